Context: an optimization exercise on an open-source flow, tuned for small area, a short achievable clock period and few clock cycles. The choices shown serve that exercise and are no tape-out recipe.
Where RTL was checked, it was by simulation tests only, not by an equivalence proof against the original.
Order is by start time. A run may have started before the one above it ended, and the first run may already hold edits.
Not every run is shown, and edits may drop behaviour that the tests do not exercise.
Function not checked in runs 2 to 5 and 9 to 13: the RTL went through the layout flow alone.

## flow/config.mk

```make
export PLATFORM = sky130hd
export DESIGN_NAME = CONV
export DESIGN_NICKNAME = CONV
export VERILOG_FILES = /design/flow/design.v
export SDC_FILE = /design/flow/constraint.sdc
export NUM_CORES = 4
export LEC_CHECK = 0
export CAP_MARGIN = 20
export CORE_MARGIN = 2
export CORE_UTILIZATION = 40
export SLEW_MARGIN = 20
```

## flow/constraint.sdc

```tcl
create_clock -name core_clock -period 10.0 [get_ports {clk}]
set_input_delay 2.0000 -clock core_clock [delete_from_list [all_inputs] [get_ports {clk}]]
set_output_delay 2.0000 -clock core_clock [all_outputs]
set_load 0.01 [all_outputs]
```

## flow/design.v

```verilog
module  CONV(
	input		clk,
	input		reset,
	output	reg	busy,	
	input		ready,	
	output	reg [11:0]	iaddr,
	input	signed [19:0] idata,	
	output	 reg cwr,
	output	 reg [11:0]	caddr_wr,
	output	 reg [19:0]	cdata_wr,
	output	 reg	crd,
	output	 reg [11:0]	caddr_rd,
	input	 [19:0]	cdata_rd,
	output reg 	[2:0] 	csel
	);
	reg [11:0] image_addr;
	reg [11:0] L1_image_addr;
	reg [9:0] L1_write_addr;
	wire [11:0] L1_image_addr1;
	wire [11:0] L1_image_addr2;
	wire [11:0] L1_image_addr3;
	wire [11:0] image_addr1;
	wire [11:0] image_addr2;
	wire [11:0] image_addr3;
	wire [11:0] image_addr4;
	wire [11:0] image_addr5;
	wire [11:0] image_addr6;
	wire [11:0] image_addr7;
	wire [11:0] image_addr8;
	reg [2:0] state , next_state;
	reg [3:0] kernel_count;
	reg signed	[19:0] ker;
	reg signed [19:0] cdata_max;
	reg signed [39:0] gray_data;
	reg signed [39:0] L0_conv_data;
	wire signed [39:0] L0_round_data;
	wire signed [19:0] L0_relu_data;
	wire zero_padding;
	parameter  INIT = 3'b000 ;
	parameter  L0_READ = 3'b001 ;
	parameter  RELU = 3'b010 ;
	parameter  L0_WRITE = 3'b011 ;
	parameter  L1_INIT = 3'b100 ;
	parameter  L1_READ = 3'b101 ;
	parameter  L1_WRITE = 3'b110 ;
	parameter  FINISH = 3'b111 ;
always @(posedge clk or posedge reset) begin
	if (reset) begin
		state <= INIT;
	end
	else begin
		state <= next_state;
	end
end
always@(*)begin
    case (state)
        INIT:begin
			if(ready) next_state =  L0_READ;
            else next_state = INIT;
		end 
        L0_READ :begin
			if(kernel_count == 4'd10) next_state = RELU;
			else next_state = L0_READ;
		end 
		RELU :begin
			next_state = L0_WRITE;
		end 
		L0_WRITE: begin
			if(image_addr == 12'd4095) next_state = L1_INIT;
			else next_state = L0_READ;
		end
		L1_INIT: begin
			 next_state = L1_READ;
		end
		L1_READ: begin
			 if(kernel_count ==  4'd6) next_state = L1_WRITE;
			 else next_state = L1_READ;
		end
		L1_WRITE: begin
			 if(L1_write_addr == 10'd1023) next_state = FINISH;
			 else next_state = L1_READ;
		end
		FINISH: begin
			 next_state = FINISH;
		end
        default: begin
			next_state = FINISH;
		end
    endcase
end
always @(*) begin
    case (state)
        INIT: begin
                busy = 0;
				cwr =  0;
				csel = 3'b000;
				crd = 0;
        end 
        L0_READ: begin
                busy = 1;
				cwr =  0;
				csel = 3'b000;
				crd = 0; 
        end
		RELU: begin
				busy = 1;
				cwr =  0;
				csel = 3'b000;
				crd = 0;
		end
		L0_WRITE: begin
				busy = 1;
				cwr =  1;
				csel = 3'b001;
				crd = 0;
		end
		L1_INIT:begin
				busy = 1;
				cwr =  0;
				csel = 3'b000;
				crd = 0;
		end
		L1_READ:begin
				busy = 1;
				cwr =  0;
				csel = 3'b001;
				crd =  1;
		end
		L1_WRITE:begin
				busy = 1;
				cwr =  1;
				csel = 3'b011;
				crd =  0;
		end
        FINISH: begin
                busy = 0;
				cwr =  0;
				csel = 3'b000;
				crd = 0;
        end
        default: begin
                busy = 0;
				cwr =  0;
				csel = 3'b000;
				crd = 0;
		end
    endcase
end
always @(posedge clk) begin
	if(state == INIT) begin
		image_addr <= 12'b0;
	end
	else if(state == L0_WRITE ) begin
		image_addr <= image_addr + 1;
	end
end
assign image_addr1 = image_addr-12'b000001000001;
assign image_addr2 = image_addr1+12'b000000000001;
assign image_addr3 = image_addr2+12'b000000000001;
assign image_addr4 = image_addr-12'b000000000001;
assign image_addr5 = image_addr+12'b000000000001;
assign image_addr6 = image_addr+12'b000000111111;
assign image_addr7 = image_addr6+12'b000000000001;
assign image_addr8 = image_addr7+12'b000000000001;
always @(posedge clk ) begin
	case (kernel_count)
		4'd0: 	iaddr <= image_addr;
		4'd1: 	iaddr <= image_addr1;
		4'd2: 	iaddr <= image_addr2;
		4'd3:	iaddr <= image_addr3;
		4'd4:	iaddr <= image_addr4;
		4'd5:	iaddr <= image_addr5;
		4'd6:	iaddr <= image_addr6;
		4'd7:	iaddr <= image_addr7;
		4'd8:	iaddr <= image_addr8;
		default: begin
		end
	endcase
end
assign zero_padding = 	 ((image_addr[11:6] == 6'b000000) && (kernel_count==4'd2||kernel_count==4'd3||kernel_count==4'd4))
						||((image_addr[11:6] == 6'b111111) && (kernel_count==4'd7||kernel_count==4'd8||kernel_count==4'd9))
						||((image_addr[5:0] == 6'b000000) && (kernel_count==4'd2||kernel_count==4'd5||kernel_count==4'd7))
						||((image_addr[5:0]	== 6'b111111) && (kernel_count==4'd4||kernel_count==4'd6||kernel_count==4'd9));
always@(*) begin
	if(reset) begin
		ker = 20'HF8F71;
	end
	else begin
		case (kernel_count)
			4'd1:	ker = 20'HF8F71;
			4'd2:	ker = 20'H0A89E;
			4'd3:	ker = 20'H092D5;
			4'd4:	ker = 20'H06D43;
			4'd5:	ker = 20'H01004;
			4'd6:	ker = 20'HF6E54;
			4'd7:	ker = 20'HFA6D7;
			4'd8:	ker = 20'HFC834;
			4'd9:	ker = 20'HFAC19;
			default:ker = 20'H00000;
		endcase
	end
end
always @(posedge clk) begin
	if(state == INIT) begin
		gray_data <= 20'sb0;
	end
	else if(state == L0_READ ) begin
		case (kernel_count)
			4'd1: 	gray_data  <= (zero_padding)?20'sb0:idata*ker;
			4'd2: 	gray_data  <= (zero_padding)?20'sb0:idata*ker;
			4'd3:	gray_data  <= (zero_padding)?20'sb0:idata*ker;
			4'd4:	gray_data  <= (zero_padding)?20'sb0:idata*ker;
			4'd5:	gray_data  <= (zero_padding)?20'sb0:idata*ker;
			4'd6:	gray_data  <= (zero_padding)?20'sb0:idata*ker;
			4'd7:	gray_data  <= (zero_padding)?20'sb0:idata*ker;
			4'd8:	gray_data  <= (zero_padding)?20'sb0:idata*ker; 
			4'd9: 	gray_data  <= (zero_padding)?20'sb0:idata*ker;
			default: begin
				gray_data  <= 20'sb0;
			end
		endcase
	end
end
always @(posedge clk) begin
	if(state == INIT || state == RELU || state == L1_WRITE) begin
		kernel_count <= 4'b0;
	end
	else if(state == L0_READ ) begin
		kernel_count <= kernel_count + 1;
	end
	else if (state == L1_READ)begin
		kernel_count <= kernel_count + 1;
	end
end
always@(posedge clk or posedge reset) 
begin
	if(reset) begin
		L0_conv_data <= 0;
    end else if (state == L0_WRITE) begin 
        L0_conv_data <= 0;       
    end else begin 
        L0_conv_data <= L0_conv_data + gray_data;
    end
end
assign L0_round_data = (state == RELU && L0_conv_data[15] ) ? 
						(L0_conv_data+40'h0013110000):(L0_conv_data+40'h0013100000);
assign L0_relu_data =  (L0_round_data>0) ? L0_round_data[35:16] :20'b0; 
always @(posedge clk or posedge reset) begin
	if(reset)begin
		cdata_wr <= 0;
	end
	else begin
		case (state)
			INIT:		cdata_wr <= 0;
			L0_READ:	cdata_wr <= 0;
			RELU:		cdata_wr <= L0_relu_data;
			L0_WRITE:	cdata_wr <= cdata_wr;
			L1_INIT:	cdata_wr <= 0;
			L1_READ:	cdata_wr <= (kernel_count == 4'd6)?cdata_max:0;
			L1_WRITE:	cdata_wr <= 0;
			FINISH: 	cdata_wr <= 0;
			default: 	cdata_wr <= 0;
		endcase
	end
end
always @(posedge clk or posedge reset) begin
	if(reset)begin
		caddr_wr <= 0;
	end
	else begin
		case (state)
			INIT:		caddr_wr <= image_addr;
			L0_READ:	caddr_wr <= image_addr;
			RELU:		caddr_wr <= image_addr;
			L0_WRITE:	caddr_wr <= image_addr;
			L1_INIT:	caddr_wr <= L1_write_addr;
			L1_READ:	caddr_wr <= L1_write_addr;
			L1_WRITE:	caddr_wr <= L1_write_addr;
			FINISH: 	caddr_wr <= 0;
			default: 	begin
			end
		endcase
	end
end
always @(posedge clk or posedge reset) begin
	if (reset) begin
		L1_image_addr <=12'b0; 
	end
	else if(state == L1_WRITE) begin
		if(L1_image_addr[5:0] == 6'b111110)
			L1_image_addr <= L1_image_addr +12'b000001000010;
		else 
			L1_image_addr <= L1_image_addr +12'b000000000010;	
	end
end
assign L1_image_addr1 = L1_image_addr + 12'd1;
assign L1_image_addr2 = L1_image_addr + 12'd64;
assign L1_image_addr3 = L1_image_addr + 12'd65;
always @(posedge clk or posedge reset) begin
	if (reset) begin
		L1_write_addr <= 10'b0;
	end
	else if (state == L1_WRITE)begin
		L1_write_addr <= L1_write_addr +1;
	end
end
always@(posedge clk or posedge reset) begin
	if(reset) begin
		caddr_rd <= 12'b0;
	end
	else if (state == L1_READ)begin
		case (kernel_count)
			4'd1:	caddr_rd  <= L1_image_addr;
			4'd2:	caddr_rd  <= L1_image_addr1;
			4'd3:	caddr_rd  <= L1_image_addr2;
			4'd4:	caddr_rd  <= L1_image_addr3;
			default: caddr_rd <=  12'b0;
		endcase
	end
end
always@(posedge clk or posedge reset)begin
	if(reset) begin
		cdata_max <= 20'b0;
	end
	else if(state == L1_READ)begin
		case (kernel_count)
			4'd0:  	cdata_max  <= 20'b0;
			4'd1:  	cdata_max  <= 20'b0;
			4'd2:	cdata_max  <= (cdata_max >= cdata_rd)?cdata_max:cdata_rd;
			4'd3:	cdata_max  <= (cdata_max >= cdata_rd)?cdata_max:cdata_rd;
			4'd4:	cdata_max  <= (cdata_max >= cdata_rd)?cdata_max:cdata_rd;
			4'd5:	cdata_max  <= (cdata_max >= cdata_rd)?cdata_max:cdata_rd;
			default: begin
			end
		endcase
	end
end
endmodule
```

## flow/run.sh

```bash
#!/bin/bash
# synth_recipe.tcl (not shown) runs the flow's synth.tcl, then flattens the netlist and writes it again
# the make line also repeats each setting of config.mk as NAME=value (left out here)
make -C /OpenROAD-flow-scripts/flow DESIGN_CONFIG=/design/flow/config.mk WORK_HOME=/design/flow/orfs CLKGATE_MAP_FILE= SYNTH_SCRIPT=/design/flow/synth_recipe.tcl finish
```

==> results of run 1 <==
==> metal layers <==
metal,vias to the layer above,GRT usage [%],routed length (um)
li1,10340,-,-
met1,10860,30.09,35650
met2,544,34.79,35090
met3,104,2.485,3672
met4,0,4.532,1606
met5,-,0,0
==> worst register-to-register path: stages (launching register included) <==
cell and delay, ns:
dfxtp_1 0.36, nor2b_1 0.15, buf_4 0.28, nand2_1 0.18
fa_1 0.70, inv_1 0.13, fa_1 0.53, fa_1 0.44
fa_1 0.50, fa_1 0.51, fa_1 0.49, inv_1 0.05
fa_1 0.52, inv_1 0.04, ha_1 0.32, a21oi_1 0.14
o21ai_0 0.14, or3b_2 0.46, a21oi_1 0.29, o31ai_2 0.14
a2111oi_2 0.44, o31ai_1 0.15, xnor2_1 0.14, a22o_1 0.18
==> kinds of logic after synthesis <==
kind of cell / after synthesis / synth area share [%]
compound gates: 534 / 12.60
mux: 33 / 1.179
xor+xnor: 161 / 4.995
simple gates: 930 / 15.88
flops: 213 / 17.80
buf+inv: 709 / 9.547
fa+ha+maj: 610 / 37.99
other cells: 1 / 0.01328
==> layout by cell type (no fill, tap or decap), types with 103 or more instances in the layout <==
cell type        Yosys  layout
o21ai_0            128     128
nor2_1             233     233
a21oi_1            124     124
fa_1               413     413
nand2_1            313     313
inv_1              560     559
dfrtp_1            128     128
ha_1               193     193
clkdlybuf4s50_1      0     103
==> state kept, by name (all words and copies together), names as in the netlist, named ones only <==
register / count
caddr_wr: 12
image_addr: 12
state: 3
L1_image_addr: 11
L0_conv_data: 40
iaddr: 12
cdata_wr: 20
gray_data: 40
kernel_count: 4
caddr_rd: 12
cdata_max: 20
L1_write_addr: 10
==> through the flow <==
stage                     util [%]  hold WS, ns  area (um2)  setup WS (ns)
final                        45.11       0.4651       31530         0.8264
after global routing         45.10       0.4900       31530         0.4351
after global placement       43.82       0.4547       30640         0.3276
after detailed placement     43.84       0.4638       30650         0.3122
after CTS                    45.08       0.4699       31520         0.8571
after floorplan                  -       0.4323       28230         0.8113
==> worst max path at each step <==
stage	startpoint	endpoint	slack [ns]
final	reset	gray_data[38]$_SDFFE_PP0P_	0.83
after global routing	reset	gray_data[38]$_SDFFE_PP0P_	0.44
after CTS	reset	gray_data[39]$_SDFFE_PP0P_	0.86
after detailed placement	reset	gray_data[39]$_SDFFE_PP0P_	0.31
after global placement	reset	gray_data[39]$_SDFFE_PP0P_	0.33
after floorplan	reset	gray_data[39]$_SDFFE_PP0P_	0.81
==> layout make-up <==
class	instances	area [um2]	area share, %
antenna	1	2.502	0.007936
clock buffer	37	763.2	2.420
clock inverter	11	106.4	0.3373
inverter	565	2126	6.742
multi-input combinational	2269	20560	65.19
sequential	213	5025	15.94
tap	940	1176	3.730
timing repair buffer	189	1777	5.634
==> impl_metrics.env, run 1 <==
export IMPL_status="timing/DRC/antenna clean"
export IMPL_cts_resized=0
export IMPL_htree_levels=1
export IMPL_required_ns=10.43
export IMPL_overflow=0
export IMPL_reg2reg_setup_slack_ns=2.60
export IMPL_drive_gt1_share_pct=5.390
export IMPL_viasPerCell=5.171
export IMPL_drtPass1Iterations=7
export IMPL_insertion_delay_ns=0.57
export IMPL_crit_cells=28
export IMPL_fin_cells=4225
export IMPL_start_util_pct=40.38
export IMPL_slowest_delay_ns=0.54
export IMPL_ioPinCount=105
export IMPL_setup_viol=0
export IMPL_place_inst=4176
export IMPL_synth_common_cells="inv_1 (560), fa_1 (413), nand2_1 (313)"
export IMPL_fp_dieH_um=269.7
export IMPL_async_reset_ff_share_pct=60.09
export IMPL_wirelength_um=76020
export IMPL_slew_viol_final=0
export IMPL_drc=0
export IMPL_rr_worst_depth=23
export IMPL_crit_top_cell="fa_1"
export IMPL_regToRegEndpoint="gray_data[39]$_SDFFE_PP0P_"
export IMPL_ys_warn_count=1
export IMPL_yosys_area_top_type="fa_1"
export IMPL_portBuffers=103
export IMPL_gp_congestion=0.9475
export IMPL_worst_setup_path_end_kind="flop"
export IMPL_drv_cap=0
export IMPL_fillers=6939
export IMPL_hold_depth=2
export IMPL_cp_start_kind="input pin"
export IMPL_hold_violations=0
export IMPL_ys_seq_elements=213
export IMPL_cts_setup_buffers=0
export IMPL_clockBufferDepth=3
export IMPL_clkSlewWorstSetupHoldPaths_ns=0.06
export IMPL_min_period_ns=9.174
export IMPL_yosys_top_cells_area="fa_1 (29%), dfrtp_1 (11%), ha_1 (8.6%), inv_1 (7.4%), dfxtp_1 (5.2%)"
export IMPL_wl_per_cell_um=17.99
export IMPL_hold_end="gray_data[0]$_SDFFE_PP0P_"
export IMPL_max_freq_mhz=109.0
export IMPL_synth_ff_type="dfrtp_1"
export IMPL_antenna_found_initial=0
export IMPL_critPathBufInv=9
export IMPL_cts_made_buffers=26
export IMPL_synth_top_cell_area_share_pct=29.29
export IMPL_grt_setup_unrepaired="no"
export IMPL_grt_pass1_wl_um=124400
export IMPL_drtIter0Drc=1299
export IMPL_synth_cells=3191
export IMPL_fin_worst_skew_ns=0.04008
export IMPL_vias=21850
export IMPL_post_route_period_util_pct=91.74
export IMPL_dp_hpwl_um=61260
export IMPL_grt_pass1_vias=22540
export IMPL_nets=3913
export IMPL_die_w_um=269.7
export IMPL_area_growth_syn_to_layout_pct=11.71
export IMPL_cts_sinks=213
export IMPL_core_um2=69910
export IMPL_synth_avg_cell_area_um2=8.846
export IMPL_critPathTopFamily="adder cells"
export IMPL_relSlewSlack_pct=28.35
export IMPL_cp_max_fo=30
export IMPL_setup_tns_ns=0
export IMPL_cts_tree="yes"
export IMPL_critPathSlowestCell="fa_1"
export IMPL_hp_class="flop to flop"
export IMPL_holdBufCountCts=0
export IMPL_netlist_area_um2=28230
export IMPL_ctsRootBufferMaster="clkbuf_16"
export IMPL_grt_total_usage_pct=21.19
export IMPL_rows=97
export IMPL_syn_nets=3840
export IMPL_ys_types=94
export IMPL_synth_seq_area_share_pct=17.80
export IMPL_worst_pin_slew_ns=1.073
export IMPL_antenna_left=0
export IMPL_worstSetupPathType="input pin to flop"
export IMPL_synth_most_common_cell="inv_1"
export IMPL_hp_start="gray_data[0]$_SDFFE_PP0P_"
export IMPL_synth_edf_count=12
export IMPL_worstPathArrival_ns=9.60
export IMPL_die_area_um2=72710
export IMPL_grt_max_degree=76
Testbench counts, summed over its fixed seeds: cycles 983,072.
Power of run 1 is left out: the tool's default activity adds up to more than one toggle a clock period on the data nets, which glitch-free logic cannot reach.
--- run 2: outline of the changes from run 1 ---
flow/design.v: 338 -> 4398 lines; modules unchanged: 0
  CONV: edited, 338 -> 4390 lines, shown in part
  FA3: new, 4 lines
  HA2: new, 4 lines
==> module CONV, changes in run 2, first 68 of 4698 lines <==
@@ -1,10 +1,10 @@
-module  CONV(
+module CONV(
 	input		clk,
 	input		reset,
-	output	reg	busy,	
-	input		ready,	
+	output	reg	busy,
+	input		ready,
 	output	reg [11:0]	iaddr,
-	input	signed [19:0] idata,	
+	input	signed [19:0] idata,
 	output	 reg cwr,
 	output	 reg [11:0]	caddr_wr,
 	output	 reg [19:0]	cdata_wr,
@@ -13,326 +13,4378 @@
 	input	 [19:0]	cdata_rd,
 	output reg 	[2:0] 	csel
 	);
-	reg [11:0] image_addr;
-	reg [11:0] L1_image_addr;
-	reg [9:0] L1_write_addr;
-	wire [11:0] L1_image_addr1;
-	wire [11:0] L1_image_addr2;
-	wire [11:0] L1_image_addr3;
-	wire [11:0] image_addr1;
-	wire [11:0] image_addr2;
-	wire [11:0] image_addr3;
-	wire [11:0] image_addr4;
-	wire [11:0] image_addr5;
-	wire [11:0] image_addr6;
-	wire [11:0] image_addr7;
-	wire [11:0] image_addr8;
-	reg [2:0] state , next_state;
-	reg [3:0] kernel_count;
-	reg signed	[19:0] ker;
-	reg signed [19:0] cdata_max;
-	reg signed [39:0] gray_data;
-	reg signed [39:0] L0_conv_data;
-	wire signed [39:0] L0_round_data;
-	wire signed [19:0] L0_relu_data;
-	wire zero_padding;
-	parameter  INIT = 3'b000 ;
-	parameter  L0_READ = 3'b001 ;
-	parameter  RELU = 3'b010 ;
-	parameter  L0_WRITE = 3'b011 ;
-	parameter  L1_INIT = 3'b100 ;
-	parameter  L1_READ = 3'b101 ;
-	parameter  L1_WRITE = 3'b110 ;
-	parameter  FINISH = 3'b111 ;
+reg        run, fin;
+reg  [3:0] k;        
+reg  [6:0] x;        
+reg  [3:0] S;        
+wire       last = S[3] & (k == 4'd9);
 always @(posedge clk or posedge reset) begin
 	if (reset) begin
-		state <= INIT;
+		run <= 1'b0; fin <= 1'b0;
+		k <= 4'd0; x <= 7'd0; S <= 4'd0;
+	end else if (!run) begin
+		if (ready && !fin) run <= 1'b1;
+	end else if (!fin) begin
+		if (last) fin <= 1'b1;
+		if (k == 4'd9) begin
+			k <= 4'd0;
+			if (x == 7'd64) begin
+				x <= 7'd0; S <= S + 4'd1;
==> module FA3 as of run 2 <==
module FA3(input a, input b, input c, output s, output co);
	assign s = a ^ b ^ c;
	assign co = (a & b) | (a & c) | (b & c);
endmodule
==> module HA2 as of run 2 <==
module HA2(input a, input b, output s, output co);
	assign s = a ^ b;
	assign co = a & b;
endmodule
removed: flow/run.sh
==> flow/flow/run.sh (new file) <==
#!/bin/bash
# Standard layout, with timing repair asked for extra setup slack so that the
# resizer also works on paths that already meet the 10 ns clock.
set -euo pipefail
bash standard.sh SETUP_SLACK_MARGIN=7.0 finish > flow_standard.log 2>&1
==> flow/standard.sh (new file) <==
#!/bin/bash
# synth_recipe.tcl (not shown) runs the flow's synth.tcl, then flattens the netlist and writes it again
# the make line also repeats each setting of config.mk as NAME=value (left out here)
make -C /OpenROAD-flow-scripts/flow DESIGN_CONFIG=/design/flow/config.mk WORK_HOME=/design/flow/orfs CLKGATE_MAP_FILE= SYNTH_SCRIPT=/design/flow/synth_recipe.tcl "${@:-finish}"
==> flow/config.mk (replaced) <==
export PLATFORM = sky130hd
export DESIGN_NAME = CONV
export DESIGN_NICKNAME = CONV
export VERILOG_FILES = /design/flow/design.v
export SDC_FILE = /design/flow/constraint.sdc
export NUM_CORES = 4
export LEC_CHECK = 0
export CAP_MARGIN = 50
export CORE_MARGIN = 2
export CORE_UTILIZATION = 65
export CTS_CLUSTER_DIAMETER = 100
export CTS_CLUSTER_SIZE = 25
export SLEW_MARGIN = 75
export SYNTH_HIERARCHICAL = 1
==> run 2 against run 1 <==
  * Sequential share of layout area up 24 points
  * Die area rose by 0.91%
  * Critical path depth shrank 21
  * Hold slack worse by 0.14 ns
  * Clock skew decreased by 0.020 ns
  * Non-clock buffer count grew 159
  * Critical path type is now flop to flop
  * Largest cell class unchanged
  * Highest routed layer is now met5
==> impl_metrics.env, run 2 <==
export IMPL_synth_cells=2952
export IMPL_cts_tree="yes"
export IMPL_fillers=4065
export IMPL_hold_violations=0
export IMPL_die_w_um=270.9
export IMPL_fp_dieH_um=270.9
export IMPL_area_growth_syn_to_layout_pct=14.76
export IMPL_nets=4457
export IMPL_rows=97
export IMPL_fin_cells=4312
export IMPL_fin_ws_ns=6.794
export IMPL_fin_worst_skew_ns=0.01997
export IMPL_ctsRootBufferMaster="clkbuf_16"
export IMPL_min_period_ns=3.206
export IMPL_max_freq_mhz=311.9
export IMPL_cts_made_buffers=49
export IMPL_synth_top_cell_area_share_pct=41.73
export IMPL_antenna_found_initial=6
export IMPL_synth_seq_area_share_pct=44.82
export IMPL_post_route_period_util_pct=32.06
export IMPL_grt_pass1_vias=28380
export IMPL_htree_levels=2
export IMPL_yosys_top_cells_area="fa_1 (42%), dfxtp_1 (39%), dfrtp_1 (3.6%), ha_1 (3.3%), inv_1 (2.8%)"
export IMPL_dp_hpwl_um=104400
export IMPL_wl_per_cell_um=33.34
export IMPL_synth_ff_type="dfxtp_1"
export IMPL_antenna_left=0
export IMPL_cp_max_fo=3
export IMPL_slew_viol_final=0
export IMPL_ys_types=70
export IMPL_async_reset_ff_share_pct=6.600
export IMPL_core_um2=70270
export IMPL_synth_edf_count=40
export IMPL_grt_total_usage_pct=40.41
export IMPL_overflow=0
export IMPL_insertion_delay_ns=0.66
export IMPL_vias=25490
export IMPL_drc=0
export IMPL_start_util_pct=65.88
export IMPL_syn_nets=4082
export IMPL_drtPass1Iterations=8
export IMPL_grt_pass1_wl_um=202500
export IMPL_cts_sinks=1000
export IMPL_synth_common_cells="fa_1 (965), dfxtp_1 (894), inv_1 (348)"
export IMPL_critPathSlowestCell="fa_1"
export IMPL_netlist_area_um2=46300
export IMPL_drive_gt1_share_pct=22.34
export IMPL_setup_viol=0
export IMPL_viasPerCell=5.912
export IMPL_worst_setup_path_end_kind="flop"
export IMPL_status="timing/DRC/antenna clean"
export IMPL_setup_tns_ns=0
export IMPL_pre_cts_slack_ns=6.662
export IMPL_final_common_cell="fa_1"
export IMPL_place_inst=3984
export IMPL_drtIter0Drc=2635
export IMPL_synth_most_common_cell="fa_1"
export IMPL_required_ns=10.60
export IMPL_hp_class="flop to flop"
export IMPL_synth_avg_cell_area_um2=15.68
export IMPL_cp_start_kind="flop"
export IMPL_grt_setup_unrepaired="yes"
export IMPL_ys_seq_elements=1000
export IMPL_clockBufferDepth=3
export IMPL_worstSetupPathType="flop to flop"
export IMPL_grt_max_degree=48
export IMPL_multi_input_area_um2=24570
export IMPL_worstPathArrival_ns=3.80
export IMPL_slowest_delay_ns=0.57
export IMPL_wirelength_um=143800
export IMPL_whs_ns=0.3232
export IMPL_seq_area_um2=21390
export IMPL_gp_congestion=1.022
export IMPL_ys_warn_count=7
export IMPL_yosys_area_top_type="fa_1"
export IMPL_ioPinCount=105
export IMPL_crit_top_cell="fa_2"
export IMPL_clkSlewWorstSetupHoldPaths_ns=0.11
export IMPL_final_cell_mix="fa_1 (888), dfxtp_1 (689), inv_1 (333), buf_4 (207), dfxtp_4 (151)"
export IMPL_portBuffers=102
export IMPL_worstPathCellList="buf_12 > fa_1 > fa_1 > inv_2 > fa_2 > fa_2 > fa_2"
export IMPL_die_area_um2=73380
export IMPL_drv_cap=0
run 2: cells by family (layout without fill, tap and decap cells):
group | count (synthesis) | after routing | synth area share (%)
multiplexers | 44 | 44 | 1.035
AND/OR/NAND/NOR | 208 | 208 | 2.286
buffers and inverters | 372 | 786 | 3.121
XOR/XNOR | 64 | 64 | 1.211
AO/OA/AOI/OAI | 175 | 175 | 2.486
adder cells (fa/ha/maj) | 1087 | 1087 | 45.02
flip-flops | 1000 | 1000 | 44.82
other | 2 | 8 | 0.01622
run 2: metrics by stage:
step	instance area [um2]	util (%)
CTS	52530	74.76
finish	53130	75.60
global route	53120	75.59
detailed placement	49070	69.83
floorplan	46540	-
global placement	48660	69.24
run 2: final timing paths:
path	start	endpoint	slack, ns	cells after the start
max	sr2[17]$_DFF_P_	r5_19_3$_DFF_P_	6.79	7
min	sr7[11]$_DFF_P_	sr8[11]$_DFF_P_	0.32	0
max reg2reg	sr2[17]$_DFF_P_	r5_19_3$_DFF_P_	6.79	7
min reg2reg	sr7[11]$_DFF_P_	sr8[11]$_DFF_P_	0.32	0
max in group asynchronous	reset	rv$_DFF_PP0_	7.98	4
min in group asynchronous	reset	cwr$_DFF_PP0_	1.66	3
run 2: repair_timing:
action,in CTS,in global routing
resized for setup,432,70
endpoints found under the setup margin,106,120
pin swaps,98,69
gates cloned,0,0
hold buffers,0,0
buffers inserted,198,32
run 2: routing by layer:
metal  share of wire, %  track usage, %  wire length, um
met2                 45           60.74            65020
met3                 11           13.23            16320
met1                 36           51.46            51310
met5              0.016               0               23
met4                7.7           24.93            11100
run 2: Yosys stat by module (local to each module, per instance):
module	copies in the design	cells inside	cell area, um2	flops+latches
CONV	1	1966	26720	1000
FA3	964	1	20.02	0
HA2	22	1	12.51	0
run 2: cell type report:
class | instances | area share (%)
tap | 940 | 2.214
sequential | 1000 | 40.26
antenna | 6 | 0.02826
clock inverter | 11 | 0.3580
clock buffer | 79 | 2.560
timing repair buffer | 348 | 5.873
multi-input combinational | 1580 | 46.24
inverter | 348 | 2.466
run 2: critical path, delay by kind of cell (launching register included):
family | cells | cell delay [ns]
fa+ha+maj | 5 | 2.55
buf+inv | 2 | 0.19
flops | 1 | 0.40
Power of run 2 is left out for the same reason.
==> run 3: changes to the inputs <==
==> flow/flow/run.sh (replaced) <==
#!/bin/bash
# Standard layout, with timing repair asked for extra setup slack so that the
# resizer also works on paths that already meet the 10 ns clock.
set -euo pipefail
bash standard.sh SETUP_SLACK_MARGIN=6.8 finish > flow_standard.log 2>&1
==> run 3 against run 2 <==
  * Die area stayed put
  * Count of clock-buffer cells in the layout shrank 3
  * First-iteration DRC count is 3.0% lower
  * Utilization decreased by 1.4 points
  * Clock skew is 0.017 ns higher
  * Global-route usage decreased by 2.0 points
  * Hold slack better by 0.0038 ns
  * Critical path depth down 1
  * Via count is 2.0% lower
  * Wire length fell by 5.0%
  * Largest cell class unchanged
  * Fmax decreased by 0.44%
  * Sequential share of layout area grew 0.69 points
==> impl_metrics.env, run 3 <==
export IMPL_status="timing/DRC/antenna clean"
export IMPL_synth_cells=2952
export IMPL_gp_congestion=1.044
export IMPL_antenna_left=0
export IMPL_synth_top_cell_area_share_pct=41.73
export IMPL_wl_per_cell_um=32.04
export IMPL_die_w_um=270.9
export IMPL_required_ns=10.54
export IMPL_ctsRootBufferMaster="clkbuf_16"
export IMPL_start_util_pct=65.88
export IMPL_final_cell_mix="fa_1 (941), dfxtp_1 (704), inv_1 (344), buf_4 (178), dfxtp_4 (140)"
export IMPL_hold_depth=0
export IMPL_htree_levels=2
export IMPL_cts_tree="yes"
export IMPL_synth_simple_area_share_pct=2.286
export IMPL_rows=97
export IMPL_clkSlewWorstSetupHoldPaths_ns=0.11
export IMPL_min_period_ns=3.220
export IMPL_ys_types=70
export IMPL_dp_hpwl_um=105700
export IMPL_wirelength_um=136600
export IMPL_synth_avg_cell_area_um2=15.68
export IMPL_clockBufferDepth=3
export IMPL_cp_start_kind="flop"
export IMPL_setup_tns_ns=0
export IMPL_synth_seq_area_share_pct=44.82
export IMPL_hp_class="flop to flop"
export IMPL_overflow=0
export IMPL_fin_area_um2=52120
export IMPL_nets=4415
export IMPL_synth_common_cells="fa_1 (965), dfxtp_1 (894), inv_1 (348)"
export IMPL_drc=0
export IMPL_setup_viol=0
export IMPL_ys_warn_count=7
export IMPL_cts_sinks=1000
export IMPL_grt_total_usage_pct=38.40
export IMPL_worstSetupPathType="flop to flop"
export IMPL_synth_top_family_by_area="adder cells"
export IMPL_cp_max_fo=5
export IMPL_fp_dieH_um=270.9
export IMPL_synthMuxAreaShare_pct=1.035
export IMPL_synth_fa_ha_area_share_pct=45.02
export IMPL_drtIter0Drc=2557
export IMPL_synth_ff_type="dfxtp_1"
export IMPL_slew_viol_final=0
export IMPL_grt_pass1_vias=27550
export IMPL_holdBufCountCts=0
export IMPL_viasPerCell=5.860
export IMPL_portBuffers=102
export IMPL_synth_compound_area_share_pct=2.486
export IMPL_placedInstanceArea_um2=49090
export IMPL_ioPinCount=105
export IMPL_area_growth_syn_to_layout_pct=12.58
export IMPL_synth_edf_count=40
export IMPL_max_freq_mhz=310.6
export IMPL_netlist_area_um2=46300
export IMPL_drive_gt1_share_pct=18.40
export IMPL_whs_ns=0.3269
export IMPL_yosys_area_top_type="fa_1"
export IMPL_syn_nets=4082
export IMPL_synth_most_common_cell="fa_1"
export IMPL_rr_worst_depth=6
export IMPL_yosys_top_cells_area="fa_1 (42%), dfxtp_1 (39%), dfrtp_1 (3.6%), ha_1 (3.3%), inv_1 (2.8%)"
export IMPL_drtPass1Iterations=7
export IMPL_final_common_cell="fa_1"
export IMPL_async_reset_ff_share_pct=6.600
export IMPL_grt_max_degree=48
export IMPL_insertion_delay_ns=0.66
export IMPL_post_route_period_util_pct=32.20
export IMPL_cts_made_buffers=48
export IMPL_core_um2=70270
export IMPL_die_area_um2=73380
export IMPL_drv_cap=0
export IMPL_worst_setup_path_end_kind="flop"
export IMPL_vias=24990
export IMPL_grt_setup_unrepaired="yes"
export IMPL_grt_pass1_wl_um=193300
export IMPL_fin_worst_skew_ns=0.03737
export IMPL_worstPathArrival_ns=3.76
export IMPL_ys_seq_elements=1000
export IMPL_antenna_found_initial=3
export IMPL_synth_xor_area_share_pct=1.211
export IMPL_hold_violations=0
==> run 3: cell types whose count changed in the layout (fill, tap and decap cells not counted), moves of 5 or more <==
cell / change
buf_12: -7
inv_1: +11
buf_4: -29
buf_6: -40
inv_2: -11
fa_1: +53
buf_2: +33
dfxtp_1: +15
ha_4: -5
ha_1: +8
dfxtp_4: -11
fa_2: -53
==> run 3: worst paths after layout <==
path	from	to	slack, ns
worst max-delay path	sr11[19]$_DFF_P_	r5_20_3$_DFF_P_	6.78
min in group asynchronous	reset	rc[11]$_DFFE_PP0P_	1.71
worst min register to register	sr7[14]$_DFF_P_	sr8[14]$_DFF_P_	0.33
worst max register to register	sr11[19]$_DFF_P_	r5_20_3$_DFF_P_	6.78
max in group asynchronous	reset	k[2]$_DFFE_PP0P_	7.70
worst min-delay path	sr7[14]$_DFF_P_	sr8[14]$_DFF_P_	0.33
==> run 3: stage by stage <==
stage / std cells / utilization (%) / setup WS (ns)
after CTS: 4171 / 72.98 / 6.752
after detailed placement: 3993 / 69.86 / 6.562
after global placement: 3986 / 69.00 / 6.085
after floorplan: 2952 / - / 6.805
after global routing: 4261 / 74.16 / 6.745
final: 4264 / 74.17 / 6.780
==> run 3: worst max-delay path, stage by stage, from the launching register on <==
cell and delay, ns:
dfxtp_2 0.50, fa_1 0.47, fa_1 0.49, fa_1 0.51, fa_1 0.59, inv_1 0.08, fa_1 0.47
==> run 3: logic make-up after synthesis <==
kind of cell	after synthesis
AO/OA/AOI/OAI	175
XOR/XNOR	64
adder cells (fa/ha/maj)	1087
buffers and inverters	372
flip-flops	1000
multiplexers	44
other	2
AND/OR/NAND/NOR	208
==> run 3: per-module statistics from Yosys, one instance, submodules excluded <==
module | times used | flops+latches | cells | cell area [um2]
HA2 | 22 | 0 | 1 | 12.51
CONV | 1 | 1000 | 1966 | 26720
FA3 | 964 | 0 | 1 | 20.02
==> run 3: per-layer routing <==
layer / global-route usage (%) / vias up / part of all wire, %
li1: - / 9804 / -
met1: 50.04 / 13290 / 37
met2: 59.01 / 1467 / 46
met3: 11.47 / 423 / 10
met4: 20.11 / 2 / 6.7
met5: 0 / - / 0.0095
==> run 3: layout make-up <==
class | instances | area [um2]
multi-input cells | 1580 | 24310
flip-flops and latches | 1000 | 21340
fillers | 4263 | 18150
repair buffers | 307 | 2505
inverters | 348 | 1310
clock buffers | 76 | 1306
well taps | 940 | 1176
clock inverters | 10 | 165.2
diodes | 3 | 7.507
==> run 3: repair_timing <==
item / CTS / global route
gates resized for setup: 328 / 50
setup buffers: 92 / 90
pin swaps: 12 / 40
setup endpoints to repair: 86 / 31
Power of run 3 is left out for the same reason.
## Run 4: large edit since run 3, in outline
flow/design.v: 4398 -> 3928 lines; modules unchanged: 2
  CONV: edited, 4390 -> 3920 lines, shown in part
==> module CONV, changes in run 4, first 137 of 3769 lines <==
@@ -1716,149 +1716,226 @@
 wire t1635;
 wire t1636;
 wire t1637;
+wire t1638;
+wire t1639;
+wire t1640;
+wire t1641;
+wire t1642;
+wire t1643;
+wire t1644;
+wire t1645;
+wire t1646;
+wire t1647;
+wire t1648;
+wire t1649;
+wire t1650;
+wire t1651;
+wire t1652;
+wire t1653;
+wire t1654;
+wire t1655;
+wire t1656;
+wire t1657;
+wire t1658;
+wire t1659;
+wire t1660;
+wire t1661;
+wire t1662;
+wire t1663;
+wire t1664;
+wire t1665;
+wire t1666;
+wire t1667;
+wire t1668;
+wire t1669;
+wire t1670;
+wire t1671;
+wire t1672;
+wire t1673;
+wire t1674;
+wire t1675;
+wire t1676;
+wire t1677;
+wire t1678;
+wire t1679;
+wire t1680;
+wire t1681;
+wire t1682;
+wire t1683;
+wire t1684;
+wire t1685;
+wire t1686;
+wire t1687;
+wire t1688;
+wire t1689;
+wire t1690;
+wire t1691;
+wire t1692;
+wire t1693;
+wire t1694;
+wire t1695;
+wire t1696;
+wire t1697;
+wire t1698;
+wire t1699;
+wire t1700;
+wire t1701;
+wire t1702;
+wire t1703;
+wire t1704;
+wire t1705;
+wire t1706;
+wire t1707;
+wire t1708;
+wire t1709;
+wire t1710;
+wire t1711;
+wire t1712;
+wire t1713;
+wire t1714;
+wire t1715;
+wire t1716;
+wire t1717;
+wire t1718;
+wire t1719;
+wire t1720;
+wire t1721;
+wire t1722;
+wire t1723;
+wire t1724;
+wire t1725;
+wire t1726;
+wire t1727;
+wire t1728;
+wire t1729;
+wire t1730;
+wire t1731;
+wire t1732;
+wire t1733;
+wire t1734;
+wire t1735;
+wire t1736;
+wire t1737;
+wire t1738;
+wire t1739;
+wire t1740;
+wire t1741;
+wire t1742;
+wire t1743;
+wire t1744;
+wire t1745;
+wire t1746;
+wire t1747;
+wire t1748;
+wire t1749;
+wire t1750;
+wire t1751;
+wire t1752;
+wire t1753;
+wire t1754;
+wire t1755;
+wire t1756;
+wire t1757;
+wire t1758;
+wire t1759;
+wire t1760;
+wire t1761;
+wire t1762;
+wire t1763;
+wire t1764;
+wire t1765;
+wire t1766;
+wire t1767;
+wire t1768;
+wire t1769;
+wire t1770;
==> run 4 against run 3 <==
  * Global-route usage fell by 1.6 points
  * Non-clock buffer count fell by 21
  * Die area fell by 6.2%
  * Critical path depth rose by 1
  * Setup slack got worse by 0.12 ns
  * Cell area fell by 5.1%
  * Synthesized area fell by 6.3%
  * Register-to-register slack got worse by 0.12 ns
==> impl_metrics.env, run 4 <==
export IMPL_synth_edf_count=40
export IMPL_drv_cap=0
export IMPL_pre_cts_slack_ns=6.514
export IMPL_fin_ws_ns=6.658
export IMPL_synth_seq_area_share_pct=42.49
export IMPL_overflow=0
export IMPL_wirelength_um=123600
export IMPL_max_freq_mhz=299.2
export IMPL_required_ns=10.57
export IMPL_worstPathArrival_ns=3.91
export IMPL_grt_max_degree=43
export IMPL_status="timing/DRC/antenna clean"
export IMPL_reg2reg_setup_slack_ns=6.66
export IMPL_slew_viol_final=0
export IMPL_hold_end="sr7[12]$_DFF_P_"
export IMPL_fp_dieH_um=262.3
export IMPL_seq_area_um2=19050
export IMPL_cts_made_buffers=44
export IMPL_drc=0
export IMPL_worst_setup_path_end_kind="flop"
export IMPL_whs_ns=0.3165
export IMPL_syn_nets=3814
export IMPL_worstSetupPathType="flop to flop"
export IMPL_ctsRootBufferMaster="clkbuf_16"
export IMPL_grt_total_usage_pct=36.80
export IMPL_crit_top_cell="fa_1"
export IMPL_wl_per_cell_um=31.62
export IMPL_setup_viol=0
export IMPL_synth_top_cell_area_share_pct=44.69
export IMPL_core_um2=65860
export IMPL_final_common_cell="fa_1"
export IMPL_portBuffers=102
export IMPL_antenna_left=0
export IMPL_final_cell_mix="fa_1 (882), dfxtp_1 (586), inv_1 (239), dfxtp_4 (151), buf_4 (132)"
export IMPL_cts_tree="yes"
export IMPL_synth_cells=2690
export IMPL_netlist_area_um2=43370
export IMPL_slowest_delay_ns=0.59
export IMPL_setup_tns_ns=0
export IMPL_clkSlewWorstSetupHoldPaths_ns=0.11
export IMPL_synth_ff_type="dfxtp_1"
export IMPL_gp_congestion=1.041
export IMPL_worstPathCellList="buf_4 > fa_1 > fa_1 > fa_1 > fa_1 > inv_2 > fa_2"
export IMPL_drtIter0Drc=2507
export IMPL_reg2reg_from="sr12[8]$_DFF_P_"
export IMPL_area_growth_syn_to_layout_pct=14.10
export IMPL_critPathSlowestCell="fa_1"
export IMPL_insertion_delay_ns=0.64
export IMPL_ys_types=63
export IMPL_ys_seq_elements=884
export IMPL_fillers=3905
export IMPL_synth_avg_cell_area_um2=16.12
export IMPL_grt_pass1_wl_um=177300
export IMPL_post_route_period_util_pct=33.42
export IMPL_drtPass1Iterations=7
export IMPL_min_period_ns=3.342
export IMPL_vias=23180
export IMPL_met2_usage_pct=55.75
export IMPL_viasPerCell=5.929
export IMPL_clockBufferDepth=3
export IMPL_ioPinCount=105
export IMPL_dp_hpwl_um=93370
export IMPL_critPathTopFamily="adder cells"
export IMPL_start_util_pct=65.84
export IMPL_hp_start="sr6[12]$_DFF_P_"
export IMPL_cp_max_fo=6
export IMPL_multi_input_area_um2=24330
export IMPL_async_reset_ff_share_pct=7.466
export IMPL_ys_warn_count=7
export IMPL_grt_pass1_vias=25870
export IMPL_synth_most_common_cell="fa_1"
export IMPL_die_w_um=262.3
export IMPL_cp_start_kind="flop"
export IMPL_rows=94
export IMPL_htree_levels=2
export IMPL_regToRegEndpoint="r5_10_2$_DFF_P_"
export IMPL_fin_worst_skew_ns=0.04411
export IMPL_rr_worst_depth=7
export IMPL_hold_violations=0
export IMPL_die_area_um2=68800
export IMPL_antenna_found_initial=6
export IMPL_grt_use_met1_pct=50.28
export IMPL_gr_usage_met3_pct=11.83
export IMPL_cts_sinks=884
export IMPL_critPathBufInv=2
export IMPL_hold_depth=0
export IMPL_hp_class="flop to flop"
export IMPL_yosys_top_cells_area="fa_1 (45%), dfxtp_1 (36%), dfrtp_1 (3.8%), ha_1 (3.3%), edfxtp_1 (2.8%)"
export IMPL_busiest_layer="met2"
export IMPL_yosys_area_top_type="fa_1"
export IMPL_nets=4130
export IMPL_synth_common_cells="fa_1 (968), dfxtp_1 (778), inv_1 (245)"
export IMPL_holdBufCountCts=0
export IMPL_grt_setup_unrepaired="yes"
export IMPL_drive_gt1_share_pct=21.05
## run 4: modules after synthesis, one instance, submodules excluded
| module | area [um2] | flip-flops and latches | cells |
|---|---|---|---|
| CONV | 23790 | 884 | 1706 |
| FA3 | 20.02 | 0 | 1 |
| HA2 | 12.51 | 0 | 1 |
## run 4: cells by family (layout without fill, tap and decap cells)
group | after synthesis | after routing | synth area share, %
multiplexers | 46 | 46 | 1.143
AO/OA/AOI/OAI | 156 | 156 | 2.447
AND/OR/NAND/NOR | 194 | 194 | 2.331
XOR/XNOR | 65 | 65 | 1.313
flip-flops | 884 | 884 | 42.49
adder cells (fa/ha/maj) | 1081 | 1081 | 47.95
buffers and inverters | 262 | 613 | 2.308
other | 2 | 6 | 0.01732
## run 4: how the worst max path moves through the flow
stage	endpoint	from	cells after the start	slack, ns
global route	r5_15_5$_DFF_P_	sr2[4]$_DFF_P_	7	6.64
global placement	r5_15_5$_DFF_P_	sr2[4]$_DFF_P_	6	6.07
detailed placement	r5_25_4$_DFF_P_	sr12[19]$_DFF_P_	6	6.51
finish	r5_10_2$_DFF_P_	sr12[8]$_DFF_P_	7	6.66
CTS	cdata_wr[9]	cdata_wr[9]$_DFF_P_	1	6.71
floorplan	r5_10_2$_DFF_P_	sr12[5]$_DFF_P_	6	6.81
## run 4: metal layers
metal / up-vias / wire [um]
li1: 9062 / -
met1: 12310 / 46940
met2: 1484 / 55410
met3: 318 / 14770
met4: 2 / 6480
met5: - / 13
## run 4: final cells by class
| cell class | count | share of cell area (%) |
|---|---|---|
| antenna | 4 | 0.02023 |
| timing repair buffer | 286 | 5.505 |
| sequential | 884 | 38.50 |
| tap | 864 | 2.185 |
| clock buffer | 71 | 2.430 |
| clock inverter | 10 | 0.3161 |
| multi-input combinational | 1544 | 49.16 |
| inverter | 246 | 1.879 |
## run 4: repair_timing
action,CTS,global route
pin swaps,25,64
setup endpoints to repair,106,113
gates cloned,0,0
gates resized for setup,227,118
buffers inserted,80,93
## run 4: through the flow
stage | util, % | std cells | cell area [um2]
2_1_floorplan | - | 2690 | 43370
3_3_place_gp | 68.99 | 3645 | 45440
5_1_grt | 75.11 | 3905 | 49470
3_5_place_dp | 70.09 | 3651 | 46170
6_report | 75.13 | 3909 | 49480
4_1_cts | 73.56 | 3812 | 48450
Power of run 4 is left out for the same reason.
==> run 5: changes to the inputs <==
==> flow/flow/run.sh (replaced) <==
#!/bin/bash
# Standard layout, with timing repair asked for extra setup slack so that the
# resizer also works on paths that already meet the 10 ns clock.
set -euo pipefail
bash standard.sh SETUP_SLACK_MARGIN=6.5 finish > flow_standard.log 2>&1
==> run 5 against run 4 <==
  * Via count down 3.4%
  * Synthesized area unchanged
  * Global-route usage down 0.92 points
  * Fmax down 3.4%
  * Count of clock-buffer cells in the layout down 1
  * Wire length down 3.5%
  * Setup slack worse by 0.12 ns
  * Cell area down 3.6%
  * Sequential cell count unchanged
  * Non-clock buffer count down 165
  * Die area unchanged
  * Largest cell class unchanged
==> impl_metrics.env, run 5 <==
export IMPL_ioPinCount=105
export IMPL_viasPerCell=5.983
export IMPL_required_ns=8.00
export IMPL_wl_per_cell_um=31.89
export IMPL_drtPass1Iterations=7
export IMPL_antenna_left=0
export IMPL_htree_levels=2
export IMPL_grt_setup_unrepaired="no"
export IMPL_gp_congestion=1.050
export IMPL_clkSlewWorstSetupHoldPaths_ns=0.10
export IMPL_critPathTopFamily="buffers and inverters"
export IMPL_hp_start="sr19[15]$_DFF_P_"
export IMPL_setup_viol=0
export IMPL_final_cell_mix="fa_1 (968), dfxtp_1 (614), inv_1 (244), dfxtp_4 (127), ha_1 (113)"
export IMPL_overflow=0
export IMPL_synth_ff_type="dfxtp_1"
export IMPL_die_area_um2=68800
export IMPL_setup_tns_ns=0
export IMPL_antenna_found_initial=6
export IMPL_reg2reg_from="sr0[0]$_SDFF_PP0_"
export IMPL_fin_worst_skew_ns=0.03515
export IMPL_synth_cells=2690
export IMPL_async_reset_ff_share_pct=7.466
export IMPL_area_growth_syn_to_layout_pct=9.940
export IMPL_hold_violations=0
export IMPL_grt_total_usage_pct=35.88
export IMPL_core_um2=65860
export IMPL_hold_depth=0
export IMPL_netlist_area_um2=43370
export IMPL_drive_gt1_share_pct=10.40
export IMPL_regToRegEndpoint="r5_10_2$_DFF_P_"
export IMPL_synth_edf_count=40
export IMPL_synth_avg_cell_area_um2=16.12
export IMPL_drc=0
export IMPL_hold_end="sr20[15]$_DFF_P_"
export IMPL_cts_tree="yes"
export IMPL_post_route_period_util_pct=34.59
export IMPL_max_freq_mhz=289.1
export IMPL_syn_nets=3814
export IMPL_grt_pass1_wl_um=172800
export IMPL_drtIter0Drc=2262
export IMPL_whs_ns=0.3114
export IMPL_cp_max_fo=1
export IMPL_rows=94
export IMPL_ys_seq_elements=884
export IMPL_start_util_pct=65.84
export IMPL_reg2reg_setup_slack_ns=6.54
export IMPL_cts_sinks=884
export IMPL_worstSetupPathType="flop to primary output"
export IMPL_ys_types=63
export IMPL_slew_viol_final=0
export IMPL_status="timing/DRC/antenna clean"
export IMPL_nets=3965
export IMPL_grt_pass1_vias=25070
export IMPL_grt_max_degree=43
export IMPL_critPathBufInv=1
export IMPL_min_period_ns=3.459
export IMPL_ys_warn_count=7
export IMPL_synth_top_cell_area_share_pct=44.69
export IMPL_crit_cells=1
export IMPL_wirelength_um=119300
export IMPL_insertion_delay_ns=0.64
export IMPL_fp_dieH_um=262.3
export IMPL_hp_class="flop to flop"
export IMPL_worstPathCellList="clkdlybuf4s50_1"
export IMPL_rr_worst_depth=7
export IMPL_vias=22390
export IMPL_critPathSlowestCell="clkdlybuf4s50_1"
export IMPL_dp_hpwl_um=93210
export IMPL_worstPathArrival_ns=1.46
export IMPL_synth_common_cells="fa_1 (968), dfxtp_1 (778), inv_1 (245)"
export IMPL_holdBufCountCts=0
export IMPL_slowest_delay_ns=0.52
export IMPL_synth_seq_area_share_pct=42.49
export IMPL_portBuffers=102
export IMPL_ctsRootBufferMaster="clkbuf_16"
export IMPL_die_w_um=262.3
export IMPL_yosys_area_top_type="fa_1"
export IMPL_clockBufferDepth=3
export IMPL_cts_made_buffers=44
export IMPL_yosys_top_cells_area="fa_1 (45%), dfxtp_1 (36%), dfrtp_1 (3.8%), ha_1 (3.3%), edfxtp_1 (2.8%)"
export IMPL_synth_most_common_cell="fa_1"
export IMPL_final_common_cell="fa_1"
export IMPL_cts_setup_buffers=0
export IMPL_drv_cap=0
export IMPL_worst_setup_path_end_kind="primary output"
export IMPL_cp_start_kind="flop"
-- run 5: Yosys stat by module, one instance, submodules excluded --
module  area, um2  cells inside  flip-flops and latches  times used
HA2         12.51             1                       0          17
FA3         20.02             1                       0         967
CONV        23790          1706                     884           1
-- run 5: layout make-up --
class / count / area, um2
fill: 4134 / 18190
timing repair buffer: 121 / 1239
multi-input combinational: 1544 / 24110
inverter: 246 / 929.6
clock buffer: 70 / 1209
sequential: 884 / 18960
tap: 864 / 1081
antenna: 2 / 5.005
clock inverter: 11 / 151.4
-- run 5: stage by stage --
stage | cell area (um2) | util [%] | setup slack, ns | cells
finish | 47680 | 72.39 | 6.541 | 3742
global route | 47670 | 72.38 | 6.489 | 3740
CTS | 47480 | 72.09 | 6.455 | 3735
detailed placement | 46170 | 70.09 | 6.616 | 3654
global placement | 45440 | 69.00 | 6.022 | 3646
floorplan | 43370 | - | 6.792 | 2690
-- run 5: what timing repair did --
action                     4_1_cts  5_1_grt
resized for setup               37       24
pin swaps                        0        1
cloned                           0        0
setup endpoints to repair       37       25
-- run 5: how the worst max path moves through the flow --
stage                             start              end  slack (ns)
global placement       sr12[10]$_DFF_P_  r5_10_2$_DFF_P_        6.02
detailed placement       sr1[1]$_DFF_P_  r5_10_2$_DFF_P_        6.62
finish              caddr_rd[5]$_DFF_P_      caddr_rd[5]        6.54
CTS                 cdata_wr[6]$_DFF_P_      cdata_wr[6]        6.45
floorplan              sr12[10]$_DFF_P_  r5_10_2$_DFF_P_        6.79
global route        caddr_rd[5]$_DFF_P_      caddr_rd[5]        6.49
-- run 5: logic make-up (layout without fill, tap and decap cells) --
group,after synthesis,in the layout,share of synthesized area (%)
buffers and inverters,262,448,2.308
DFF,884,884,42.49
and+or+nand+nor,194,194,2.331
xor gates and xnor gates,65,65,1.313
muxes,46,46,1.143
AOI/OAI and AO/OA,156,156,2.447
other,2,4,0.01732
adders and majority gates,1081,1081,47.95
-- run 5: layer usage --
metal | track usage, % | vias up | share of wire, %
li1 | - | 8745 | -
met1 | 48.72 | 11950 | 38
met2 | 54.42 | 1411 | 45
met3 | 13.90 | 280 | 13
met4 | 10.98 | 8 | 3.9
met5 | 0 | - | 0.047
Power of run 5 is left out for the same reason.
==> run 6: changes to the inputs <==
--- a/flow/design.v
+++ b/flow/design.v
@@ -3875,6 +3875,7 @@
 reg  [19:0] hold;        
 reg         hold_v;
 reg  [9:0]  wc;          
+reg         endw;        
 wire [19:0] mx    = (rf || rq > acc) ? rq : acc;
 wire        res_v = rv & rl;
 wire        wr1   = ~l0go & (hold_v | res_v);
@@ -3888,7 +3889,7 @@
 	if (reset) begin
 		oc <= 12'd0; l0done <= 1'b0; rc <= 12'd0; rdone <= 1'b0;
 		rv1 <= 1'b0; rl1 <= 1'b0; rf1 <= 1'b0; rv <= 1'b0; rl <= 1'b0; rf <= 1'b0;
-		hold_v <= 1'b0; wc <= 10'd0;
+		hold_v <= 1'b0; wc <= 10'd0; endw <= 1'b0;
 		cwr <= 1'b0; crd <= 1'b0; busy <= 1'b0;
 	end else begin
 		if (l0go) oc <= oc + 12'd1;
@@ -3903,7 +3904,8 @@
 		cwr <= l0go | wr1;
 		crd <= rd1;
 		if (!run && ready && !fin) busy <= 1'b1;
-		if (cwr && csel[1] && wc == 10'd0 && rdone) busy <= 1'b0;
+		endw <= wr1 && wc == 10'h3ff;
+		if (endw) busy <= 1'b0;
 	end
 end
 always @(posedge clk) begin
==> flow/flow/run.sh (replaced) <==
#!/bin/bash
# The standard layout (standard.sh, unchanged synthesis and steps),
# with the timing repair asked for extra setup slack (SETUP_SLACK_MARGIN) so
# that the resizer also speeds up paths that already meet the 10 ns clock.
# The clock period and constraints are the design's. make's output goes to
# flow_standard.log; each ORFS step also logs under orfs/logs/.
set -euo pipefail
bash standard.sh SETUP_SLACK_MARGIN=6.8 finish > flow_standard.log 2>&1
==> run 6 against run 5 <==
  * Via count grew 5.3%
  * Sequential cell count grew 1
  * Wire length rose by 6.9%
  * Sequential share of layout area decreased by 1.4 points
  * Critical path type is now flop to flop
==> impl_metrics.env, run 6 <==
export IMPL_status="timing/DRC/antenna clean"
export IMPL_gp_congestion=1.047
export IMPL_worstPathArrival_ns=3.89
export IMPL_hold_depth=0
export IMPL_die_w_um=262.8
export IMPL_drtIter0Drc=2548
export IMPL_seq_area_um2=19070
export IMPL_fp_dieH_um=262.8
export IMPL_dp_hpwl_um=95830
export IMPL_setup_tns_ns=0
export IMPL_drv_cap=0
export IMPL_synth_top_cell_area_share_pct=44.51
export IMPL_cts_made_buffers=46
export IMPL_setup_viol=0
export IMPL_cts_tree="yes"
export IMPL_rows=94
export IMPL_multi_input_area_um2=24420
export IMPL_htree_levels=2
export IMPL_vias=23580
export IMPL_antenna_found_initial=5
export IMPL_drtPass1Iterations=7
export IMPL_die_area_um2=69070
export IMPL_ioPinCount=105
export IMPL_fin_worst_skew_ns=0.05067
export IMPL_synth_cells=2715
export IMPL_cp_start_kind="flop"
export IMPL_drc=0
export IMPL_grt_max_degree=43
export IMPL_grt_pass1_vias=26240
export IMPL_rr_worst_depth=6
export IMPL_synth_common_cells="fa_1 (968), dfxtp_1 (778), inv_1 (244)"
export IMPL_clkSlewWorstSetupHoldPaths_ns=0.11
export IMPL_wirelength_um=127500
export IMPL_ctsRootBufferMaster="clkbuf_16"
export IMPL_pre_cts_slack_ns=6.558
export IMPL_synth_seq_area_share_pct=42.38
export IMPL_cp_max_fo=9
export IMPL_synth_most_common_cell="fa_1"
export IMPL_wl_per_cell_um=32.45
export IMPL_required_ns=10.52
export IMPL_core_um2=65980
export IMPL_viasPerCell=5.999
export IMPL_hp_class="flop to flop"
export IMPL_fillers=3839
export IMPL_worstSetupPathType="flop to flop"
export IMPL_hold_violations=0
export IMPL_grt_setup_unrepaired="yes"
export IMPL_overflow=0
export IMPL_worst_setup_path_end_kind="flop"
export IMPL_clockBufferDepth=3
export IMPL_synth_avg_cell_area_um2=16.04
export IMPL_final_cell_mix="fa_1 (891), dfxtp_1 (593), inv_1 (238), dfxtp_4 (154), buf_4 (134)"
export IMPL_ys_warn_count=7
export IMPL_start_util_pct=65.99
export IMPL_synth_ff_type="dfxtp_1"
export IMPL_insertion_delay_ns=0.67
export IMPL_max_freq_mhz=296.8
export IMPL_netlist_area_um2=43540
export IMPL_cts_sinks=885
export IMPL_min_period_ns=3.370
export IMPL_holdBufCountCts=0
export IMPL_slowest_delay_ns=0.61
export IMPL_drive_gt1_share_pct=20.80
export IMPL_nets=4148
export IMPL_critPathSlowestCell="fa_1"
export IMPL_ys_types=66
export IMPL_worstPathCellList="fa_1 > fa_1 > fa_1 > fa_1 > inv_1 > fa_1"
export IMPL_crit_top_cell="fa_1"
export IMPL_ys_seq_elements=885
export IMPL_post_route_period_util_pct=33.70
export IMPL_grt_total_usage_pct=37.66
export IMPL_syn_nets=3838
export IMPL_antenna_left=0
export IMPL_slew_viol_final=0
export IMPL_area_growth_syn_to_layout_pct=14.10
export IMPL_portBuffers=102
export IMPL_fin_ws_ns=6.630
export IMPL_async_reset_ff_share_pct=7.571
export IMPL_synth_edf_count=40
export IMPL_grt_pass1_wl_um=181100
export IMPL_yosys_area_top_type="fa_1"
export IMPL_final_common_cell="fa_1"
export IMPL_yosys_top_cells_area="fa_1 (45%), dfxtp_1 (36%), dfrtp_1 (3.9%), ha_1 (3.2%), edfxtp_1 (2.8%)"
## run 6: cell types whose count changed after synthesis, sizes merged, moves of 4 or more
cell / change
buf: +5
clkbuf: +5
mux2: +4
nor2: +15
nor2b: -4
nor3: +4
o22ai: +15
o2bb2ai: -19
## run 6: routing by layer
layer | part of all wire [%] | vias to the layer above | track usage [%]
met2 | 46 | 1511 | 57.45
met1 | 37 | 12520 | 51.14
met4 | 5.6 | 4 | 16.94
met3 | 11 | 396 | 10.89
met5 | 0.051 | - | 0
li1 | - | 9141 | -
## run 6: logic make-up (layout without fill, tap and decap cells)
| kind of cell | count (synthesis) | after routing | synth area share (%) |
|---|---|---|---|
| AO/OA/AOI/OAI | 158 | 158 | 2.486 |
| XOR/XNOR | 62 | 62 | 1.247 |
| adder cells (fa/ha/maj) | 1080 | 1080 | 47.73 |
| buffers and inverters | 270 | 618 | 2.405 |
| flip-flops | 885 | 885 | 42.38 |
| multiplexers | 53 | 53 | 1.310 |
| other | 2 | 5 | 0.01725 |
| AND/OR/NAND/NOR | 205 | 205 | 2.425 |
## run 6: layout make-up
cell class | instances | share of cell area, %
multi-input combinational | 1560 | 49.16
sequential | 885 | 38.40
timing repair buffer | 288 | 5.382
clock buffer | 74 | 2.529
tap | 864 | 2.176
inverter | 244 | 1.851
clock inverter | 12 | 0.4937
antenna | 3 | 0.01511
## run 6: per-module statistics from Yosys, one instance, submodules excluded
| module | flops+latches | cells | copies in the design | cell area (um2) |
|---|---|---|---|---|
| HA2 | 0 | 1 | 17 | 12.51 |
| FA3 | 0 | 1 | 967 | 20.02 |
| CONV | 885 | 1731 | 1 | 23970 |
## run 6: worst paths after layout
check                              endpoint  slack (ns)        startpoint
setup / recovery            r5_33_1$_DFF_P_        6.63  sr12[17]$_DFF_P_
setup reg to reg            r5_33_1$_DFF_P_        6.63  sr12[17]$_DFF_P_
max in group asynchronous      rv$_DFF_PP0_        7.67             reset
hold reg to reg            sr19[11]$_DFF_P_        0.32  sr18[11]$_DFF_P_
min in group asynchronous  k[1]$_DFFE_PP0P_        1.72             reset
hold / removal             sr19[11]$_DFF_P_        0.32  sr18[11]$_DFF_P_
## run 6: repair_timing
item	in CTS	in global routing
setup endpoints to repair	106	75
pin swaps	17	63
endpoints found under the hold margin	0	0
buffers inserted	101	69
resized for setup	303	74
gates cloned	0	0
## run 6: per-stage QoR
stage               area [um2]  hold slack (ns)  cells  utilization, %
finish                   49680           0.3161   3930           75.29
global route             49670           0.3257   3928           75.28
CTS                      48870           0.3212   3858           74.07
detailed placement       46340           0.3118   3671           70.24
global placement         45580           0.3095   3663           69.08
floorplan                43540           0.3096   2715               -
## run 6: critical path, delay by kind of cell (launching register included)
family     cells  cell delay [ns]
buf+inv        1             0.08
flops          1             0.47
fa+ha+maj      5             2.69
Testbench counts for the RTL of run 6, summed over its fixed seeds: cycles 83,824.
Power of run 6 is left out for the same reason.
==> run 7: changes to the inputs <==
--- a/flow/config.mk
+++ b/flow/config.mk
@@ -5,6 +5,7 @@
 export SDC_FILE = /design/flow/constraint.sdc
 export NUM_CORES = 4
 export LEC_CHECK = 0
+export ABC_AREA = 1
 export CAP_MARGIN = 50
 export CORE_MARGIN = 2
 export CORE_UTILIZATION = 65
==> run 7 against run 6 <==
  * Cell area increased by 2.4%
  * Critical path type unchanged
  * Still clean
  * Utilization decreased by 0.86 points
  * Die area increased by 2.8%
  * Largest cell class unchanged
  * Synthesized area increased by 2.9%
  * Global-route usage increased by 1.5 points
==> impl_metrics.env, run 7 <==
export IMPL_drtIter0Drc=2857
export IMPL_yosys_area_top_type="fa_1"
export IMPL_cp_start_kind="flop"
export IMPL_clkSlewWorstSetupHoldPaths_ns=0.10
export IMPL_drtPass1Iterations=6
export IMPL_critPathSlowestCell="fa_1"
export IMPL_dp_hpwl_um=101200
export IMPL_grt_pass1_vias=28590
export IMPL_synth_top_cell_area_share_pct=43.27
export IMPL_synth_edf_count=40
export IMPL_worstPathArrival_ns=3.82
export IMPL_insertion_delay_ns=0.65
export IMPL_worstSetupPathType="flop to flop"
export IMPL_synth_most_common_cell="fa_1"
export IMPL_fin_ws_ns=6.673
export IMPL_die_area_um2=71010
export IMPL_vias=26090
export IMPL_yosys_top_cells_area="fa_1 (43%), dfxtp_1 (35%), dfrtp_1 (3.7%), inv_1 (3.4%), nand2_1 (3.2%)"
export IMPL_synth_common_cells="fa_1 (968), dfxtp_1 (778), inv_1 (400)"
export IMPL_reg2reg_from="sr11[1]$_DFF_P_"
export IMPL_portBuffers=102
export IMPL_grt_total_usage_pct=39.19
export IMPL_antenna_left=0
export IMPL_cts_tree="yes"
export IMPL_core_um2=68350
export IMPL_wl_per_cell_um=30.36
export IMPL_worstPathCellList="fa_1 > fa_1 > inv_1 > fa_1 > fa_1 > fa_1"
export IMPL_regToRegEndpoint="r5_16_4$_DFF_P_"
export IMPL_max_freq_mhz=300.6
export IMPL_rows=96
export IMPL_setup_tns_ns=0
export IMPL_setup_viol=0
export IMPL_drive_gt1_share_pct=16.40
export IMPL_hp_start="sr19[16]$_DFF_P_"
export IMPL_wirelength_um=135500
export IMPL_ioPinCount=105
export IMPL_synth_cells=3248
export IMPL_hold_end="sr20[16]$_DFF_P_"
export IMPL_cts_sinks=885
export IMPL_overflow=0
export IMPL_multi_input_area_um2=24950
export IMPL_die_w_um=266.5
export IMPL_worst_setup_path_end_kind="flop"
export IMPL_slowest_delay_ns=0.54
export IMPL_slew_viol_final=0
export IMPL_grt_max_degree=55
export IMPL_htree_levels=2
export IMPL_nets=4668
export IMPL_netlist_area_um2=44780
export IMPL_final_common_cell="fa_1"
export IMPL_final_cell_mix="fa_1 (896), dfxtp_1 (600), inv_1 (392), nand2_1 (380), nor2_1 (167)"
export IMPL_rr_worst_depth=6
export IMPL_hold_depth=0
export IMPL_viasPerCell=5.844
export IMPL_grt_pass1_wl_um=192100
export IMPL_async_reset_ff_share_pct=7.571
export IMPL_start_util_pct=65.53
export IMPL_min_period_ns=3.327
export IMPL_ys_types=42
export IMPL_antenna_found_initial=9
export IMPL_hold_violations=0
export IMPL_ctsRootBufferMaster="clkbuf_16"
export IMPL_fillers=4091
export IMPL_gp_congestion=1.023
export IMPL_synth_avg_cell_area_um2=13.79
export IMPL_required_ns=10.49
export IMPL_ys_warn_count=7
export IMPL_status="timing/DRC/antenna clean"
export IMPL_post_route_period_util_pct=33.27
export IMPL_seq_area_um2=19050
export IMPL_grt_setup_unrepaired="yes"
export IMPL_syn_nets=4371
export IMPL_fin_worst_skew_ns=0.04724
export IMPL_synth_ff_type="dfxtp_1"
export IMPL_crit_top_cell="fa_1"
export IMPL_drc=0
export IMPL_reg2reg_setup_slack_ns=6.67
export IMPL_hp_class="flop to flop"
export IMPL_clockBufferDepth=3
export IMPL_pre_cts_slack_ns=6.626
export IMPL_fp_dieH_um=266.5
export IMPL_cp_max_fo=6
export IMPL_area_growth_syn_to_layout_pct=13.59
export IMPL_drv_cap=0
export IMPL_ys_seq_elements=885
export IMPL_synth_seq_area_share_pct=41.20
export IMPL_cts_made_buffers=44
run 7: modules after synthesis (local to each module, per instance):
module	copies in the design	cells inside	cell area, um2
CONV	1	2264	25210
FA3	967	1	20.02
HA2	17	1	12.51
run 7: timing repair:
item / in CTS / in global routing
pin swaps: 19 / 57
setup buffers: 68 / 96
hold buffers: 0 / 0
endpoints found under the setup margin: 98 / 88
gates resized for setup: 201 / 113
run 7: area by class of cell:
cell class,count,share of cell area (%)
clock inverters,11,0.3493
multi-input cells,1935,49.05
repair buffers,275,5.595
diodes,3,0.01476
well taps,882,2.169
clock buffers,69,2.369
inverters,404,3.006
flip-flops and latches,885,37.44
run 7: logic make-up after synthesis:
family | after synthesis | synth area share, %
XOR/XNOR | 43 | 0.8409
AO/OA/AOI/OAI | 101 | 1.254
adder cells (fa/ha/maj) | 1080 | 46.40
other | 2 | 0.01677
buffers and inverters | 428 | 3.671
flip-flops | 885 | 41.20
AND/OR/NAND/NOR | 709 | 6.613
run 7: metal layers:
layer	track usage [%]	routed length [um]	up-vias
met5	0	83	-
met4	18.36	8194	12
met3	13.20	16050	444
met2	61.67	63070	1752
met1	49.56	48140	13450
li1	-	-	10430
run 7: worst max-delay path: cells and delay by family, from the launching register on:
kind	cells	cell delay, ns
fa+ha+maj	5	2.45
flops	1	0.52
buf+inv	1	0.21
run 7: per-stage QoR:
stage,std cells,cell area [um2],util (%),hold WS (ns)
floorplan,3248,44790,-,0.3096
global placement,4214,46830,68.52,0.3096
detailed placement,4216,47480,69.46,0.3118
CTS,4364,49730,72.76,0.3180
global route,4461,50860,74.42,0.3280
finish,4464,50870,74.43,0.3204
run 7: worst max-delay path by stage:
stage / start / to / slack (ns)
floorplan: sr12[5]$_DFF_P_ / r5_10_2$_DFF_P_ / 6.81
global placement: sr2[4]$_DFF_P_ / r5_15_5$_DFF_P_ / 6.10
detailed placement: sr20[0]$_DFF_P_ / r5_16_5$_DFF_P_ / 6.63
CTS: sr12[8]$_DFF_P_ / r5_15_5$_DFF_P_ / 6.72
global route: sr11[1]$_DFF_P_ / r5_16_4$_DFF_P_ / 6.68
finish: sr11[1]$_DFF_P_ / r5_16_4$_DFF_P_ / 6.67
Power of run 7 is not shown: the default activity estimate is doubtful for this run.
==> run 8: changes to the inputs <==
--- a/flow/flow/run.sh
+++ b/flow/flow/run.sh
@@ -5,4 +5,4 @@
 # The clock period and constraints are the design's. make's output goes to
 # flow_standard.log; each ORFS step also logs under orfs/logs/.
 set -euo pipefail
-bash standard.sh SETUP_SLACK_MARGIN=6.8 finish > flow_standard.log 2>&1
+bash standard.sh SETUP_SLACK_MARGIN=6.7 finish > flow_standard.log 2>&1
==> flow/config.mk (replaced) <==
export PLATFORM = sky130hd
export DESIGN_NAME = CONV
export DESIGN_NICKNAME = CONV
export VERILOG_FILES = /design/flow/design.v
export SDC_FILE = /design/flow/constraint.sdc
export NUM_CORES = 4
export LEC_CHECK = 0
export CAP_MARGIN = 20
export CORE_MARGIN = 2
export CORE_UTILIZATION = 65
export CTS_CLUSTER_DIAMETER = 100
export CTS_CLUSTER_SIZE = 25
export SLEW_MARGIN = 40
export SYNTH_HIERARCHICAL = 1
==> run 8 against run 7 <==
  * Cell area shrank 4.8%
  * Critical path depth is the same
  * Synthesized area is 2.8% lower
  * Clock skew fell by 0.010 ns
  * Count of clock-buffer cells in the layout shrank 15
  * Sequential share of layout area rose by 1.7 points
  * Highest routed layer unchanged
  * Synthesized cell count down 16%
  * Setup slack got worse by 0.011 ns
  * Still clean
  * First-iteration DRC count down 13%
  * Hold slack worse by 0.0043 ns
==> impl_metrics.env, run 8 <==
export IMPL_worst_setup_path_end_kind="flop"
export IMPL_drive_gt1_share_pct=12.89
export IMPL_min_period_ns=3.338
export IMPL_antenna_found_initial=5
export IMPL_yosys_top_cells_area="fa_1 (45%), dfxtp_1 (36%), dfrtp_1 (3.9%), ha_1 (3.2%), edfxtp_1 (2.8%)"
export IMPL_cts_sinks=885
export IMPL_nets=4058
export IMPL_worstSetupPathType="flop to flop"
export IMPL_grt_total_usage_pct=37.51
export IMPL_slew_viol_final=0
export IMPL_clkSlewWorstSetupHoldPaths_ns=0.11
export IMPL_cp_max_fo=7
export IMPL_synth_common_cells="fa_1 (968), dfxtp_1 (778), inv_1 (244)"
export IMPL_relSlewSlack_pct=38.42
export IMPL_cp_start_kind="flop"
export IMPL_post_route_period_util_pct=33.38
export IMPL_whs_ns=0.3161
export IMPL_synth_most_common_cell="fa_1"
export IMPL_grt_pass1_vias=25870
export IMPL_htree_levels=2
export IMPL_hp_class="flop to flop"
export IMPL_final_common_cell="fa_1"
export IMPL_rows=94
export IMPL_hold_violations=0
export IMPL_ioPinCount=105
export IMPL_start_util_pct=65.99
export IMPL_viasPerCell=6.053
export IMPL_overflow=0
export IMPL_area_growth_syn_to_layout_pct=11.22
export IMPL_synth_top_cell_area_share_pct=44.51
export IMPL_die_w_um=262.8
export IMPL_synth_ff_type="dfxtp_1"
export IMPL_worstPathArrival_ns=3.83
export IMPL_worst_pin_slew_ns=0.9141
export IMPL_synth_avg_cell_area_um2=16.04
export IMPL_vias=23130
export IMPL_max_freq_mhz=299.6
export IMPL_gp_congestion=1.069
export IMPL_grt_pass1_wl_um=180100
export IMPL_fin_worst_skew_ns=0.03680
export IMPL_synth_seq_area_share_pct=42.38
export IMPL_fin_cells=3821
export IMPL_ctsRootBufferMaster="clkbuf_16"
export IMPL_place_inst=3660
export IMPL_drtIter0Drc=2486
export IMPL_synth_cells=2715
export IMPL_async_reset_ff_share_pct=7.571
export IMPL_required_ns=10.49
export IMPL_cts_made_buffers=44
export IMPL_setup_tns_ns=0
export IMPL_core_um2=65980
export IMPL_grt_max_degree=68
export IMPL_dp_hpwl_um=96260
export IMPL_setup_viol=0
export IMPL_wirelength_um=126200
export IMPL_insertion_delay_ns=0.65
export IMPL_syn_nets=3838
export IMPL_antenna_left=0
export IMPL_final_cell_mix="fa_1 (958), dfxtp_1 (615), inv_1 (241), dfxtp_4 (120), ha_1 (112)"
export IMPL_drtPass1Iterations=5
export IMPL_die_area_um2=69070
export IMPL_clockBufferDepth=3
export IMPL_drc=0
export IMPL_drv_cap=0
export IMPL_ys_seq_elements=885
export IMPL_wl_per_cell_um=33.02
export IMPL_status="timing/DRC/antenna clean"
export IMPL_cts_tree="yes"
export IMPL_portBuffers=102
export IMPL_grt_setup_unrepaired="yes"
export IMPL_yosys_area_top_type="fa_1"
export IMPL_ys_types=66
export IMPL_netlist_area_um2=43540
export IMPL_synth_edf_count=40
export IMPL_fp_dieH_um=262.8
export IMPL_ys_warn_count=7
[run 8: cell types whose count changed in the layout (fill, tap and decap cells not counted), moves of 23 or more]
cell / previous run / this run
nand3_1: 96 / 14
nor2_1: 167 / 43
buf_12: 47 / 24
dfxtp_4: 147 / 120
mux2_2: 0 / 27
dlygate4sd2_1: 0 / 57
buf_4: 116 / 73
nand2_1: 380 / 53
xnor2_1: 7 / 41
fa_2: 72 / 10
fa_1: 896 / 958
inv_1: 392 / 241
[run 8: cell type report]
class	instances	area, um2
Inverter	244	919.6
Clock inverter	12	211.5
Clock buffer	54	1160
Timing Repair Buffer	200	1984
Tap cell	864	1081
Fill cell	4024	17560
Multi-Input combinational cell	1560	24100
Antenna cell	2	5.005
Sequential cell	885	18960
[run 8: final timing paths]
check	from	end	slack [ns]	cells past startpoint
max	sr0[12]$_SDFF_PP0_	r5_22_5$_DFF_P_	6.66	6
max in group asynchronous	reset	rv$_DFF_PP0_	7.65	3
min reg2reg	sr9[17]$_DFF_P_	sr10[17]$_DFF_P_	0.32	0
min	sr9[17]$_DFF_P_	sr10[17]$_DFF_P_	0.32	0
min in group asynchronous	reset	endw$_DFF_PP0_	1.89	3
max reg2reg	sr0[12]$_SDFF_PP0_	r5_22_5$_DFF_P_	6.66	6
[run 8: metrics by stage]
stage | instance area (um2) | util [%] | setup WS, ns
4_1_cts | 47540 | 72.05 | 6.661
6_report | 48420 | 73.39 | 6.662
5_1_grt | 48420 | 73.39 | 6.696
3_3_place_gp | 45560 | 69.04 | 6.155
2_1_floorplan | 43540 | - | 6.792
3_5_place_dp | 45600 | 69.11 | 6.240
[run 8: timing repair]
item	4_1_cts	5_1_grt
setup endpoints to repair	195	43
buffers inserted	20	73
pin swaps	2	8
hold buffers	0	0
resized for setup	273	57
[run 8: cell families (layout without fill, tap and decap cells)]
| logic type | after synthesis | in the layout | share of synthesized area [%] |
|---|---|---|---|
| flip-flops | 885 | 885 | 42.38 |
| buffers and inverters | 270 | 510 | 2.405 |
| adder cells (fa/ha/maj) | 1080 | 1080 | 47.73 |
| AND/OR/NAND/NOR | 205 | 205 | 2.425 |
| AO/OA/AOI/OAI | 158 | 158 | 2.486 |
| other | 2 | 4 | 0.01725 |
| multiplexers | 53 | 53 | 1.310 |
| XOR/XNOR | 62 | 62 | 1.247 |
[run 8: modules after synthesis, one instance, submodules excluded]
module | area, um2 | flops+latches
HA2 | 12.51 | 0
CONV | 23970 | 885
FA3 | 20.02 | 0
[run 8: routing by layer]
layer	routed length, um	vias up	GRT usage [%]	share of wire (%)
li1	-	8937	-	-
met1	47960	12390	51.21	38
met2	58380	1449	57.21	46
met3	13590	349	11.61	11
met4	6218	4	15.00	4.9
met5	20	-	0	0.016
[run 8: critical path, cell delays in order (launching register included)]
cell	delay (ns)
dfxtp_4	0.54
fa_1	0.46
fa_1	0.48
fa_1	0.60
inv_1	0.12
fa_1	0.54
fa_1	0.44
Power of run 8 is left out: the tool's default activity adds up to more than one toggle a clock period on the data nets, which glitch-free logic cannot reach.
==> run 9: changes to the inputs <==
--- a/flow/design.v
+++ b/flow/design.v
@@ -2388,35 +2388,8 @@
 wire t2138;
 wire t2139;
 wire t2140;
-reg r9_0_0;
-reg r9_1_0;
-reg r9_1_1;
-reg r9_2_0;
-reg r9_3_0;
-reg r9_3_1;
-reg r9_4_0;
-reg r9_5_0;
-reg r9_5_1;
-reg r9_6_0;
-reg r9_6_1;
-reg r9_7_0;
-reg r9_7_1;
-reg r9_8_0;
-reg r9_8_1;
-reg r9_9_0;
-reg r9_9_1;
-reg r9_10_0;
-reg r9_10_1;
-reg r9_11_0;
-reg r9_11_1;
-reg r9_12_0;
-reg r9_12_1;
-reg r9_13_0;
-reg r9_13_1;
-reg r9_14_0;
-reg r9_14_1;
-reg r9_15_0;
-reg r9_15_1;
+wire [16:0] lows;
+reg lowc;
 reg r9_16_0;
 reg r9_16_1;
 reg r9_17_0;
@@ -3786,35 +3759,8 @@
 assign t2138 = ~t2049;
 assign t2139 = t2050 ^ t2138;
 assign t2140 = t2050 | t2138;
-always @(posedge clk) r9_0_0 <= r5_0_0;
-always @(posedge clk) r9_1_0 <= r5_1_0;
-always @(posedge clk) r9_1_1 <= r5_1_1;
-always @(posedge clk) r9_2_0 <= t2053;
-always @(posedge clk) r9_3_0 <= r5_3_0;
-always @(posedge clk) r9_3_1 <= t2054;
-always @(posedge clk) r9_4_0 <= t2056;
-always @(posedge clk) r9_5_0 <= t2058;
-always @(posedge clk) r9_5_1 <= t2057;
-always @(posedge clk) r9_6_0 <= t2061;
-always @(posedge clk) r9_6_1 <= t2059;
-always @(posedge clk) r9_7_0 <= t2064;
-always @(posedge clk) r9_7_1 <= t2062;
-always @(posedge clk) r9_8_0 <= t2066;
-always @(posedge clk) r9_8_1 <= t2065;
-always @(posedge clk) r9_9_0 <= t2069;
-always @(posedge clk) r9_9_1 <= t2067;
-always @(posedge clk) r9_10_0 <= t2072;
-always @(posedge clk) r9_10_1 <= t2070;
-always @(posedge clk) r9_11_0 <= t2075;
-always @(posedge clk) r9_11_1 <= t2073;
-always @(posedge clk) r9_12_0 <= t2078;
-always @(posedge clk) r9_12_1 <= t2076;
-always @(posedge clk) r9_13_0 <= t2080;
-always @(posedge clk) r9_13_1 <= t2079;
-always @(posedge clk) r9_14_0 <= t2083;
-always @(posedge clk) r9_14_1 <= t2081;
-always @(posedge clk) r9_15_0 <= t2086;
-always @(posedge clk) r9_15_1 <= t2084;
+assign lows = {1'b0, t2086, ~t2083, ~t2080, ~t2078, t2075, t2072, t2069, ~t2066, t2064, t2061, t2058, ~t2056, r5_3_0, ~t2053, r5_1_0, ~r5_0_0} + {1'b0, ~t2084, ~t2081, t2079, t2076, t2073, t2070, t2067, t2065, t2062, t2059, ~t2057, 1'b0, t2054, 1'b0, ~r5_1_1, 1'b0};
+always @(posedge clk) lowc <= lows[16];
 always @(posedge clk) r9_16_0 <= t2089;
 always @(posedge clk) r9_16_1 <= t2087;
 always @(posedge clk) r9_17_0 <= t2091;
@@ -3859,10 +3805,10 @@
 always @(posedge clk) r9_36_1 <= t2137;
 always @(posedge clk) r9_37_0 <= t2051;
 always @(posedge clk) r9_37_1 <= t2140;
-wire [37:0] fa = {r9_37_0, r9_36_0, r9_35_0, r9_34_0, ~r9_33_0, ~r9_32_0, r9_31_0, r9_30_0, ~r9_29_0, ~r9_28_0, ~r9_27_0, r9_26_0, r9_25_0, r9_24_0, r9_23_0, r9_22_0, ~r9_21_0, r9_20_0, r9_19_0, r9_18_0, ~r9_17_0, r9_16_0, r9_15_0, ~r9_14_0, ~r9_13_0, ~r9_12_0, r9_11_0, r9_10_0, r9_9_0, ~r9_8_0, r9_7_0, r9_6_0, r9_5_0, ~r9_4_0, r9_3_0, ~r9_2_0, r9_1_0, ~r9_0_0};
-wire [37:0] fb = {~r9_37_1, ~r9_36_1, ~r9_35_1, ~r9_34_1, ~r9_33_1, r9_32_1, r9_31_1, r9_30_1, r9_29_1, ~r9_28_1, r9_27_1, r9_26_1, r9_25_1, r9_24_1, r9_23_1, ~r9_22_1, r9_21_1, r9_20_1, r9_19_1, r9_18_1, r9_17_1, r9_16_1, ~r9_15_1, ~r9_14_1, r9_13_1, r9_12_1, r9_11_1, r9_10_1, r9_9_1, r9_8_1, r9_7_1, r9_6_1, ~r9_5_1, 1'b0, r9_3_1, 1'b0, ~r9_1_1, 1'b0};
-wire [37:0] tsum = fa + fb;
-wire [19:0] l0v = tsum[37] ? 20'd0 : tsum[35:16];
+wire [37:0] fa = {r9_37_0, r9_36_0, r9_35_0, r9_34_0, ~r9_33_0, ~r9_32_0, r9_31_0, r9_30_0, ~r9_29_0, ~r9_28_0, ~r9_27_0, r9_26_0, r9_25_0, r9_24_0, r9_23_0, r9_22_0, ~r9_21_0, r9_20_0, r9_19_0, r9_18_0, ~r9_17_0, r9_16_0, 1'b0, 1'b0, 1'b0, 1'b0, 1'b0, 1'b0, 1'b0, 1'b0, 1'b0, 1'b0, 1'b0, 1'b0, 1'b0, 1'b0, 1'b0, 1'b0};
+wire [37:0] fb = {~r9_37_1, ~r9_36_1, ~r9_35_1, ~r9_34_1, ~r9_33_1, r9_32_1, r9_31_1, r9_30_1, r9_29_1, ~r9_28_1, r9_27_1, r9_26_1, r9_25_1, r9_24_1, r9_23_1, ~r9_22_1, r9_21_1, r9_20_1, r9_19_1, r9_18_1, r9_17_1, r9_16_1, 1'b0, 1'b0, 1'b0, 1'b0, 1'b0, 1'b0, 1'b0, 1'b0, 1'b0, 1'b0, 1'b0, 1'b0, 1'b0, 1'b0, 1'b0, 1'b0};
+wire [21:0] tsum = fa[37:16] + fb[37:16] + {21'd0, lowc};
+wire [19:0] l0v = tsum[21] ? 20'd0 : tsum[19:0];
 wire        l0go = vp[2];
 reg  [11:0] oc;          
 reg         l0done;      
==> run 9 against run 8 <==
  * Still clean on timing, DRC and antenna
  * First-iteration DRC count is 11% lower
  * Sequential share of layout area rose by 0.22 points
  * Utilization is 2.0 points lower
  * Critical path type unchanged
==> impl_metrics.env, run 9 <==
export IMPL_status="timing/DRC/antenna clean"
export IMPL_synth_seq_area_share_pct=41.85
export IMPL_wl_per_cell_um=31.80
export IMPL_synth_edf_count=40
export IMPL_synth_ff_type="dfxtp_1"
export IMPL_whs_ns=0.3054
export IMPL_drc=0
export IMPL_cts_tree="yes"
export IMPL_fin_ws_ns=6.651
export IMPL_setup_tns_ns=0
export IMPL_setup_viol=0
export IMPL_die_area_um2=67920
export IMPL_area_growth_syn_to_layout_pct=9.288
export IMPL_min_period_ns=3.349
export IMPL_pre_cts_slack_ns=6.227
export IMPL_critPathSlowestCell="fa_1"
export IMPL_yosys_top_cells_area="fa_1 (45%), dfxtp_1 (35%), dfrtp_1 (3.9%), ha_1 (3.2%), edfxtp_1 (2.8%)"
export IMPL_ctsRootBufferMaster="clkbuf_16"
export IMPL_synth_most_common_cell="fa_1"
export IMPL_synth_avg_cell_area_um2=16.30
export IMPL_slew_viol_final=0
export IMPL_syn_nets=3749
export IMPL_antenna_found_initial=4
export IMPL_ys_seq_elements=858
export IMPL_max_freq_mhz=298.6
export IMPL_rows=94
export IMPL_vias=21600
export IMPL_worstSetupPathType="flop to flop"
export IMPL_relSlewSlack_pct=44.62
export IMPL_cp_start_kind="flop"
export IMPL_drive_gt1_share_pct=10.92
export IMPL_dp_hpwl_um=91740
export IMPL_drtPass1Iterations=7
export IMPL_grt_setup_unrepaired="yes"
export IMPL_fin_cells=3667
export IMPL_worst_setup_path_end_kind="flop"
export IMPL_drtIter0Drc=2202
export IMPL_worst_pin_slew_ns=0.8296
export IMPL_grt_max_degree=68
export IMPL_hp_class="flop to flop"
export IMPL_synth_common_cells="fa_1 (970), dfxtp_1 (751), inv_1 (239)"
export IMPL_async_reset_ff_share_pct=7.809
export IMPL_antenna_left=0
export IMPL_yosys_area_top_type="fa_1"
export IMPL_grt_pass1_vias=24260
export IMPL_startpoint="sr2[14]$_DFF_P_"
export IMPL_fp_dieH_um=260.6
export IMPL_core_um2=65510
export IMPL_synth_cells=2626
export IMPL_grt_total_usage_pct=36.09
export IMPL_insertion_delay_ns=0.64
export IMPL_die_w_um=260.6
export IMPL_final_cell_mix="fa_1 (966), dfxtp_1 (592), inv_1 (238), dfxtp_4 (121), ha_1 (110)"
export IMPL_gp_congestion=1.039
export IMPL_viasPerCell=5.891
export IMPL_wirelength_um=116600
export IMPL_clockBufferDepth=3
export IMPL_final_common_cell="fa_1"
export IMPL_crit_top_cell="fa_1"
export IMPL_cts_sinks=858
export IMPL_nets=3907
export IMPL_grt_pass1_wl_um=167500
export IMPL_start_util_pct=65.33
export IMPL_netlist_area_um2=42800
export IMPL_place_inst=3571
export IMPL_htree_levels=2
export IMPL_diodes=0
export IMPL_synth_top_cell_area_share_pct=45.37
export IMPL_ys_warn_count=7
export IMPL_post_route_period_util_pct=33.49
export IMPL_overflow=0
export IMPL_fin_worst_skew_ns=0.04202
export IMPL_drv_cap=0
export IMPL_hp_start="sr9[12]$_DFF_P_"
export IMPL_required_ns=10.50
export IMPL_reg2reg_from="sr2[14]$_DFF_P_"
export IMPL_cts_made_buffers=43
export IMPL_portBuffers=102
export IMPL_clkSlewWorstSetupHoldPaths_ns=0.11
export IMPL_hold_violations=0
export IMPL_ys_types=66
export IMPL_slowest_delay_ns=0.70
export IMPL_cp_max_fo=8
export IMPL_ioPinCount=105
export IMPL_worstPathArrival_ns=3.85
export IMPL_worstPathCellList="fa_1 > fa_1 > fa_1 > inv_1 > fa_1 > fa_1"
[run 9: cell types whose count changed after synthesis, sizes merged, moves of 6 or more]
| cell | delta |
|---|---|
| dfxtp | -27 |
| o2bb2ai | +20 |
| a21o | -17 |
| o22ai | -17 |
| nor2 | -11 |
| nand2 | -6 |
| o21ai | -6 |
[run 9: timing repair]
item	in CTS	in global routing
setup buffers	1	31
pin swaps	0	1
resized for setup	239	74
setup endpoints to repair	191	46
hold buffers	0	0
[run 9: path summary, 6_finish.rpt]
kind | endpoint | slack [ns] | cells after the start
hold reg to reg | sr10[12]$_DFF_P_ | 0.31 | 0
hold / removal | sr10[12]$_DFF_P_ | 0.31 | 0
setup / recovery | r5_15_5$_DFF_P_ | 6.65 | 6
min in group asynchronous | x[3]$_DFFE_PP0P_ | 1.89 | 3
setup reg to reg | r5_15_5$_DFF_P_ | 6.65 | 6
max in group asynchronous | rv$_DFF_PP0_ | 7.65 | 3
[run 9: per-layer routing]
layer  track usage (%)  share of wire [%]
met5                 0                  0
met3             13.94                 13
met1             49.46                 39
met2             53.61                 45
met4             12.56                3.8
[run 9: final cells by class]
| type | count | area (um2) |
|---|---|---|
| fill | 4115 | 18740 |
| clock inverter | 10 | 156.4 |
| timing repair buffer | 138 | 1257 |
| sequential | 858 | 18420 |
| inverter | 239 | 900.9 |
| clock buffer | 54 | 1127 |
| tap | 864 | 1081 |
| multi-input combinational | 1504 | 23840 |
[run 9: cells by family after synthesis]
family                   count (synthesis)  synth area share (%)
buffers and inverters                  264                 2.517
adder cells (fa/ha/maj)               1080                 48.59
AO/OA/AOI/OAI                          124                 1.970
AND/OR/NAND/NOR                        180                 2.222
flip-flops                             858                 41.85
other                                    2               0.01755
XOR/XNOR                                66                 1.351
multiplexers                            52                 1.485
[run 9: metrics by stage]
step / utilization (%) / cell area, um2
after global placement: 68.33 / 44760
after global routing: 71.40 / 46770
after CTS: 70.70 / 46320
after detailed placement: 68.40 / 44810
final: 71.40 / 46770
after floorplan: - / 42800
[run 9: modules after synthesis, one instance, submodules excluded]
module  area (um2)  cells  times used  flops+latches
HA2          12.51      1          17              0
FA3          20.02      1         967              0
CONV         23230   1642           1            858
[run 9: critical path, delay by kind of cell (launching register included)]
| kind | cells | cell delay, ns |
|---|---|---|
| DFF | 1 | 0.54 |
| adders and majority gates | 5 | 2.58 |
| buffers and inverters | 1 | 0.11 |
Power of run 9 is left out for the same reason.
==> run 10: changes to the inputs <==
==> flow/flow/run.sh (replaced) <==
#!/bin/bash
set -euo pipefail
export BUFFER_PORTS_ARGS="-buffer_cell sky130_fd_sc_hd__buf_1"
bash standard.sh SETUP_SLACK_MARGIN=6.7 finish > flow_standard.log 2>&1
==> run 10 against run 9 <==
  * Critical path depth is 1 higher
  * Clock skew fell by 0.0031 ns
  * Cell count rose by 1.6%
  * Sequential cell count is the same
  * Utilization up 0.10 points
  * Setup slack improved by 0.040 ns
  * Global-route usage increased by 0.21 points
  * Cell area grew 0.14%
  * Die area unchanged
  * Largest cell class unchanged
==> impl_metrics.env, run 10 <==
export IMPL_final_common_cell="fa_1"
export IMPL_setup_viol=0
export IMPL_drtPass1Iterations=5
export IMPL_drv_cap=0
export IMPL_place_inst=3571
export IMPL_cts_sinks=858
export IMPL_worstPathArrival_ns=3.79
export IMPL_required_ns=10.48
export IMPL_slew_viol_final=0
export IMPL_htree_levels=2
export IMPL_synth_most_common_cell="fa_1"
export IMPL_hp_class="flop to flop"
export IMPL_min_period_ns=3.309
export IMPL_synth_common_cells="fa_1 (970), dfxtp_1 (751), inv_1 (239)"
export IMPL_vias=21950
export IMPL_regToRegEndpoint="r5_22_5$_DFF_P_"
export IMPL_antenna_found_initial=7
export IMPL_seq_area_um2=18450
export IMPL_area_growth_syn_to_layout_pct=9.445
export IMPL_post_route_period_util_pct=33.09
export IMPL_cts_tree="yes"
export IMPL_hold_violations=0
export IMPL_reg2reg_setup_slack_ns=6.69
export IMPL_drc=0
export IMPL_worst_pin_slew_ns=0.7015
export IMPL_ioPinCount=105
export IMPL_setup_tns_ns=0
export IMPL_fillers=4184
export IMPL_yosys_area_top_type="fa_1"
export IMPL_multi_input_area_um2=23840
export IMPL_ys_warn_count=7
export IMPL_grt_setup_unrepaired="yes"
export IMPL_cp_start_kind="flop"
export IMPL_grt_max_degree=68
export IMPL_portBuffers=102
export IMPL_worstSetupPathType="flop to flop"
export IMPL_synth_edf_count=40
export IMPL_hold_depth=0
export IMPL_overflow=0
export IMPL_worst_setup_path_end_kind="flop"
export IMPL_synth_avg_cell_area_um2=16.30
export IMPL_die_w_um=260.6
export IMPL_fp_dieH_um=260.6
export IMPL_drtIter0Drc=2170
export IMPL_cp_max_fo=8
export IMPL_clockBufferDepth=3
export IMPL_final_cell_mix="fa_1 (961), dfxtp_1 (588), inv_1 (236), dfxtp_4 (132), ha_1 (110)"
export IMPL_startpoint="sr2[10]$_DFF_P_"
export IMPL_grt_pass1_vias=24250
export IMPL_cp_endpoint="r5_22_5$_DFF_P_"
export IMPL_ctsRootBufferMaster="clkbuf_16"
export IMPL_die_area_um2=67920
export IMPL_wirelength_um=118000
export IMPL_antenna_left=0
export IMPL_drive_gt1_share_pct=12.97
export IMPL_fin_cells=3724
export IMPL_gp_congestion=1.021
export IMPL_wl_per_cell_um=31.67
export IMPL_async_reset_ff_share_pct=7.809
export IMPL_synth_cells=2626
export IMPL_grt_pass1_wl_um=168100
export IMPL_insertion_delay_ns=0.63
export IMPL_reg2reg_from="sr2[10]$_DFF_P_"
export IMPL_core_um2=65510
export IMPL_netlist_area_um2=42800
export IMPL_nets=3963
export IMPL_rows=94
export IMPL_max_freq_mhz=302.2
export IMPL_ys_types=66
export IMPL_fin_worst_skew_ns=0.03887
export IMPL_synth_top_cell_area_share_pct=45.37
export IMPL_dp_hpwl_um=91410
export IMPL_status="timing/DRC/antenna clean"
export IMPL_syn_nets=3749
export IMPL_viasPerCell=5.894
export IMPL_diodes=0
export IMPL_relSlewSlack_pct=53.23
export IMPL_start_util_pct=65.33
export IMPL_synth_seq_area_share_pct=41.85
export IMPL_cts_made_buffers=44
export IMPL_ys_seq_elements=858
export IMPL_rr_worst_depth=7
export IMPL_clkSlewWorstSetupHoldPaths_ns=0.11
export IMPL_synth_ff_type="dfxtp_1"
export IMPL_grt_total_usage_pct=36.30
export IMPL_yosys_top_cells_area="fa_1 (45%), dfxtp_1 (35%), dfrtp_1 (3.9%), ha_1 (3.2%), edfxtp_1 (2.8%)"
-- run 10: changes by cell type in the layout (fill, tap and decap cells not counted), moves of 5 or more --
cell / before / now
buf_1: 0 / 102
dlygate4sd2_1: 56 / 0
buf_4: 32 / 75
clkdlybuf4s50_1: 42 / 0
buf_12: 3 / 15
dfxtp_4: 121 / 132
dfxtp_2: 38 / 31
fa_1: 966 / 961
fa_2: 4 / 9
-- run 10: final cells by class --
cell class | count | share of cell area (%)
Clock buffer | 56 | 2.492
Clock inverter | 10 | 0.3125
Inverter | 239 | 1.923
Multi-Input combinational cell | 1504 | 50.90
Sequential cell | 858 | 39.38
Tap cell | 864 | 2.308
Timing Repair Buffer | 193 | 2.684
-- run 10: critical path, stage by stage (launching register included) --
cell and delay (ns):
dfxtp_4 0.47, buf_4 0.15, fa_1 0.44, fa_1 0.54, fa_1 0.41, inv_1 0.24, fa_1 0.48, fa_1 0.44
-- run 10: worst min path at each step --
stage                     from  slack [ns]          endpoint
2_1_floorplan   sr9[0]$_DFF_P_        0.31   sr10[0]$_DFF_P_
3_3_place_gp   sr8[18]$_DFF_P_        0.31   sr9[18]$_DFF_P_
5_1_grt        sr9[11]$_DFF_P_        0.32  sr10[11]$_DFF_P_
4_1_cts        sr9[11]$_DFF_P_        0.31  sr10[11]$_DFF_P_
3_5_place_dp   sr9[11]$_DFF_P_        0.31  sr10[11]$_DFF_P_
6_report       sr9[11]$_DFF_P_        0.31  sr10[11]$_DFF_P_
-- run 10: what timing repair did --
action	4_1_cts	5_1_grt
resized for setup	190	78
pin swaps	0	7
buffers inserted	13	74
endpoints found under the setup margin	131	52
hold buffers	0	0
-- run 10: logic make-up after synthesis --
| group | count (synthesis) | share of synthesized area [%] |
|---|---|---|
| multiplexers | 52 | 1.485 |
| other | 2 | 0.01755 |
| buffers and inverters | 264 | 2.517 |
| AO/OA/AOI/OAI | 124 | 1.970 |
| AND/OR/NAND/NOR | 180 | 2.222 |
| flip-flops | 858 | 41.85 |
| XOR/XNOR | 66 | 1.351 |
| adder cells (fa/ha/maj) | 1080 | 48.59 |
-- run 10: through the flow --
step	util [%]	instance area [um2]	hold slack [ns]	setup WS [ns]
finish	71.50	46840	0.3073	6.691
global placement	67.35	44120	0.3098	6.079
global route	71.50	46840	0.3152	6.695
detailed placement	67.43	44170	0.3121	6.293
floorplan	-	42800	0.3096	6.792
CTS	70.15	45960	0.3128	6.682
-- run 10: routing by layer --
layer	share of wire (%)	track usage [%]	wire [um]
met1	40	50.94	46710
met2	45	54.37	52700
met3	11	11.64	13450
met4	4.3	12.71	5083
met5	0.011	0	13
-- run 10: per-module statistics from Yosys (local to each module, per instance) --
module,cells,cell area (um2)
FA3,1,20.02
HA2,1,12.51
CONV,1642,23230
Power of run 10 is left out for the same reason.
==> run 11: changes to the inputs <==
==> flow/flow/run.sh (replaced) <==
#!/bin/bash
# The standard layout (standard.sh, unchanged synthesis and steps),
# with the timing repair asked for extra setup slack (SETUP_SLACK_MARGIN) so
# that the resizer also speeds up paths that already meet the 10 ns clock.
# The clock period and constraints are the design's. make's output goes to
# flow_standard.log; each ORFS step also logs under orfs/logs/.
set -euo pipefail
bash standard.sh SETUP_SLACK_MARGIN=6.7 finish > flow_standard.log 2>&1
--- a/flow/config.mk
+++ b/flow/config.mk
@@ -10,5 +10,5 @@
 export CORE_UTILIZATION = 65
 export CTS_CLUSTER_DIAMETER = 100
 export CTS_CLUSTER_SIZE = 25
-export SLEW_MARGIN = 40
+export SLEW_MARGIN = 20
 export SYNTH_HIERARCHICAL = 1
==> run 11 against run 10 <==
  * Synthesized cell count stayed put
  * Die area stayed put
  * Critical path type unchanged
  * Fmax is 0.35% higher
  * Cell area is 0.46% higher
  * Utilization is 0.33 points higher
  * Count of clock-buffer cells in the layout is 4 lower
  * Sequential cell count stayed put
  * Hold slack better by 0.0031 ns
  * Via count is 1.2% lower
  * Largest cell class unchanged
  * Cell count is 0.91% lower
  * Setup slack better by 0.011 ns
==> impl_metrics.env, run 11 <==
export IMPL_cts_tree="yes"
export IMPL_cp_start_kind="flop"
export IMPL_hp_start="sr9[12]$_DFF_P_"
export IMPL_htree_levels=2
export IMPL_worst_pin_slew_ns=0.8963
export IMPL_ctsRootBufferMaster="clkbuf_16"
export IMPL_wl_per_cell_um=31.75
export IMPL_required_ns=10.50
export IMPL_netlist_area_um2=42800
export IMPL_synth_top_cell_area_share_pct=45.37
export IMPL_slowest_delay_ns=0.61
export IMPL_multi_input_area_um2=23840
export IMPL_synth_ff_type="dfxtp_1"
export IMPL_diodes=0
export IMPL_portBuffers=102
export IMPL_grt_pass1_vias=24300
export IMPL_overflow=0
export IMPL_grt_total_usage_pct=36.34
export IMPL_synth_avg_cell_area_um2=16.30
export IMPL_seq_area_um2=18440
export IMPL_clkSlewWorstSetupHoldPaths_ns=0.11
export IMPL_setup_viol=0
export IMPL_grt_pass1_wl_um=168900
export IMPL_startpoint="sr11[15]$_DFF_P_"
export IMPL_ys_warn_count=7
export IMPL_ioPinCount=105
export IMPL_wirelength_um=117200
export IMPL_area_growth_syn_to_layout_pct=9.948
export IMPL_start_util_pct=65.33
export IMPL_drc=0
export IMPL_holdBufCountCts=0
export IMPL_yosys_area_top_type="fa_1"
export IMPL_antenna_found_initial=8
export IMPL_die_w_um=260.6
export IMPL_post_route_period_util_pct=32.97
export IMPL_dp_hpwl_um=91760
export IMPL_clockBufferDepth=3
export IMPL_reg2reg_from="sr11[15]$_DFF_P_"
export IMPL_grt_max_degree=68
export IMPL_cts_made_buffers=43
export IMPL_synth_seq_area_share_pct=41.85
export IMPL_fillers=4125
export IMPL_insertion_delay_ns=0.64
export IMPL_critPathSlowestCell="fa_1"
export IMPL_slew_viol_final=0
export IMPL_fin_cells=3690
export IMPL_nets=3929
export IMPL_cts_sinks=858
export IMPL_gp_congestion=1.039
export IMPL_drtIter0Drc=2237
export IMPL_ys_types=66
export IMPL_synth_cells=2626
export IMPL_setup_tns_ns=0
export IMPL_synth_most_common_cell="fa_1"
export IMPL_syn_nets=3749
export IMPL_hold_violations=0
export IMPL_min_period_ns=3.297
export IMPL_fp_dieH_um=260.6
export IMPL_crit_top_cell="fa_1"
export IMPL_drtPass1Iterations=8
export IMPL_rows=94
export IMPL_ys_seq_elements=858
export IMPL_drv_cap=0
export IMPL_core_um2=65510
export IMPL_yosys_top_cells_area="fa_1 (45%), dfxtp_1 (35%), dfrtp_1 (3.9%), ha_1 (3.2%), edfxtp_1 (2.8%)"
export IMPL_worst_setup_path_end_kind="flop"
export IMPL_worstPathCellList="fa_1 > fa_1 > fa_1 > inv_1 > fa_1 > fa_1"
export IMPL_antenna_left=0
export IMPL_max_freq_mhz=303.3
export IMPL_placedInstanceArea_um2=44760
export IMPL_hp_class="flop to flop"
export IMPL_vias=21690
export IMPL_worstSetupPathType="flop to flop"
export IMPL_relSlewSlack_pct=40.25
export IMPL_viasPerCell=5.878
export IMPL_die_area_um2=67920
export IMPL_cp_max_fo=6
export IMPL_grt_setup_unrepaired="no"
export IMPL_drive_gt1_share_pct=11.71
export IMPL_synth_common_cells="fa_1 (970), dfxtp_1 (751), inv_1 (239)"
export IMPL_final_cell_mix="fa_1 (964), dfxtp_1 (591), inv_1 (238), dfxtp_4 (132), ha_1 (110)"
export IMPL_fin_worst_skew_ns=0.04529
export IMPL_fin_util_pct=71.83
export IMPL_final_common_cell="fa_1"
export IMPL_place_inst=3571
export IMPL_status="timing/DRC/antenna clean"
export IMPL_fin_area_um2=47060
export IMPL_async_reset_ff_share_pct=7.809
export IMPL_worstPathArrival_ns=3.80
export IMPL_synth_edf_count=40
## run 11: cell counts after synthesis
No cell type changed its count.
## run 11: kinds of logic after synthesis
kind of cell,Yosys count,share of synthesized area [%]
AOI/OAI and AO/OA,124,1.970
xor gates and xnor gates,66,1.351
adders and majority gates,1080,48.59
buffers and inverters,264,2.517
DFF,858,41.85
muxes,52,1.485
other,2,0.01755
and+or+nand+nor,180,2.222
## run 11: metal layers
metal  GRT usage (%)  vias up  share of wire (%)
met4           11.90        2                3.7
met1           50.21    11610                 39
met3           13.07      251                 12
li1                -     8530                  -
met5               0        -              0.010
met2           54.60     1296                 45
## run 11: area by class of cell
type | instances | area share [%]
tap | 864 | 2.297
clock inverter | 13 | 0.4041
timing repair buffer | 160 | 3.175
clock buffer | 52 | 2.358
inverter | 239 | 1.914
multi-input combinational | 1504 | 50.66
sequential | 858 | 39.19
## run 11: through the flow
step,worst slack (ns),hold WS (ns)
finish,6.703,0.3103
global route,6.695,0.3149
CTS,6.676,0.3150
detailed placement,6.111,0.3121
global placement,6.148,0.3096
floorplan,6.792,0.3096
## run 11: Yosys stat by module, one instance, submodules excluded
| module | copies in the design | cells |
|---|---|---|
| CONV | 1 | 1642 |
| FA3 | 967 | 1 |
| HA2 | 17 | 1 |
## run 11: path summary, 6_finish.rpt
check | endpoint | slack (ns) | depth (start not counted)
max | r5_22_5$_DFF_P_ | 6.70 | 6
min | sr10[12]$_DFF_P_ | 0.31 | 0
max reg2reg | r5_22_5$_DFF_P_ | 6.70 | 6
min reg2reg | sr10[12]$_DFF_P_ | 0.31 | 0
max in group asynchronous | rv$_DFF_PP0_ | 7.47 | 3
min in group asynchronous | rc[7]$_DFFE_PP0P_ | 2.00 | 3
## run 11: timing repair
item,4_1_cts,5_1_grt
resized for setup,296,69
endpoints found under the setup margin,198,47
endpoints found under the hold margin,0,0
pin swaps,0,2
setup buffers,8,46
## run 11: worst max-delay path: cells and delay by family (launching register included)
| family | cells | cell delay, ns |
|---|---|---|
| adders and majority gates | 5 | 2.50 |
| buffers and inverters | 1 | 0.11 |
| DFF | 1 | 0.58 |
Power of run 11 is left out for the same reason.
==> run 12: changes to the inputs <==
--- a/flow/design.v
+++ b/flow/design.v
@@ -1875,26 +1875,16 @@
 wire t1794;
 wire t1795;
 wire t1796;
-reg r5_0_0;
-reg r5_1_0;
-reg r5_1_1;
-reg r5_2_0;
-reg r5_2_1;
-reg r5_3_0;
-reg r5_4_0;
-reg r5_4_1;
-reg r5_5_0;
-reg r5_5_1;
-reg r5_6_0;
-reg r5_6_1;
-reg r5_6_2;
+wire [8:0] lowe;
 reg r5_7_0;
 reg r5_7_1;
 reg r5_7_2;
 reg r5_7_3;
+reg r5_7_4;
 reg r5_8_0;
 reg r5_8_1;
 reg r5_8_2;
+reg r5_8_3;
 reg r5_9_0;
 reg r5_9_1;
 reg r5_9_2;
@@ -2382,12 +2372,6 @@
 wire t2132;
 wire t2133;
 wire t2134;
-wire t2135;
-wire t2136;
-wire t2137;
-wire t2138;
-wire t2139;
-wire t2140;
 wire [16:0] lows;
 reg lowc;
 reg r9_16_0;
@@ -3359,26 +3343,16 @@
 assign t1792 = ~t1438;
 FA3 ut1793(.a(t1649), .b(t1651), .c(t1792), .s(t1793), .co(t1794));
 FA3 ut1795(.a(t1441), .b(t1443), .c(t1652), .s(t1795), .co(t1796));
-always @(posedge clk) r5_0_0 <= t678;
-always @(posedge clk) r5_1_0 <= t681;
-always @(posedge clk) r5_1_1 <= t679;
-always @(posedge clk) r5_2_0 <= t1132;
-always @(posedge clk) r5_2_1 <= t11;
-always @(posedge clk) r5_3_0 <= t1445;
-always @(posedge clk) r5_4_0 <= t1141;
-always @(posedge clk) r5_4_1 <= t1653;
-always @(posedge clk) r5_5_0 <= t1654;
-always @(posedge clk) r5_5_1 <= t1656;
-always @(posedge clk) r5_6_0 <= t1657;
-always @(posedge clk) r5_6_1 <= t1456;
-always @(posedge clk) r5_6_2 <= t1659;
+assign lowe = {2'b00, t1657, t1654, ~t1141, t1445, t1132, t681, ~t678} + {2'b00, ~t1456, t1656, t1653, 1'b0, ~t11, ~t679, 1'b0} + {2'b00, t1659, 1'b0, 1'b1, 1'b0, 1'b1, 1'b0, 1'b0};
 always @(posedge clk) r5_7_0 <= t1660;
 always @(posedge clk) r5_7_1 <= t1158;
 always @(posedge clk) r5_7_2 <= t1457;
 always @(posedge clk) r5_7_3 <= t1661;
+always @(posedge clk) r5_7_4 <= lowe[7];
 always @(posedge clk) r5_8_0 <= t1662;
 always @(posedge clk) r5_8_1 <= t1663;
 always @(posedge clk) r5_8_2 <= t1666;
+always @(posedge clk) r5_8_3 <= lowe[8];
 always @(posedge clk) r5_9_0 <= t1664;
 always @(posedge clk) r5_9_1 <= t1667;
 always @(posedge clk) r5_9_2 <= t1466;
@@ -3562,249 +3536,244 @@
 HA2 ut1848(.a(r5_26_1), .b(r5_26_2), .s(t1848), .co(t1849));
 assign t1850 = ~r5_27_1;
 HA2 ut1851(.a(r5_27_0), .b(t1850), .s(t1851), .co(t1852));
-HA2 ut1853(.a(r5_9_0), .b(r5_9_1), .s(t1853), .co(t1854));
-assign t1855 = r5_10_0 ^ r5_10_1;
-assign t1856 = r5_10_0 | r5_10_1;
-FA3 ut1857(.a(r5_11_0), .b(r5_11_2), .c(r5_11_3), .s(t1857), .co(t1858));
-HA2 ut1859(.a(r5_11_1), .b(r5_11_4), .s(t1859), .co(t1860));
-FA3 ut1861(.a(r5_12_0), .b(r5_12_2), .c(r5_12_3), .s(t1861), .co(t1862));
-assign t1863 = ~t1861;
-FA3 ut1864(.a(r5_12_1), .b(r5_12_4), .c(t1863), .s(t1864), .co(t1865));
-FA3 ut1866(.a(r5_13_0), .b(r5_13_2), .c(r5_13_4), .s(t1866), .co(t1867));
+assign t1853 = ~r5_7_1;
+HA2 ut1854(.a(r5_7_0), .b(t1853), .s(t1854), .co(t1855));
+FA3 ut1856(.a(r5_8_0), .b(r5_8_1), .c(r5_8_2), .s(t1856), .co(t1857));
+FA3 ut1858(.a(r5_9_0), .b(r5_9_1), .c(r5_9_4), .s(t1858), .co(t1859));
+assign t1860 = r5_10_0 ^ r5_10_1;
+assign t1861 = r5_10_0 | r5_10_1;
+FA3 ut1862(.a(r5_11_0), .b(r5_11_2), .c(r5_11_3), .s(t1862), .co(t1863));
+HA2 ut1864(.a(r5_11_1), .b(r5_11_4), .s(t1864), .co(t1865));
+FA3 ut1866(.a(r5_12_0), .b(r5_12_2), .c(r5_12_3), .s(t1866), .co(t1867));
 assign t1868 = ~t1866;
-FA3 ut1869(.a(r5_13_1), .b(r5_13_3), .c(t1868), .s(t1869), .co(t1870));
-FA3 ut1871(.a(r5_14_0), .b(r5_14_2), .c(r5_14_3), .s(t1871), .co(t1872));
-assign t1873 = ~r5_14_4;
-FA3 ut1874(.a(r5_14_1), .b(t1873), .c(r5_14_5), .s(t1874), .co(t1875));
-assign t1876 = ~r5_15_3;
-FA3 ut1877(.a(r5_15_2), .b(t1876), .c(r5_15_4), .s(t1877), .co(t1878));
-assign t1879 = ~t1797;
-HA2 ut1880(.a(r5_15_5), .b(t1879), .s(t1880), .co(t1881));
-FA3 ut1882(.a(r5_16_2), .b(r5_16_3), .c(r5_16_4), .s(t1882), .co(t1883));
-assign t1884 = ~r5_16_5;
-FA3 ut1885(.a(t1884), .b(t1800), .c(t1798), .s(t1885), .co(t1886));
-FA3 ut1887(.a(r5_17_5), .b(r5_17_6), .c(t1802), .s(t1887), .co(t1888));
-assign t1889 = ~t1804;
-FA3 ut1890(.a(t1889), .b(t1801), .c(t1887), .s(t1890), .co(t1891));
-FA3 ut1892(.a(r5_18_5), .b(r5_18_6), .c(t1806), .s(t1892), .co(t1893));
-assign t1894 = ~t1803;
-FA3 ut1895(.a(t1808), .b(t1894), .c(t1805), .s(t1895), .co(t1896));
-FA3 ut1897(.a(t1812), .b(t1814), .c(t1809), .s(t1897), .co(t1898));
-HA2 ut1899(.a(t1810), .b(t1807), .s(t1899), .co(t1900));
-assign t1901 = ~t1811;
-FA3 ut1902(.a(t1818), .b(t1901), .c(t1813), .s(t1902), .co(t1903));
-assign t1904 = ~t1820;
-HA2 ut1905(.a(t1815), .b(t1904), .s(t1905), .co(t1906));
-assign t1907 = ~t1817;
-FA3 ut1908(.a(t1824), .b(t1907), .c(t1819), .s(t1908), .co(t1909));
-assign t1910 = ~t1908;
-FA3 ut1911(.a(t1827), .b(t1821), .c(t1910), .s(t1911), .co(t1912));
-assign t1913 = ~t1831;
-FA3 ut1914(.a(r5_22_5), .b(t1829), .c(t1913), .s(t1914), .co(t1915));
-assign t1916 = ~t1825;
-FA3 ut1917(.a(t1823), .b(t1916), .c(t1828), .s(t1917), .co(t1918));
-FA3 ut1919(.a(t1835), .b(t1837), .c(t1832), .s(t1919), .co(t1920));
-HA2 ut1921(.a(t1833), .b(t1830), .s(t1921), .co(t1922));
-assign t1923 = ~t1841;
-FA3 ut1924(.a(r5_24_5), .b(t1839), .c(t1923), .s(t1924), .co(t1925));
-assign t1926 = ~t1836;
-FA3 ut1927(.a(t1834), .b(t1926), .c(t1838), .s(t1927), .co(t1928));
-assign t1929 = ~r5_25_2;
-FA3 ut1930(.a(t1929), .b(r5_25_3), .c(r5_25_4), .s(t1930), .co(t1931));
-assign t1932 = ~t1842;
-FA3 ut1933(.a(t1844), .b(t1840), .c(t1932), .s(t1933), .co(t1934));
-assign t1935 = ~t1846;
-FA3 ut1936(.a(r5_26_4), .b(r5_26_6), .c(t1935), .s(t1936), .co(t1937));
-assign t1938 = ~t1845;
-assign t1939 = t1848 ^ t1938;
-assign t1940 = t1848 | t1938;
-assign t1941 = ~r5_27_4;
-FA3 ut1942(.a(r5_27_2), .b(r5_27_3), .c(t1941), .s(t1942), .co(t1943));
-FA3 ut1944(.a(t1851), .b(t1847), .c(t1942), .s(t1944), .co(t1945));
-assign t1946 = ~r5_28_1;
-FA3 ut1947(.a(r5_28_0), .b(t1946), .c(r5_28_2), .s(t1947), .co(t1948));
-assign t1949 = ~r5_28_3;
-FA3 ut1950(.a(t1949), .b(t1852), .c(t1947), .s(t1950), .co(t1951));
-FA3 ut1952(.a(r5_29_0), .b(r5_29_2), .c(r5_29_3), .s(t1952), .co(t1953));
-assign t1954 = ~t1952;
-FA3 ut1955(.a(r5_29_1), .b(r5_29_4), .c(t1954), .s(t1955), .co(t1956));
-assign t1957 = ~r5_30_1;
-FA3 ut1958(.a(r5_30_0), .b(t1957), .c(r5_30_2), .s(t1958), .co(t1959));
-FA3 ut1960(.a(r5_31_1), .b(r5_31_2), .c(r5_31_3), .s(t1960), .co(t1961));
-assign t1962 = r5_31_0 ^ r5_31_4;
-assign t1963 = r5_31_0 | r5_31_4;
-assign t1964 = ~r5_32_0;
-FA3 ut1965(.a(t1964), .b(r5_32_1), .c(r5_32_2), .s(t1965), .co(t1966));
-assign t1967 = ~t1965;
-assign t1968 = r5_32_3 ^ t1967;
-assign t1969 = r5_32_3 | t1967;
-assign t1970 = ~r5_7_1;
-HA2 ut1971(.a(r5_7_0), .b(t1970), .s(t1971), .co(t1972));
-FA3 ut1973(.a(r5_8_0), .b(r5_8_1), .c(r5_8_2), .s(t1973), .co(t1974));
-assign t1975 = ~r5_9_4;
-FA3 ut1976(.a(r5_9_2), .b(r5_9_3), .c(t1975), .s(t1976), .co(t1977));
-assign t1978 = r5_10_2 ^ t1855;
-assign t1979 = r5_10_2 | t1855;
-assign t1980 = ~t1859;
-HA2 ut1981(.a(t1857), .b(t1980), .s(t1981), .co(t1982));
-assign t1983 = ~t1858;
-FA3 ut1984(.a(t1983), .b(t1860), .c(t1864), .s(t1984), .co(t1985));
-assign t1986 = ~t1862;
-FA3 ut1987(.a(t1986), .b(t1869), .c(t1865), .s(t1987), .co(t1988));
-assign t1989 = ~t1874;
-FA3 ut1990(.a(t1871), .b(t1989), .c(t1867), .s(t1990), .co(t1991));
-assign t1992 = ~t1872;
-FA3 ut1993(.a(t1877), .b(t1992), .c(t1875), .s(t1993), .co(t1994));
-assign t1995 = ~t1878;
-FA3 ut1996(.a(t1882), .b(t1995), .c(t1885), .s(t1996), .co(t1997));
-FA3 ut1998(.a(t1883), .b(t1886), .c(t1890), .s(t1998), .co(t1999));
-assign t2000 = ~t1895;
-FA3 ut2001(.a(t1892), .b(t2000), .c(t1888), .s(t2001), .co(t2002));
-assign t2003 = ~t1897;
-FA3 ut2004(.a(t2003), .b(t1899), .c(t1893), .s(t2004), .co(t2005));
-assign t2006 = ~t1900;
-FA3 ut2007(.a(t1902), .b(t1898), .c(t2006), .s(t2007), .co(t2008));
-assign t2009 = ~t1903;
-FA3 ut2010(.a(t2009), .b(t1911), .c(t1906), .s(t2010), .co(t2011));
-assign t2012 = ~t1909;
-FA3 ut2013(.a(t1914), .b(t2012), .c(t1917), .s(t2013), .co(t2014));
-assign t2015 = ~t1919;
-FA3 ut2016(.a(t2015), .b(t1921), .c(t1915), .s(t2016), .co(t2017));
-FA3 ut2018(.a(t1924), .b(t1927), .c(t1922), .s(t2018), .co(t2019));
-assign t2020 = ~t1930;
-FA3 ut2021(.a(t2020), .b(t1933), .c(t1925), .s(t2021), .co(t2022));
-assign t2023 = ~t1939;
-FA3 ut2024(.a(t1931), .b(t1936), .c(t2023), .s(t2024), .co(t2025));
-assign t2026 = ~t1944;
-FA3 ut2027(.a(t1849), .b(t2026), .c(t1937), .s(t2027), .co(t2028));
-FA3 ut2029(.a(t1943), .b(t1950), .c(t1945), .s(t2029), .co(t2030));
-assign t2031 = ~t1955;
-FA3 ut2032(.a(t1948), .b(t2031), .c(t1951), .s(t2032), .co(t2033));
-assign t2034 = ~r5_30_3;
-FA3 ut2035(.a(t2034), .b(t1958), .c(t1953), .s(t2035), .co(t2036));
-assign t2037 = t1960 ^ t1962;
-assign t2038 = t1960 | t1962;
-assign t2039 = ~t1963;
-assign t2040 = t1961 ^ t2039;
-assign t2041 = t1961 | t2039;
-assign t2042 = ~r5_33_0;
-FA3 ut2043(.a(t2042), .b(r5_33_1), .c(t1966), .s(t2043), .co(t2044));
-assign t2045 = ~r5_34_1;
-HA2 ut2046(.a(r5_34_0), .b(t2045), .s(t2046), .co(t2047));
-assign t2048 = r5_35_0 ^ r5_35_1;
-assign t2049 = r5_35_0 | r5_35_1;
-assign t2050 = r5_36_0 ^ r5_36_1;
-assign t2051 = r5_36_0 | r5_36_1;
-assign t2052 = ~r5_2_1;
-assign t2053 = r5_2_0 ^ t2052;
-assign t2054 = r5_2_0 | t2052;
-assign t2055 = ~r5_4_1;
-HA2 ut2056(.a(r5_4_0), .b(t2055), .s(t2056), .co(t2057));
-HA2 ut2058(.a(r5_5_0), .b(r5_5_1), .s(t2058), .co(t2059));
-assign t2060 = ~r5_6_1;
-FA3 ut2061(.a(r5_6_0), .b(t2060), .c(r5_6_2), .s(t2061), .co(t2062));
-assign t2063 = ~r5_7_2;
-FA3 ut2064(.a(t2063), .b(r5_7_3), .c(t1971), .s(t2064), .co(t2065));
-assign t2066 = t1973 ^ t1972;
-assign t2067 = t1973 | t1972;
-assign t2068 = ~t1976;
-FA3 ut2069(.a(t1853), .b(t2068), .c(t1974), .s(t2069), .co(t2070));
-assign t2071 = ~t1977;
-FA3 ut2072(.a(t1854), .b(t2071), .c(t1978), .s(t2072), .co(t2073));
-assign t2074 = ~t1979;
-FA3 ut2075(.a(t1856), .b(t1981), .c(t2074), .s(t2075), .co(t2076));
-assign t2077 = ~t1984;
-assign t2078 = t1982 ^ t2077;
-assign t2079 = t1982 | t2077;
-HA2 ut2080(.a(t1987), .b(t1985), .s(t2080), .co(t2081));
-assign t2082 = ~t1990;
-FA3 ut2083(.a(t1870), .b(t2082), .c(t1988), .s(t2083), .co(t2084));
-assign t2085 = ~t1993;
-FA3 ut2086(.a(t1880), .b(t2085), .c(t1991), .s(t2086), .co(t2087));
-assign t2088 = ~t1994;
-FA3 ut2089(.a(t1881), .b(t2088), .c(t1996), .s(t2089), .co(t2090));
-assign t2091 = t1997 ^ t1998;
-assign t2092 = t1997 | t1998;
-FA3 ut2093(.a(t1891), .b(t2001), .c(t1999), .s(t2093), .co(t2094));
-assign t2095 = ~t1896;
-FA3 ut2096(.a(t2095), .b(t2004), .c(t2002), .s(t2096), .co(t2097));
-assign t2098 = ~t2007;
-FA3 ut2099(.a(t1905), .b(t2098), .c(t2005), .s(t2099), .co(t2100));
-assign t2101 = ~t2010;
-HA2 ut2102(.a(t2008), .b(t2101), .s(t2102), .co(t2103));
-FA3 ut2104(.a(t1912), .b(t2013), .c(t2011), .s(t2104), .co(t2105));
-FA3 ut2106(.a(t1918), .b(t2016), .c(t2014), .s(t2106), .co(t2107));
-assign t2108 = ~t1920;
-FA3 ut2109(.a(t2108), .b(t2018), .c(t2017), .s(t2109), .co(t2110));
-FA3 ut2111(.a(t1928), .b(t2021), .c(t2019), .s(t2111), .co(t2112));
-assign t2113 = ~t2024;
-FA3 ut2114(.a(t1934), .b(t2113), .c(t2022), .s(t2114), .co(t2115));
-FA3 ut2116(.a(t1940), .b(t2027), .c(t2025), .s(t2116), .co(t2117));
-assign t2118 = ~t2028;
-assign t2119 = t2029 ^ t2118;
-assign t2120 = t2029 | t2118;
-assign t2121 = t2032 ^ t2030;
-assign t2122 = t2032 | t2030;
-assign t2123 = ~t1956;
-FA3 ut2124(.a(t2123), .b(t2035), .c(t2033), .s(t2124), .co(t2125));
-FA3 ut2126(.a(t1959), .b(t2037), .c(t2036), .s(t2126), .co(t2127));
-assign t2128 = ~t2040;
-FA3 ut2129(.a(t1968), .b(t2128), .c(t2038), .s(t2129), .co(t2130));
-assign t2131 = ~t1969;
-FA3 ut2132(.a(t2131), .b(t2043), .c(t2041), .s(t2132), .co(t2133));
-assign t2134 = t2046 ^ t2044;
-assign t2135 = t2046 | t2044;
-assign t2136 = t2048 ^ t2047;
-assign t2137 = t2048 | t2047;
-assign t2138 = ~t2049;
-assign t2139 = t2050 ^ t2138;
-assign t2140 = t2050 | t2138;
-assign lows = {1'b0, t2086, ~t2083, ~t2080, ~t2078, t2075, t2072, t2069, ~t2066, t2064, t2061, t2058, ~t2056, r5_3_0, ~t2053, r5_1_0, ~r5_0_0} + {1'b0, ~t2084, ~t2081, t2079, t2076, t2073, t2070, t2067, t2065, t2062, t2059, ~t2057, 1'b0, t2054, 1'b0, ~r5_1_1, 1'b0};
+FA3 ut1869(.a(r5_12_1), .b(r5_12_4), .c(t1868), .s(t1869), .co(t1870));
+FA3 ut1871(.a(r5_13_0), .b(r5_13_2), .c(r5_13_4), .s(t1871), .co(t1872));
+assign t1873 = ~t1871;
+FA3 ut1874(.a(r5_13_1), .b(r5_13_3), .c(t1873), .s(t1874), .co(t1875));
+FA3 ut1876(.a(r5_14_0), .b(r5_14_2), .c(r5_14_3), .s(t1876), .co(t1877));
+assign t1878 = ~r5_14_4;
+FA3 ut1879(.a(r5_14_1), .b(t1878), .c(r5_14_5), .s(t1879), .co(t1880));
+assign t1881 = ~r5_15_3;
+FA3 ut1882(.a(r5_15_2), .b(t1881), .c(r5_15_4), .s(t1882), .co(t1883));
+assign t1884 = ~t1797;
+HA2 ut1885(.a(r5_15_5), .b(t1884), .s(t1885), .co(t1886));
+FA3 ut1887(.a(r5_16_2), .b(r5_16_3), .c(r5_16_4), .s(t1887), .co(t1888));
+assign t1889 = ~r5_16_5;
+FA3 ut1890(.a(t1889), .b(t1800), .c(t1798), .s(t1890), .co(t1891));
+FA3 ut1892(.a(r5_17_5), .b(r5_17_6), .c(t1802), .s(t1892), .co(t1893));
+assign t1894 = ~t1804;
+FA3 ut1895(.a(t1894), .b(t1801), .c(t1892), .s(t1895), .co(t1896));
+FA3 ut1897(.a(r5_18_5), .b(r5_18_6), .c(t1806), .s(t1897), .co(t1898));
+assign t1899 = ~t1803;
+FA3 ut1900(.a(t1808), .b(t1899), .c(t1805), .s(t1900), .co(t1901));
+FA3 ut1902(.a(t1812), .b(t1814), .c(t1809), .s(t1902), .co(t1903));
+HA2 ut1904(.a(t1810), .b(t1807), .s(t1904), .co(t1905));
+assign t1906 = ~t1811;
+FA3 ut1907(.a(t1818), .b(t1906), .c(t1813), .s(t1907), .co(t1908));
+assign t1909 = ~t1820;
+HA2 ut1910(.a(t1815), .b(t1909), .s(t1910), .co(t1911));
+assign t1912 = ~t1817;
+FA3 ut1913(.a(t1824), .b(t1912), .c(t1819), .s(t1913), .co(t1914));
+assign t1915 = ~t1913;
+FA3 ut1916(.a(t1827), .b(t1821), .c(t1915), .s(t1916), .co(t1917));
+assign t1918 = ~t1831;
+FA3 ut1919(.a(r5_22_5), .b(t1829), .c(t1918), .s(t1919), .co(t1920));
+assign t1921 = ~t1825;
+FA3 ut1922(.a(t1823), .b(t1921), .c(t1828), .s(t1922), .co(t1923));
+FA3 ut1924(.a(t1835), .b(t1837), .c(t1832), .s(t1924), .co(t1925));
+HA2 ut1926(.a(t1833), .b(t1830), .s(t1926), .co(t1927));
+assign t1928 = ~t1841;
+FA3 ut1929(.a(r5_24_5), .b(t1839), .c(t1928), .s(t1929), .co(t1930));
+assign t1931 = ~t1836;
+FA3 ut1932(.a(t1834), .b(t1931), .c(t1838), .s(t1932), .co(t1933));
+assign t1934 = ~r5_25_2;
+FA3 ut1935(.a(t1934), .b(r5_25_3), .c(r5_25_4), .s(t1935), .co(t1936));
+assign t1937 = ~t1842;
+FA3 ut1938(.a(t1844), .b(t1840), .c(t1937), .s(t1938), .co(t1939));
+assign t1940 = ~t1846;
+FA3 ut1941(.a(r5_26_4), .b(r5_26_6), .c(t1940), .s(t1941), .co(t1942));
+assign t1943 = ~t1845;
+assign t1944 = t1848 ^ t1943;
+assign t1945 = t1848 | t1943;
+assign t1946 = ~r5_27_4;
+FA3 ut1947(.a(r5_27_2), .b(r5_27_3), .c(t1946), .s(t1947), .co(t1948));
+FA3 ut1949(.a(t1851), .b(t1847), .c(t1947), .s(t1949), .co(t1950));
+assign t1951 = ~r5_28_1;
+FA3 ut1952(.a(r5_28_0), .b(t1951), .c(r5_28_2), .s(t1952), .co(t1953));
+assign t1954 = ~r5_28_3;
+FA3 ut1955(.a(t1954), .b(t1852), .c(t1952), .s(t1955), .co(t1956));
+FA3 ut1957(.a(r5_29_0), .b(r5_29_2), .c(r5_29_3), .s(t1957), .co(t1958));
+assign t1959 = ~t1957;
+FA3 ut1960(.a(r5_29_1), .b(r5_29_4), .c(t1959), .s(t1960), .co(t1961));
+assign t1962 = ~r5_30_1;
+FA3 ut1963(.a(r5_30_0), .b(t1962), .c(r5_30_2), .s(t1963), .co(t1964));
+FA3 ut1965(.a(r5_31_1), .b(r5_31_2), .c(r5_31_3), .s(t1965), .co(t1966));
+assign t1967 = r5_31_0 ^ r5_31_4;
+assign t1968 = r5_31_0 | r5_31_4;
+assign t1969 = ~r5_32_0;
+FA3 ut1970(.a(t1969), .b(r5_32_1), .c(r5_32_2), .s(t1970), .co(t1971));
+assign t1972 = ~t1970;
+assign t1973 = r5_32_3 ^ t1972;
+assign t1974 = r5_32_3 | t1972;
+assign t1975 = ~r5_7_3;
+assign t1976 = r5_7_2 ^ t1975;
+assign t1977 = r5_7_2 | t1975;
+FA3 ut1978(.a(r5_8_3), .b(t1856), .c(t1855), .s(t1978), .co(t1979));
+assign t1980 = ~t1858;
+FA3 ut1981(.a(r5_9_2), .b(r5_9_3), .c(t1980), .s(t1981), .co(t1982));
+assign t1983 = r5_10_2 ^ t1860;
+assign t1984 = r5_10_2 | t1860;
+assign t1985 = ~t1864;
+HA2 ut1986(.a(t1862), .b(t1985), .s(t1986), .co(t1987));
+assign t1988 = ~t1863;
+FA3 ut1989(.a(t1988), .b(t1865), .c(t1869), .s(t1989), .co(t1990));
+assign t1991 = ~t1867;
+FA3 ut1992(.a(t1991), .b(t1874), .c(t1870), .s(t1992), .co(t1993));
+assign t1994 = ~t1879;
+FA3 ut1995(.a(t1876), .b(t1994), .c(t1872), .s(t1995), .co(t1996));
+assign t1997 = ~t1877;
+FA3 ut1998(.a(t1882), .b(t1997), .c(t1880), .s(t1998), .co(t1999));
+assign t2000 = ~t1883;
+FA3 ut2001(.a(t1887), .b(t2000), .c(t1890), .s(t2001), .co(t2002));
+FA3 ut2003(.a(t1888), .b(t1891), .c(t1895), .s(t2003), .co(t2004));
+assign t2005 = ~t1900;
+FA3 ut2006(.a(t1897), .b(t2005), .c(t1893), .s(t2006), .co(t2007));
+assign t2008 = ~t1902;
+FA3 ut2009(.a(t2008), .b(t1904), .c(t1898), .s(t2009), .co(t2010));
+assign t2011 = ~t1905;
+FA3 ut2012(.a(t1907), .b(t1903), .c(t2011), .s(t2012), .co(t2013));
+assign t2014 = ~t1908;
+FA3 ut2015(.a(t2014), .b(t1916), .c(t1911), .s(t2015), .co(t2016));
+assign t2017 = ~t1914;
+FA3 ut2018(.a(t1919), .b(t2017), .c(t1922), .s(t2018), .co(t2019));
+assign t2020 = ~t1924;
+FA3 ut2021(.a(t2020), .b(t1926), .c(t1920), .s(t2021), .co(t2022));
+FA3 ut2023(.a(t1929), .b(t1932), .c(t1927), .s(t2023), .co(t2024));
+assign t2025 = ~t1935;
+FA3 ut2026(.a(t2025), .b(t1938), .c(t1930), .s(t2026), .co(t2027));
+assign t2028 = ~t1944;
+FA3 ut2029(.a(t1936), .b(t1941), .c(t2028), .s(t2029), .co(t2030));
+assign t2031 = ~t1949;
+FA3 ut2032(.a(t1849), .b(t2031), .c(t1942), .s(t2032), .co(t2033));
+FA3 ut2034(.a(t1948), .b(t1955), .c(t1950), .s(t2034), .co(t2035));
+assign t2036 = ~t1960;
+FA3 ut2037(.a(t1953), .b(t2036), .c(t1956), .s(t2037), .co(t2038));
+assign t2039 = ~r5_30_3;
+FA3 ut2040(.a(t2039), .b(t1963), .c(t1958), .s(t2040), .co(t2041));
+assign t2042 = t1965 ^ t1967;
+assign t2043 = t1965 | t1967;
+assign t2044 = ~t1968;
+assign t2045 = t1966 ^ t2044;
+assign t2046 = t1966 | t2044;
+assign t2047 = ~r5_33_0;
+FA3 ut2048(.a(t2047), .b(r5_33_1), .c(t1971), .s(t2048), .co(t2049));
+assign t2050 = ~r5_34_1;
+HA2 ut2051(.a(r5_34_0), .b(t2050), .s(t2051), .co(t2052));
+assign t2053 = r5_35_0 ^ r5_35_1;
+assign t2054 = r5_35_0 | r5_35_1;
+assign t2055 = r5_36_0 ^ r5_36_1;
+assign t2056 = r5_36_0 | r5_36_1;
+HA2 ut2057(.a(r5_7_4), .b(t1854), .s(t2057), .co(t2058));
+assign t2059 = ~t1978;
+HA2 ut2060(.a(t1977), .b(t2059), .s(t2060), .co(t2061));
+assign t2062 = ~t1981;
+FA3 ut2063(.a(t1857), .b(t2062), .c(t1979), .s(t2063), .co(t2064));
+assign t2065 = ~t1982;
+FA3 ut2066(.a(t1859), .b(t1983), .c(t2065), .s(t2066), .co(t2067));
+assign t2068 = ~t1984;
+FA3 ut2069(.a(t1861), .b(t1986), .c(t2068), .s(t2069), .co(t2070));
+assign t2071 = ~t1989;
+assign t2072 = t1987 ^ t2071;
+assign t2073 = t1987 | t2071;
+HA2 ut2074(.a(t1992), .b(t1990), .s(t2074), .co(t2075));
+assign t2076 = ~t1995;
+FA3 ut2077(.a(t1875), .b(t2076), .c(t1993), .s(t2077), .co(t2078));
+assign t2079 = ~t1998;
+FA3 ut2080(.a(t1885), .b(t2079), .c(t1996), .s(t2080), .co(t2081));
+assign t2082 = ~t1999;
+FA3 ut2083(.a(t1886), .b(t2082), .c(t2001), .s(t2083), .co(t2084));
+assign t2085 = t2002 ^ t2003;
+assign t2086 = t2002 | t2003;
+FA3 ut2087(.a(t1896), .b(t2006), .c(t2004), .s(t2087), .co(t2088));
+assign t2089 = ~t1901;
+FA3 ut2090(.a(t2089), .b(t2009), .c(t2007), .s(t2090), .co(t2091));
+assign t2092 = ~t2012;
+FA3 ut2093(.a(t1910), .b(t2092), .c(t2010), .s(t2093), .co(t2094));
+assign t2095 = ~t2015;
+HA2 ut2096(.a(t2013), .b(t2095), .s(t2096), .co(t2097));
+FA3 ut2098(.a(t1917), .b(t2018), .c(t2016), .s(t2098), .co(t2099));
+FA3 ut2100(.a(t1923), .b(t2021), .c(t2019), .s(t2100), .co(t2101));
+assign t2102 = ~t1925;
+FA3 ut2103(.a(t2102), .b(t2023), .c(t2022), .s(t2103), .co(t2104));
+FA3 ut2105(.a(t1933), .b(t2026), .c(t2024), .s(t2105), .co(t2106));
+assign t2107 = ~t2029;
+FA3 ut2108(.a(t1939), .b(t2107), .c(t2027), .s(t2108), .co(t2109));
+FA3 ut2110(.a(t1945), .b(t2032), .c(t2030), .s(t2110), .co(t2111));
+assign t2112 = ~t2033;
+assign t2113 = t2034 ^ t2112;
+assign t2114 = t2034 | t2112;
+assign t2115 = t2037 ^ t2035;
+assign t2116 = t2037 | t2035;
+assign t2117 = ~t1961;
+FA3 ut2118(.a(t2117), .b(t2040), .c(t2038), .s(t2118), .co(t2119));
+FA3 ut2120(.a(t1964), .b(t2042), .c(t2041), .s(t2120), .co(t2121));
+assign t2122 = ~t2045;
+FA3 ut2123(.a(t1973), .b(t2122), .c(t2043), .s(t2123), .co(t2124));
+assign t2125 = ~t1974;
+FA3 ut2126(.a(t2125), .b(t2048), .c(t2046), .s(t2126), .co(t2127));
+assign t2128 = t2051 ^ t2049;
+assign t2129 = t2051 | t2049;
+assign t2130 = t2053 ^ t2052;
+assign t2131 = t2053 | t2052;
+assign t2132 = ~t2054;
+assign t2133 = t2055 ^ t2132;
+assign t2134 = t2055 | t2132;
+assign lows = {1'b0, t2080, ~t2077, ~t2074, ~t2072, t2069, t2066, t2063, ~t2060, t1976, 1'b0, 1'b0, 1'b0, 1'b0, 1'b0, 1'b0, 1'b0} + {1'b0, ~t2078, ~t2075, t2073, t2070, t2067, t2064, ~t2061, t2058, t2057, 1'b0, 1'b0, 1'b0, 1'b0, 1'b0, 1'b0, 1'b0};
 always @(posedge clk) lowc <= lows[16];
-always @(posedge clk) r9_16_0 <= t2089;
-always @(posedge clk) r9_16_1 <= t2087;
-always @(posedge clk) r9_17_0 <= t2091;
-always @(posedge clk) r9_17_1 <= t2090;
-always @(posedge clk) r9_18_0 <= t2093;
-always @(posedge clk) r9_18_1 <= t2092;
-always @(posedge clk) r9_19_0 <= t2096;
-always @(posedge clk) r9_19_1 <= t2094;
-always @(posedge clk) r9_20_0 <= t2099;
-always @(posedge clk) r9_20_1 <= t2097;
-always @(posedge clk) r9_21_0 <= t2102;
-always @(posedge clk) r9_21_1 <= t2100;
-always @(posedge clk) r9_22_0 <= t2104;
-always @(posedge clk) r9_22_1 <= t2103;
-always @(posedge clk) r9_23_0 <= t2106;
-always @(posedge clk) r9_23_1 <= t2105;
-always @(posedge clk) r9_24_0 <= t2109;
-always @(posedge clk) r9_24_1 <= t2107;
-always @(posedge clk) r9_25_0 <= t2111;
-always @(posedge clk) r9_25_1 <= t2110;
-always @(posedge clk) r9_26_0 <= t2114;
-always @(posedge clk) r9_26_1 <= t2112;
-always @(posedge clk) r9_27_0 <= t2116;
-always @(posedge clk) r9_27_1 <= t2115;
-always @(posedge clk) r9_28_0 <= t2119;
-always @(posedge clk) r9_28_1 <= t2117;
-always @(posedge clk) r9_29_0 <= t2121;
-always @(posedge clk) r9_29_1 <= t2120;
-always @(posedge clk) r9_30_0 <= t2124;
-always @(posedge clk) r9_30_1 <= t2122;
-always @(posedge clk) r9_31_0 <= t2126;
-always @(posedge clk) r9_31_1 <= t2125;
-always @(posedge clk) r9_32_0 <= t2129;
-always @(posedge clk) r9_32_1 <= t2127;
-always @(posedge clk) r9_33_0 <= t2132;
-always @(posedge clk) r9_33_1 <= t2130;
-always @(posedge clk) r9_34_0 <= t2134;
-always @(posedge clk) r9_34_1 <= t2133;
-always @(posedge clk) r9_35_0 <= t2136;
-always @(posedge clk) r9_35_1 <= t2135;
-always @(posedge clk) r9_36_0 <= t2139;
-always @(posedge clk) r9_36_1 <= t2137;
-always @(posedge clk) r9_37_0 <= t2051;
-always @(posedge clk) r9_37_1 <= t2140;
+always @(posedge clk) r9_16_0 <= t2083;
+always @(posedge clk) r9_16_1 <= t2081;
+always @(posedge clk) r9_17_0 <= t2085;
+always @(posedge clk) r9_17_1 <= t2084;
+always @(posedge clk) r9_18_0 <= t2087;
+always @(posedge clk) r9_18_1 <= t2086;
+always @(posedge clk) r9_19_0 <= t2090;
+always @(posedge clk) r9_19_1 <= t2088;
+always @(posedge clk) r9_20_0 <= t2093;
+always @(posedge clk) r9_20_1 <= t2091;
+always @(posedge clk) r9_21_0 <= t2096;
+always @(posedge clk) r9_21_1 <= t2094;
+always @(posedge clk) r9_22_0 <= t2098;
+always @(posedge clk) r9_22_1 <= t2097;
+always @(posedge clk) r9_23_0 <= t2100;
+always @(posedge clk) r9_23_1 <= t2099;
+always @(posedge clk) r9_24_0 <= t2103;
+always @(posedge clk) r9_24_1 <= t2101;
+always @(posedge clk) r9_25_0 <= t2105;
+always @(posedge clk) r9_25_1 <= t2104;
+always @(posedge clk) r9_26_0 <= t2108;
+always @(posedge clk) r9_26_1 <= t2106;
+always @(posedge clk) r9_27_0 <= t2110;
+always @(posedge clk) r9_27_1 <= t2109;
+always @(posedge clk) r9_28_0 <= t2113;
+always @(posedge clk) r9_28_1 <= t2111;
+always @(posedge clk) r9_29_0 <= t2115;
+always @(posedge clk) r9_29_1 <= t2114;
+always @(posedge clk) r9_30_0 <= t2118;
+always @(posedge clk) r9_30_1 <= t2116;
+always @(posedge clk) r9_31_0 <= t2120;
+always @(posedge clk) r9_31_1 <= t2119;
+always @(posedge clk) r9_32_0 <= t2123;
+always @(posedge clk) r9_32_1 <= t2121;
+always @(posedge clk) r9_33_0 <= t2126;
+always @(posedge clk) r9_33_1 <= t2124;
+always @(posedge clk) r9_34_0 <= t2128;
+always @(posedge clk) r9_34_1 <= t2127;
+always @(posedge clk) r9_35_0 <= t2130;
+always @(posedge clk) r9_35_1 <= t2129;
+always @(posedge clk) r9_36_0 <= t2133;
+always @(posedge clk) r9_36_1 <= t2131;
+always @(posedge clk) r9_37_0 <= t2056;
+always @(posedge clk) r9_37_1 <= t2134;
 wire [37:0] fa = {r9_37_0, r9_36_0, r9_35_0, r9_34_0, ~r9_33_0, ~r9_32_0, r9_31_0, r9_30_0, ~r9_29_0, ~r9_28_0, ~r9_27_0, r9_26_0, r9_25_0, r9_24_0, r9_23_0, r9_22_0, ~r9_21_0, r9_20_0, r9_19_0, r9_18_0, ~r9_17_0, r9_16_0, 1'b0, 1'b0, 1'b0, 1'b0, 1'b0, 1'b0, 1'b0, 1'b0, 1'b0, 1'b0, 1'b0, 1'b0, 1'b0, 1'b0, 1'b0, 1'b0};
 wire [37:0] fb = {~r9_37_1, ~r9_36_1, ~r9_35_1, ~r9_34_1, ~r9_33_1, r9_32_1, r9_31_1, r9_30_1, r9_29_1, ~r9_28_1, r9_27_1, r9_26_1, r9_25_1, r9_24_1, r9_23_1, ~r9_22_1, r9_21_1, r9_20_1, r9_19_1, r9_18_1, r9_17_1, r9_16_1, 1'b0, 1'b0, 1'b0, 1'b0, 1'b0, 1'b0, 1'b0, 1'b0, 1'b0, 1'b0, 1'b0, 1'b0, 1'b0, 1'b0, 1'b0, 1'b0};
 wire [21:0] tsum = fa[37:16] + fb[37:16] + {21'd0, lowc};
--- a/flow/flow/run.sh
+++ b/flow/flow/run.sh
@@ -5,4 +5,4 @@
 # The clock period and constraints are the design's. make's output goes to
 # flow_standard.log; each ORFS step also logs under orfs/logs/.
 set -euo pipefail
-bash standard.sh SETUP_SLACK_MARGIN=6.7 finish > flow_standard.log 2>&1
+bash standard.sh SETUP_SLACK_MARGIN=6.9 finish > flow_standard.log 2>&1
==> run 12 against run 11 <==
  * The run now fails in global routing
  * Synthesized area up 0.66%
  * Synthesized cell count grew 3.9%
==> impl_metrics.env, run 12 <==
export IMPL_dp_hpwl_um=107100
export IMPL_synth_seq_area_share_pct=41.11
export IMPL_pre_cts_slack_ns=5.653
export IMPL_rows=94
export IMPL_ys_seq_elements=848
export IMPL_clockBufferDepth=3
export IMPL_portBuffers=102
export IMPL_ys_types=60
export IMPL_stop_stage="global routing"
export IMPL_overflow=36
export IMPL_synth_cells=2729
export IMPL_ioPinCount=105
export IMPL_cts_made_buffers=44
export IMPL_grt_max_degree=68
export IMPL_synth_top_cell_area_share_pct=45.12
export IMPL_holdBufCountCts=0
export IMPL_place_inst=3672
export IMPL_cts_sinks=848
export IMPL_fp_dieH_um=261.4
export IMPL_synth_avg_cell_area_um2=15.79
export IMPL_async_reset_ff_share_pct=7.901
export IMPL_gp_congestion=1.037
export IMPL_synth_common_cells="fa_1 (971), dfxtp_1 (741), inv_1 (244)"
export IMPL_htree_levels=2
export IMPL_die_w_um=261.4
export IMPL_synth_edf_count=40
export IMPL_yosys_top_cells_area="fa_1 (45%), dfxtp_1 (34%), dfrtp_1 (3.9%), ha_1 (3.2%), edfxtp_1 (2.8%)"
export IMPL_start_util_pct=65.53
export IMPL_worst_path_end_type="sequential cell input"
export IMPL_ys_warn_count=7
export IMPL_synth_ff_type="dfxtp_1"
export IMPL_synth_most_common_cell="fa_1"
export IMPL_ctsRootBufferMaster="clkbuf_16"
export IMPL_syn_nets=3854
export IMPL_grt_total_usage_pct=64.15
export IMPL_grt_worst_endpoint="r5_7_4$_DFF_P_/D"
export IMPL_yosys_area_top_type="fa_1"
export IMPL_netlist_area_um2=43080
export IMPL_tool_error="[ERROR GRT-0232] Routing congestion too high. Check the congestion heatmap in the GUI."
export IMPL_status="did not finish"
run 12: per-stage QoR:
step	instance area (um2)	hold slack, ns
2_1_floorplan	43220	0.3089
3_3_place_gp	45280	0.3098
3_5_place_dp	45280	0.3120
4_1_cts	49600	0.3182
run 12: Yosys stat by module, one instance, submodules excluded:
| module | flip-flops and latches | copies in the design |
|---|---|---|
| CONV | 848 | 1 |
| FA3 | 0 | 967 |
| HA2 | 0 | 16 |
run 12: kinds of logic after synthesis:
family / Yosys count / synth area share (%)
adders and majority gates: 1082 / 48.34
DFF: 848 / 41.11
buffers and inverters: 279 / 2.489
and+or+nand+nor: 266 / 3.465
AOI/OAI and AO/OA: 176 / 2.957
xor gates and xnor gates: 64 / 1.301
muxes: 12 / 0.3137
other: 2 / 0.01743
run 12: worst max-delay path by stage:
| stage | slack (ns) | start | endpoint | cells past startpoint |
|---|---|---|---|---|
| detailed placement | 5.65 | sr11[2]$_DFF_P_ | r5_7_4$_DFF_P_ | 14 |
| global placement | 5.67 | sr12[2]$_DFF_P_ | r5_7_4$_DFF_P_ | 9 |
| CTS | 5.88 | sr11[1]$_DFF_P_ | r5_7_4$_DFF_P_ | 13 |
| floorplan | 6.12 | sr11[1]$_DFF_P_ | r5_7_4$_DFF_P_ | 13 |
run 12: routing by layer:
layer  track usage, %  overflow
met3            50.88        20
met1            65.80         1
met2            79.62         3
met4            55.54        12
met5            34.51         0
run 12: repair_timing:
item / 4_1_cts
setup endpoints to repair: 268
gates cloned: 2
pin swaps: 147
gates resized for setup: 787
setup buffers: 170
==> run 13: changes to the inputs <==
--- a/flow/design.v
+++ b/flow/design.v
@@ -3797,7 +3797,7 @@
 wire        rd1   = (l0go & (|oc[11:4])) | (l0done & ~rdone & ~wr1);
 always @(posedge clk) begin
 	rq <= cdata_rd;
-	if (rv) acc <= mx;
+	acc <= mx;
 	if (!hold_v || wr1) hold <= mx;
 end
 always @(posedge clk or posedge reset) begin
@@ -3809,7 +3809,7 @@
 	end else begin
 		if (l0go) oc <= oc + 12'd1;
 		if (l0go && oc == 12'hfff) l0done <= 1'b1;
-		rv1 <= rd1; rl1 <= rc[1:0] == 2'd3; rf1 <= rc[1:0] == 2'd0;
+		rv1 <= rd1; rl1 <= rd1 && rc[1:0] == 2'd3; rf1 <= rd1 && rc[1:0] == 2'd0;
 		rv <= rv1; rl <= rl1; rf <= rf1;
 		if (rd1) rc <= rc + 12'd1;
 		if (rd1 && rc == 12'hfff) rdone <= 1'b1;
--- a/flow/flow/run.sh
+++ b/flow/flow/run.sh
@@ -5,4 +5,4 @@
 # The clock period and constraints are the design's. make's output goes to
 # flow_standard.log; each ORFS step also logs under orfs/logs/.
 set -euo pipefail
-bash standard.sh SETUP_SLACK_MARGIN=6.9 finish > flow_standard.log 2>&1
+bash standard.sh SETUP_SLACK_MARGIN=6.7 finish > flow_standard.log 2>&1
--- a/flow/config.mk
+++ b/flow/config.mk
@@ -7,7 +7,7 @@
 export LEC_CHECK = 0
 export CAP_MARGIN = 20
 export CORE_MARGIN = 2
-export CORE_UTILIZATION = 65
+export CORE_UTILIZATION = 60
 export CTS_CLUSTER_DIAMETER = 100
 export CTS_CLUSTER_SIZE = 25
 export SLEW_MARGIN = 20
==> run 13 against run 12 <==
  * Now clean on timing, DRC and antenna
  * Synthesized area fell by 1.3%
  * Synthesized cell count is 1.2% lower
==> impl_metrics.env, run 13 <==
export IMPL_status="timing/DRC/antenna clean"
export IMPL_required_ns=10.54
export IMPL_start_util_pct=60.69
export IMPL_overflow=0
export IMPL_gp_congestion=1.004
export IMPL_grt_pass1_vias=26420
export IMPL_grt_pass1_wl_um=195900
export IMPL_worst_pin_slew_ns=1.150
export IMPL_synth_edf_count=20
export IMPL_htree_levels=2
export IMPL_clkSlewWorstSetupHoldPaths_ns=0.10
export IMPL_slew_viol_final=0
export IMPL_viasPerCell=6.101
export IMPL_hold_violations=0
export IMPL_cp_start_kind="flop"
export IMPL_drive_gt1_share_pct=15.63
export IMPL_synth_most_common_cell="fa_1"
export IMPL_netlist_area_um2=42500
export IMPL_post_route_period_util_pct=41.24
export IMPL_synth_ff_type="dfxtp_1"
export IMPL_routed_wl_met2_um=64080
export IMPL_synth_seq_area_share_pct=41.20
export IMPL_yosys_area_top_type="fa_1"
export IMPL_portBuffers=102
export IMPL_worstSetupPathType="flop to flop"
export IMPL_die_w_um=270.2
export IMPL_synth_cells=2696
export IMPL_min_period_ns=4.124
export IMPL_setup_tns_ns=0
export IMPL_rows=97
export IMPL_ys_warn_count=7
export IMPL_ys_types=57
export IMPL_top_layer_used="met5"
export IMPL_wl_met1_um=52580
export IMPL_async_reset_ff_share_pct=7.901
export IMPL_vias=24060
export IMPL_ys_seq_elements=848
export IMPL_cts_made_buffers=43
export IMPL_fin_worst_skew_ns=0.03349
export IMPL_hp_class="flop to flop"
export IMPL_cp_max_fo=5
export IMPL_drc=0
export IMPL_drtIter0Drc=3056
export IMPL_yosys_top_cells_area="fa_1 (46%), dfxtp_1 (36%), dfrtp_1 (3.9%), ha_1 (3.3%), inv_1 (2.1%)"
export IMPL_setup_viol=0
export IMPL_nets=4104
export IMPL_final_cell_mix="fa_1 (917), dfxtp_1 (602), inv_1 (235), dfxtp_4 (131), buf_4 (122)"
export IMPL_synth_avg_cell_area_um2=15.76
export IMPL_cts_tree="yes"
export IMPL_synth_common_cells="fa_1 (971), dfxtp_1 (761), inv_1 (239)"
export IMPL_wl_per_cell_um=36.54
export IMPL_fin_area_um2=48190
export IMPL_core_um2=70030
export IMPL_area_growth_syn_to_layout_pct=13.38
export IMPL_clockBufferDepth=3
export IMPL_ctsRootBufferMaster="clkbuf_16"
export IMPL_syn_nets=3821
export IMPL_insertion_delay_ns=0.63
export IMPL_drv_cap=0
export IMPL_fp_dieH_um=270.2
export IMPL_placedInstanceArea_um2=44800
export IMPL_grt_setup_unrepaired="yes"
export IMPL_ioPinCount=105
export IMPL_die_area_um2=72980
export IMPL_grt_total_usage_pct=39.53
export IMPL_grt_max_degree=68
export IMPL_worstPathArrival_ns=4.67
export IMPL_wl_met3_um=17230
export IMPL_synth_top_cell_area_share_pct=45.74
export IMPL_cts_sinks=848
export IMPL_wirelength_um=144100
export IMPL_antenna_found_initial=4
export IMPL_max_freq_mhz=242.5
export IMPL_drtPass1Iterations=6
export IMPL_antenna_left=0
export IMPL_final_common_cell="fa_1"
export IMPL_worst_setup_path_end_kind="flop"
export IMPL_dp_hpwl_um=104800
export IMPL_relSlewSlack_pct=21.38
run 13: changes by cell type after synthesis, sizes merged, moves of 19 or more:
| cell | previous run | this run |
|---|---|---|
| nor2 | 34 | 64 |
| o22ai | 39 | 1 |
| dfxtp | 741 | 761 |
| o21ai | 17 | 40 |
| or3 | 24 | 5 |
| a32o | 0 | 20 |
| edfxtp | 40 | 20 |
| o41ai | 22 | 1 |
run 13: layout make-up:
type                            instances  area [um2]
Timing Repair Buffer                  263        2554
Multi-Input combinational cell       1583       24180
Fill cell                            4403       21840
Tap cell                              940        1176
Antenna cell                            3       7.507
Clock buffer                           56        1125
Clock inverter                         11       198.9
Sequential cell                       848       18040
Inverter                              240       904.6
run 13: worst paths after layout:
kind / start / slack [ns] / endpoint / cells past startpoint
setup / recovery: sr0[2]$_SDFF_PP0_ / 5.88 / r5_7_4$_DFF_P_ / 13
hold / removal: sr9[16]$_DFF_P_ / 0.32 / sr10[16]$_DFF_P_ / 0
setup reg to reg: sr0[2]$_SDFF_PP0_ / 5.88 / r5_7_4$_DFF_P_ / 13
hold reg to reg: sr9[16]$_DFF_P_ / 0.32 / sr10[16]$_DFF_P_ / 0
max in group asynchronous: reset / 7.36 / hold_v$_DFFE_PP0P_ / 3
min in group asynchronous: reset / 2.00 / S[0]$_DFFE_PP0P_ / 3
run 13: per-module statistics from Yosys (local to each module, per instance):
module | copies in the design | cells inside | flip-flops and latches | cell area [um2]
CONV | 1 | 1713 | 848 | 22940
HA2 | 16 | 1 | 0 | 12.51
FA3 | 967 | 1 | 0 | 20.02
run 13: kinds of logic after synthesis:
group / synth area share, %
adder cells (fa/ha/maj): 49.00
other: 0.01767
multiplexers: 0.7683
AND/OR/NAND/NOR: 2.923
flip-flops: 41.20
XOR/XNOR: 1.339
buffers and inverters: 2.411
AO/OA/AOI/OAI: 2.335
run 13: per-stage QoR:
step | cells | hold WS [ns] | setup slack [ns] | utilization [%]
after global placement | 3727 | 0.3099 | 5.635 | 63.97
after global routing | 3942 | 0.3319 | 5.733 | 68.81
after floorplan | 2696 | 0.3089 | 6.117 | -
final | 3944 | 0.3195 | 5.876 | 68.81
after detailed placement | 3727 | 0.3121 | 5.624 | 63.98
after CTS | 3852 | 0.3282 | 5.832 | 67.39
run 13: worst max-delay path: stages (launching register included):
cell and delay [ns]:
dfxtp_4 0.38, fa_1 0.58, fa_1 0.46, fa_1 0.49, fa_1 0.49, inv_1 0.05, fa_1 0.44, ha_1 0.30
ha_1 0.30, nor2b_4 0.12, o21ai_1 0.06, nand2b_1 0.09, a21oi_2 0.16, xnor2_1 0.14
run 13: per-layer routing:
layer,vias to the layer above,track usage [%]
li1,8939,-
met1,12730,52.05
met2,1814,59.71
met3,578,12.86
met4,6,19.72
met5,-,0
run 13: timing repair:
action | in CTS | in global routing
hold endpoints to repair | 0 | 0
buffers inserted | 57 | 89
setup endpoints to repair | 218 | 57
gates cloned | 1 | 0
gates resized for setup | 329 | 64
hold buffers | 0 | 0
pin swaps | 7 | 31
Power of run 13 is left out for the same reason.
==> run 14: changes to the inputs <==
--- a/flow/design.v
+++ b/flow/design.v
@@ -1875,16 +1875,26 @@
 wire t1794;
 wire t1795;
 wire t1796;
-wire [8:0] lowe;
+reg r5_0_0;
+reg r5_1_0;
+reg r5_1_1;
+reg r5_2_0;
+reg r5_2_1;
+reg r5_3_0;
+reg r5_4_0;
+reg r5_4_1;
+reg r5_5_0;
+reg r5_5_1;
+reg r5_6_0;
+reg r5_6_1;
+reg r5_6_2;
 reg r5_7_0;
 reg r5_7_1;
 reg r5_7_2;
 reg r5_7_3;
-reg r5_7_4;
 reg r5_8_0;
 reg r5_8_1;
 reg r5_8_2;
-reg r5_8_3;
 reg r5_9_0;
 reg r5_9_1;
 reg r5_9_2;
@@ -2372,6 +2382,12 @@
 wire t2132;
 wire t2133;
 wire t2134;
+wire t2135;
+wire t2136;
+wire t2137;
+wire t2138;
+wire t2139;
+wire t2140;
 wire [16:0] lows;
 reg lowc;
 reg r9_16_0;
@@ -3343,16 +3359,26 @@
 assign t1792 = ~t1438;
 FA3 ut1793(.a(t1649), .b(t1651), .c(t1792), .s(t1793), .co(t1794));
 FA3 ut1795(.a(t1441), .b(t1443), .c(t1652), .s(t1795), .co(t1796));
-assign lowe = {2'b00, t1657, t1654, ~t1141, t1445, t1132, t681, ~t678} + {2'b00, ~t1456, t1656, t1653, 1'b0, ~t11, ~t679, 1'b0} + {2'b00, t1659, 1'b0, 1'b1, 1'b0, 1'b1, 1'b0, 1'b0};
+always @(posedge clk) r5_0_0 <= t678;
+always @(posedge clk) r5_1_0 <= t681;
+always @(posedge clk) r5_1_1 <= t679;
+always @(posedge clk) r5_2_0 <= t1132;
+always @(posedge clk) r5_2_1 <= t11;
+always @(posedge clk) r5_3_0 <= t1445;
+always @(posedge clk) r5_4_0 <= t1141;
+always @(posedge clk) r5_4_1 <= t1653;
+always @(posedge clk) r5_5_0 <= t1654;
+always @(posedge clk) r5_5_1 <= t1656;
+always @(posedge clk) r5_6_0 <= t1657;
+always @(posedge clk) r5_6_1 <= t1456;
+always @(posedge clk) r5_6_2 <= t1659;
 always @(posedge clk) r5_7_0 <= t1660;
 always @(posedge clk) r5_7_1 <= t1158;
 always @(posedge clk) r5_7_2 <= t1457;
 always @(posedge clk) r5_7_3 <= t1661;
-always @(posedge clk) r5_7_4 <= lowe[7];
 always @(posedge clk) r5_8_0 <= t1662;
 always @(posedge clk) r5_8_1 <= t1663;
 always @(posedge clk) r5_8_2 <= t1666;
-always @(posedge clk) r5_8_3 <= lowe[8];
 always @(posedge clk) r5_9_0 <= t1664;
 always @(posedge clk) r5_9_1 <= t1667;
 always @(posedge clk) r5_9_2 <= t1466;
@@ -3536,244 +3562,249 @@
 HA2 ut1848(.a(r5_26_1), .b(r5_26_2), .s(t1848), .co(t1849));
 assign t1850 = ~r5_27_1;
 HA2 ut1851(.a(r5_27_0), .b(t1850), .s(t1851), .co(t1852));
-assign t1853 = ~r5_7_1;
-HA2 ut1854(.a(r5_7_0), .b(t1853), .s(t1854), .co(t1855));
-FA3 ut1856(.a(r5_8_0), .b(r5_8_1), .c(r5_8_2), .s(t1856), .co(t1857));
-FA3 ut1858(.a(r5_9_0), .b(r5_9_1), .c(r5_9_4), .s(t1858), .co(t1859));
-assign t1860 = r5_10_0 ^ r5_10_1;
-assign t1861 = r5_10_0 | r5_10_1;
-FA3 ut1862(.a(r5_11_0), .b(r5_11_2), .c(r5_11_3), .s(t1862), .co(t1863));
-HA2 ut1864(.a(r5_11_1), .b(r5_11_4), .s(t1864), .co(t1865));
-FA3 ut1866(.a(r5_12_0), .b(r5_12_2), .c(r5_12_3), .s(t1866), .co(t1867));
+HA2 ut1853(.a(r5_9_0), .b(r5_9_1), .s(t1853), .co(t1854));
+assign t1855 = r5_10_0 ^ r5_10_1;
+assign t1856 = r5_10_0 | r5_10_1;
+FA3 ut1857(.a(r5_11_0), .b(r5_11_2), .c(r5_11_3), .s(t1857), .co(t1858));
+HA2 ut1859(.a(r5_11_1), .b(r5_11_4), .s(t1859), .co(t1860));
+FA3 ut1861(.a(r5_12_0), .b(r5_12_2), .c(r5_12_3), .s(t1861), .co(t1862));
+assign t1863 = ~t1861;
+FA3 ut1864(.a(r5_12_1), .b(r5_12_4), .c(t1863), .s(t1864), .co(t1865));
+FA3 ut1866(.a(r5_13_0), .b(r5_13_2), .c(r5_13_4), .s(t1866), .co(t1867));
 assign t1868 = ~t1866;
-FA3 ut1869(.a(r5_12_1), .b(r5_12_4), .c(t1868), .s(t1869), .co(t1870));
-FA3 ut1871(.a(r5_13_0), .b(r5_13_2), .c(r5_13_4), .s(t1871), .co(t1872));
-assign t1873 = ~t1871;
-FA3 ut1874(.a(r5_13_1), .b(r5_13_3), .c(t1873), .s(t1874), .co(t1875));
-FA3 ut1876(.a(r5_14_0), .b(r5_14_2), .c(r5_14_3), .s(t1876), .co(t1877));
-assign t1878 = ~r5_14_4;
-FA3 ut1879(.a(r5_14_1), .b(t1878), .c(r5_14_5), .s(t1879), .co(t1880));
-assign t1881 = ~r5_15_3;
-FA3 ut1882(.a(r5_15_2), .b(t1881), .c(r5_15_4), .s(t1882), .co(t1883));
-assign t1884 = ~t1797;
-HA2 ut1885(.a(r5_15_5), .b(t1884), .s(t1885), .co(t1886));
-FA3 ut1887(.a(r5_16_2), .b(r5_16_3), .c(r5_16_4), .s(t1887), .co(t1888));
-assign t1889 = ~r5_16_5;
-FA3 ut1890(.a(t1889), .b(t1800), .c(t1798), .s(t1890), .co(t1891));
-FA3 ut1892(.a(r5_17_5), .b(r5_17_6), .c(t1802), .s(t1892), .co(t1893));
-assign t1894 = ~t1804;
-FA3 ut1895(.a(t1894), .b(t1801), .c(t1892), .s(t1895), .co(t1896));
-FA3 ut1897(.a(r5_18_5), .b(r5_18_6), .c(t1806), .s(t1897), .co(t1898));
-assign t1899 = ~t1803;
-FA3 ut1900(.a(t1808), .b(t1899), .c(t1805), .s(t1900), .co(t1901));
-FA3 ut1902(.a(t1812), .b(t1814), .c(t1809), .s(t1902), .co(t1903));
-HA2 ut1904(.a(t1810), .b(t1807), .s(t1904), .co(t1905));
-assign t1906 = ~t1811;
-FA3 ut1907(.a(t1818), .b(t1906), .c(t1813), .s(t1907), .co(t1908));
-assign t1909 = ~t1820;
-HA2 ut1910(.a(t1815), .b(t1909), .s(t1910), .co(t1911));
-assign t1912 = ~t1817;
-FA3 ut1913(.a(t1824), .b(t1912), .c(t1819), .s(t1913), .co(t1914));
-assign t1915 = ~t1913;
-FA3 ut1916(.a(t1827), .b(t1821), .c(t1915), .s(t1916), .co(t1917));
-assign t1918 = ~t1831;
-FA3 ut1919(.a(r5_22_5), .b(t1829), .c(t1918), .s(t1919), .co(t1920));
-assign t1921 = ~t1825;
-FA3 ut1922(.a(t1823), .b(t1921), .c(t1828), .s(t1922), .co(t1923));
-FA3 ut1924(.a(t1835), .b(t1837), .c(t1832), .s(t1924), .co(t1925));
-HA2 ut1926(.a(t1833), .b(t1830), .s(t1926), .co(t1927));
-assign t1928 = ~t1841;
-FA3 ut1929(.a(r5_24_5), .b(t1839), .c(t1928), .s(t1929), .co(t1930));
-assign t1931 = ~t1836;
-FA3 ut1932(.a(t1834), .b(t1931), .c(t1838), .s(t1932), .co(t1933));
-assign t1934 = ~r5_25_2;
-FA3 ut1935(.a(t1934), .b(r5_25_3), .c(r5_25_4), .s(t1935), .co(t1936));
-assign t1937 = ~t1842;
-FA3 ut1938(.a(t1844), .b(t1840), .c(t1937), .s(t1938), .co(t1939));
-assign t1940 = ~t1846;
-FA3 ut1941(.a(r5_26_4), .b(r5_26_6), .c(t1940), .s(t1941), .co(t1942));
-assign t1943 = ~t1845;
-assign t1944 = t1848 ^ t1943;
-assign t1945 = t1848 | t1943;
-assign t1946 = ~r5_27_4;
-FA3 ut1947(.a(r5_27_2), .b(r5_27_3), .c(t1946), .s(t1947), .co(t1948));
-FA3 ut1949(.a(t1851), .b(t1847), .c(t1947), .s(t1949), .co(t1950));
-assign t1951 = ~r5_28_1;
-FA3 ut1952(.a(r5_28_0), .b(t1951), .c(r5_28_2), .s(t1952), .co(t1953));
-assign t1954 = ~r5_28_3;
-FA3 ut1955(.a(t1954), .b(t1852), .c(t1952), .s(t1955), .co(t1956));
-FA3 ut1957(.a(r5_29_0), .b(r5_29_2), .c(r5_29_3), .s(t1957), .co(t1958));
-assign t1959 = ~t1957;
-FA3 ut1960(.a(r5_29_1), .b(r5_29_4), .c(t1959), .s(t1960), .co(t1961));
-assign t1962 = ~r5_30_1;
-FA3 ut1963(.a(r5_30_0), .b(t1962), .c(r5_30_2), .s(t1963), .co(t1964));
-FA3 ut1965(.a(r5_31_1), .b(r5_31_2), .c(r5_31_3), .s(t1965), .co(t1966));
-assign t1967 = r5_31_0 ^ r5_31_4;
-assign t1968 = r5_31_0 | r5_31_4;
-assign t1969 = ~r5_32_0;
-FA3 ut1970(.a(t1969), .b(r5_32_1), .c(r5_32_2), .s(t1970), .co(t1971));
-assign t1972 = ~t1970;
-assign t1973 = r5_32_3 ^ t1972;
-assign t1974 = r5_32_3 | t1972;
-assign t1975 = ~r5_7_3;
-assign t1976 = r5_7_2 ^ t1975;
-assign t1977 = r5_7_2 | t1975;
-FA3 ut1978(.a(r5_8_3), .b(t1856), .c(t1855), .s(t1978), .co(t1979));
-assign t1980 = ~t1858;
-FA3 ut1981(.a(r5_9_2), .b(r5_9_3), .c(t1980), .s(t1981), .co(t1982));
-assign t1983 = r5_10_2 ^ t1860;
-assign t1984 = r5_10_2 | t1860;
-assign t1985 = ~t1864;
-HA2 ut1986(.a(t1862), .b(t1985), .s(t1986), .co(t1987));
-assign t1988 = ~t1863;
-FA3 ut1989(.a(t1988), .b(t1865), .c(t1869), .s(t1989), .co(t1990));
-assign t1991 = ~t1867;
-FA3 ut1992(.a(t1991), .b(t1874), .c(t1870), .s(t1992), .co(t1993));
-assign t1994 = ~t1879;
-FA3 ut1995(.a(t1876), .b(t1994), .c(t1872), .s(t1995), .co(t1996));
-assign t1997 = ~t1877;
-FA3 ut1998(.a(t1882), .b(t1997), .c(t1880), .s(t1998), .co(t1999));
-assign t2000 = ~t1883;
-FA3 ut2001(.a(t1887), .b(t2000), .c(t1890), .s(t2001), .co(t2002));
-FA3 ut2003(.a(t1888), .b(t1891), .c(t1895), .s(t2003), .co(t2004));
-assign t2005 = ~t1900;
-FA3 ut2006(.a(t1897), .b(t2005), .c(t1893), .s(t2006), .co(t2007));
-assign t2008 = ~t1902;
-FA3 ut2009(.a(t2008), .b(t1904), .c(t1898), .s(t2009), .co(t2010));
-assign t2011 = ~t1905;
-FA3 ut2012(.a(t1907), .b(t1903), .c(t2011), .s(t2012), .co(t2013));
-assign t2014 = ~t1908;
-FA3 ut2015(.a(t2014), .b(t1916), .c(t1911), .s(t2015), .co(t2016));
-assign t2017 = ~t1914;
-FA3 ut2018(.a(t1919), .b(t2017), .c(t1922), .s(t2018), .co(t2019));
-assign t2020 = ~t1924;
-FA3 ut2021(.a(t2020), .b(t1926), .c(t1920), .s(t2021), .co(t2022));
-FA3 ut2023(.a(t1929), .b(t1932), .c(t1927), .s(t2023), .co(t2024));
-assign t2025 = ~t1935;
-FA3 ut2026(.a(t2025), .b(t1938), .c(t1930), .s(t2026), .co(t2027));
-assign t2028 = ~t1944;
-FA3 ut2029(.a(t1936), .b(t1941), .c(t2028), .s(t2029), .co(t2030));
-assign t2031 = ~t1949;
-FA3 ut2032(.a(t1849), .b(t2031), .c(t1942), .s(t2032), .co(t2033));
-FA3 ut2034(.a(t1948), .b(t1955), .c(t1950), .s(t2034), .co(t2035));
-assign t2036 = ~t1960;
-FA3 ut2037(.a(t1953), .b(t2036), .c(t1956), .s(t2037), .co(t2038));
-assign t2039 = ~r5_30_3;
-FA3 ut2040(.a(t2039), .b(t1963), .c(t1958), .s(t2040), .co(t2041));
-assign t2042 = t1965 ^ t1967;
-assign t2043 = t1965 | t1967;
-assign t2044 = ~t1968;
-assign t2045 = t1966 ^ t2044;
-assign t2046 = t1966 | t2044;
-assign t2047 = ~r5_33_0;
-FA3 ut2048(.a(t2047), .b(r5_33_1), .c(t1971), .s(t2048), .co(t2049));
-assign t2050 = ~r5_34_1;
-HA2 ut2051(.a(r5_34_0), .b(t2050), .s(t2051), .co(t2052));
-assign t2053 = r5_35_0 ^ r5_35_1;
-assign t2054 = r5_35_0 | r5_35_1;
-assign t2055 = r5_36_0 ^ r5_36_1;
-assign t2056 = r5_36_0 | r5_36_1;
-HA2 ut2057(.a(r5_7_4), .b(t1854), .s(t2057), .co(t2058));
-assign t2059 = ~t1978;
-HA2 ut2060(.a(t1977), .b(t2059), .s(t2060), .co(t2061));
-assign t2062 = ~t1981;
-FA3 ut2063(.a(t1857), .b(t2062), .c(t1979), .s(t2063), .co(t2064));
-assign t2065 = ~t1982;
-FA3 ut2066(.a(t1859), .b(t1983), .c(t2065), .s(t2066), .co(t2067));
-assign t2068 = ~t1984;
-FA3 ut2069(.a(t1861), .b(t1986), .c(t2068), .s(t2069), .co(t2070));
-assign t2071 = ~t1989;
-assign t2072 = t1987 ^ t2071;
-assign t2073 = t1987 | t2071;
-HA2 ut2074(.a(t1992), .b(t1990), .s(t2074), .co(t2075));
-assign t2076 = ~t1995;
-FA3 ut2077(.a(t1875), .b(t2076), .c(t1993), .s(t2077), .co(t2078));
-assign t2079 = ~t1998;
-FA3 ut2080(.a(t1885), .b(t2079), .c(t1996), .s(t2080), .co(t2081));
-assign t2082 = ~t1999;
-FA3 ut2083(.a(t1886), .b(t2082), .c(t2001), .s(t2083), .co(t2084));
-assign t2085 = t2002 ^ t2003;
-assign t2086 = t2002 | t2003;
-FA3 ut2087(.a(t1896), .b(t2006), .c(t2004), .s(t2087), .co(t2088));
-assign t2089 = ~t1901;
-FA3 ut2090(.a(t2089), .b(t2009), .c(t2007), .s(t2090), .co(t2091));
-assign t2092 = ~t2012;
-FA3 ut2093(.a(t1910), .b(t2092), .c(t2010), .s(t2093), .co(t2094));
-assign t2095 = ~t2015;
-HA2 ut2096(.a(t2013), .b(t2095), .s(t2096), .co(t2097));
-FA3 ut2098(.a(t1917), .b(t2018), .c(t2016), .s(t2098), .co(t2099));
-FA3 ut2100(.a(t1923), .b(t2021), .c(t2019), .s(t2100), .co(t2101));
-assign t2102 = ~t1925;
-FA3 ut2103(.a(t2102), .b(t2023), .c(t2022), .s(t2103), .co(t2104));
-FA3 ut2105(.a(t1933), .b(t2026), .c(t2024), .s(t2105), .co(t2106));
-assign t2107 = ~t2029;
-FA3 ut2108(.a(t1939), .b(t2107), .c(t2027), .s(t2108), .co(t2109));
-FA3 ut2110(.a(t1945), .b(t2032), .c(t2030), .s(t2110), .co(t2111));
-assign t2112 = ~t2033;
-assign t2113 = t2034 ^ t2112;
-assign t2114 = t2034 | t2112;
-assign t2115 = t2037 ^ t2035;
-assign t2116 = t2037 | t2035;
-assign t2117 = ~t1961;
-FA3 ut2118(.a(t2117), .b(t2040), .c(t2038), .s(t2118), .co(t2119));
-FA3 ut2120(.a(t1964), .b(t2042), .c(t2041), .s(t2120), .co(t2121));
-assign t2122 = ~t2045;
-FA3 ut2123(.a(t1973), .b(t2122), .c(t2043), .s(t2123), .co(t2124));
-assign t2125 = ~t1974;
-FA3 ut2126(.a(t2125), .b(t2048), .c(t2046), .s(t2126), .co(t2127));
-assign t2128 = t2051 ^ t2049;
-assign t2129 = t2051 | t2049;
-assign t2130 = t2053 ^ t2052;
-assign t2131 = t2053 | t2052;
-assign t2132 = ~t2054;
-assign t2133 = t2055 ^ t2132;
-assign t2134 = t2055 | t2132;
-assign lows = {1'b0, t2080, ~t2077, ~t2074, ~t2072, t2069, t2066, t2063, ~t2060, t1976, 1'b0, 1'b0, 1'b0, 1'b0, 1'b0, 1'b0, 1'b0} + {1'b0, ~t2078, ~t2075, t2073, t2070, t2067, t2064, ~t2061, t2058, t2057, 1'b0, 1'b0, 1'b0, 1'b0, 1'b0, 1'b0, 1'b0};
+FA3 ut1869(.a(r5_13_1), .b(r5_13_3), .c(t1868), .s(t1869), .co(t1870));
+FA3 ut1871(.a(r5_14_0), .b(r5_14_2), .c(r5_14_3), .s(t1871), .co(t1872));
+assign t1873 = ~r5_14_4;
+FA3 ut1874(.a(r5_14_1), .b(t1873), .c(r5_14_5), .s(t1874), .co(t1875));
+assign t1876 = ~r5_15_3;
+FA3 ut1877(.a(r5_15_2), .b(t1876), .c(r5_15_4), .s(t1877), .co(t1878));
+assign t1879 = ~t1797;
+HA2 ut1880(.a(r5_15_5), .b(t1879), .s(t1880), .co(t1881));
+FA3 ut1882(.a(r5_16_2), .b(r5_16_3), .c(r5_16_4), .s(t1882), .co(t1883));
+assign t1884 = ~r5_16_5;
+FA3 ut1885(.a(t1884), .b(t1800), .c(t1798), .s(t1885), .co(t1886));
+FA3 ut1887(.a(r5_17_5), .b(r5_17_6), .c(t1802), .s(t1887), .co(t1888));
+assign t1889 = ~t1804;
+FA3 ut1890(.a(t1889), .b(t1801), .c(t1887), .s(t1890), .co(t1891));
+FA3 ut1892(.a(r5_18_5), .b(r5_18_6), .c(t1806), .s(t1892), .co(t1893));
+assign t1894 = ~t1803;
+FA3 ut1895(.a(t1808), .b(t1894), .c(t1805), .s(t1895), .co(t1896));
+FA3 ut1897(.a(t1812), .b(t1814), .c(t1809), .s(t1897), .co(t1898));
+HA2 ut1899(.a(t1810), .b(t1807), .s(t1899), .co(t1900));
+assign t1901 = ~t1811;
+FA3 ut1902(.a(t1818), .b(t1901), .c(t1813), .s(t1902), .co(t1903));
+assign t1904 = ~t1820;
+HA2 ut1905(.a(t1815), .b(t1904), .s(t1905), .co(t1906));
+assign t1907 = ~t1817;
+FA3 ut1908(.a(t1824), .b(t1907), .c(t1819), .s(t1908), .co(t1909));
+assign t1910 = ~t1908;
+FA3 ut1911(.a(t1827), .b(t1821), .c(t1910), .s(t1911), .co(t1912));
+assign t1913 = ~t1831;
+FA3 ut1914(.a(r5_22_5), .b(t1829), .c(t1913), .s(t1914), .co(t1915));
+assign t1916 = ~t1825;
+FA3 ut1917(.a(t1823), .b(t1916), .c(t1828), .s(t1917), .co(t1918));
+FA3 ut1919(.a(t1835), .b(t1837), .c(t1832), .s(t1919), .co(t1920));
+HA2 ut1921(.a(t1833), .b(t1830), .s(t1921), .co(t1922));
+assign t1923 = ~t1841;
+FA3 ut1924(.a(r5_24_5), .b(t1839), .c(t1923), .s(t1924), .co(t1925));
+assign t1926 = ~t1836;
+FA3 ut1927(.a(t1834), .b(t1926), .c(t1838), .s(t1927), .co(t1928));
+assign t1929 = ~r5_25_2;
+FA3 ut1930(.a(t1929), .b(r5_25_3), .c(r5_25_4), .s(t1930), .co(t1931));
+assign t1932 = ~t1842;
+FA3 ut1933(.a(t1844), .b(t1840), .c(t1932), .s(t1933), .co(t1934));
+assign t1935 = ~t1846;
+FA3 ut1936(.a(r5_26_4), .b(r5_26_6), .c(t1935), .s(t1936), .co(t1937));
+assign t1938 = ~t1845;
+assign t1939 = t1848 ^ t1938;
+assign t1940 = t1848 | t1938;
+assign t1941 = ~r5_27_4;
+FA3 ut1942(.a(r5_27_2), .b(r5_27_3), .c(t1941), .s(t1942), .co(t1943));
+FA3 ut1944(.a(t1851), .b(t1847), .c(t1942), .s(t1944), .co(t1945));
+assign t1946 = ~r5_28_1;
+FA3 ut1947(.a(r5_28_0), .b(t1946), .c(r5_28_2), .s(t1947), .co(t1948));
+assign t1949 = ~r5_28_3;
+FA3 ut1950(.a(t1949), .b(t1852), .c(t1947), .s(t1950), .co(t1951));
+FA3 ut1952(.a(r5_29_0), .b(r5_29_2), .c(r5_29_3), .s(t1952), .co(t1953));
+assign t1954 = ~t1952;
+FA3 ut1955(.a(r5_29_1), .b(r5_29_4), .c(t1954), .s(t1955), .co(t1956));
+assign t1957 = ~r5_30_1;
+FA3 ut1958(.a(r5_30_0), .b(t1957), .c(r5_30_2), .s(t1958), .co(t1959));
+FA3 ut1960(.a(r5_31_1), .b(r5_31_2), .c(r5_31_3), .s(t1960), .co(t1961));
+assign t1962 = r5_31_0 ^ r5_31_4;
+assign t1963 = r5_31_0 | r5_31_4;
+assign t1964 = ~r5_32_0;
+FA3 ut1965(.a(t1964), .b(r5_32_1), .c(r5_32_2), .s(t1965), .co(t1966));
+assign t1967 = ~t1965;
+assign t1968 = r5_32_3 ^ t1967;
+assign t1969 = r5_32_3 | t1967;
+assign t1970 = ~r5_7_1;
+HA2 ut1971(.a(r5_7_0), .b(t1970), .s(t1971), .co(t1972));
+FA3 ut1973(.a(r5_8_0), .b(r5_8_1), .c(r5_8_2), .s(t1973), .co(t1974));
+assign t1975 = ~r5_9_4;
+FA3 ut1976(.a(r5_9_2), .b(r5_9_3), .c(t1975), .s(t1976), .co(t1977));
+assign t1978 = r5_10_2 ^ t1855;
+assign t1979 = r5_10_2 | t1855;
+assign t1980 = ~t1859;
+HA2 ut1981(.a(t1857), .b(t1980), .s(t1981), .co(t1982));
+assign t1983 = ~t1858;
+FA3 ut1984(.a(t1983), .b(t1860), .c(t1864), .s(t1984), .co(t1985));
+assign t1986 = ~t1862;
+FA3 ut1987(.a(t1986), .b(t1869), .c(t1865), .s(t1987), .co(t1988));
+assign t1989 = ~t1874;
+FA3 ut1990(.a(t1871), .b(t1989), .c(t1867), .s(t1990), .co(t1991));
+assign t1992 = ~t1872;
+FA3 ut1993(.a(t1877), .b(t1992), .c(t1875), .s(t1993), .co(t1994));
+assign t1995 = ~t1878;
+FA3 ut1996(.a(t1882), .b(t1995), .c(t1885), .s(t1996), .co(t1997));
+FA3 ut1998(.a(t1883), .b(t1886), .c(t1890), .s(t1998), .co(t1999));
+assign t2000 = ~t1895;
+FA3 ut2001(.a(t1892), .b(t2000), .c(t1888), .s(t2001), .co(t2002));
+assign t2003 = ~t1897;
+FA3 ut2004(.a(t2003), .b(t1899), .c(t1893), .s(t2004), .co(t2005));
+assign t2006 = ~t1900;
+FA3 ut2007(.a(t1902), .b(t1898), .c(t2006), .s(t2007), .co(t2008));
+assign t2009 = ~t1903;
+FA3 ut2010(.a(t2009), .b(t1911), .c(t1906), .s(t2010), .co(t2011));
+assign t2012 = ~t1909;
+FA3 ut2013(.a(t1914), .b(t2012), .c(t1917), .s(t2013), .co(t2014));
+assign t2015 = ~t1919;
+FA3 ut2016(.a(t2015), .b(t1921), .c(t1915), .s(t2016), .co(t2017));
+FA3 ut2018(.a(t1924), .b(t1927), .c(t1922), .s(t2018), .co(t2019));
+assign t2020 = ~t1930;
+FA3 ut2021(.a(t2020), .b(t1933), .c(t1925), .s(t2021), .co(t2022));
+assign t2023 = ~t1939;
+FA3 ut2024(.a(t1931), .b(t1936), .c(t2023), .s(t2024), .co(t2025));
+assign t2026 = ~t1944;
+FA3 ut2027(.a(t1849), .b(t2026), .c(t1937), .s(t2027), .co(t2028));
+FA3 ut2029(.a(t1943), .b(t1950), .c(t1945), .s(t2029), .co(t2030));
+assign t2031 = ~t1955;
+FA3 ut2032(.a(t1948), .b(t2031), .c(t1951), .s(t2032), .co(t2033));
+assign t2034 = ~r5_30_3;
+FA3 ut2035(.a(t2034), .b(t1958), .c(t1953), .s(t2035), .co(t2036));
+assign t2037 = t1960 ^ t1962;
+assign t2038 = t1960 | t1962;
+assign t2039 = ~t1963;
+assign t2040 = t1961 ^ t2039;
+assign t2041 = t1961 | t2039;
+assign t2042 = ~r5_33_0;
+FA3 ut2043(.a(t2042), .b(r5_33_1), .c(t1966), .s(t2043), .co(t2044));
+assign t2045 = ~r5_34_1;
+HA2 ut2046(.a(r5_34_0), .b(t2045), .s(t2046), .co(t2047));
+assign t2048 = r5_35_0 ^ r5_35_1;
+assign t2049 = r5_35_0 | r5_35_1;
+assign t2050 = r5_36_0 ^ r5_36_1;
+assign t2051 = r5_36_0 | r5_36_1;
+assign t2052 = ~r5_2_1;
+assign t2053 = r5_2_0 ^ t2052;
+assign t2054 = r5_2_0 | t2052;
+assign t2055 = ~r5_4_1;
+HA2 ut2056(.a(r5_4_0), .b(t2055), .s(t2056), .co(t2057));
+HA2 ut2058(.a(r5_5_0), .b(r5_5_1), .s(t2058), .co(t2059));
+assign t2060 = ~r5_6_1;
+FA3 ut2061(.a(r5_6_0), .b(t2060), .c(r5_6_2), .s(t2061), .co(t2062));
+assign t2063 = ~r5_7_2;
+FA3 ut2064(.a(t2063), .b(r5_7_3), .c(t1971), .s(t2064), .co(t2065));
+assign t2066 = t1973 ^ t1972;
+assign t2067 = t1973 | t1972;
+assign t2068 = ~t1976;
+FA3 ut2069(.a(t1853), .b(t2068), .c(t1974), .s(t2069), .co(t2070));
+assign t2071 = ~t1977;
+FA3 ut2072(.a(t1854), .b(t2071), .c(t1978), .s(t2072), .co(t2073));
+assign t2074 = ~t1979;
+FA3 ut2075(.a(t1856), .b(t1981), .c(t2074), .s(t2075), .co(t2076));
+assign t2077 = ~t1984;
+assign t2078 = t1982 ^ t2077;
+assign t2079 = t1982 | t2077;
+HA2 ut2080(.a(t1987), .b(t1985), .s(t2080), .co(t2081));
+assign t2082 = ~t1990;
+FA3 ut2083(.a(t1870), .b(t2082), .c(t1988), .s(t2083), .co(t2084));
+assign t2085 = ~t1993;
+FA3 ut2086(.a(t1880), .b(t2085), .c(t1991), .s(t2086), .co(t2087));
+assign t2088 = ~t1994;
+FA3 ut2089(.a(t1881), .b(t2088), .c(t1996), .s(t2089), .co(t2090));
+assign t2091 = t1997 ^ t1998;
+assign t2092 = t1997 | t1998;
+FA3 ut2093(.a(t1891), .b(t2001), .c(t1999), .s(t2093), .co(t2094));
+assign t2095 = ~t1896;
+FA3 ut2096(.a(t2095), .b(t2004), .c(t2002), .s(t2096), .co(t2097));
+assign t2098 = ~t2007;
+FA3 ut2099(.a(t1905), .b(t2098), .c(t2005), .s(t2099), .co(t2100));
+assign t2101 = ~t2010;
+HA2 ut2102(.a(t2008), .b(t2101), .s(t2102), .co(t2103));
+FA3 ut2104(.a(t1912), .b(t2013), .c(t2011), .s(t2104), .co(t2105));
+FA3 ut2106(.a(t1918), .b(t2016), .c(t2014), .s(t2106), .co(t2107));
+assign t2108 = ~t1920;
+FA3 ut2109(.a(t2108), .b(t2018), .c(t2017), .s(t2109), .co(t2110));
+FA3 ut2111(.a(t1928), .b(t2021), .c(t2019), .s(t2111), .co(t2112));
+assign t2113 = ~t2024;
+FA3 ut2114(.a(t1934), .b(t2113), .c(t2022), .s(t2114), .co(t2115));
+FA3 ut2116(.a(t1940), .b(t2027), .c(t2025), .s(t2116), .co(t2117));
+assign t2118 = ~t2028;
+assign t2119 = t2029 ^ t2118;
+assign t2120 = t2029 | t2118;
+assign t2121 = t2032 ^ t2030;
+assign t2122 = t2032 | t2030;
+assign t2123 = ~t1956;
+FA3 ut2124(.a(t2123), .b(t2035), .c(t2033), .s(t2124), .co(t2125));
+FA3 ut2126(.a(t1959), .b(t2037), .c(t2036), .s(t2126), .co(t2127));
+assign t2128 = ~t2040;
+FA3 ut2129(.a(t1968), .b(t2128), .c(t2038), .s(t2129), .co(t2130));
+assign t2131 = ~t1969;
+FA3 ut2132(.a(t2131), .b(t2043), .c(t2041), .s(t2132), .co(t2133));
+assign t2134 = t2046 ^ t2044;
+assign t2135 = t2046 | t2044;
+assign t2136 = t2048 ^ t2047;
+assign t2137 = t2048 | t2047;
+assign t2138 = ~t2049;
+assign t2139 = t2050 ^ t2138;
+assign t2140 = t2050 | t2138;
+assign lows = {1'b0, t2086, ~t2083, ~t2080, ~t2078, t2075, t2072, t2069, ~t2066, t2064, t2061, t2058, ~t2056, r5_3_0, ~t2053, r5_1_0, ~r5_0_0} + {1'b0, ~t2084, ~t2081, t2079, t2076, t2073, t2070, t2067, t2065, t2062, t2059, ~t2057, 1'b0, t2054, 1'b0, ~r5_1_1, 1'b0};
 always @(posedge clk) lowc <= lows[16];
-always @(posedge clk) r9_16_0 <= t2083;
-always @(posedge clk) r9_16_1 <= t2081;
-always @(posedge clk) r9_17_0 <= t2085;
-always @(posedge clk) r9_17_1 <= t2084;
-always @(posedge clk) r9_18_0 <= t2087;
-always @(posedge clk) r9_18_1 <= t2086;
-always @(posedge clk) r9_19_0 <= t2090;
-always @(posedge clk) r9_19_1 <= t2088;
-always @(posedge clk) r9_20_0 <= t2093;
-always @(posedge clk) r9_20_1 <= t2091;
-always @(posedge clk) r9_21_0 <= t2096;
-always @(posedge clk) r9_21_1 <= t2094;
-always @(posedge clk) r9_22_0 <= t2098;
-always @(posedge clk) r9_22_1 <= t2097;
-always @(posedge clk) r9_23_0 <= t2100;
-always @(posedge clk) r9_23_1 <= t2099;
-always @(posedge clk) r9_24_0 <= t2103;
-always @(posedge clk) r9_24_1 <= t2101;
-always @(posedge clk) r9_25_0 <= t2105;
-always @(posedge clk) r9_25_1 <= t2104;
-always @(posedge clk) r9_26_0 <= t2108;
-always @(posedge clk) r9_26_1 <= t2106;
-always @(posedge clk) r9_27_0 <= t2110;
-always @(posedge clk) r9_27_1 <= t2109;
-always @(posedge clk) r9_28_0 <= t2113;
-always @(posedge clk) r9_28_1 <= t2111;
-always @(posedge clk) r9_29_0 <= t2115;
-always @(posedge clk) r9_29_1 <= t2114;
-always @(posedge clk) r9_30_0 <= t2118;
-always @(posedge clk) r9_30_1 <= t2116;
-always @(posedge clk) r9_31_0 <= t2120;
-always @(posedge clk) r9_31_1 <= t2119;
-always @(posedge clk) r9_32_0 <= t2123;
-always @(posedge clk) r9_32_1 <= t2121;
-always @(posedge clk) r9_33_0 <= t2126;
-always @(posedge clk) r9_33_1 <= t2124;
-always @(posedge clk) r9_34_0 <= t2128;
-always @(posedge clk) r9_34_1 <= t2127;
-always @(posedge clk) r9_35_0 <= t2130;
-always @(posedge clk) r9_35_1 <= t2129;
-always @(posedge clk) r9_36_0 <= t2133;
-always @(posedge clk) r9_36_1 <= t2131;
-always @(posedge clk) r9_37_0 <= t2056;
-always @(posedge clk) r9_37_1 <= t2134;
+always @(posedge clk) r9_16_0 <= t2089;
+always @(posedge clk) r9_16_1 <= t2087;
+always @(posedge clk) r9_17_0 <= t2091;
+always @(posedge clk) r9_17_1 <= t2090;
+always @(posedge clk) r9_18_0 <= t2093;
+always @(posedge clk) r9_18_1 <= t2092;
+always @(posedge clk) r9_19_0 <= t2096;
+always @(posedge clk) r9_19_1 <= t2094;
+always @(posedge clk) r9_20_0 <= t2099;
+always @(posedge clk) r9_20_1 <= t2097;
+always @(posedge clk) r9_21_0 <= t2102;
+always @(posedge clk) r9_21_1 <= t2100;
+always @(posedge clk) r9_22_0 <= t2104;
+always @(posedge clk) r9_22_1 <= t2103;
+always @(posedge clk) r9_23_0 <= t2106;
+always @(posedge clk) r9_23_1 <= t2105;
+always @(posedge clk) r9_24_0 <= t2109;
+always @(posedge clk) r9_24_1 <= t2107;
+always @(posedge clk) r9_25_0 <= t2111;
+always @(posedge clk) r9_25_1 <= t2110;
+always @(posedge clk) r9_26_0 <= t2114;
+always @(posedge clk) r9_26_1 <= t2112;
+always @(posedge clk) r9_27_0 <= t2116;
+always @(posedge clk) r9_27_1 <= t2115;
+always @(posedge clk) r9_28_0 <= t2119;
+always @(posedge clk) r9_28_1 <= t2117;
+always @(posedge clk) r9_29_0 <= t2121;
+always @(posedge clk) r9_29_1 <= t2120;
+always @(posedge clk) r9_30_0 <= t2124;
+always @(posedge clk) r9_30_1 <= t2122;
+always @(posedge clk) r9_31_0 <= t2126;
+always @(posedge clk) r9_31_1 <= t2125;
+always @(posedge clk) r9_32_0 <= t2129;
+always @(posedge clk) r9_32_1 <= t2127;
+always @(posedge clk) r9_33_0 <= t2132;
+always @(posedge clk) r9_33_1 <= t2130;
+always @(posedge clk) r9_34_0 <= t2134;
+always @(posedge clk) r9_34_1 <= t2133;
+always @(posedge clk) r9_35_0 <= t2136;
+always @(posedge clk) r9_35_1 <= t2135;
+always @(posedge clk) r9_36_0 <= t2139;
+always @(posedge clk) r9_36_1 <= t2137;
+always @(posedge clk) r9_37_0 <= t2051;
+always @(posedge clk) r9_37_1 <= t2140;
 wire [37:0] fa = {r9_37_0, r9_36_0, r9_35_0, r9_34_0, ~r9_33_0, ~r9_32_0, r9_31_0, r9_30_0, ~r9_29_0, ~r9_28_0, ~r9_27_0, r9_26_0, r9_25_0, r9_24_0, r9_23_0, r9_22_0, ~r9_21_0, r9_20_0, r9_19_0, r9_18_0, ~r9_17_0, r9_16_0, 1'b0, 1'b0, 1'b0, 1'b0, 1'b0, 1'b0, 1'b0, 1'b0, 1'b0, 1'b0, 1'b0, 1'b0, 1'b0, 1'b0, 1'b0, 1'b0};
 wire [37:0] fb = {~r9_37_1, ~r9_36_1, ~r9_35_1, ~r9_34_1, ~r9_33_1, r9_32_1, r9_31_1, r9_30_1, r9_29_1, ~r9_28_1, r9_27_1, r9_26_1, r9_25_1, r9_24_1, r9_23_1, ~r9_22_1, r9_21_1, r9_20_1, r9_19_1, r9_18_1, r9_17_1, r9_16_1, 1'b0, 1'b0, 1'b0, 1'b0, 1'b0, 1'b0, 1'b0, 1'b0, 1'b0, 1'b0, 1'b0, 1'b0, 1'b0, 1'b0, 1'b0, 1'b0};
 wire [21:0] tsum = fa[37:16] + fb[37:16] + {21'd0, lowc};
--- a/flow/config.mk
+++ b/flow/config.mk
@@ -7,7 +7,7 @@
 export LEC_CHECK = 0
 export CAP_MARGIN = 20
 export CORE_MARGIN = 2
-export CORE_UTILIZATION = 60
+export CORE_UTILIZATION = 62
 export CTS_CLUSTER_DIAMETER = 100
 export CTS_CLUSTER_SIZE = 25
 export SLEW_MARGIN = 20
==> run 14 against run 13 <==
  * Still clean
  * Die area decreased by 3.2%
  * Hold slack improved by 0.0058 ns
  * Fmax increased by 25%
  * Wire length decreased by 15%
  * Clock skew increased by 0.026 ns
  * Critical path depth decreased by 7
  * Synthesized cell count decreased by 2.0%
  * Sequential cell count increased by 10
  * Non-clock buffer count decreased by 68
  * Count of clock-buffer cells in the layout decreased by 3
  * Cell area decreased by 1.9%
  * Utilization increased by 1.2 points
  * Critical endpoint is now r5_21_6$_DFF_P_
==> impl_metrics.env, run 14 <==
export IMPL_status="timing/DRC/antenna clean"
export IMPL_netlist_area_um2=42470
export IMPL_fin_util_pct=70.05
export IMPL_drtIter0Drc=2361
export IMPL_start_util_pct=62.91
export IMPL_rows=95
export IMPL_grt_setup_unrepaired="yes"
export IMPL_synth_seq_area_share_pct=41.70
export IMPL_setup_viol=0
export IMPL_placedInstanceArea_um2=44510
export IMPL_worstPathArrival_ns=3.84
export IMPL_dp_hpwl_um=93940
export IMPL_insertion_delay_ns=0.66
export IMPL_grt_pass1_vias=25040
export IMPL_cts_tree="yes"
export IMPL_hp_class="flop to flop"
export IMPL_ioPinCount=105
export IMPL_required_ns=10.55
export IMPL_synth_edf_count=20
export IMPL_post_route_period_util_pct=32.92
export IMPL_antenna_found_initial=6
export IMPL_busiest_layer="met2"
export IMPL_cp_max_fo=8
export IMPL_synth_avg_cell_area_um2=16.08
export IMPL_wirelength_um=122400
export IMPL_fin_cells=3753
export IMPL_cp_start_kind="flop"
export IMPL_setup_tns_ns=0
export IMPL_synth_cells=2642
export IMPL_relSlewSlack_pct=24.98
export IMPL_yosys_top_cells_area="fa_1 (46%), dfxtp_1 (36%), dfrtp_1 (3.9%), ha_1 (3.2%), inv_1 (2.1%)"
export IMPL_drc=0
export IMPL_diodes=0
export IMPL_vias=22330
export IMPL_ys_types=57
export IMPL_synth_common_cells="fa_1 (970), dfxtp_1 (771), inv_1 (240)"
export IMPL_core_um2=67510
export IMPL_place_inst=3597
export IMPL_seq_area_um2=18240
export IMPL_synth_most_common_cell="fa_1"
export IMPL_gr_usage_met3_pct=8.937
export IMPL_fillers=4389
export IMPL_antenna_left=0
export IMPL_fp_dieH_um=265.7
export IMPL_grt_total_usage_pct=36.45
export IMPL_slew_viol_final=0
export IMPL_cts_made_buffers=44
export IMPL_drive_gt1_share_pct=12.85
export IMPL_synth_top_cell_area_share_pct=45.72
export IMPL_wl_per_cell_um=32.61
export IMPL_synth_ff_type="dfxtp_1"
export IMPL_die_area_um2=70620
export IMPL_min_period_ns=3.292
export IMPL_viasPerCell=5.951
export IMPL_hold_violations=0
export IMPL_grt_use_met1_pct=49.52
export IMPL_grt_pass1_wl_um=176200
export IMPL_final_common_cell="fa_1"
export IMPL_multi_input_area_um2=23840
export IMPL_max_freq_mhz=303.8
export IMPL_drtPass1Iterations=7
export IMPL_overflow=0
export IMPL_final_cell_mix="fa_1 (966), dfxtp_1 (607), inv_1 (237), dfxtp_4 (129), ha_1 (107)"
export IMPL_portBuffers=102
export IMPL_yosys_area_top_type="fa_1"
export IMPL_syn_nets=3765
export IMPL_gp_congestion=1.067
export IMPL_cts_sinks=858
export IMPL_met2_usage_pct=55.60
export IMPL_ys_warn_count=7
export IMPL_clockBufferDepth=3
export IMPL_grt_max_degree=68
export IMPL_worst_pin_slew_ns=1.123
export IMPL_nets=3983
export IMPL_htree_levels=2
export IMPL_async_reset_ff_share_pct=7.809
export IMPL_die_w_um=265.7
export IMPL_area_growth_syn_to_layout_pct=11.36
export IMPL_holdBufCountCts=0
export IMPL_clkSlewWorstSetupHoldPaths_ns=0.10
export IMPL_fin_area_um2=47300
export IMPL_ys_seq_elements=858
export IMPL_worstSetupPathType="flop to flop"
export IMPL_drv_cap=0
export IMPL_worst_setup_path_end_kind="flop"
export IMPL_ctsRootBufferMaster="clkbuf_16"
export IMPL_fin_worst_skew_ns=0.05918
==> run 14: cell types whose count changed after synthesis, sizes merged, moves of 7 or more <==
| cell | previous run | this run |
|---|---|---|
| a21o | 14 | 29 |
| a21oi | 42 | 33 |
| a22o | 0 | 16 |
| a31oi | 2 | 9 |
| a32o | 20 | 1 |
| dfxtp | 761 | 771 |
| mux2 | 13 | 32 |
| mux2i | 18 | 4 |
| nand2 | 66 | 48 |
| nand2b | 22 | 6 |
| nor2 | 64 | 36 |
| o21ai | 40 | 20 |
==> run 14: Yosys stat by module, one instance, submodules excluded <==
module  area [um2]  cells inside
FA3          20.02             1
HA2          12.51             1
CONV         22900          1658
==> run 14: timing repair <==
action	CTS	global route
gates cloned	0	0
setup buffers	0	90
endpoints found under the setup margin	209	44
pin swaps	10	9
gates resized for setup	304	68
==> run 14: kinds of logic after synthesis <==
family | synth area share (%)
AOI/OAI and AO/OA | 2.215
xor gates and xnor gates | 1.320
adders and majority gates | 48.96
buffers and inverters | 2.371
DFF | 41.70
muxes | 0.9427
other | 0.01768
and+or+nand+nor | 2.472
==> run 14: worst max-delay path: stages, from the launching register on <==
cell     delay (ns)
dfxtp_4        0.56
fa_1           0.51
fa_1           0.51
fa_2           0.60
inv_1          0.07
fa_1           0.52
fa_1           0.42
==> run 14: cell type report <==
class | count | area share [%]
clock inverters | 13 | 0.5397
well taps | 873 | 2.309
multi-input cells | 1521 | 50.40
clock buffers | 53 | 2.399
repair buffers | 195 | 3.870
inverters | 240 | 1.913
flip-flops and latches | 858 | 38.57
==> run 14: layer usage <==
metal,share of wire [%],wire (um)
met3,9.6,11760
met5,0,0
met1,38,46460
met4,6.1,7419
met2,46,56740
==> run 14: metrics by stage <==
step                      setup slack [ns]  hold WS, ns
after floorplan                      6.792       0.3096
after global placement               6.078       0.3096
after detailed placement             6.090       0.3121
after CTS                            6.648       0.3288
after global routing                 6.681       0.3285
final                                6.708       0.3253
==> run 14: worst paths after layout <==
path                            slack, ns       startpoint                 to  cells after the start
min in group asynchronous            1.98            reset     endw$_DFF_PP0_                      3
worst max-delay path                 6.71   sr2[9]$_DFF_P_    r5_21_6$_DFF_P_                      6
max in group asynchronous            7.40            reset  rc[4]$_DFFE_PP0P_                      3
worst min-delay path                 0.33  sr19[0]$_DFF_P_    sr20[0]$_DFF_P_                      0
worst max register to register       6.71   sr2[9]$_DFF_P_    r5_21_6$_DFF_P_                      6
worst min register to register       0.33  sr19[0]$_DFF_P_    sr20[0]$_DFF_P_                      0
Testbench counts for the RTL of run 14, summed over its fixed seeds: cycles 83,824.
Power of run 14 is left out for the same reason.
==> run 15: changes to the inputs <==
==> flow/flow/run.sh (replaced) <==
#!/bin/bash
set -euo pipefail
export BUFFER_PORTS_ARGS="-buffer_cell sky130_fd_sc_hd__buf_2"
bash standard.sh SETUP_SLACK_MARGIN=6.8 finish > flow_standard.log 2>&1
==> run 15 against run 14 <==
  * Synthesized area did not move
  * Wire length rose by 1.2%
  * Global-route usage fell by 0.31 points
  * Register-to-register slack got worse by 0.05 ns
  * Hold slack got worse by 0.0010 ns
  * Synthesized cell count did not move
  * Fmax fell by 1.4%
  * Sequential share of layout area fell by 0.81 points
  * Cell area rose by 2.4%
  * Via count rose by 1.8%
  * Critical path depth did not move
==> impl_metrics.env, run 15 <==
export IMPL_multi_input_area_um2=24060
export IMPL_reg2reg_from="sr0[16]$_SDFF_PP0_"
export IMPL_synth_common_cells="fa_1 (970), dfxtp_1 (771), inv_1 (240)"
export IMPL_cts_tree="yes"
export IMPL_ys_seq_elements=858
export IMPL_slew_viol_final=0
export IMPL_ioPinCount=105
export IMPL_drc=0
export IMPL_start_util_pct=62.91
export IMPL_grt_total_usage_pct=36.14
export IMPL_grt_setup_unrepaired="yes"
export IMPL_critPathSlowestCell="fa_1"
export IMPL_portBuffers=102
export IMPL_max_freq_mhz=299.5
export IMPL_die_area_um2=70620
export IMPL_setup_viol=0
export IMPL_htree_levels=2
export IMPL_grt_max_degree=68
export IMPL_reg2reg_setup_slack_ns=6.66
export IMPL_drtPass1Iterations=5
export IMPL_drv_cap=0
export IMPL_antenna_found_initial=5
export IMPL_antenna_left=0
export IMPL_async_reset_ff_share_pct=7.809
export IMPL_critPathBufInv=1
export IMPL_synth_cells=2642
export IMPL_gp_congestion=1.065
export IMPL_yosys_area_top_type="fa_1"
export IMPL_setup_tns_ns=0
export IMPL_hold_violations=0
export IMPL_fin_worst_skew_ns=0.04829
export IMPL_slowest_delay_ns=0.64
export IMPL_post_route_period_util_pct=33.39
export IMPL_cp_start_kind="flop"
export IMPL_grt_pass1_vias=25150
export IMPL_syn_nets=3765
export IMPL_ctsRootBufferMaster="clkbuf_16"
export IMPL_worstPathCellList="buf_4 > fa_1 > fa_1 > fa_1 > fa_1 > fa_1"
export IMPL_hp_start="sr14[18]$_DFF_P_"
export IMPL_fp_dieH_um=265.7
export IMPL_final_common_cell="fa_1"
export IMPL_insertion_delay_ns=0.66
export IMPL_critPathTopFamily="adder cells"
export IMPL_regToRegEndpoint="r5_28_3$_DFF_P_"
export IMPL_overflow=0
export IMPL_relSlewSlack_pct=22.90
export IMPL_grt_pass1_wl_um=175200
export IMPL_required_ns=10.55
export IMPL_hold_end="sr15[18]$_DFF_P_"
export IMPL_synth_avg_cell_area_um2=16.08
export IMPL_seq_area_um2=18280
export IMPL_worst_setup_path_end_kind="flop"
export IMPL_final_cell_mix="fa_1 (888), dfxtp_1 (603), inv_1 (234), buf_4 (163), dfxtp_4 (143)"
export IMPL_synth_seq_area_share_pct=41.70
export IMPL_status="timing/DRC/antenna clean"
export IMPL_min_period_ns=3.339
export IMPL_clockBufferDepth=3
export IMPL_rr_worst_depth=6
export IMPL_synth_edf_count=20
export IMPL_hold_depth=0
export IMPL_ys_warn_count=7
export IMPL_fillers=4290
export IMPL_yosys_top_cells_area="fa_1 (46%), dfxtp_1 (36%), dfrtp_1 (3.9%), ha_1 (3.2%), inv_1 (2.1%)"
export IMPL_synth_top_cell_area_share_pct=45.72
export IMPL_drtIter0Drc=2419
export IMPL_worst_pin_slew_ns=1.152
export IMPL_cts_sinks=858
export IMPL_viasPerCell=5.870
export IMPL_area_growth_syn_to_layout_pct=13.99
export IMPL_drive_gt1_share_pct=22.59
export IMPL_crit_top_cell="fa_1"
export IMPL_synth_most_common_cell="fa_1"
export IMPL_wl_per_cell_um=31.98
export IMPL_wirelength_um=123900
export IMPL_clkSlewWorstSetupHoldPaths_ns=0.10
export IMPL_nets=4101
export IMPL_core_um2=67510
export IMPL_ys_types=57
export IMPL_diodes=0
export IMPL_hp_class="flop to flop"
export IMPL_dp_hpwl_um=94120
export IMPL_vias=22740
export IMPL_worstSetupPathType="flop to flop"
export IMPL_netlist_area_um2=42470
export IMPL_cts_made_buffers=45
export IMPL_rows=95
export IMPL_synth_ff_type="dfxtp_1"
export IMPL_cp_max_fo=7
export IMPL_die_w_um=265.7
export IMPL_worstPathArrival_ns=3.89
## run 15: cell counts after synthesis
No cell type changed its count.
## run 15: modules after synthesis, one instance, submodules excluded
module  flops+latches  times used  cells inside  cell area, um2
HA2                 0          17             1           12.51
CONV              858           1          1658           22900
FA3                 0         967             1           20.02
## run 15: what timing repair did
action	in CTS	in global routing
pin swaps	31	59
endpoints found under the setup margin	152	72
hold buffers	0	0
buffers inserted	120	86
gates resized for setup	329	91
cloned	0	0
## run 15: logic make-up after synthesis
| family | count (synthesis) | share of synthesized area (%) |
|---|---|---|
| buffers and inverters | 263 | 2.371 |
| XOR/XNOR | 64 | 1.320 |
| other | 2 | 0.01768 |
| adder cells (fa/ha/maj) | 1080 | 48.96 |
| multiplexers | 36 | 0.9427 |
| flip-flops | 858 | 41.70 |
| AO/OA/AOI/OAI | 138 | 2.215 |
| AND/OR/NAND/NOR | 201 | 2.472 |
## run 15: cell type report
class / count / share of cell area (%)
inverters: 240 / 1.869
clock buffers: 57 / 2.460
flip-flops and latches: 858 / 37.76
well taps: 873 / 2.256
repair buffers: 312 / 5.391
clock inverters: 13 / 0.5789
multi-input cells: 1521 / 49.69
## run 15: layer usage
metal / wire [um] / global-route usage [%] / vias up / share of wire (%)
met5: 52 / 0 / - / 0.042
met4: 7332 / 16.34 / 8 / 5.9
met3: 11520 / 8.105 / 365 / 9.3
met2: 57070 / 55.30 / 1345 / 46
met1: 47910 / 50.45 / 12140 / 39
li1: - / - / 8882 / -
## run 15: how the worst max path moves through the flow
| stage | startpoint | end | slack [ns] | cells after the start |
|---|---|---|---|---|
| after floorplan | sr12[5]$_DFF_P_ | r5_10_2$_DFF_P_ | 6.81 | 6 |
| after detailed placement | sr2[10]$_DFF_P_ | r5_22_5$_DFF_P_ | 6.17 | 6 |
| final | sr0[16]$_SDFF_PP0_ | r5_28_3$_DFF_P_ | 6.66 | 6 |
| after CTS | r5_13_4$_DFF_P_ | lowc$_DFF_P_ | 6.69 | 11 |
| after global routing | r5_13_4$_DFF_P_ | lowc$_DFF_P_ | 6.59 | 11 |
| after global placement | sr2[10]$_DFF_P_ | r5_22_5$_DFF_P_ | 6.17 | 6 |
## run 15: through the flow
| step | hold WS, ns | util [%] | worst slack [ns] | cells | area (um2) |
|---|---|---|---|---|---|
| floorplan | 0.3096 | - | 6.813 | 2642 | 42480 |
| global placement | 0.3097 | 65.18 | 6.172 | 3598 | 44010 |
| detailed placement | 0.3121 | 65.18 | 6.167 | 3598 | 44010 |
| CTS | 0.3215 | 70.17 | 6.687 | 3788 | 47370 |
| global route | 0.3269 | 71.71 | 6.592 | 3874 | 48410 |
| finish | 0.3243 | 71.71 | 6.661 | 3874 | 48410 |
## run 15: worst reg2reg max path, cell delays in order (launching register included)
cell and delay [ns]:
dfxtp_4 0.41, buf_4 0.16, fa_1 0.54, fa_1 0.64, fa_1 0.46, fa_1 0.54
fa_1 0.50
Power of run 15 is left out for the same reason.
==> run 16: changes to the inputs <==
==> flow/flow/run.sh (replaced) <==
#!/bin/bash
# The standard layout (standard.sh, unchanged synthesis and steps),
# with the timing repair asked for extra setup slack (SETUP_SLACK_MARGIN) so
# that the resizer also speeds up paths that already meet the 10 ns clock.
# The clock period and constraints are the design's. make's output goes to
# flow_standard.log; each ORFS step also logs under orfs/logs/.
set -euo pipefail
bash standard.sh SETUP_SLACK_MARGIN=6.55 finish > flow_standard.log 2>&1
==> run 16 against run 15 <==
  * Sequential share of layout area up 1.2 points
  * Critical path type unchanged
  * Highest routed layer is now met4
  * Critical path depth down 1
  * Cell area down 4.7%
  * Critical endpoint is now r5_15_5$_DFF_P_
==> impl_metrics.env, run 16 <==
export IMPL_grt_setup_unrepaired="yes"
export IMPL_cts_made_buffers=44
export IMPL_fin_cells=3664
export IMPL_clkSlewWorstSetupHoldPaths_ns=0.09
export IMPL_slew_viol_final=0
export IMPL_cts_setup_buffers=0
export IMPL_synth_ff_type="dfxtp_1"
export IMPL_drv_cap=0
export IMPL_clockBufferDepth=3
export IMPL_area_growth_syn_to_layout_pct=8.608
export IMPL_synth_seq_area_share_pct=41.70
export IMPL_worstPathCellList="fa_1 > fa_1 > fa_1 > fa_1 > fa_1"
export IMPL_setup_tns_ns=0
export IMPL_viasPerCell=5.944
export IMPL_worst_pin_slew_ns=1.114
export IMPL_cts_sinks=858
export IMPL_start_util_pct=62.91
export IMPL_max_freq_mhz=291.7
export IMPL_yosys_area_top_type="fa_1"
export IMPL_synth_avg_cell_area_um2=16.08
export IMPL_status="timing/DRC/antenna clean"
export IMPL_critPathBufInv=0
export IMPL_fin_area_um2=46130
export IMPL_die_w_um=265.7
export IMPL_worstSetupPathType="flop to flop"
export IMPL_hp_start="sr19[0]$_DFF_P_"
export IMPL_rr_worst_depth=5
export IMPL_ioPinCount=105
export IMPL_final_cell_mix="fa_1 (969), dfxtp_1 (615), inv_1 (239), dfxtp_2 (123), ha_1 (110)"
export IMPL_required_ns=10.49
export IMPL_overflow=0
export IMPL_drtIter0Drc=2152
export IMPL_core_um2=67510
export IMPL_synth_common_cells="fa_1 (970), dfxtp_1 (771), inv_1 (240)"
export IMPL_ys_types=57
export IMPL_reg2reg_setup_slack_ns=6.57
export IMPL_synth_edf_count=20
export IMPL_gp_congestion=1.067
export IMPL_post_route_period_util_pct=34.29
export IMPL_portBuffers=102
export IMPL_final_common_cell="fa_1"
export IMPL_slowest_delay_ns=0.70
export IMPL_antenna_found_initial=3
export IMPL_grt_max_degree=68
export IMPL_hp_class="flop to flop"
export IMPL_min_period_ns=3.429
export IMPL_fp_dieH_um=265.7
export IMPL_hold_violations=0
export IMPL_syn_nets=3765
export IMPL_hold_end="sr20[0]$_DFF_P_"
export IMPL_regToRegEndpoint="r5_15_5$_DFF_P_"
export IMPL_fin_util_pct=68.32
export IMPL_nets=3893
export IMPL_die_area_um2=70620
export IMPL_synth_cells=2642
export IMPL_cts_tree="yes"
export IMPL_critPathTopFamily="adder cells"
export IMPL_hold_depth=0
export IMPL_htree_levels=2
export IMPL_drive_gt1_share_pct=9.355
export IMPL_critPathSlowestCell="dfxtp_2"
export IMPL_async_reset_ff_share_pct=7.809
export IMPL_antenna_left=0
export IMPL_yosys_top_cells_area="fa_1 (46%), dfxtp_1 (36%), dfrtp_1 (3.9%), ha_1 (3.2%), inv_1 (2.1%)"
export IMPL_fin_worst_skew_ns=0.06254
export IMPL_place_inst=3597
export IMPL_wirelength_um=121100
export IMPL_netlist_area_um2=42470
export IMPL_reg2reg_from="sr12[0]$_DFF_P_"
export IMPL_worst_setup_path_end_kind="flop"
export IMPL_rows=95
export IMPL_drc=0
export IMPL_worstPathArrival_ns=3.92
export IMPL_cp_start_kind="flop"
export IMPL_crit_top_cell="fa_1"
export IMPL_grt_pass1_vias=25000
export IMPL_wl_per_cell_um=33.06
export IMPL_cp_max_fo=9
export IMPL_ys_seq_elements=858
export IMPL_synth_most_common_cell="fa_1"
export IMPL_ctsRootBufferMaster="clkbuf_16"
export IMPL_setup_viol=0
export IMPL_ys_warn_count=7
export IMPL_placedInstanceArea_um2=44510
export IMPL_dp_hpwl_um=93940
export IMPL_synth_top_cell_area_share_pct=45.72
export IMPL_drtPass1Iterations=5
export IMPL_insertion_delay_ns=0.67
export IMPL_relSlewSlack_pct=25.58
export IMPL_grt_pass1_wl_um=175800
export IMPL_vias=21780
export IMPL_grt_total_usage_pct=36.32
## run 16: layout make-up
class / instances / area [um2]
clock buffers: 53 / 1135
fillers: 4522 / 21390
clock inverters: 13 / 255.2
inverters: 240 / 904.6
multi-input cells: 1521 / 23780
flip-flops and latches: 858 / 17990
repair buffers: 105 / 968.4
diodes: 1 / 2.502
well taps: 873 / 1092
## run 16: repair_timing
action                                  in CTS  in global routing
gates resized for setup                    214                 39
endpoints found under the hold margin        0                  0
pin swaps                                    0                  4
hold buffers                                 0                  0
endpoints found under the setup margin     193                 30
## run 16: layer usage
| layer | up-vias | global-route usage [%] | part of all wire [%] |
|---|---|---|---|
| li1 | 8474 | - | - |
| met1 | 11730 | 49.08 | 38 |
| met2 | 1235 | 55.35 | 46 |
| met3 | 344 | 9.011 | 9.4 |
| met4 | 0 | 19.16 | 6.4 |
| met5 | - | 0 | 0 |
## run 16: how the worst max path moves through the flow
stage	from	to	slack [ns]	cells after the start
after global routing	sr2[2]$_DFF_P_	r5_15_5$_DFF_P_	6.50	6
after detailed placement	sr12[5]$_DFF_P_	r5_10_2$_DFF_P_	6.09	6
after CTS	sr2[10]$_DFF_P_	r5_10_2$_DFF_P_	6.54	7
final	sr12[0]$_DFF_P_	r5_15_5$_DFF_P_	6.57	5
after global placement	sr2[12]$_DFF_P_	r5_22_5$_DFF_P_	6.08	6
after floorplan	sr12[10]$_DFF_P_	r5_10_2$_DFF_P_	6.79	6
## run 16: logic make-up after synthesis
family,after synthesis,share of synthesized area [%]
buf+inv,263,2.371
xor+xnor,64,1.320
compound gates,138,2.215
simple gates,201,2.472
flops,858,41.70
other cells,2,0.01768
fa+ha+maj,1080,48.96
mux,36,0.9427
## run 16: per-module statistics from Yosys, one instance, submodules excluded
module	copies in the design	cells	area, um2
CONV	1	1658	22900
HA2	17	1	12.51
FA3	967	1	20.02
## run 16: through the flow
step,hold slack [ns],setup WS [ns]
after floorplan,0.3096,6.792
after global placement,0.3096,6.078
after detailed placement,0.3121,6.090
after CTS,0.3287,6.539
after global routing,0.3285,6.503
final,0.3243,6.571
Power of run 16 is left out for the same reason.
==> run 17: changes to the inputs <==
--- a/flow/design.v
+++ b/flow/design.v
@@ -3812,7 +3812,7 @@
 wire        l0go = vp[2];
 reg  [11:0] oc;          
 reg         l0done;      
-reg  [11:0] rc;          
+wire [11:0] rc = oc - 12'd16;
 reg         rdone;       
 reg         rv1, rl1, rf1;   
 reg         rv, rl, rf;      
@@ -3833,16 +3833,15 @@
 end
 always @(posedge clk or posedge reset) begin
 	if (reset) begin
-		oc <= 12'd0; l0done <= 1'b0; rc <= 12'd0; rdone <= 1'b0;
+		oc <= 12'd0; l0done <= 1'b0; rdone <= 1'b0;
 		rv1 <= 1'b0; rl1 <= 1'b0; rf1 <= 1'b0; rv <= 1'b0; rl <= 1'b0; rf <= 1'b0;
 		hold_v <= 1'b0; wc <= 10'd0; endw <= 1'b0;
 		cwr <= 1'b0; crd <= 1'b0; busy <= 1'b0;
 	end else begin
-		if (l0go) oc <= oc + 12'd1;
+		if (l0go || (l0done && rd1)) oc <= oc + 12'd1;
 		if (l0go && oc == 12'hfff) l0done <= 1'b1;
 		rv1 <= rd1; rl1 <= rd1 && rc[1:0] == 2'd3; rf1 <= rd1 && rc[1:0] == 2'd0;
 		rv <= rv1; rl <= rl1; rf <= rf1;
-		if (rd1) rc <= rc + 12'd1;
 		if (rd1 && rc == 12'hfff) rdone <= 1'b1;
 		if (wr1) hold_v <= hold_v & res_v;
 		else if (res_v) hold_v <= 1'b1;
--- a/flow/flow/run.sh
+++ b/flow/flow/run.sh
@@ -5,4 +5,4 @@
 # The clock period and constraints are the design's. make's output goes to
 # flow_standard.log; each ORFS step also logs under orfs/logs/.
 set -euo pipefail
-bash standard.sh SETUP_SLACK_MARGIN=6.55 finish > flow_standard.log 2>&1
+bash standard.sh SETUP_SLACK_MARGIN=6.7 finish > flow_standard.log 2>&1
==> run 17 against run 16 <==
  * Highest routed layer is now met5
  * Setup slack improved by 0.12 ns
  * Synthesized cell count fell by 0.91%
  * Via count fell by 0.56%
  * Hold slack got worse by 0.0081 ns
  * Clock skew fell by 0.043 ns
  * Sequential share of layout area fell by 0.58 points
  * Non-clock buffer count rose by 45
  * Synthesized area fell by 0.55%
==> impl_metrics.env, run 17 <==
export IMPL_status="timing/DRC/antenna clean"
export IMPL_grt_pass1_wl_um=169800
export IMPL_antenna_left=0
export IMPL_clkSlewWorstSetupHoldPaths_ns=0.10
export IMPL_fin_area_um2=46630
export IMPL_crit_top_cell="fa_1"
export IMPL_relSlewSlack_pct=34.36
export IMPL_min_period_ns=3.311
export IMPL_post_route_period_util_pct=33.11
export IMPL_die_area_um2=70230
export IMPL_fin_worst_skew_ns=0.01948
export IMPL_rows=95
export IMPL_placedInstanceArea_um2=44270
export IMPL_pre_cts_slack_ns=6.031
export IMPL_synth_seq_area_share_pct=41.22
export IMPL_synth_top_cell_area_share_pct=45.97
export IMPL_core_um2=67280
export IMPL_yosys_area_top_type="fa_1"
export IMPL_hp_class="flop to flop"
export IMPL_fp_dieH_um=265.0
export IMPL_vias=21660
export IMPL_area_growth_syn_to_layout_pct=10.39
export IMPL_hold_depth=0
export IMPL_nets=3915
export IMPL_required_ns=10.50
export IMPL_final_cell_mix="fa_1 (963), dfxtp_1 (611), inv_1 (240), dfxtp_4 (121), ha_1 (109)"
export IMPL_htree_levels=2
export IMPL_clockBufferDepth=3
export IMPL_portBuffers=102
export IMPL_grt_max_degree=56
export IMPL_synth_most_common_cell="fa_1"
export IMPL_viasPerCell=5.871
export IMPL_slowest_delay_ns=0.60
export IMPL_cts_made_buffers=44
export IMPL_fillers=4362
export IMPL_ioPinCount=105
export IMPL_ctsRootBufferMaster="clkbuf_16"
export IMPL_gp_congestion=1.023
export IMPL_ys_warn_count=7
export IMPL_insertion_delay_ns=0.63
export IMPL_fin_ws_ns=6.689
export IMPL_hp_start="sr19[19]$_DFF_P_"
export IMPL_dp_hpwl_um=92020
export IMPL_max_freq_mhz=302.0
export IMPL_final_common_cell="fa_1"
export IMPL_synth_avg_cell_area_um2=16.13
export IMPL_reg2reg_setup_slack_ns=6.69
export IMPL_worstPathCellList="fa_1 > fa_1 > fa_1 > fa_1 > fa_1"
export IMPL_overflow=0
export IMPL_synth_common_cells="fa_1 (970), dfxtp_1 (771), inv_1 (243)"
export IMPL_ys_seq_elements=846
export IMPL_drc=0
export IMPL_slew_viol_final=0
export IMPL_regToRegEndpoint="r5_15_5$_DFF_P_"
export IMPL_cts_tree="yes"
export IMPL_drive_gt1_share_pct=11.59
export IMPL_wl_per_cell_um=31.87
export IMPL_synth_cells=2618
export IMPL_worst_setup_path_end_kind="flop"
export IMPL_cp_start_kind="flop"
export IMPL_die_w_um=265.0
export IMPL_grt_pass1_vias=24300
export IMPL_fin_util_pct=69.31
export IMPL_drtIter0Drc=2029
export IMPL_cp_max_fo=8
export IMPL_async_reset_ff_share_pct=6.501
export IMPL_setup_viol=0
export IMPL_ys_types=64
export IMPL_hold_violations=0
export IMPL_wirelength_um=117600
export IMPL_critPathSlowestCell="fa_1"
export IMPL_worstSetupPathType="flop to flop"
export IMPL_worstPathArrival_ns=3.81
export IMPL_drtPass1Iterations=5
export IMPL_cts_sinks=846
export IMPL_rr_worst_depth=5
export IMPL_start_util_pct=62.79
export IMPL_grt_setup_unrepaired="yes"
export IMPL_synth_ff_type="dfxtp_1"
export IMPL_grt_total_usage_pct=35.18
export IMPL_synth_edf_count=20
export IMPL_reg2reg_from="sr2[12]$_DFF_P_"
export IMPL_antenna_found_initial=7
export IMPL_worst_pin_slew_ns=0.9826
export IMPL_drv_cap=0
export IMPL_holdBufCountCts=0
export IMPL_setup_tns_ns=0
export IMPL_hold_end="sr20[19]$_DFF_P_"
export IMPL_yosys_top_cells_area="fa_1 (46%), dfxtp_1 (37%), ha_1 (3.3%), dfrtp_1 (3.3%), inv_1 (2.2%)"
export IMPL_netlist_area_um2=42240
export IMPL_syn_nets=3743
## run 17: logic make-up (layout without fill, tap and decap cells)
family / count (synthesis) / count (layout) / synth area share (%)
xor+xnor: 56 / 56 / 1.161
fa+ha+maj: 1082 / 1082 / 49.29
mux: 38 / 38 / 1.084
simple gates: 183 / 183 / 2.284
other cells: 2 / 6 / 0.01778
buf+inv: 268 / 461 / 2.464
flops: 846 / 846 / 41.22
compound gates: 143 / 144 / 2.479
## run 17: worst max-delay path by stage
stage	cells past startpoint	slack, ns	from	to
final	5	6.69	sr2[12]$_DFF_P_	r5_15_5$_DFF_P_
after global routing	11	6.62	r5_13_0$_DFF_P_	lowc$_DFF_P_
after CTS	6	6.54	sr2[2]$_DFF_P_	r5_15_5$_DFF_P_
after detailed placement	6	6.03	sr2[4]$_DFF_P_	r5_15_5$_DFF_P_
after global placement	6	6.01	sr2[4]$_DFF_P_	r5_15_5$_DFF_P_
after floorplan	6	6.79	sr12[10]$_DFF_P_	r5_10_2$_DFF_P_
## run 17: modules after synthesis, one instance, submodules excluded
module  cells inside  cell area, um2  flops+latches
CONV            1634           22670            846
FA3                1           20.02              0
HA2                1           12.51              0
## run 17: per-layer routing
metal | wire [um] | up-vias | share of wire [%] | track usage, %
met3 | 13930 | 228 | 12 | 12.43
met2 | 52330 | 1284 | 45 | 52.70
met1 | 46780 | 11630 | 40 | 48.80
met4 | 4524 | 2 | 3.8 | 11.68
met5 | 8 | - | 0.0068 | 0
li1 | - | 8518 | - | -
## run 17: layout make-up
class | count | area [um2] | area share (%)
Antenna cell | 4 | 10.01 | 0.02147
Clock buffer | 54 | 1139 | 2.442
Clock inverter | 14 | 209.0 | 0.4481
Inverter | 243 | 918.4 | 1.970
Multi-Input combinational cell | 1505 | 23870 | 51.20
Sequential cell | 846 | 17910 | 38.42
Tap cell | 873 | 1092 | 2.343
Timing Repair Buffer | 150 | 1473 | 3.158
## run 17: through the flow
step	hold WS [ns]	std cells
floorplan	0.3096	2618
global placement	0.3098	3573
global route	0.3167	3685
detailed placement	0.3121	3573
CTS	0.3196	3644
finish	0.3162	3689
## run 17: repair_timing
item | CTS | global route
pin swaps | 6 | 14
hold endpoints to repair | 0 | 0
gates cloned | 1 | 0
buffers inserted | 2 | 41
setup endpoints to repair | 241 | 56
gates resized for setup | 285 | 79
## run 17: worst max-delay path, delay by kind of cell, from the launching register on
family,cells,cell delay (ns)
DFF,1,0.54
adders and majority gates,5,2.62
Testbench counts for the RTL of run 17, summed over its fixed seeds: cycles 83,824.
Power of run 17 is left out for the same reason.

-- afterwards: timing with drivers on the ports --
No port has a modelled driver above. Below, the same layouts with a new extraction and two added sets of constraints. Step 1, drivers: a clkbuf_16 drives clk and a buf_2 each remaining input, both assumed. Step 2, shift: input delay + t, output delay - t, t = (earliest + latest rising clock arrival at the registers) / 2. This alone moves slack from input paths to output paths. Three values: no drivers, after step 1, after step 2; two values: the first two.
run | t, ns | setup slack, ns | cell pins on the clock port's net
run 1 | 0.602 | 0.826 / 0.860 / 0.258 | 1
run 2 | 0.720 | 6.794 / 6.747 / 6.794 | 1
run 3 | 0.714 | 6.780 / 6.733 / 6.780 | 1
run 4 | 0.692 | 6.658 / 6.658 / 6.658 | 1
run 5 | 0.692 | 6.541 / 6.471 / 6.545 | 1
run 6 | 0.714 | 6.630 / 6.630 / 6.630 | 1
run 7 | 0.692 | 6.673 / 6.673 / 6.673 | 1
run 8 | 0.693 | 6.662 / 6.662 / 6.662 | 1
run 9 | 0.682 | 6.651 / 6.651 / 6.651 | 1
run 10 | 0.677 | 6.691 / 6.691 / 6.691 | 1
run 11 | 0.686 | 6.703 / 6.686 / 6.703 | 1
run 13 | 0.686 | 5.876 / 5.876 / 5.876 | 1
run 14 | 0.700 | 6.708 / 6.660 / 6.708 | 1
run 15 | 0.707 | 6.661 / 6.661 / 6.661 | 1
run 16 | 0.699 | 6.571 / 6.571 / 6.571 | 1
run 17 | 0.682 | 6.689 / 6.689 / 6.689 | 1
After both steps setup and hold are still met in every run listed. The setup slack of run 1, which loses most, moves by +0.034 ns with the drivers and by -0.568 ns with both steps.
